Background: an optimization exercise with open tools, aiming at a short achievable clock period and few clock cycles. Do not read the settings as production practice.
RTL that was checked went through simulation tests only; none was proved equivalent to the original.
Order is by start time. A run may have started before the one above it ended, and the first run may already hold edits.
The series may have gaps, and a smaller design here may also do less where the tests do not look.
No functional check of the RTL was part of runs 2 to 5.
No activity file was given, so power comes from the tool's default toggle rates.

### flow/config.mk
export PLATFORM = sky130hd
export DESIGN_NAME = cpu
export DESIGN_NICKNAME = cpu
export VERILOG_FILES = /design/flow/design.v
export SDC_FILE = /design/flow/constraint.sdc
export NUM_CORES = 4
export LEC_CHECK = 0
export CAP_MARGIN = 20
export CORE_MARGIN = 2
export CORE_UTILIZATION = 40
export PLACE_DENSITY = 0.6
export SLEW_MARGIN = 20
### flow/constraint.sdc
create_clock -name core_clock -period 10.0 [get_ports {clk}]
set_input_delay 2.0000 -clock core_clock [delete_from_list [all_inputs] [get_ports {clk}]]
set_output_delay 2.0000 -clock core_clock [all_outputs]
set_load 0.01 [all_outputs]
### flow/design.v
module decode(
	input wire [31:0] inst,
	output wire bout,lout, otout, sout, ldr, str, p, u, byt, w,
	output wire [23:0] offset,
	output wire [3:0] cond, op, rn, rd, rm,
	output wire [11:0] operand,
	output wire [31:0] branchimm
	);
	reg [3:0] r1_temp, r2_temp;
	reg [2:0] itype;
	reg optype;
	reg b, l;
	reg ldr_temp, str_temp;
	assign branchimm[31:26] = {6{inst[23]}};
   assign branchimm[25:2] = inst[23:0];
   assign branchimm[1:0] = 2'b00;
	assign cond = inst[31:28];
	assign op = inst[24:21];
	assign operand = inst[11:0];
	assign otout  = inst[25];
	assign sout = inst[20];
	assign offset = inst[23:0];
	assign p = inst[24];
	assign u = inst[23];
	assign byt = inst[22];
	assign w = inst[21];
	assign rn = inst[19:16];
	assign rd = inst[15:12];
	assign rm = inst[3:0];
	assign bout = b;
	assign lout = l;
	assign ldr = ldr_temp;
	assign str = str_temp;
	always @ ( * ) begin
		itype = inst[27:26];
		b = 1'b0; l = 1'b0; ldr_temp = 1'b0; str_temp = 1'b0;
		case (itype)
			2'b00: begin
					end	
			2'b01: begin
						ldr_temp = inst[20];
						str_temp = ~inst[20];
					end
			default: begin
							b = 1'b1;
							if (inst[24]) l = 1'b1;
							else l = 1'b0;
						end
		endcase
	end
endmodule
module ALU #(parameter width = 32)(
	input [3:0] ALUop,  
	input [width-1:0] oprd1,
	input [width-1:0] oprd2,
	output reg [width-1:0] result,
	output reg negative,
	output reg zero,
	output reg carry_bit,
	output reg overflow
	);
	reg [width:0] temp_result;  
	always @(*) begin
		carry_bit = 1'b0;
		overflow = 1'b0;
		negative = 1'b0;
		zero = 1'b0;
		temp_result = 33'b0;
		result = 32'b0;
		case(ALUop)
			4'b0100: begin  
							temp_result = oprd1 + oprd2;
							result = temp_result[width-1:0];
							carry_bit = temp_result[width];
							if((~oprd1[width-1] && ~oprd2[width-1] && temp_result[width-1]) || (oprd1[width-1] && oprd2[width-1] && ~temp_result[width-1]))
								overflow = 1'b1;
							if(temp_result[width-1]) negative = 1'b1;
						end
			4'b0010: begin   
							temp_result = oprd1 - oprd2;
							result = temp_result[width-1:0];
							carry_bit = temp_result[width];
							if((~oprd1[width-1] && oprd2[width-1] && temp_result[width-1]) || (oprd1[width-1] && ~oprd2[width-1] && temp_result[width-1]) 
							|| (~oprd1[width-1] && oprd2[width-1] && ~temp_result[width-1]) || (oprd1[width-1] && ~oprd2[width-1] && ~temp_result[width-1]))
								overflow = 1'b1;
							if(temp_result[width-1]) negative = 1'b1;
						end
			4'b1010: begin  
							result = oprd1 - oprd2;   
							if (result[width - 1]) negative = 1'b1;  
						end
			4'b1000: begin  
							result = oprd1 & oprd2;  
							if (result[width - 1]) negative = 1'b1;
						end
			4'b1001: begin  
							result = oprd1 ^ oprd2;   
							if (result[width - 1]) negative = 1'b1;
						end
			4'b1110: begin   
							result = oprd1 & ~oprd2;
							if (result[width - 1]) negative = 1'b1;
						end
			4'b1100: begin  
							result = oprd1 | oprd2;
							if (result[width - 1]) negative = 1'b1;
						end
			4'b0001: begin  
							result = oprd1 ^ oprd2;  
							if (result[width - 1]) negative = 1'b1;
						end
			4'b1101: begin  
							result = oprd2;
							if (result[width - 1]) negative = 1'b1;
						end
			4'b1111: begin  
							result = ~oprd2;
							if (result[width - 1]) negative = 1'b1;
						end
			default: begin end
		endcase
		if (result == 1'b0)
		zero = 1'b1;
	end
endmodule
module shifter(shift, data, out_shift, c_flag);  
	input wire [7:0] shift;
	input wire [31:0] data;
	output wire [31:0] out_shift;
	output wire c_flag;
	wire [4:0] shift_amount;
	wire [1:0] shift_type;
	wire do_shift_amount, do_shift_register;
	reg [31:0] out;
	reg t_c_flag;
	assign do_shift_amount = (!shift[0]) ? 1'b1 : 1'b0;
	assign shift_amount = shift[7:3];
	assign shift_type = shift[2:1];
	assign out_shift = out;
	assign c_flag = t_c_flag;
	always @(*) begin
			case(shift_type)
			2'b00: begin
						t_c_flag = data[31-shift_amount];
						out = data << shift_amount;
					 end
			2'b01: begin
						t_c_flag = data[shift_amount - 1];
						out = data >> shift_amount;
					end 	
			2'b10: begin
						t_c_flag = data[shift_amount - 1];
						out = data >>> shift_amount;
					 end
			2'b11: begin
						t_c_flag = 0;
						if (shift_amount == 0) begin
							out = data;
						end
						else out = (data << (32-shift_amount)) + (data >> shift_amount);
					 end
			endcase					 
	end			
endmodule
module rotate ( 
	input wire [3:0] rotate_amount, 
	input wire [7:0] value,
	output wire [31:0] out_rotate,
	output wire c_flag
	);
	reg [31:0] out;
	wire [31:0] temp_value;
	wire [4:0] true_rot;
	assign out_rotate = out;
	assign true_rot = {rotate_amount,1'b0};
	assign temp_value = {24'b0,value};
	assign c_flag = 0;
	always @(*) begin	
		if (true_rot == 0) out = temp_value;
		else out = ((temp_value >> true_rot) + (temp_value << (32 - true_rot)));
	end
endmodule
module cycles(
	input wire clk,
	input wire reset,
	input wire [31:0] pc,
	input wire [1:0] state,
	input wire [3:0] op,
	input wire b, l, t, s, ldr, str, p, u, byt, w,
	input wire [23:0] offset,
	input wire [3:0] cond, rn, rd, rm,
	input wire [11:0] operand,
	input wire [31:0] regdata1, regdata2, memdata,
	output wire [3:0] regaddrIn, 
	output wire [3:0] regaddrOut1, regaddrOut2, 
	output wire [31:0] regdataIn,
	output wire regwr, regrd1, regrd2,
	output wire [31:0] memaddrIn, memaddrOut, memdataIn,
	output wire memwr, memrd,
	output wire bf
	);
	reg [31:0]  alu1, alu2,cpsr;
	wire [31:0] ALUresult, out_shift, out_rotate;
	reg [3:0] opcode;
	wire [3:0] newcond;
	reg [3:0]temp;
	reg condition, tbf;
	wire c_flag, c_flag2;
	reg [3:0] tregaddrIn; 
	reg [3:0] tregaddrOut1, tregaddrOut2;
	reg [31:0] tregdataIn;
	reg tregwr, tregrd1, tregrd2;
	reg [31:0] tmemaddrIn, tmemaddrOut, tmemdataIn;
	reg tmemwr, tmemrd;
	assign regaddrIn 		= tregaddrIn;
	assign regaddrOut1 	= tregaddrOut1;
	assign regaddrOut2 	= tregaddrOut2;
	assign regdataIn 		= tregdataIn;
	assign regwr 			= tregwr;
	assign regrd1 			= tregrd1;
	assign regrd2 			= tregrd2;
	assign memaddrIn 		= tmemaddrIn;
	assign memaddrOut 	= tmemaddrOut;
	assign memdataIn 		= tmemdataIn;
	assign memwr 			= tmemwr;
	assign memrd 			= tmemrd;
	assign bf 				= tbf;
	localparam EQcc = 4'b0000;
	localparam NEcc = 4'b0001;
	localparam CScc = 4'b0010;
	localparam CCcc = 4'b0011;
	localparam MIcc = 4'b0100;
	localparam PLcc = 4'b0101;
	localparam VScc = 4'b0110;
	localparam VCcc = 4'b0111;
	localparam HIcc = 4'b1000;
	localparam LScc = 4'b1001;
	localparam GEcc = 4'b1010;
	localparam LTcc = 4'b1011;
	localparam GTcc = 4'b1100;
	localparam LEcc = 4'b1101;
	localparam ALcc = 4'b1110;
	always @(*) begin
		case (cond)
			EQcc: condition = cpsr[30];
			NEcc: condition = ~cpsr[30];
			CScc: condition = cpsr[29];
			CCcc: condition = ~cpsr[29];
			MIcc: condition = cpsr[31];
			PLcc: condition = ~cpsr[31];
			VScc: condition = cpsr[28];
			VCcc: condition = ~cpsr[28];
			HIcc: condition = cpsr[28] && ~cpsr[30];
			LScc: condition = ~cpsr[28] && cpsr[30];
			GEcc: condition = cpsr[31] == cpsr[28];
			LTcc: condition = cpsr[31] != cpsr[28];
			GTcc: condition = ~cpsr[30] && (cpsr[31] == cpsr[28]);
			LEcc: condition = cpsr[30] && (cpsr[31] != cpsr[28]);
			ALcc: condition = 1'b1;
			default: condition = 1'b1;
		endcase
	end
	shifter shifting (operand[11:4], regdata2, out_shift, c_flag);  
	rotate rotating(operand[11:8], operand[7:0], out_rotate, c_flag2);  
	ALU calculation(opcode, alu1, alu2, ALUresult, newcond[3], newcond[2], newcond[1], newcond[0]);
	always @(posedge clk) begin
		if (reset) cpsr <= 32'b0;
		else if (s && (state == 2'b10) && !b && !ldr && !str) cpsr <= {newcond, 28'b0};
	end
	always @(*) begin
		tregaddrIn = 0; tregaddrOut1 = 0; tregaddrOut2 = 0; tregdataIn = 0;
		tregwr = 0; tregrd1 = 0; tregrd2 = 0; 
		tmemaddrIn = 0; tmemaddrOut = 0; tmemdataIn = 0; 
		tmemwr = 0; tmemrd = 0; 
		opcode = 0; alu1 = 0; alu2 = 0;
		tbf = 0;
		if (ldr || str) begin
			if (condition) begin
				case (state)
				2'b00: begin
						end
				2'b01: begin
							if (ldr) begin
								tregaddrOut1 = rn;
								tregrd1 = 1'b1;
							end
							else begin
								tregaddrOut1 = rd;
								tregrd1 = 1'b1;
							end
						end
				2'b10: begin
							if (ldr) begin
								if (p) tmemaddrOut = regdata1 + operand;
								else tmemaddrOut = regdata1;
								tmemrd = 1'b1;
							end
							else begin
								tregaddrOut2 = rn;
								tregrd2 = 1'b1;
							end
						end
				2'b11: begin
							if (ldr) begin
								tregaddrIn = rd;
								tregwr = 1'b1;
								if (byt) tregdataIn = {24'b0, memdata[7:0]};
								else tregdataIn = memdata;
							end
							else begin
								if (p) tmemaddrIn = regdata2 + operand;
								else tmemaddrIn = regdata2;
								tmemwr = 1'b1;
								if (byt) tmemdataIn = {4{regdata1[7:0]}};
								else tmemdataIn = regdata1;
								if (w) begin
									tregaddrIn = rn;
									if (u)										
										tregdataIn = regdata2 + operand;
									else tregdataIn = regdata2 - operand;
								end
							end
						end
				endcase
			end
		end
		else begin
			if (b) begin
				if (condition) begin
					tbf = 1'b1;
					if (l) begin
						tregaddrIn = 4'b1110;  
						tregdataIn = pc;  
						tregwr = 1'b1;
					end
				end
			end
			else
				case (op)
				4'b0000: begin  
								case (state)
								2'b00: begin
										end
								2'b01: begin
										end
								2'b10: begin
										end
								2'b11: begin
										end
								endcase
							end
				4'b0001: begin  
								case (state)
								2'b00: begin
										end
								2'b01: begin
											tregaddrOut1 = rn; tregrd1 = 1;
											if (!t) begin
												tregaddrOut2 = rm; tregrd2 = 1;
											end
										end
								2'b10: begin
											opcode = 4'b0001;
											alu1 = regdata1;  
											if (t) alu2 = out_rotate;  
											else alu2 = out_shift;  
											tregaddrIn = rd; tregwr = 1;
											tregdataIn = ALUresult;
										end
								2'b11: begin
										end
								endcase
							end
				4'b0010: begin  
								case (state)
								2'b00: begin
										end
								2'b01: begin
											tregaddrOut1 = rn; tregrd1 = 1;
											if (!t) begin
												tregaddrOut2 = rm; tregrd2 = 1;
											end
										end
								2'b10: begin
											opcode = 4'b0010;
											alu1 = regdata1;  
											if (t) alu2 = out_rotate;  
											else alu2 = out_shift;  
											tregaddrIn = rd; tregwr = 1;
											tregdataIn = ALUresult;
										end
								2'b11: begin
										end
								endcase
							end
				4'b0011: begin  
								case (state)
								2'b00: begin
										end
								2'b01: begin
										end
								2'b10: begin
										end
								2'b11: begin
										end
								endcase
							end
				4'b0100: begin  
								case (state)
								2'b00: begin
										end
								2'b01: begin
											tregaddrOut1 = rn; tregrd1 = 1;
											if (!t) begin
												tregaddrOut2 = rm; tregrd2 = 1;
											end
										end
								2'b10: begin	
											opcode = 4'b0100;
											alu1 = regdata1;  
											if (t) alu2 = out_rotate;  
											else alu2 = out_shift;  
											tregaddrIn = rd; tregwr = 1;
											tregdataIn = ALUresult;
										end
								2'b11: begin
										end
								endcase
							end
				4'b0101: begin  
								case (state)
								2'b00: begin
										end
								2'b01: begin
										end
								2'b10: begin
										end
								2'b11: begin
										end
								endcase
							end
				4'b0110: begin  
								case (state)
								2'b00: begin
										end
								2'b01: begin
										end
								2'b10: begin
										end
								2'b11: begin
										end
								endcase
							end
				4'b0111: begin  
								case (state)
								2'b00: begin
										end
								2'b01: begin
										end
								2'b10: begin
										end
								2'b11: begin
										end
								endcase
							end
				4'b1000: begin  
								case (state)
								2'b00: begin
										end
								2'b01: begin
											tregaddrOut1 = rn; tregrd1 = 1;
											if (!t) begin
												tregaddrOut2 = rm; tregrd2 = 1;
											end
										end
								2'b10: begin
											opcode = 4'b1000;											
											alu1 = regdata1;  
											if (t) alu2 = out_rotate;  
											else alu2 = out_shift;  
											tregaddrIn = rd; tregwr = 1;
											tregdataIn = ALUresult;
										end
								2'b11: begin
										end
								endcase
							end
				4'b1001: begin 
								case (state)
								2'b00: begin
										end
								2'b01: begin
											tregaddrOut1 = rn; tregrd1 = 1;
											if (!t) begin
												tregaddrOut2 = rm; tregrd2 = 1;
											end
										end
								2'b10: begin
											opcode = 4'b1001;
											alu1 = regdata1;  
											if (t) alu2 = out_rotate;  
											else alu2 = out_shift;  
										end
								2'b11: begin
										end
								endcase
							end
				4'b1010: begin 
								case (state)
								2'b00: begin
										end
								2'b01: begin
											tregaddrOut1 = rn; tregrd1 = 1;
											if (!t) begin
												tregaddrOut2 = rm; tregrd2 = 1;
											end
										end
								2'b10: begin
											opcode = 4'b1010;
											alu1 = regdata1;  
											if (t) alu2 = out_rotate;
											else alu2 = out_shift;  
										end
								2'b11: begin
										end
								endcase
							end
				4'b1011: begin 
								case (state)
								2'b00: begin
										end
								2'b01: begin
										end
								2'b10: begin
										end
								2'b11: begin
										end
								endcase
							end
				4'b1100: begin  
								case (state)
								2'b00: begin
										end
								2'b01: begin
											tregaddrOut1 = rn; tregrd1 = 1;
											if (!t) begin
												tregaddrOut2 = rm; tregrd2 = 1;
											end
										end
								2'b10: begin
											opcode = 4'b1100;
											alu1 = regdata1;  
											if (t) alu2 = out_rotate;  
											else alu2 = out_shift;  
											tregaddrIn = rd; tregwr = 1;
											tregdataIn = ALUresult;
										end
								2'b11: begin
										end
								endcase
							end
				4'b1101: begin 
								case (state)
								2'b00: begin
										end
								2'b01: begin
											tregaddrOut1 = rm; tregrd1 = 1;	
										end
								2'b10: begin
											opcode = 4'b1101;
											alu1 = rd;  
											alu2 = regdata1;  
											tregaddrIn = rd; tregwr = 1;
											tregdataIn = ALUresult;
										end
								2'b11: begin 
										end
								endcase
							end
				4'b1110: begin  
								case (state)
								2'b00: begin
										end
								2'b01: begin
											tregaddrOut1 = rm; tregrd1 = 1;
											tregaddrOut2 = rn; tregrd2 = 1;
										end
								2'b10: begin
											opcode = 4'b1110;
											alu1 = regdata1;
											alu2 = regdata2;											
											tregaddrIn = rd; tregwr = 1;
											tregdataIn = ALUresult;
										end
								2'b11: begin
										end
								endcase
							end
				4'b1111: begin  
								case (state)
								2'b00: begin
										end
								2'b01: begin
											tregaddrOut1 = rm; tregrd1 = 1;				
										end
								2'b10: begin
											opcode = 4'b1111;
											alu1 = rd;  
											alu2 = regdata1;  
											tregaddrIn = rd; tregwr = 1;
											tregdataIn = ALUresult;
										end
								2'b11: begin
										end
								endcase
							end
				endcase
		end
	end
endmodule
module registers(
	input wire clk,
	input wire [3:0] addrIn,
	input wire [3:0] addrOut1, addrOut2,
	input wire [31:0] dataIn,
	input wire wr, rd1, rd2,
	output wire [31:0] dataOut1, dataOut2,
	input wire [3:0] dbgAddr,
	output wire [31:0] dbgData) ;
	reg [31:0] ram [0:15];
	reg [31:0] out1, out2;
	assign dataOut1 = out1;
	assign dataOut2 = out2;
	assign dbgData = ram[dbgAddr];
	always @(posedge clk) begin
		if (wr)
			ram[addrIn] <= dataIn;
		if (rd1)
			out1 <= ram[addrOut1];
		if (rd2)
			out2 <= ram[addrOut2];
	end
endmodule
module memory(
	input wire clk,
	input wire [31:0] addrIn,
	input wire [31:0] addrOut,
	input wire [31:0] dataIn,
	input wire wr, rd,
	output wire [31:0] dataOut,
	input wire [4:0] dbgAddr,
	output wire [7:0] dbgData) ;
	reg [7:0] mem [31:0];
	reg [7:0] a,b,c,d;
	wire [4:0] wa, ra;
	assign wa = addrIn[4:0];
	assign ra = addrOut[4:0];
	assign dataOut = {a,b,c,d};
	assign dbgData = mem[dbgAddr];
	always @(posedge clk) begin
		if (wr) begin
			mem[wa] <= dataIn[7:0];
			mem[wa + 5'd1] <= dataIn[15:8];
			mem[wa + 5'd2] <= dataIn[23:16];
			mem[wa + 5'd3] <= dataIn[31:24];
		end
		if (rd) begin
			d <= mem[ra];
			c <= mem[ra + 5'd1];
			b <= mem[ra + 5'd2];
			a <= mem[ra + 5'd3];
		end
	end
endmodule
module cpu(
	input wire clk,
	input wire nreset,
	output wire [31:0] imem_addr,
	input wire [31:0] imem_data,
	input wire [3:0] dbg_reg_addr,
	output wire [31:0] dbg_reg_data,
	input wire [4:0] dbg_mem_addr,
	output wire [7:0] dbg_mem_data,
	output wire halted
	);
	wire reset;
	wire [31:0] regdata1, regdata2, memdata;
	wire [31:0] inst;
	reg [31:0] pc;
	reg [1:0] state;
	wire [3:0] cond, op, rn, rd, rm; 
	wire [11:0] operand;
	wire b, l, t, s, ldr, str, p, u, byt, w;
	wire [23:0] offset;
	wire [3:0] regaddrIn, regaddrOut1, regaddrOut2;
	wire regwr, regrd1, regrd2, memwr, memrd;
	wire [31:0] regdataIn, memaddrIn, memaddrOut, memdataIn; 
	wire bf;
	wire [31:0] branchimm; 
	assign reset = ~nreset;
	assign imem_addr = pc;
	assign inst = imem_data;
	assign halted = (inst == 32'hEAFFFFFE);
	decode decoder(inst, b, l, t, s, ldr, str, p, u, byt, w, offset, cond, op, rn, rd, rm, operand, branchimm);
	cycles operation(clk, reset, pc, state, op, b, l, t, s, ldr, str, p, u, byt, w, offset, cond, rn, rd, rm, operand, regdata1, regdata2, memdata,
						 regaddrIn, regaddrOut1, regaddrOut2, regdataIn, regwr, regrd1, regrd2, 
						 memaddrIn, memaddrOut, memdataIn, memwr, memrd, bf); 
	registers RAM(clk, regaddrIn, regaddrOut1, regaddrOut2, regdataIn, regwr, regrd1, regrd2, regdata1, regdata2,
					  dbg_reg_addr, dbg_reg_data);
	memory MEM(clk, memaddrIn, memaddrOut, memdataIn, memwr, memrd, memdata, dbg_mem_addr, dbg_mem_data);
	always @(posedge clk) begin
		if (reset) begin
			state <= 2'b00;
			pc <= 32'b0;
		end
		else begin
			if (state == 2'b11) begin
				if (!bf) pc <= pc + 1;
				else pc <= pc + {{2{branchimm[31]}}, branchimm[31:2]} + 32'd2;
				state <= 2'b00;
			end
			else state <= state + 1'b1;
		end
	end
endmodule
### flow/run.sh
#!/bin/bash
# synth_recipe.tcl (not shown) runs the flow's synth.tcl, then flattens the netlist and writes it again
# the make line also repeats each setting of config.mk as NAME=value (left out here)
make -C /OpenROAD-flow-scripts/flow DESIGN_CONFIG=/design/flow/config.mk WORK_HOME=/design/flow/orfs CLKGATE_MAP_FILE= SYNTH_SCRIPT=/design/flow/synth_recipe.tcl finish
==> results of run 1 <==
power groups by stage:
stage                     clock (uW)  sequential [uW]  combinational [uW]
after CTS                       4130             4170                2020
final                           4120             4180                2100
after global placement             0             4250                2010
after global routing            4270             4170                2170
after detailed placement           0             4250                2010
after floorplan                    0             4220                1090
cells in the final DEF (no fill, tap or decap), types with 49 or more instances in the layout:
cell	instances
buf_4	939
a221oi_1	107
clkbuf_16	103
inv_1	215
nand3_1	379
mux4_2	434
and3_1	126
a22oi_1	69
clkdlybuf4s50_1	98
a31oi_1	151
xor2_1	49
o22ai_1	96
xnor2_1	79
o211ai_1	89
mux2i_1	237
mux2_2	81
nand2_1	1772
a211oi_1	307
o221ai_1	81
and2_1	186
ha_1	244
a311oi_1	208
o21ai_0	374
edfxtp_1	864
a21oi_1	614
nor2_1	698
a21o_1	68
nor3_1	94
timing repair:
action | 4_1_cts | 5_1_grt
endpoints found under the setup margin | 0 | 17
buffers inserted | 0 | 0
hold endpoints to repair | 0 | 0
resized for setup | 0 | 3
area by class of cell:
| class | count | area [sq um] | area share (%) |
|---|---|---|---|
| clock inverters | 66 | 930 | 0.974 |
| repair buffers | 1082 | 8800 | 9.21 |
| diodes | 18 | 45.0 | 0.0472 |
| flip-flops and latches | 902 | 26700 | 28.0 |
| well taps | 2688 | 3360 | 3.52 |
| multi-input cells | 7417 | 52100 | 54.6 |
| inverters | 227 | 862 | 0.903 |
| clock buffers | 122 | 2650 | 2.77 |
how the worst max path moves through the flow:
stage	startpoint	end	slack (ps)
after global placement	imem_data[8]	RAM.ram[12][31]	-260
after global routing	imem_data[8]	operation.cpsr[30]	30
final	imem_data[8]	RAM.ram[13][31]	320
after detailed placement	imem_data[8]	RAM.ram[13][31]	-240
after floorplan	imem_data[7]	operation.cpsr[30]	4
after CTS	imem_data[8]	RAM.ram[2][31]	540
routing by layer:
metal  part of all wire, %  routed length, um  global-route usage [%]  vias to the layer above
met4                   5.8              27700                    21.4                       42
met5                 0.089                425                   0.574                        -
li1                      -                  -                       -                    36400
met3                    17              79700                    20.6                     1358
met2                    39             183000                    58.0                     7408
met1                    39             184000                    58.7                    43700
registers in the layout, indices dropped and copies added (netlist names):
signal	count
MEM.a	8
RAM.ram	512
MEM.d	8
RAM.out2	32
RAM.out1	32
pc	32
state	2
MEM.b	8
MEM.mem	256
MEM.c	8
operation.cpsr	4
cell families after synthesis:
| logic type | count (synthesis) | synth area share [%] |
|---|---|---|
| flops | 902 | 32.4 |
| mux | 758 | 15.9 |
| xor+xnor | 132 | 1.40 |
| fa+ha+maj | 254 | 3.93 |
| buf+inv | 1074 | 5.01 |
| compound gates | 2652 | 21.9 |
| simple gates | 3621 | 19.4 |
stage by stage:
step           area [sq um]  utilization (%)  hold WS [ps]  instances  power, uW
2_1_floorplan         82500                -           433       9393       5310
3_3_place_gp          91700             44.8           449      12300       6260
3_5_place_dp          91800             44.8           456      12300       6260
4_1_cts               95400             46.6           472      12500      10300
5_1_grt               95400             46.6           515      12500      10600
6_report              95500             46.6           478      12500      10400
critical path, delay by kind of cell:
kind / cells / cell delay (ps)
buffers and inverters: 12 / 2100
AO/OA/AOI/OAI: 12 / 3500
AND/OR/NAND/NOR: 8 / 910
XOR/XNOR: 3 / 800
adder cells (fa/ha/maj): 3 / 900
==> impl_metrics.toml, run 1 <==
[synthesis]
avgSynthCellArea_sq_um = 8.77
ys_seq_area_share_pct = 32.4
synth_edf_count = 864
ys_ff_latch = 902
synth_top_cell_area_share_pct = 31.5
async_reset_ff_share_pct = 0
synth_nets = 9689
synth_area_sq_mm = 0.0824
synth_cells = 9393
synth_area_leaders = "edfxtp_1 31%, mux4_2 12%, nand2_1 8.1%, a21oi_1 3.8%, ha_1 3.7%"
yosys_warnings = 8
synth_commonest_cells = "1775 x nand2_1, 864 x edfxtp_1, 728 x nor2_1"
synth_area_leader_cell = "edfxtp_1"
ys_types = 105
synthFlopType = "edfxtp_1"
yosysMostFrequentCell = "nand2_1"

[sta]
period_needed_ps = 9680
fin_setup_tns_ps = 0
relSlewSlack_pct = 12.0
max_freq_mhz = 103
finalClockSkew_ps = 100
period_share_pct = 96.8
finalSetupViolCount = 0
rsz0062_at_grt = "false"
fin_ws_ps = 319
hold_viol = 0
worst_pin_slew_ps = 1300
drv_slew = 0

[worst_setup_path]
crit_fanout = 16
worstRegToRegCells = 33
slowest_stage = "a2111oi_0"
worstPathRequired_ps = 10540
critPathArrivalTime_ps = 10220
cp_slowest_stage_delay_ps = 640
r2r-end = "operation.cpsr[30]"
startpoint_type = "primary input"
rrSetupSlack_ps = 940
crit_type = "primary input to flip-flop"
r2r_start = "RAM.out2[11]"
cpMostUsedCell = "buf_4"
cp-end-kind = "flip-flop"

[floorplan]
ios = 116
fp.dieW_um = 458
die-area_sq_mm = 0.210
coreArea_sq_mm = 0.205
start_util_pct = 40.2
rows = 166
die_h_um = 458

[route]
drt-initial-drc-count = 16700
via_per_inst = 7.10
wl_per_cell_um = 38.0
ant_nets = 0
dr_total_vias = 88900
drc_errors = 0
drt_pass1_iterations = 9
wl_mm = 475

[worst_hold_path]
hp-class = "flip-flop to flip-flop"
hold_start = "state[0]"
hold_depth = 1
hold_path_end = "state[0]"

[global_routing]
grt_pass1_vias = 80700
grt_pass1_wl_mm = 648
grt.total_usage_pct = 43.7
overflow = 0
antenna_found_initial = 59
grt_max_degree = 192

[power]
combPwrFrac_pct = 20.2
switchingPower_uw = 3160
p_clk_share_pct = 39.6
vdd_ir_drop_max_uv = 151
cell_internal_pwr_uw = 7240
swShare_pct = 30.4
p_leak_uw = 0.0359
p_per_area_mw_per_mm2 = 109
seq_power_share_pct = 40.2

[finish]
drive_above_1_share_pct = 18.4
nNetsFinal = 10000
fillers = 19600
area_growth_syn_to_layout_pct = 15.9

[clock_tree]
cts_tree = "yes"
htree_num_levels = 3
clkSinkCount = 902
clock_path_buffers = 3
cts_buffers = 102
clk_pin_slew_ps = 70
cts-root-buf = "clkbuf_16"
cts_hold_buf = 0
clock_latency_ps = 840

[placed_design]
dp_hpwl_mm = 349
gp_congestion = 1.10
portBuffers = 115
pre_cts_ws_ps = -244

[status]
status = "timing/DRC/antenna clean"

[job]
cap_violations = 0
Testbench counts, summed over its fixed seeds: cycles 299,092.
==> run 2: changes to the inputs <==
==> flow/design.v (replaced) <==
module condition (
	input wire [3:0] cond,
	input wire [3:0] flags,
	output reg ok
	);
	wire n = flags[3], z = flags[2], c = flags[1], v = flags[0];
	always @(*) begin
		case (cond)
			4'd0:  ok = z;
			4'd1:  ok = ~z;
			4'd2:  ok = c;
			4'd3:  ok = ~c;
			4'd4:  ok = n;
			4'd5:  ok = ~n;
			4'd6:  ok = v;
			4'd7:  ok = ~v;
			4'd8:  ok = v & ~z;
			4'd9:  ok = ~v & z;
			4'd10: ok = (n == v);
			4'd11: ok = (n != v);
			4'd12: ok = ~z & (n == v);
			4'd13: ok = z & (n != v);
			default: ok = 1'b1;
		endcase
	end
endmodule
module ALU (
	input wire [3:0] op,
	input wire [31:0] a, b, op2,
	output reg [31:0] result,
	output wire [3:0] flags
	);
	wire [32:0] sum = {1'b0, a} + {1'b0, op2};
	wire [32:0] dif = {1'b0, a} - {1'b0, op2};
	wire [31:0] x = a ^ op2;
	wire add_zero = (x == {a[30:0] | op2[30:0], 1'b0});
	wire eq = (x == 32'b0);
	reg c, v, z;
	always @(*) begin
		c = 1'b0; v = 1'b0;
		case (op)
			4'b0001: begin result = x;                  z = eq; end                     
			4'b0010: begin result = dif[31:0];          z = eq;                         
			         c = dif[32]; v = a[31] ^ op2[31]; end
			4'b0100: begin result = sum[31:0];          z = add_zero;                   
			         c = sum[32]; v = (a[31] == op2[31]) & (sum[31] != a[31]); end
			4'b1000: begin result = a & op2;            z = ((a & op2) == 32'b0); end   
			4'b1001: begin result = x;                  z = eq; end                     
			4'b1010: begin result = dif[31:0];          z = eq; end                     
			4'b1100: begin result = a | op2;            z = ((a | op2) == 32'b0); end   
			4'b1101: begin result = b;                  z = (b == 32'b0); end           
			4'b1110: begin result = b & ~a;             z = ((b & ~a) == 32'b0); end    
			4'b1111: begin result = ~b;                 z = (b == 32'hFFFFFFFF); end    
			default: begin result = 32'b0;              z = 1'b1; end                   
		endcase
	end
	assign flags = {result[31], z, c, v};
endmodule
module shifter (
	input wire [4:0] amount,
	input wire [1:0] stype,
	input wire [31:0] data,
	output wire [31:0] out_shift
	);
	wire [63:0] ror_in = {data, data};
	wire [63:0] ror_out = ror_in >> amount;
	assign out_shift = (stype == 2'b00) ? (data << amount) :
	                   (stype == 2'b11) ? ror_out[31:0] :
	                                      (data >> amount);
endmodule
module rotate (
	input wire [3:0] rotate_amount,
	input wire [7:0] value,
	output wire [31:0] out_rotate
	);
	wire [63:0] twice = {24'b0, value, 24'b0, value};
	wire [63:0] shifted = twice >> {rotate_amount, 1'b0};
	assign out_rotate = shifted[31:0];
endmodule
module registers (
	input wire clk,
	input wire wr,
	input wire [3:0] waddr,
	input wire [31:0] wdata,
	input wire [3:0] ra1, ra2, ra3,
	output wire [31:0] rd1, rd2, rd3,
	input wire [3:0] dbgAddr,
	output wire [31:0] dbgData
	);
	reg [31:0] ram [0:15];
	always @(posedge clk)
		if (wr) ram[waddr] <= wdata;
	function [31:0] rsel(input [3:0] addr, input [511:0] flat);
		integer k;
		begin
			rsel = 32'b0;
			for (k = 0; k < 16; k = k + 1)
				rsel = rsel | ({32{addr == k}} & flat[32*k +: 32]);
		end
	endfunction
	wire [511:0] flat;
	genvar i;
	generate for (i = 0; i < 16; i = i + 1) begin : g
		assign flat[32*i +: 32] = ram[i];
	end endgenerate
	assign rd1 = (wr && waddr == ra1) ? wdata : rsel(ra1, flat);
	assign rd2 = (wr && waddr == ra2) ? wdata : rsel(ra2, flat);
	assign rd3 = (wr && waddr == ra3) ? wdata : rsel(ra3, flat);
	assign dbgData = rsel(dbgAddr, flat);
endmodule
module memory (
	input wire clk,
	input wire [4:0] addr,
	input wire [31:0] wdata,
	input wire wr,
	output wire [31:0] rdata,
	input wire [4:0] dbgAddr,
	output wire [7:0] dbgData
	);
	reg [7:0] mem [0:31];
	function [7:0] bsel(input [4:0] a, input [255:0] flat);
		integer k;
		begin
			bsel = 8'b0;
			for (k = 0; k < 32; k = k + 1)
				bsel = bsel | ({8{a == k}} & flat[8*k +: 8]);
		end
	endfunction
	wire [255:0] flat;
	genvar i;
	generate for (i = 0; i < 32; i = i + 1) begin : g
		assign flat[8*i +: 8] = mem[i];
	end endgenerate
	assign rdata = {bsel(addr + 5'd3, flat), bsel(addr + 5'd2, flat), bsel(addr + 5'd1, flat), bsel(addr, flat)};
	assign dbgData = bsel(dbgAddr, flat);
	always @(posedge clk)
		if (wr) begin
			mem[addr]        <= wdata[7:0];
			mem[addr + 5'd1] <= wdata[15:8];
			mem[addr + 5'd2] <= wdata[23:16];
			mem[addr + 5'd3] <= wdata[31:24];
		end
endmodule
module cpu(
	input wire clk,
	input wire nreset,
	output wire [31:0] imem_addr,
	input wire [31:0] imem_data,
	input wire [3:0] dbg_reg_addr,
	output wire [31:0] dbg_reg_data,
	input wire [4:0] dbg_mem_addr,
	output wire [7:0] dbg_mem_data,
	output wire halted
	);
	wire reset = ~nreset;
	wire [31:0] inst = imem_data;
	reg [31:0] pc;
	reg [3:0] flags;           
	assign imem_addr = pc;
	reg [31:0] a2, b2;         
	reg [31:0] op2r;           
	reg [3:0]  op2c;           
	reg        setf2;          
	reg        wdp2;           
	reg        ldr2, str2, byt2;
	reg [3:0]  cond2;
	reg [4:0]  off2;
	reg        link2;
	reg [31:0] lpc2;
	reg [3:0]  rd2;
	wire [31:0] alu_res;
	wire [3:0]  alu_flags;
	ALU calculation(op2c, a2, b2, op2r, alu_res, alu_flags);
	wire ls_ok;
	condition ls_cond(cond2, flags, ls_ok);
	wire [4:0]  maddr = a2[4:0] + off2;
	wire [31:0] mword;
	wire        mwr = str2 & ls_ok;
	memory MEM(clk, maddr, byt2 ? {4{b2[7:0]}} : b2, mwr, mword, dbg_mem_addr, dbg_mem_data);
	wire        rwr = wdp2 | (ldr2 & ls_ok) | link2;
	wire [3:0]  rwaddr = link2 ? 4'd14 : rd2;
	wire [31:0] rwdata = link2 ? lpc2 : ldr2 ? (byt2 ? {24'b0, mword[7:0]} : mword) : alu_res;
	wire [3:0] flags_next = setf2 ? alu_flags : flags;
	always @(posedge clk)
		if (reset) flags <= 4'b0;
		else flags <= flags_next;
	wire [1:0] cls = inst[27:26];
	wire dp  = (cls == 2'b00);
	wire ls  = (cls == 2'b01);
	wire br  = inst[27];
	wire [3:0] op = inst[24:21];
	wire [3:0] rn = inst[19:16], rd = inst[15:12], rm = inst[3:0];
	wire [31:0] vn, vm, vd;
	registers RAM(clk, rwr, rwaddr, rwdata, rn, rm, rd, vn, vm, vd, dbg_reg_addr, dbg_reg_data);
	wire [31:0] rot;
	rotate rotating(inst[11:8], inst[7:0], rot);
	wire [31:0] sh_out;
	shifter shifting(inst[11:7], inst[6:5], vm, sh_out);
	wire br_ok;
	condition br_cond(inst[31:28], flags_next, br_ok);
	wire taken = br & br_ok;
	wire writes_rd = (op == 4'b0001) | (op == 4'b0010) | (op == 4'b0100) | (op == 4'b1000) |
	                 (op == 4'b1100) | (op == 4'b1101) | (op == 4'b1110) | (op == 4'b1111);
	always @(posedge clk) begin
		a2    <= vn;
		b2    <= (ls & ~inst[20]) ? vd : vm;
		op2r  <= inst[25] ? rot : sh_out;
		op2c  <= op;
		byt2  <= inst[22];
		cond2 <= inst[31:28];
		off2  <= inst[24] ? inst[4:0] : 5'd0;
		lpc2  <= pc;
		rd2   <= rd;
		if (reset) begin
			setf2 <= 1'b0; wdp2 <= 1'b0; ldr2 <= 1'b0; str2 <= 1'b0; link2 <= 1'b0;
		end else begin
			setf2 <= dp & inst[20];
			wdp2  <= dp & writes_rd;
			ldr2  <= ls & inst[20];
			str2  <= ls & ~inst[20];
			link2 <= taken & inst[24];
		end
	end
	always @(posedge clk)
		if (reset) pc <= 32'b0;
		else if (taken) pc <= pc + {{8{inst[23]}}, inst[23:0]} + 32'd2;
		else pc <= pc + 32'd1;
	wire busy2 = rwr | mwr | setf2;
	assign halted = (inst == 32'hEAFFFFFE) & ~busy2;
endmodule
--- a/flow/config.mk
+++ b/flow/config.mk
@@ -5,8 +5,10 @@
 export SDC_FILE = /design/flow/constraint.sdc
 export NUM_CORES = 4
 export LEC_CHECK = 0
+export ABC_CLOCK_PERIOD_IN_PS = 4500
 export CAP_MARGIN = 20
 export CORE_MARGIN = 2
 export CORE_UTILIZATION = 40
 export PLACE_DENSITY = 0.6
+export SETUP_SLACK_MARGIN = 5
 export SLEW_MARGIN = 20
==> impl_metrics.toml, run 2 <==
[status]
status = "aborted with a tool error"
lastStage = "global routing"
firstError = "[ERROR GRT-0116] Global routing finished with congestion. Check the congestion regions in the DRC Viewer."

[clock_tree]
cts_buffers = 110
cts-root-buf = "clkbuf_16"
htree_num_levels = 3
clock_path_buffers = 3
clkSinkCount = 954

[placed_design]
dp_hpwl_mm = 457
placedCellCount = 11500
gp_congestion = 1.36
placed_cell_area_sq_mm = 0.0862
portBuffers = 115

[synthesis]
synth_edf_count = 768
synth_top_cell_area_share_pct = 29.0
synth_area_leader_cell = "edfxtp_1"
synth_area_sq_mm = 0.0794
synth_area_leaders = "edfxtp_1 29%, a22oi_1 4.8%, dfxtp_1 4.7%, a221oi_1 4.6%, a22o_1 4.5%"
yosysMostFrequentCell = "nor2_1"
synth_nets = 9354
ys_ff_latch = 954
avgSynthCellArea_sq_um = 8.69
ys_seq_area_share_pct = 33.7
synthFlopType = "edfxtp_1"
synth_commonest_cells = "774 x nor2_1, 768 x edfxtp_1, 634 x clkbuf_1"
async_reset_ff_share_pct = 0
synth_cells = 9141
yosys_warnings = 5
ys_types = 127

[floorplan]
fp.dieW_um = 450
rows = 163
start_util_pct = 40.2
die_h_um = 450
ios = 116

[global_routing]
grt_pass1_vias = 110000
overflow = 477
grt.total_usage_pct = 74.2
grt_max_degree = 74
grt_pass1_wl_mm = 1070
==> run 2: cells by family after synthesis <==
family	share of synthesized area, %
xor gates and xnor gates	1.25
DFF	33.7
AOI/OAI and AO/OA	36.2
buffers and inverters	5.39
adders and majority gates	2.72
muxes	4.43
and+or+nand+nor	16.3
==> run 2: worst max path at each step <==
| stage | from | endpoint | cells past startpoint |
|---|---|---|---|
| 4_1_cts | imem_data[19] | halted | 8 |
| 3_3_place_gp | a2[0] | RAM.ram[12][28] | 15 |
| 3_5_place_dp | a2[0] | RAM.ram[10][28] | 15 |
| 2_1_floorplan | a2[0] | op2r[29] | 27 |
==> run 2: what timing repair did <==
item	in CTS
pin swaps	240
hold buffers	0
setup endpoints to repair	1195
cloned	29
gates resized for setup	1247
setup buffers	359
==> run 2: routing by layer <==
layer  track usage (%)  overflow
met1              76.1        12
met2              87.9       246
met3              61.7        21
met4              69.3       196
met5              31.8         2
==> run 2: power by group through the flow <==
stage               Combinational (uW)  Sequential [uW]  Clock [uW]
global placement                  7260             4960           0
CTS                               8560             4880        4230
detailed placement                7260             4960           0
floorplan                         4050             4760           0
==> run 2: metrics by stage <==
step	hold slack (ps)	worst slack, ps
after detailed placement	377	1760
after CTS	388	3940
after global placement	378	1710
after floorplan	405	4320
==> run 3: changes to the inputs <==
--- a/flow/design.v
+++ b/flow/design.v
@@ -77,13 +77,39 @@
 	wire [63:0] shifted = twice >> {rotate_amount, 1'b0};
 	assign out_rotate = shifted[31:0];
 endmodule
+module ksadd (
+	input wire [31:0] a, b,
+	input wire cin,
+	output wire [31:0] s,
+	output wire cout
+	);
+	wire [31:0] p0 = a ^ b;
+	wire [31:0] g0 = a & b;
+	wire [31:0] g1, p1, g2, p2, g3, p3, g4, p4, g5, p5;
+	wire [31:0] gi = {g0[31:1], g0[0] | (p0[0] & cin)};
+	genvar i;
+	generate for (i = 0; i < 32; i = i + 1) begin : t
+		if (i >= 1)  begin assign g1[i] = gi[i] | (p0[i] & gi[i-1]);  assign p1[i] = p0[i] & p0[i-1]; end
+		else         begin assign g1[i] = gi[i];                      assign p1[i] = p0[i]; end
+		if (i >= 2)  begin assign g2[i] = g1[i] | (p1[i] & g1[i-2]);  assign p2[i] = p1[i] & p1[i-2]; end
+		else         begin assign g2[i] = g1[i];                      assign p2[i] = p1[i]; end
+		if (i >= 4)  begin assign g3[i] = g2[i] | (p2[i] & g2[i-4]);  assign p3[i] = p2[i] & p2[i-4]; end
+		else         begin assign g3[i] = g2[i];                      assign p3[i] = p2[i]; end
+		if (i >= 8)  begin assign g4[i] = g3[i] | (p3[i] & g3[i-8]);  assign p4[i] = p3[i] & p3[i-8]; end
+		else         begin assign g4[i] = g3[i];                      assign p4[i] = p3[i]; end
+		if (i >= 16) begin assign g5[i] = g4[i] | (p4[i] & g4[i-16]); assign p5[i] = p4[i] & p4[i-16]; end
+		else         begin assign g5[i] = g4[i];                      assign p5[i] = p4[i]; end
+	end endgenerate
+	assign s = p0 ^ {g5[30:0], cin};
+	assign cout = g5[31];
+endmodule
 module registers (
 	input wire clk,
 	input wire wr,
 	input wire [3:0] waddr,
 	input wire [31:0] wdata,
 	input wire [3:0] ra1, ra2, ra3,
-	output wire [31:0] rd1, rd2, rd3,
+	output wire [31:0] rd1, rd2, rd3, rd2_old,
 	input wire [3:0] dbgAddr,
 	output wire [31:0] dbgData
 	);
@@ -104,7 +130,8 @@
 		assign flat[32*i +: 32] = ram[i];
 	end endgenerate
 	assign rd1 = (wr && waddr == ra1) ? wdata : rsel(ra1, flat);
-	assign rd2 = (wr && waddr == ra2) ? wdata : rsel(ra2, flat);
+	assign rd2_old = rsel(ra2, flat);
+	assign rd2 = (wr && waddr == ra2) ? wdata : rd2_old;
 	assign rd3 = (wr && waddr == ra3) ? wdata : rsel(ra3, flat);
 	assign dbgData = rsel(dbgAddr, flat);
 endmodule
@@ -190,12 +217,14 @@
 	wire br  = inst[27];
 	wire [3:0] op = inst[24:21];
 	wire [3:0] rn = inst[19:16], rd = inst[15:12], rm = inst[3:0];
-	wire [31:0] vn, vm, vd;
-	registers RAM(clk, rwr, rwaddr, rwdata, rn, rm, rd, vn, vm, vd, dbg_reg_addr, dbg_reg_data);
+	wire [31:0] vn, vm, vd, vm_old;
+	registers RAM(clk, rwr, rwaddr, rwdata, rn, rm, rd, vn, vm, vd, vm_old, dbg_reg_addr, dbg_reg_data);
+	wire shop  = dp & ~inst[25] & ~(op == 4'b1101 | op == 4'b1110 | op == 4'b1111);
+	wire stall = shop & rwr & (rwaddr == rm);
 	wire [31:0] rot;
 	rotate rotating(inst[11:8], inst[7:0], rot);
 	wire [31:0] sh_out;
-	shifter shifting(inst[11:7], inst[6:5], vm, sh_out);
+	shifter shifting(inst[11:7], inst[6:5], vm_old, sh_out);
 	wire br_ok;
 	condition br_cond(inst[31:28], flags_next, br_ok);
 	wire taken = br & br_ok;
@@ -211,7 +240,7 @@
 		off2  <= inst[24] ? inst[4:0] : 5'd0;
 		lpc2  <= pc;
 		rd2   <= rd;
-		if (reset) begin
+		if (reset | stall) begin
 			setf2 <= 1'b0; wdp2 <= 1'b0; ldr2 <= 1'b0; str2 <= 1'b0; link2 <= 1'b0;
 		end else begin
 			setf2 <= dp & inst[20];
@@ -221,9 +250,13 @@
 			link2 <= taken & inst[24];
 		end
 	end
+	wire [31:0] target;
+	wire        target_c;
+	ksadd target_add(pc + 32'd2, {{8{inst[23]}}, inst[23:0]}, 1'b0, target, target_c);
 	always @(posedge clk)
 		if (reset) pc <= 32'b0;
-		else if (taken) pc <= pc + {{8{inst[23]}}, inst[23:0]} + 32'd2;
+		else if (stall) pc <= pc;
+		else if (taken) pc <= target;
 		else pc <= pc + 32'd1;
 	wire busy2 = rwr | mwr | setf2;
 	assign halted = (inst == 32'hEAFFFFFE) & ~busy2;
--- a/flow/config.mk
+++ b/flow/config.mk
@@ -8,7 +8,7 @@
 export ABC_CLOCK_PERIOD_IN_PS = 4500
 export CAP_MARGIN = 20
 export CORE_MARGIN = 2
-export CORE_UTILIZATION = 40
-export PLACE_DENSITY = 0.6
+export CORE_UTILIZATION = 60
+export PLACE_DENSITY = 0.72
 export SETUP_SLACK_MARGIN = 5
 export SLEW_MARGIN = 20
==> impl_metrics.toml, run 3 <==
[status]
status = "aborted with a tool error"
lastStage = "global routing"
firstError = "[ERROR GRT-0116] Global routing finished with congestion. Check the congestion regions in the DRC Viewer."

[synthesis]
synth_nets = 8522
synth_commonest_cells = "883 x nor2_1, 768 x edfxtp_1, 657 x a21oi_1"
ys_ff_latch = 954
async_reset_ff_share_pct = 0
synth_cells = 8338
ys_types = 96
synth_edf_count = 768
synthFlopType = "edfxtp_1"
ys_seq_area_share_pct = 36.6
yosys_warnings = 5
synth_area_leader_cell = "edfxtp_1"
synth_top_cell_area_share_pct = 31.5
synth_area_sq_mm = 0.0731
synth_area_leaders = "edfxtp_1 32%, a22oi_1 6.6%, a221oi_1 5.1%, dfxtp_1 5.1%, a22o_1 4.7%"
avgSynthCellArea_sq_um = 8.77
yosysMostFrequentCell = "nor2_1"

[floorplan]
die_h_um = 353
ios = 116
start_util_pct = 60.2
fp.dieW_um = 353
rows = 128

[placed_design]
pre_cts_ws_ps = 2530
placed_cell_area_sq_mm = 0.0782
dp_hpwl_mm = 319
placedCellCount = 9780
portBuffers = 115
gp_congestion = 1.59

[clock_tree]
clkSinkCount = 954
clock_path_buffers = 3
cts-root-buf = "clkbuf_16"
htree_num_levels = 3
cts_buffers = 100
cts_hold_buf = 0

[global_routing]
grt_pass1_vias = 100000
grt.total_usage_pct = 90.8
grt_pass1_wl_mm = 830
grt_max_degree = 60
overflow = 2490
run 3: logic make-up after synthesis:
| logic type | count (synthesis) | synth area share [%] |
|---|---|---|
| compound gates | 3472 | 34.2 |
| simple gates | 2475 | 16.0 |
| xor+xnor | 136 | 1.72 |
| buf+inv | 893 | 4.71 |
| mux | 267 | 4.25 |
| fa+ha+maj | 141 | 2.45 |
| flops | 954 | 36.6 |
run 3: per-layer routing:
| layer | GRT overflow | global-route usage, % |
|---|---|---|
| met4 | 772 | 89.4 |
| met1 | 216 | 90.5 |
| met5 | 53 | 64.3 |
| met3 | 295 | 82.7 |
| met2 | 1154 | 101 |
run 3: repair_timing:
item / CTS
gates cloned: 36
pin swaps: 139
setup buffers: 232
gates resized for setup: 927
endpoints found under the setup margin: 1093
run 3: how the worst max path moves through the flow:
stage	to	slack, ps	depth (start not counted)
floorplan	halted	4330	9
global placement	dbg_reg_data[7]	2630	8
CTS	dbg_mem_data[1]	4190	9
detailed placement	dbg_reg_data[7]	2530	8
run 3: power by group through the flow:
| stage | clock network [uW] | logic [uW] | registers (uW) |
|---|---|---|---|
| floorplan | 0 | 2940 | 4780 |
| global placement | 0 | 4950 | 4950 |
| detailed placement | 0 | 5020 | 4960 |
| CTS | 3990 | 5530 | 4870 |
run 3: metrics by stage:
stage / util (%) / power, uW / hold WS (ps)
global placement: 64.3 / 9900 / 413
CTS: 71.8 / 14400 / 428
floorplan: - / 7720 / 392
detailed placement: 64.4 / 9980 / 409
==> run 4: changes to the inputs <==
--- a/flow/design.v
+++ b/flow/design.v
@@ -108,65 +108,55 @@
 	input wire wr,
 	input wire [3:0] waddr,
 	input wire [31:0] wdata,
-	input wire [3:0] ra1, ra2, ra3,
-	output wire [31:0] rd1, rd2, rd3, rd2_old,
+	input wire [3:0] ra1, ra2,
+	output wire [31:0] rd1, rd2, rd2_old,
 	input wire [3:0] dbgAddr,
-	output wire [31:0] dbgData
-	);
-	reg [31:0] ram [0:15];
-	always @(posedge clk)
-		if (wr) ram[waddr] <= wdata;
-	function [31:0] rsel(input [3:0] addr, input [511:0] flat);
-		integer k;
-		begin
-			rsel = 32'b0;
-			for (k = 0; k < 16; k = k + 1)
-				rsel = rsel | ({32{addr == k}} & flat[32*k +: 32]);
-		end
-	endfunction
+	output reg [31:0] dbgData
+	);
 	wire [511:0] flat;
 	genvar i;
-	generate for (i = 0; i < 16; i = i + 1) begin : g
-		assign flat[32*i +: 32] = ram[i];
+	generate for (i = 0; i < 16; i = i + 1) begin : r
+		reg [31:0] q;
+		always @(posedge clk)
+			if (wr && waddr == i) q <= wdata;
+		assign flat[32*i +: 32] = q;
 	end endgenerate
-	assign rd1 = (wr && waddr == ra1) ? wdata : rsel(ra1, flat);
-	assign rd2_old = rsel(ra2, flat);
+	assign rd1 = (wr && waddr == ra1) ? wdata : flat[32*ra1 +: 32];
+	assign rd2_old = flat[32*ra2 +: 32];
 	assign rd2 = (wr && waddr == ra2) ? wdata : rd2_old;
-	assign rd3 = (wr && waddr == ra3) ? wdata : rsel(ra3, flat);
-	assign dbgData = rsel(dbgAddr, flat);
+	integer k;
+	always @(*) begin
+		dbgData = 32'b0;
+		for (k = 0; k < 16; k = k + 1)
+			dbgData = dbgData | ({32{dbgAddr == k}} & flat[32*k +: 32]);
+	end
 endmodule
 module memory (
 	input wire clk,
 	input wire [4:0] addr,
+	input wire [19:0] raddr,      
 	input wire [31:0] wdata,
 	input wire wr,
 	output wire [31:0] rdata,
 	input wire [4:0] dbgAddr,
-	output wire [7:0] dbgData
-	);
-	reg [7:0] mem [0:31];
-	function [7:0] bsel(input [4:0] a, input [255:0] flat);
-		integer k;
-		begin
-			bsel = 8'b0;
-			for (k = 0; k < 32; k = k + 1)
-				bsel = bsel | ({8{a == k}} & flat[8*k +: 8]);
-		end
-	endfunction
+	output reg [7:0] dbgData
+	);
 	wire [255:0] flat;
 	genvar i;
-	generate for (i = 0; i < 32; i = i + 1) begin : g
-		assign flat[8*i +: 8] = mem[i];
+	generate for (i = 0; i < 32; i = i + 1) begin : b
+		reg [7:0] q;
+		wire [4:0] d = i - addr;
+		always @(posedge clk)
+			if (wr && d[4:2] == 3'b0) q <= wdata[8*d[1:0] +: 8];
+		assign flat[8*i +: 8] = q;
 	end endgenerate
-	assign rdata = {bsel(addr + 5'd3, flat), bsel(addr + 5'd2, flat), bsel(addr + 5'd1, flat), bsel(addr, flat)};
-	assign dbgData = bsel(dbgAddr, flat);
-	always @(posedge clk)
-		if (wr) begin
-			mem[addr]        <= wdata[7:0];
-			mem[addr + 5'd1] <= wdata[15:8];
-			mem[addr + 5'd2] <= wdata[23:16];
-			mem[addr + 5'd3] <= wdata[31:24];
-		end
+	assign rdata = {flat[8*raddr[19:15] +: 8], flat[8*raddr[14:10] +: 8], flat[8*raddr[9:5] +: 8], flat[8*raddr[4:0] +: 8]};
+	integer k;
+	always @(*) begin
+		dbgData = 8'b0;
+		for (k = 0; k < 32; k = k + 1)
+			dbgData = dbgData | ({8{dbgAddr == k}} & flat[8*k +: 8]);
+	end
 endmodule
 module cpu(
 	input wire clk,
@@ -191,7 +181,7 @@
 	reg        wdp2;           
 	reg        ldr2, str2, byt2;
 	reg [3:0]  cond2;
-	reg [4:0]  off2;
+	reg [4:0]  off2, off2_1, off2_2, off2_3;    
 	reg        link2;
 	reg [31:0] lpc2;
 	reg [3:0]  rd2;
@@ -201,9 +191,10 @@
 	wire ls_ok;
 	condition ls_cond(cond2, flags, ls_ok);
 	wire [4:0]  maddr = a2[4:0] + off2;
+	wire [19:0] mraddr = {a2[4:0] + off2_3, a2[4:0] + off2_2, a2[4:0] + off2_1, maddr};
 	wire [31:0] mword;
 	wire        mwr = str2 & ls_ok;
-	memory MEM(clk, maddr, byt2 ? {4{b2[7:0]}} : b2, mwr, mword, dbg_mem_addr, dbg_mem_data);
+	memory MEM(clk, maddr, mraddr, byt2 ? {4{b2[7:0]}} : b2, mwr, mword, dbg_mem_addr, dbg_mem_data);
 	wire        rwr = wdp2 | (ldr2 & ls_ok) | link2;
 	wire [3:0]  rwaddr = link2 ? 4'd14 : rd2;
 	wire [31:0] rwdata = link2 ? lpc2 : ldr2 ? (byt2 ? {24'b0, mword[7:0]} : mword) : alu_res;
@@ -217,14 +208,16 @@
 	wire br  = inst[27];
 	wire [3:0] op = inst[24:21];
 	wire [3:0] rn = inst[19:16], rd = inst[15:12], rm = inst[3:0];
-	wire [31:0] vn, vm, vd, vm_old;
-	registers RAM(clk, rwr, rwaddr, rwdata, rn, rm, rd, vn, vm, vd, vm_old, dbg_reg_addr, dbg_reg_data);
+	wire        st1 = ls & ~inst[20];
+	wire [3:0]  r2 = st1 ? rd : rm;
+	wire [31:0] vn, v2, v2_old;
+	registers RAM(clk, rwr, rwaddr, rwdata, rn, r2, vn, v2, v2_old, dbg_reg_addr, dbg_reg_data);
 	wire shop  = dp & ~inst[25] & ~(op == 4'b1101 | op == 4'b1110 | op == 4'b1111);
 	wire stall = shop & rwr & (rwaddr == rm);
 	wire [31:0] rot;
 	rotate rotating(inst[11:8], inst[7:0], rot);
 	wire [31:0] sh_out;
-	shifter shifting(inst[11:7], inst[6:5], vm_old, sh_out);
+	shifter shifting(inst[11:7], inst[6:5], v2_old, sh_out);
 	wire br_ok;
 	condition br_cond(inst[31:28], flags_next, br_ok);
 	wire taken = br & br_ok;
@@ -232,12 +225,15 @@
 	                 (op == 4'b1100) | (op == 4'b1101) | (op == 4'b1110) | (op == 4'b1111);
 	always @(posedge clk) begin
 		a2    <= vn;
-		b2    <= (ls & ~inst[20]) ? vd : vm;
+		b2    <= v2;
 		op2r  <= inst[25] ? rot : sh_out;
 		op2c  <= op;
 		byt2  <= inst[22];
 		cond2 <= inst[31:28];
 		off2  <= inst[24] ? inst[4:0] : 5'd0;
+		off2_1 <= (inst[24] ? inst[4:0] : 5'd0) + 5'd1;
+		off2_2 <= (inst[24] ? inst[4:0] : 5'd0) + 5'd2;
+		off2_3 <= (inst[24] ? inst[4:0] : 5'd0) + 5'd3;
 		lpc2  <= pc;
 		rd2   <= rd;
 		if (reset | stall) begin
==> flow/config.mk (replaced) <==
export PLATFORM = sky130hd
export DESIGN_NAME = cpu
export DESIGN_NICKNAME = cpu
export VERILOG_FILES = /design/flow/design.v
export SDC_FILE = /design/flow/constraint.sdc
export NUM_CORES = 4
export LEC_CHECK = 0
export CAP_MARGIN = 20
export CORE_MARGIN = 2
export CORE_UTILIZATION = 50
export PLACE_DENSITY = 0.65
export SETUP_SLACK_MARGIN = 5
export SLEW_MARGIN = 20
==> impl_metrics.toml, run 4 <==
[synthesis]
synth_area_leader_cell = "edfxtp_1"
synth_cells = 6129
yosysMostFrequentCell = "edfxtp_1"
ys_types = 99
synth_top_cell_area_share_pct = 34.6
ys_seq_area_share_pct = 40.6
synthFlopType = "edfxtp_1"
ys_ff_latch = 967
yosys_warnings = 5
synth_area_leaders = "edfxtp_1 35%, mux4_2 15%, dfxtp_1 6.0%, nand2_1 4.3%, mux2i_1 3.4%"
synth_commonest_cells = "768 x edfxtp_1, 758 x nand2_1, 452 x mux4_2"
async_reset_ff_share_pct = 0
synth_nets = 6334
synth_edf_count = 768
synth_area_sq_mm = 0.0666
avgSynthCellArea_sq_um = 10.9

[power]
p_per_area_mw_per_mm2 = 180
vdd_ir_drop_max_uv = 173
p_leak_uw = 0.0298

[placed_design]
dp_hpwl_mm = 196
portBuffers = 115
placed_cell_area_sq_mm = 0.0704
pre_cts_ws_ps = 2320
gp_congestion = 1.04

[worst_setup_path]
crit_fanout = 7
crit_type = "primary input to primary output"
crit_chain = "buf_12 -> nand2b_4 -> buf_4 -> nor2_4 -> buf_6 -> buf_12 -> buf_6 -> a221oi_4 -> nand4_1 -> buf_2"
startpoint_type = "primary input"
cp-end-kind = "primary output"
slowest_stage = "a221oi_4"
critPathArrivalTime_ps = 3890
cp_slowest_stage_delay_ps = 560
crit_family = "buffers and inverters"
path_buf_inv = 6
worstPathRequired_ps = 8000

[finish]
finish.utilization_pct = 63.5
final_common_cell = "edfxtp_1"
reg.largest.list = "RAM.r.q x512, MEM.b.q x256"
drive_above_1_share_pct = 31.9
largest_reg_flops = 512
largest_register = "RAM.r.q"
stdcell_area_sq_mm = 0.0837
nNetsFinal = 6692
area_growth_syn_to_layout_pct = 25.8
final_cell_mix = "768 x edfxtp_1, 728 x nand2_1, 452 x mux4_2"

[floorplan]
die_h_um = 369
ios = 116
fp.dieW_um = 369
coreArea_sq_mm = 0.132
start_util_pct = 50.5
rows = 133
die-area_sq_mm = 0.136

[route]
wl_met3_mm = 59.3
drt_pass1_iterations = 11
dr_total_vias = 66100
via_per_inst = 7.91
wl_met1_mm = 108
drt-initial-drc-count = 12300
drc_errors = 0
wl_per_cell_um = 40.8
ant_nets = 0
top_layer_used = "met5"
routed-wl-met2_mm = 137
wl_mm = 341

[clock_tree]
cts_hold_buf = 0
clk_pin_slew_ps = 60
cts-root-buf = "clkbuf_16"
clock_path_buffers = 3
clock_latency_ps = 830
cts_buffers = 106
clkSinkCount = 967
htree_num_levels = 3
cts_tree = "yes"

[sta]
hold_viol = 0
drv_slew = 0
worst_pin_slew_ps = 1270
period_share_pct = 58.9
fin_setup_tns_ps = 0
max_freq_mhz = 170
hold_slack_ps = 460
relSlewSlack_pct = 15.2
rsz0062_at_grt = "true"
fin_ws_ps = 4110
period_needed_ps = 5890
finalSetupViolCount = 0
finalClockSkew_ps = 98.2

[job]
cap_violations = 0

[global_routing]
antenna_found_initial = 32
grt_pass1_vias = 60900
overflow = 0
grt.total_usage_pct = 47.6
grt_pass1_wl_mm = 462
grt_max_degree = 89

[worst_hold_path]
hp-class = "flip-flop to flip-flop"

[status]
status = "timing/DRC/antenna clean"
-- run 4: cell types whose count changed after synthesis, moves of 251 or more --
cell / before / now
clkbuf_1: 603 / 327
nor2_1: 883 / 331
a221oi_1: 429 / 178
a22oi_1: 640 / 96
mux4_2: 26 / 452
nand2_1: 484 / 758
a21oi_1: 657 / 210
-- run 4: layout make-up --
class | instances | area (sq um)
Fill cell | 9906 | 48100
Multi-Input combinational cell | 4518 | 41300
Sequential cell | 967 | 27100
Timing Repair Buffer | 727 | 8640
Clock buffer | 128 | 2780
Tap cell | 1755 | 2200
Clock inverter | 71 | 1000
Inverter | 167 | 627
Antenna cell | 20 | 50.0
-- run 4: final timing paths --
kind	from	to	slack (ps)	cells after the start
worst min-delay path	pc[31]	lpc2[31]	460	0
worst max register to register	a2[1]	a2[10]	4990	14
worst max-delay path	dbg_reg_addr[1]	dbg_reg_data[14]	4110	10
worst min register to register	pc[31]	lpc2[31]	460	0
-- run 4: what timing repair did --
| item | 4_1_cts | 5_1_grt |
|---|---|---|
| hold endpoints to repair | 0 | 0 |
| gates resized for setup | 947 | 340 |
| setup buffers | 258 | 118 |
| endpoints found under the setup margin | 408 | 374 |
| gates cloned | 53 | 13 |
| pin swaps | 194 | 172 |
-- run 4: metrics by stage --
| step | std cells | power (uW) |
|---|---|---|
| after floorplan | 6129 | 7860 |
| after global placement | 7690 | 9660 |
| after detailed placement | 7690 | 9690 |
| after CTS | 8200 | 14400 |
| after global routing | 8337 | 15300 |
| final | 8353 | 15100 |
-- run 4: routing by layer --
metal	track usage [%]	vias up
li1	-	25200
met5	0	-
met3	20.1	2294
met1	56.9	31500
met2	66.2	7062
met4	39.9	24
-- run 4: cell families (layout without fill, tap and decap cells) --
| family | count (synthesis) | in the layout | share of synthesized area (%) |
|---|---|---|---|
| xor gates and xnor gates | 144 | 144 | 1.89 |
| buffers and inverters | 663 | 1093 | 4.12 |
| other | 0 | 20 | 0 |
| adders and majority gates | 162 | 162 | 3.12 |
| muxes | 794 | 794 | 20.7 |
| DFF | 967 | 967 | 40.6 |
| and+or+nand+nor | 1957 | 1964 | 13.7 |
| AOI/OAI and AO/OA | 1442 | 1454 | 15.8 |
-- run 4: worst register-to-register path, cell delays in order, from the launching register on --
cell     delay (ps)
dfxtp_1         310
buf_4           270
ha_1            300
a21o_1          170
a21oi_1         220
xnor2_2         140
buf_4           420
mux4_2          420
mux4_2          490
mux2i_1         510
nor2_1          190
a21oi_2         320
nor2_1          130
a21oi_4         390
o21ai_0         400
-- run 4: where the power goes --
part	switching (uW)	leakage, uW	total (uW)	internal, uW
clock network	1900	0.00180	4380	2470
registers	262	0.00863	4970	4710
logic	3560	0.0194	5750	2190
total	5730	0.0298	15100	9370
==> run 5: changes to the inputs <==
--- a/flow/config.mk
+++ b/flow/config.mk
@@ -7,7 +7,7 @@
 export LEC_CHECK = 0
 export CAP_MARGIN = 20
 export CORE_MARGIN = 2
-export CORE_UTILIZATION = 50
-export PLACE_DENSITY = 0.65
+export CORE_UTILIZATION = 40
+export PLACE_DENSITY = 0.6
 export SETUP_SLACK_MARGIN = 5
 export SLEW_MARGIN = 20
==> impl_metrics.toml, run 5 <==
[sta]
period_share_pct = 58.7
drv_slew = 0
hold_viol = 0
finalClockSkew_ps = 46.7
period_needed_ps = 5870
max_freq_mhz = 170
hold_slack_ps = 444
fin_setup_tns_ps = 0
rsz0062_at_grt = "true"
relSlewSlack_pct = 17.4
worst_pin_slew_ps = 1230
finalSetupViolCount = 0

[worst_hold_path]
hp-class = "flip-flop to flip-flop"

[synthesis]
ys_types = 99
synth_nets = 6334
async_reset_ff_share_pct = 0
yosys_warnings = 5
avgSynthCellArea_sq_um = 10.9
synth_edf_count = 768
synth_area_sq_mm = 0.0666
synth_area_leaders = "edfxtp_1 35%, mux4_2 15%, dfxtp_1 6.0%, nand2_1 4.3%, mux2i_1 3.4%"
synth_top_cell_area_share_pct = 34.6
yosysMostFrequentCell = "edfxtp_1"
synth_cells = 6129
ys_ff_latch = 967
ys_seq_area_share_pct = 40.6
synthFlopType = "edfxtp_1"
synth_commonest_cells = "768 x edfxtp_1, 758 x nand2_1, 452 x mux4_2"
synth_area_leader_cell = "edfxtp_1"

[route]
drt_pass1_iterations = 10
ant_nets = 0
drt-initial-drc-count = 12000
wl_mm = 346
wl_per_cell_um = 39.3
via_per_inst = 7.40
dr_total_vias = 65300
drc_errors = 0

[floorplan]
start_util_pct = 40.3
die-area_sq_mm = 0.170
die_h_um = 412
fp.dieW_um = 412
ios = 116
rows = 149
coreArea_sq_mm = 0.165

[clock_tree]
htree_num_levels = 3
cts_buffers = 108
clkSinkCount = 967
clock_path_buffers = 3
clock_latency_ps = 810
cts-root-buf = "clkbuf_16"
cts_tree = "yes"
clk_pin_slew_ps = 60

[worst_setup_path]
r2r-end = "RAM.r[3].q[19]"
startpoint = "dbg_mem_addr[4]"
crit_path_end = "dbg_mem_data[0]"
r2r_start = "a2[1]"
rrSetupSlack_ps = 5000
crit_type = "primary input to primary output"
critPathArrivalTime_ps = 3870
crit_fanout = 8
worstPathRequired_ps = 8000
startpoint_type = "primary input"
worstRegToRegCells = 14
cp-end-kind = "primary output"

[placed_design]
portBuffers = 115
dp_hpwl_mm = 201
gp_congestion = 1.04

[power]
p_leak_uw = 0.0302
p_per_area_mw_per_mm2 = 177
vdd_ir_drop_max_uv = 155

[finish]
final_common_cell = "edfxtp_1"
reg.largest.list = "RAM.r.q x512, MEM.b.q x256"
drive_above_1_share_pct = 32.3
area_growth_syn_to_layout_pct = 27.5
largest_register = "RAM.r.q"
nNetsFinal = 6736
fillers = 14000
final_cell_mix = "768 x edfxtp_1, 742 x nand2_1, 452 x mux4_2"
largest_reg_flops = 512

[global_routing]
grt_pass1_wl_mm = 469
antenna_found_initial = 26
grt_max_degree = 113
grt_pass1_vias = 60600
grt.total_usage_pct = 38.8
overflow = 0

[job]
cap_violations = 0

[status]
status = "timing/DRC/antenna clean"
run 5: cell counts after synthesis:
No cell type changed its count.
run 5: what timing repair did:
item	4_1_cts	5_1_grt
pin swaps	165	182
hold buffers	0	0
resized for setup	984	345
cloned	49	19
buffers inserted	287	132
endpoints found under the setup margin	462	394
run 5: how the worst min path moves through the flow:
stage	endpoint	cells after the start	from	slack [ps]
2_1_floorplan	lpc2[11]	0	pc[11]	390
3_3_place_gp	lpc2[31]	0	pc[31]	420
3_5_place_dp	lpc2[31]	0	pc[31]	430
4_1_cts	lpc2[31]	0	pc[31]	440
5_1_grt	lpc2[31]	0	pc[31]	450
6_report	lpc2[31]	0	pc[31]	440
run 5: logic make-up after synthesis:
kind of cell / synth area share [%]
simple gates: 13.7
flops: 40.6
fa+ha+maj: 3.12
buf+inv: 4.12
mux: 20.7
compound gates: 15.8
xor+xnor: 1.89
run 5: metrics by stage:
step	util [%]	setup WS (ps)	power, uW	area [sq um]	std cells
floorplan	-	4720	7860	67300	6129
global placement	42.9	2480	9690	70800	8120
detailed placement	42.9	2450	9730	70900	8123
CTS	49.4	4150	14400	81500	8664
global route	51.4	4120	15300	84800	8816
finish	51.4	4130	15000	84900	8826
run 5: critical path: stages:
cell and delay, ps:
buf_8 110, nand3b_1 270, buf_6 170, nor2_4 30, buf_8 150, buf_6 130
a22oi_2 160, nand4_1 120, or4_4 560, buf_6 150
run 5: cell type report:
type | count | area, sq um | area share [%]
diodes | 11 | 27.5 | 0.0324
clock buffers | 140 | 2940 | 3.47
clock inverters | 65 | 790 | 0.930
inverters | 167 | 631 | 0.743
multi-input cells | 4508 | 41300 | 48.6
flip-flops and latches | 967 | 27100 | 31.9
well taps | 2189 | 2740 | 3.23
repair buffers | 779 | 9370 | 11.0
run 5: power breakdown:
part | total (uW) | leakage, uW | switching [uW] | internal, uW
clock | 4290 | 0.00181 | 1900 | 2390
combinational | 5770 | 0.0198 | 3550 | 2220
sequential | 4990 | 0.00863 | 275 | 4710
total | 15000 | 0.0302 | 5720 | 9320
run 5: routing by layer:
| layer | track usage (%) | share of wire, % |
|---|---|---|
| met1 | 47.9 | 34 |
| met2 | 54.1 | 40 |
| met3 | 15.2 | 16 |
| met4 | 29.9 | 9.7 |
| met5 | 0.311 | 0.18 |
==> run 6: changes to the inputs <==
--- a/flow/design.v
+++ b/flow/design.v
@@ -173,7 +173,8 @@
 	wire [31:0] inst = imem_data;
 	reg [31:0] pc;
 	reg [3:0] flags;           
-	assign imem_addr = pc;
+	wire [31:0] pc_f = reset ? 32'b0 : pc;
+	assign imem_addr = pc_f;
 	reg [31:0] a2, b2;         
 	reg [31:0] op2r;           
 	reg [3:0]  op2c;           
@@ -193,9 +194,9 @@
 	wire [4:0]  maddr = a2[4:0] + off2;
 	wire [19:0] mraddr = {a2[4:0] + off2_3, a2[4:0] + off2_2, a2[4:0] + off2_1, maddr};
 	wire [31:0] mword;
-	wire        mwr = str2 & ls_ok;
+	wire        mwr = str2 & ls_ok & nreset;
 	memory MEM(clk, maddr, mraddr, byt2 ? {4{b2[7:0]}} : b2, mwr, mword, dbg_mem_addr, dbg_mem_data);
-	wire        rwr = wdp2 | (ldr2 & ls_ok) | link2;
+	wire        rwr = (wdp2 | (ldr2 & ls_ok) | link2) & nreset;
 	wire [3:0]  rwaddr = link2 ? 4'd14 : rd2;
 	wire [31:0] rwdata = link2 ? lpc2 : ldr2 ? (byt2 ? {24'b0, mword[7:0]} : mword) : alu_res;
 	wire [3:0] flags_next = setf2 ? alu_flags : flags;
@@ -219,7 +220,7 @@
 	wire [31:0] sh_out;
 	shifter shifting(inst[11:7], inst[6:5], v2_old, sh_out);
 	wire br_ok;
-	condition br_cond(inst[31:28], flags_next, br_ok);
+	condition br_cond(inst[31:28], reset ? 4'b0 : flags_next, br_ok);
 	wire taken = br & br_ok;
 	wire writes_rd = (op == 4'b0001) | (op == 4'b0010) | (op == 4'b0100) | (op == 4'b1000) |
 	                 (op == 4'b1100) | (op == 4'b1101) | (op == 4'b1110) | (op == 4'b1111);
@@ -234,9 +235,9 @@
 		off2_1 <= (inst[24] ? inst[4:0] : 5'd0) + 5'd1;
 		off2_2 <= (inst[24] ? inst[4:0] : 5'd0) + 5'd2;
 		off2_3 <= (inst[24] ? inst[4:0] : 5'd0) + 5'd3;
-		lpc2  <= pc;
+		lpc2  <= pc_f;
 		rd2   <= rd;
-		if (reset | stall) begin
+		if (stall) begin
 			setf2 <= 1'b0; wdp2 <= 1'b0; ldr2 <= 1'b0; str2 <= 1'b0; link2 <= 1'b0;
 		end else begin
 			setf2 <= dp & inst[20];
@@ -249,8 +250,9 @@
 	wire [31:0] target;
 	wire        target_c;
 	ksadd target_add(pc + 32'd2, {{8{inst[23]}}, inst[23:0]}, 1'b0, target, target_c);
+	wire [31:0] target0 = {{8{inst[23]}}, inst[23:0]} + 32'd2;    
 	always @(posedge clk)
-		if (reset) pc <= 32'b0;
+		if (reset) pc <= taken ? target0 : 32'd1;
 		else if (stall) pc <= pc;
 		else if (taken) pc <= target;
 		else pc <= pc + 32'd1;
==> impl_metrics.toml, run 6 <==
[clock_tree]
cts_hold_buf = 0
clock_path_buffers = 3
clock_latency_ps = 830
cts_tree = "yes"
clk_pin_slew_ps = 60
htree_num_levels = 3
clkSinkCount = 967
cts-root-buf = "clkbuf_16"
cts_buffers = 108

[floorplan]
coreArea_sq_mm = 0.169
ios = 116
die_h_um = 417
die-area_sq_mm = 0.174
start_util_pct = 40.3
rows = 151
fp.dieW_um = 417

[sta]
worst_pin_slew_ps = 1210
fin_setup_tns_ps = 0
max_freq_mhz = 171
finalSetupViolCount = 0
rsz0062_at_grt = "true"
relSlewSlack_pct = 19.0
period_share_pct = 58.6
finalClockSkew_ps = 67.2
fin_ws_ps = 4140
drv_slew = 0
hold_viol = 0
period_needed_ps = 5860

[finish]
area_growth_syn_to_layout_pct = 26.8
regArea_sq_mm = 0.0274
largest_reg_flops = 512
largest_register = "RAM.r.q"
drive_above_1_share_pct = 34.3
multiInputGateArea_sq_mm = 0.0429
final_cell_mix = "800 x edfxtp_1, 497 x mux4_2, 476 x nand2_1"
reg.largest.list = "RAM.r.q x512, MEM.b.q x256"
final_common_cell = "edfxtp_1"
fillers = 14300
final_cells = 8776
nNetsFinal = 6662

[synthesis]
async_reset_ff_share_pct = 0
synthXorXnorAreaFrac_pct = 2.33
yosys_warnings = 5
ys_ff_latch = 967
synth_area_leaders = "edfxtp_1 35%, mux4_2 16%, mux2i_1 6.4%, dfxtp_1 4.9%, ha_1 2.9%"
synth-adder-area-share_pct = 3.06
synth_area_sq_mm = 0.0683
synth_nets = 6221
ys_seq_area_share_pct = 40.0
synth_commonest_cells = "800 x edfxtp_1, 498 x nand2_1, 497 x mux4_2"
synth_top_cell_area_share_pct = 35.2
avgSynthCellArea_sq_um = 11.4
yosysMostFrequentCell = "edfxtp_1"
synth_edf_count = 800
yosys.area_share.simple_pct = 10.5
synth_area_leader_cell = "edfxtp_1"
synth_cells = 6015
synth-compound-area-share_pct = 16.2
synth_top_family_by_area = "multiplexers"
synthMuxAreaShare_pct = 23.9
synthFlopType = "edfxtp_1"
ys_types = 108

[route]
drt-initial-drc-count = 11100
wl_per_cell_um = 40.1
drc_errors = 0
ant_nets = 0
via_per_inst = 7.39
dr_total_vias = 64900
wl_mm = 352
drt_pass1_iterations = 10

[status]
status = "timing/DRC/antenna clean"

[power]
p_leak_uw = 0.0314
vdd_ir_drop_max_uv = 164
p_per_area_mw_per_mm2 = 176

[global_routing]
grt_pass1_wl_mm = 477
antenna_found_initial = 23
overflow = 0
grt.total_usage_pct = 38.7
grt_pass1_vias = 60300
grt_max_degree = 80

[worst_hold_path]
hp-class = "flip-flop to flip-flop"
hold_depth = 2

[worst_setup_path]
critPathArrivalTime_ps = 3860
cp-end-kind = "primary output"
worstRegToRegCells = 14
startpoint_type = "primary input"
worstPathRequired_ps = 8000
crit_type = "primary input to primary output"
crit_fanout = 8

[job]
cap_violations = 0

[placed_design]
pre_cts_ws_ps = 2410
dp_hpwl_mm = 216
placedCellCount = 8049
gp_congestion = 1.07
portBuffers = 115
[run 6: path summary, 6_finish.rpt]
path / startpoint / end / slack (ps)
worst max-delay path: dbg_mem_addr[1] / dbg_mem_data[4] / 4140
worst min-delay path: flags[1] / flags[1] / 570
worst max register to register: a2[1] / b2[6] / 4940
worst min register to register: flags[1] / flags[1] / 570
[run 6: cell families after synthesis]
logic type / after synthesis
buffers and inverters: 654
DFF: 967
xor gates and xnor gates: 182
muxes: 1000
and+or+nand+nor: 1519
AOI/OAI and AO/OA: 1530
adders and majority gates: 163
[run 6: cell type report]
cell class	count	share of cell area, %
Antenna cell	8	0.0231
Clock buffer	131	3.36
Clock inverter	73	0.873
Inverter	183	0.832
Multi-Input combinational cell	4401	49.4
Sequential cell	967	31.6
Tap cell	2218	3.20
Timing Repair Buffer	793	10.6
Timing Repair inverter	2	0.0202
[run 6: worst max-delay path, stage by stage]
cell     delay [ps]
buf_8           110
or3b_4          300
nor2_4           70
buf_6           130
buf_4           140
a22oi_2         180
nand3_1         100
or4_4           640
buf_6           160
[run 6: per-stage QoR]
step | hold slack [ps] | util [%] | area, sq um | power [uW]
finish | 569 | 51.1 | 86700 | 15200
global route | 692 | 51.1 | 86700 | 15500
CTS | 596 | 49.1 | 83200 | 14600
detailed placement | 582 | 42.9 | 72700 | 10000
global placement | 532 | 42.9 | 72700 | 9970
floorplan | 487 | - | 69000 | 8090
[run 6: per-layer routing]
metal,track usage (%),vias up,part of all wire (%)
met1,44.4,31300,32
met5,0.0834,-,0.070
li1,-,25100,-
met4,35.7,26,13
met2,56.3,6277,41
met3,14.0,2165,15
[run 6: repair_timing]
item                                    in CTS  in global routing
endpoints found under the hold margin        0                  0
cloned                                      50                  8
gates resized for setup                    983                433
pin swaps                                  178                166
endpoints found under the setup margin     638                375
setup buffers                              310                146
[run 6: report_power, final]
group	leakage (uW)	switching [uW]	internal, uW
Clock	0.00179	1880	2310
Combinational	0.0209	3670	2330
Sequential	0.00872	276	4750
Testbench counts for the RTL of run 6, summed over its fixed seeds: cycles 74,777.
==> run 7: changes to the inputs <==
--- a/flow/design.v
+++ b/flow/design.v
@@ -113,13 +113,17 @@
 	input wire [3:0] dbgAddr,
 	output reg [31:0] dbgData
 	);
-	wire [511:0] flat;
+	wire [511:0] flat, flatn;
 	genvar i;
 	generate for (i = 0; i < 16; i = i + 1) begin : r
-		reg [31:0] q;
+		reg [31:0] q, qn;
 		always @(posedge clk)
-			if (wr && waddr == i) q <= wdata;
+			if (wr && waddr == i) begin
+				q <= wdata;
+				qn <= ~wdata;
+			end
 		assign flat[32*i +: 32] = q;
+		assign flatn[32*i +: 32] = qn;
 	end endgenerate
 	assign rd1 = (wr && waddr == ra1) ? wdata : flat[32*ra1 +: 32];
 	assign rd2_old = flat[32*ra2 +: 32];
@@ -128,7 +132,7 @@
 	always @(*) begin
 		dbgData = 32'b0;
 		for (k = 0; k < 16; k = k + 1)
-			dbgData = dbgData | ({32{dbgAddr == k}} & flat[32*k +: 32]);
+			dbgData = dbgData | ({32{dbgAddr == k}} & ~flatn[32*k +: 32]);
 	end
 endmodule
 module memory (
@@ -141,21 +145,25 @@
 	input wire [4:0] dbgAddr,
 	output reg [7:0] dbgData
 	);
-	wire [255:0] flat;
+	wire [255:0] flat, flatn;
 	genvar i;
 	generate for (i = 0; i < 32; i = i + 1) begin : b
-		reg [7:0] q;
+		reg [7:0] q, qn;
 		wire [4:0] d = i - addr;
 		always @(posedge clk)
-			if (wr && d[4:2] == 3'b0) q <= wdata[8*d[1:0] +: 8];
+			if (wr && d[4:2] == 3'b0) begin
+				q <= wdata[8*d[1:0] +: 8];
+				qn <= ~wdata[8*d[1:0] +: 8];
+			end
 		assign flat[8*i +: 8] = q;
+		assign flatn[8*i +: 8] = qn;
 	end endgenerate
 	assign rdata = {flat[8*raddr[19:15] +: 8], flat[8*raddr[14:10] +: 8], flat[8*raddr[9:5] +: 8], flat[8*raddr[4:0] +: 8]};
 	integer k;
 	always @(*) begin
 		dbgData = 8'b0;
 		for (k = 0; k < 32; k = k + 1)
-			dbgData = dbgData | ({8{dbgAddr == k}} & flat[8*k +: 8]);
+			dbgData = dbgData | ({8{dbgAddr == k}} & ~flatn[8*k +: 8]);
 	end
 endmodule
 module cpu(
==> impl_metrics.toml, run 7 <==
[status]
status = "timing/DRC/antenna clean"

[synthesis]
yosys_warnings = 5
ys_seq_area_share_pct = 56.2
synth_cells = 7069
synth-compound-area-share_pct = 11.6
synthFlopType = "edfxtp_1"
synth_nets = 7275
synth-adder-area-share_pct = 2.33
synth_top_cell_area_share_pct = 52.5
synthXorXnorAreaFrac_pct = 1.87
synthMuxAreaShare_pct = 15.2
synth_area_sq_mm = 0.0897
ys_types = 88
avgSynthCellArea_sq_um = 12.7
ys_ff_latch = 1735
yosys.area_share.simple_pct = 9.52
synth_top_family_by_area = "multiplexers"
yosysMostFrequentCell = "edfxtp_1"
synth_commonest_cells = "1568 x edfxtp_1, 765 x nand2_1, 442 x mux4_2"
synth_edf_count = 1568
synth_area_leader_cell = "edfxtp_1"
synth_area_leaders = "edfxtp_1 52%, mux4_2 11%, dfxtp_1 3.7%, nand2_1 3.2%, mux2i_1 3.0%"
async_reset_ff_share_pct = 0

[worst_setup_path]
crit_fanout = 8
crit_chain = "buf_12 -> buf_6 -> nor3b_4 -> buf_4 -> nand2_8 -> o22ai_1 -> nor4_4 -> nand3_2 -> buf_6"
worstRegToRegCells = 14
startpoint_type = "primary input"
cp-end-kind = "primary output"
cpMostUsedCell = "buf_6"
crit_type = "primary input to primary output"
slowest_stage = "nor3b_4"
cp_slowest_stage_delay_ps = 490
critPathArrivalTime_ps = 3870
worstPathRequired_ps = 8000

[route]
ant_nets = 0
via_per_inst = 6.69
drt-initial-drc-count = 10800
drt_pass1_iterations = 9
wl_mm = 382
wl_per_cell_um = 35.4
drc_errors = 0
dr_total_vias = 72100

[sta]
period_share_pct = 58.7
finalSetupViolCount = 0
rsz0062_at_grt = "true"
relSlewSlack_pct = 19.2
drv_slew = 0
fin_ws_ps = 4130
fin_setup_tns_ps = 0
finalClockSkew_ps = 81.5
worst_pin_slew_ps = 1200
period_needed_ps = 5870
max_freq_mhz = 170
hold_viol = 0

[floorplan]
ios = 116
start_util_pct = 40.3
rows = 173
coreArea_sq_mm = 0.223
die_h_um = 478
die-area_sq_mm = 0.228
fp.dieW_um = 478

[global_routing]
antenna_found_initial = 14
grt_max_degree = 121
grt_pass1_wl_mm = 519
grt.total_usage_pct = 31.7
grt_pass1_vias = 67900
overflow = 0

[finish]
reg.largest.list = "RAM.r.q x512, RAM.r.qn x512"
area_growth_syn_to_layout_pct = 26.3
drive_above_1_share_pct = 30.7
final_common_cell = "edfxtp_1"
fillers = 18500
nNetsFinal = 7853
final_cell_mix = "1568 x edfxtp_1, 711 x nand2_1, 442 x mux4_2"
stdcell_area_sq_mm = 0.113

[clock_tree]
cts_hold_buf = 0
clkSinkCount = 1735
clock_latency_ps = 900
cts_buffers = 180
clk_pin_slew_ps = 70
cts_tree = "yes"
htree_num_levels = 4
clock_path_buffers = 3
cts-root-buf = "clkbuf_16"

[power]
p_leak_uw = 0.0394
vdd_ir_drop_max_uv = 190
p_per_area_mw_per_mm2 = 195

[worst_hold_path]
hp-class = "flip-flop to flip-flop"
hold_depth = 1

[placed_design]
portBuffers = 115
pre_cts_ws_ps = 2130
dp_hpwl_mm = 221
placed_cell_area_sq_mm = 0.0955
gp_congestion = 1.03

[job]
cap_violations = 0
==> run 7: cell types whose count changed after synthesis, sizes merged, moves of 63 or more <==
cell,delta
edfxtp,+768
o22ai,+357
nand2,+267
mux2i,-166
a221oi,-162
a22o,-156
nand3,+87
a22oi,-83
a311oi,+65
nor2,+63
==> run 7: area by class of cell <==
type	instances	area [sq um]	area share, %
well taps	2975	3720	3.28
repair inverters	1	7.51	0.00662
diodes	8	20.0	0.0177
inverters	228	917	0.809
flip-flops and latches	1735	50500	44.5
clock buffers	222	4830	4.26
multi-input cells	4636	41800	36.9
repair buffers	865	10300	9.08
clock inverters	105	1250	1.10
==> run 7: worst max-delay path, delay by kind of cell <==
kind / cells / cell delay [ps]
AND/OR/NAND/NOR: 4 / 870
buffers and inverters: 4 / 610
AO/OA/AOI/OAI: 1 / 380
==> run 7: cells by family (layout without fill, tap and decap cells) <==
group | Yosys count | after routing
AND/OR/NAND/NOR | 1885 | 1892
XOR/XNOR | 192 | 192
adder cells (fa/ha/maj) | 163 | 163
flip-flops | 1735 | 1735
AO/OA/AOI/OAI | 1584 | 1591
multiplexers | 795 | 798
buffers and inverters | 715 | 1421
other | 0 | 8
==> run 7: report_power, final <==
group	leakage (uW)	internal, uW	switching, uW
Clock	0.00295	3930	3050
Sequential	0.0155	8590	301
Combinational	0.0209	2320	3950
==> run 7: through the flow <==
stage               power, uW  hold slack, ps  utilization [%]  std cells
global route            22600             672             50.9      10800
global placement        14300             684             42.9       9894
finish                  22100             670             50.9      10800
detailed placement      14300             698             42.9       9894
CTS                     21600             667             48.8      10600
floorplan               12100             544                -       7069
==> run 7: final timing paths <==
check                     to  slack (ps)       startpoint
max reg2reg   RAM.r[0].q[18]        4980            a2[1]
min                 lpc2[30]         670           pc[30]
min reg2reg         lpc2[30]         670           pc[30]
max          dbg_mem_data[1]        4130  dbg_mem_addr[2]
==> run 7: repair_timing <==
item,in CTS,in global routing
setup endpoints to repair,1356,740
resized for setup,941,535
pin swaps,170,217
buffers inserted,277,187
cloned,61,19
==> run 7: routing by layer <==
layer  wire (um)  share of wire [%]  up-vias  global-route usage (%)
li1            -                  -    29000                       -
met1      140000                 37    36400                    42.0
met2      170000                 45     5522                    48.5
met3       47100                 12     1219                    7.65
met4       24500                6.4        6                    16.4
met5          43              0.011        -                       0
Testbench counts for the RTL of run 7, summed over its fixed seeds: cycles 74,777.
==> run 8: changes to the inputs <==
--- a/flow/design.v
+++ b/flow/design.v
@@ -108,8 +108,8 @@
 	input wire wr,
 	input wire [3:0] waddr,
 	input wire [31:0] wdata,
-	input wire [3:0] ra1, ra2,
-	output wire [31:0] rd1, rd2, rd2_old,
+	input wire [3:0] ra1, ra2, ra3,
+	output wire [31:0] rd1, rd2, rd3_old,
 	input wire [3:0] dbgAddr,
 	output reg [31:0] dbgData
 	);
@@ -126,8 +126,8 @@
 		assign flatn[32*i +: 32] = qn;
 	end endgenerate
 	assign rd1 = (wr && waddr == ra1) ? wdata : flat[32*ra1 +: 32];
-	assign rd2_old = flat[32*ra2 +: 32];
-	assign rd2 = (wr && waddr == ra2) ? wdata : rd2_old;
+	assign rd2 = (wr && waddr == ra2) ? wdata : flat[32*ra2 +: 32];
+	assign rd3_old = flat[32*ra3 +: 32];
 	integer k;
 	always @(*) begin
 		dbgData = 32'b0;
@@ -219,14 +219,14 @@
 	wire [3:0] rn = inst[19:16], rd = inst[15:12], rm = inst[3:0];
 	wire        st1 = ls & ~inst[20];
 	wire [3:0]  r2 = st1 ? rd : rm;
-	wire [31:0] vn, v2, v2_old;
-	registers RAM(clk, rwr, rwaddr, rwdata, rn, r2, vn, v2, v2_old, dbg_reg_addr, dbg_reg_data);
+	wire [31:0] vn, v2, vm_old;
+	registers RAM(clk, rwr, rwaddr, rwdata, rn, r2, rm, vn, v2, vm_old, dbg_reg_addr, dbg_reg_data);
 	wire shop  = dp & ~inst[25] & ~(op == 4'b1101 | op == 4'b1110 | op == 4'b1111);
 	wire stall = shop & rwr & (rwaddr == rm);
 	wire [31:0] rot;
 	rotate rotating(inst[11:8], inst[7:0], rot);
 	wire [31:0] sh_out;
-	shifter shifting(inst[11:7], inst[6:5], v2_old, sh_out);
+	shifter shifting(inst[11:7], inst[6:5], vm_old, sh_out);
 	wire br_ok;
 	condition br_cond(inst[31:28], reset ? 4'b0 : flags_next, br_ok);
 	wire taken = br & br_ok;
==> flow/flow/run.sh (new file) <==
#!/bin/bash
# Layout flow: the standard layout (standard.sh, all steps unchanged), with
# the slow 3- and 4-input OR/NOR cells added to the platform's don't-use list,
# so that synthesis maps the wide ORs of the debug read ports and the rest of
# the logic into faster NAND/NOR/AOI trees. Runs in the work folder; the full
# output of the make run (synthesis and every layout step) goes to
# flow_make.log there, and ORFS's own per-step logs to orfs/logs.
set -euo pipefail
cd "$(dirname "$0")/.."
PLATFORM_DONT_USE="sky130_fd_sc_hd__probe_p_8 sky130_fd_sc_hd__probec_p_8 sky130_fd_sc_hd__lpflow_bleeder_1 sky130_fd_sc_hd__lpflow_clkbufkapwr_1 sky130_fd_sc_hd__lpflow_clkbufkapwr_16 sky130_fd_sc_hd__lpflow_clkbufkapwr_2 sky130_fd_sc_hd__lpflow_clkbufkapwr_4 sky130_fd_sc_hd__lpflow_clkbufkapwr_8 sky130_fd_sc_hd__lpflow_clkinvkapwr_1 sky130_fd_sc_hd__lpflow_clkinvkapwr_16 sky130_fd_sc_hd__lpflow_clkinvkapwr_2 sky130_fd_sc_hd__lpflow_clkinvkapwr_4 sky130_fd_sc_hd__lpflow_clkinvkapwr_8 sky130_fd_sc_hd__lpflow_decapkapwr_12 sky130_fd_sc_hd__lpflow_decapkapwr_3 sky130_fd_sc_hd__lpflow_decapkapwr_4 sky130_fd_sc_hd__lpflow_decapkapwr_6 sky130_fd_sc_hd__lpflow_decapkapwr_8 sky130_fd_sc_hd__lpflow_inputiso0n_1 sky130_fd_sc_hd__lpflow_inputiso0p_1 sky130_fd_sc_hd__lpflow_inputiso1n_1 sky130_fd_sc_hd__lpflow_inputiso1p_1 sky130_fd_sc_hd__lpflow_inputisolatch_1 sky130_fd_sc_hd__lpflow_isobufsrc_1 sky130_fd_sc_hd__lpflow_isobufsrc_16 sky130_fd_sc_hd__lpflow_isobufsrc_2 sky130_fd_sc_hd__lpflow_isobufsrc_4 sky130_fd_sc_hd__lpflow_isobufsrc_8 sky130_fd_sc_hd__lpflow_isobufsrckapwr_16 sky130_fd_sc_hd__lpflow_lsbuf_lh_hl_isowell_tap_1 sky130_fd_sc_hd__lpflow_lsbuf_lh_hl_isowell_tap_2 sky130_fd_sc_hd__lpflow_lsbuf_lh_hl_isowell_tap_4 sky130_fd_sc_hd__lpflow_lsbuf_lh_isowell_4 sky130_fd_sc_hd__lpflow_lsbuf_lh_isowell_tap_1 sky130_fd_sc_hd__lpflow_lsbuf_lh_isowell_tap_2 sky130_fd_sc_hd__lpflow_lsbuf_lh_isowell_tap_4 "
SLOW=""
for c in or4 or4b or4bb nor4 nor4b nor4bb or3 or3b; do
  for s in 1 2 4; do SLOW="$SLOW sky130_fd_sc_hd__${c}_$s"; done
done
{ echo "== config.mk"; cat config.mk; echo "== standard.sh"; cat standard.sh; } > flow_setup.log 2>&1
bash standard.sh "DONT_USE_CELLS=$PLATFORM_DONT_USE $SLOW" finish > flow_make.log 2>&1
test -s out/final.def
==> flow/standard.sh (new file) <==
#!/bin/bash
# synth_recipe.tcl (not shown) runs the flow's synth.tcl, then flattens the netlist and writes it again
# the make line also repeats each setting of config.mk as NAME=value (left out here)
make -C /OpenROAD-flow-scripts/flow DESIGN_CONFIG=/design/flow/config.mk WORK_HOME=/design/flow/orfs CLKGATE_MAP_FILE= SYNTH_SCRIPT=/design/flow/synth_recipe.tcl "${@:-finish}"
removed: flow/run.sh
==> impl_metrics.toml, run 8 <==
[status]
status = "timing/DRC/antenna clean"

[floorplan]
rows = 177
ios = 116
fp.dieW_um = 487
coreArea_sq_mm = 0.233
die-area_sq_mm = 0.238
die_h_um = 487
start_util_pct = 40.2

[synthesis]
async_reset_ff_share_pct = 0
ys_types = 97
synth_area_sq_mm = 0.0935
yosysMostFrequentCell = "edfxtp_1"
synth_top_cell_area_share_pct = 50.4
ys_ff_latch = 1735
synth_cells = 7510
ys_seq_area_share_pct = 53.9
synth_area_leader_cell = "edfxtp_1"
synth_edf_count = 1568
avgSynthCellArea_sq_um = 12.4
synth_nets = 7716
synth_area_leaders = "edfxtp_1 50%, mux4_2 14%, nand2_1 3.9%, dfxtp_1 3.6%, o22ai_1 2.4%"
synth_commonest_cells = "1568 x edfxtp_1, 970 x nand2_1, 588 x mux4_2"
yosys_warnings = 5
synthFlopType = "edfxtp_1"

[worst_hold_path]
hp-class = "flip-flop to flip-flop"
hold_start = "pc[31]"
hold_depth = 1
hold_path_end = "lpc2[31]"

[global_routing]
grt_pass1_wl_mm = 541
overflow = 0
grt_pass1_vias = 70200
grt_max_degree = 186
grt.total_usage_pct = 31.9
antenna_found_initial = 19

[sta]
worst_pin_slew_ps = 1250
period_needed_ps = 5650
period_share_pct = 56.5
finalSetupViolCount = 0
max_freq_mhz = 177
fin_setup_tns_ps = 0
finalClockSkew_ps = 56.2
hold_viol = 0
rsz0062_at_grt = "true"
relSlewSlack_pct = 16.0
drv_slew = 0

[finish]
stdcell_area_sq_mm = 0.112
final_cell_mix = "1568 x edfxtp_1, 926 x nand2_1, 588 x mux4_2"
fillers = 19900
regArea_sq_mm = 0.0504
final_common_cell = "edfxtp_1"
area_growth_syn_to_layout_pct = 19.4
drive_above_1_share_pct = 25.3
multiInputGateArea_sq_mm = 0.0433
reg.largest.list = "RAM.r.q x512, RAM.r.qn x512"
nNetsFinal = 7980

[worst_setup_path]
cp_slowest_stage_delay_ps = 310
worstPathRequired_ps = 8000
path_buf_inv = 4
slowest_stage = "o22ai_1"
r2r-end = "RAM.r[13].q[8]"
r2r_start = "a2[0]"
rrSetupSlack_ps = 5020
startpoint = "dbg_reg_addr[0]"
crit_type = "primary input to primary output"
cp-end-kind = "primary output"
cpMostUsedCell = "buf_12"
startpoint_type = "primary input"
crit_fanout = 16
crit_chain = "buf_12 -> nor2_4 -> buf_12 -> buf_4 -> nand2_8 -> o22ai_1 -> nor2_1 -> nand4_1 -> buf_2"
worstRegToRegCells = 9
crit_family = "simple AND/OR/NAND/NOR gates"
critPathArrivalTime_ps = 3650

[power]
p_per_area_mw_per_mm2 = 198
seq_power_share_pct = 40.1
p_leak_uw = 0.0384
vdd_ir_drop_max_uv = 182
p_clk_share_pct = 32.9
cell_internal_pwr_uw = 14800
swShare_pct = 32.9
switchingPower_uw = 7270
combPwrFrac_pct = 27.0

[placed_design]
placed_cell_area_sq_mm = 0.0988
portBuffers = 115
dp_hpwl_mm = 236
gp_congestion = 0.982

[clock_tree]
clock_latency_ps = 890
cts-root-buf = "clkbuf_16"
cts_hold_buf = 0
htree_num_levels = 4
clk_pin_slew_ps = 70
cts_tree = "yes"
clkSinkCount = 1735
cts_buffers = 186
clock_path_buffers = 3

[job]
cap_violations = 0

[route]
drc_errors = 0
drt_pass1_iterations = 6
wl_mm = 390
dr_total_vias = 74000
wl_per_cell_um = 35.5
drt-initial-drc-count = 11400
ant_nets = 0
via_per_inst = 6.74
[run 8: logic make-up (layout without fill, tap and decap cells)]
| logic type | count (synthesis) | count (layout) | synth area share (%) |
|---|---|---|---|
| other | 0 | 9 | 0 |
| xor gates and xnor gates | 189 | 189 | 1.77 |
| muxes | 834 | 834 | 16.9 |
| adders and majority gates | 163 | 163 | 2.24 |
| buffers and inverters | 750 | 1155 | 3.14 |
| AOI/OAI and AO/OA | 1534 | 1535 | 11.1 |
| DFF | 1735 | 1735 | 53.9 |
| and+or+nand+nor | 2305 | 2322 | 10.9 |
[run 8: routing by layer]
layer	global-route usage (%)	wire length [um]
met1	43.1	146000
met3	6.98	47200
met4	16.4	24900
met5	0	61
met2	48.4	172000
[run 8: layout make-up]
| cell class | instances | share of cell area, % |
|---|---|---|
| antenna | 9 | 0.0202 |
| clock buffer | 216 | 4.38 |
| clock inverter | 131 | 1.32 |
| inverter | 205 | 0.730 |
| multi-input combinational | 5043 | 38.8 |
| sequential | 1735 | 45.2 |
| tap | 3043 | 3.41 |
| timing repair buffer | 602 | 6.19 |
| timing repair inverter | 1 | 0.00672 |
[run 8: repair_timing]
action | CTS | global route
gates resized for setup | 814 | 188
buffers inserted | 179 | 67
pin swaps | 158 | 101
hold endpoints to repair | 0 | 0
gates cloned | 50 | 3
setup endpoints to repair | 1173 | 629
[run 8: power by group through the flow]
| stage | Sequential [uW] | Combinational, uW | Clock (uW) |
|---|---|---|---|
| after floorplan | 8830 | 3270 | 0 |
| after global placement | 8980 | 5360 | 0 |
| after detailed placement | 8980 | 5400 | 0 |
| after CTS | 8830 | 5700 | 7270 |
| after global routing | 8840 | 6180 | 7550 |
| final | 8850 | 5960 | 7250 |
[run 8: worst max-delay path by stage]
stage / slack, ps / end / cells after the start
finish: 4350 / dbg_reg_data[6] / 9
global route: 4390 / dbg_reg_data[6] / 7
CTS: 4450 / dbg_reg_data[17] / 11
detailed placement: 2690 / dbg_mem_data[5] / 7
global placement: 2790 / dbg_mem_data[5] / 7
floorplan: 4010 / RAM.r[7].q[0] / 5
[run 8: through the flow]
step / total power (uW) / worst slack (ps) / std cells / hold slack [ps] / util (%)
floorplan: 12100 / 4010 / 7510 / 589 / -
global placement: 14300 / 2790 / 10300 / 691 / 42.5
detailed placement: 14400 / 2690 / 10300 / 700 / 42.5
CTS: 21800 / 4450 / 10900 / 669 / 47.3
global route: 22600 / 4390 / 11000 / 702 / 48.0
finish: 22100 / 4350 / 11000 / 673 / 48.0
Testbench counts for the RTL of run 8, summed over its fixed seeds: cycles 74,777.
==> run 9: changes to the inputs <==
--- a/flow/design.v
+++ b/flow/design.v
@@ -113,17 +113,13 @@
 	input wire [3:0] dbgAddr,
 	output reg [31:0] dbgData
 	);
-	wire [511:0] flat, flatn;
+	wire [511:0] flat;
 	genvar i;
 	generate for (i = 0; i < 16; i = i + 1) begin : r
-		reg [31:0] q, qn;
+		reg [31:0] q;
 		always @(posedge clk)
-			if (wr && waddr == i) begin
-				q <= wdata;
-				qn <= ~wdata;
-			end
+			if (wr && waddr == i) q <= wdata;
 		assign flat[32*i +: 32] = q;
-		assign flatn[32*i +: 32] = qn;
 	end endgenerate
 	assign rd1 = (wr && waddr == ra1) ? wdata : flat[32*ra1 +: 32];
 	assign rd2 = (wr && waddr == ra2) ? wdata : flat[32*ra2 +: 32];
@@ -132,7 +128,7 @@
 	always @(*) begin
 		dbgData = 32'b0;
 		for (k = 0; k < 16; k = k + 1)
-			dbgData = dbgData | ({32{dbgAddr == k}} & ~flatn[32*k +: 32]);
+			dbgData = dbgData | ({32{dbgAddr == k}} & flat[32*k +: 32]);
 	end
 endmodule
 module memory (
@@ -145,25 +141,21 @@
 	input wire [4:0] dbgAddr,
 	output reg [7:0] dbgData
 	);
-	wire [255:0] flat, flatn;
+	wire [255:0] flat;
 	genvar i;
 	generate for (i = 0; i < 32; i = i + 1) begin : b
-		reg [7:0] q, qn;
+		reg [7:0] q;
 		wire [4:0] d = i - addr;
 		always @(posedge clk)
-			if (wr && d[4:2] == 3'b0) begin
-				q <= wdata[8*d[1:0] +: 8];
-				qn <= ~wdata[8*d[1:0] +: 8];
-			end
+			if (wr && d[4:2] == 3'b0) q <= wdata[8*d[1:0] +: 8];
 		assign flat[8*i +: 8] = q;
-		assign flatn[8*i +: 8] = qn;
 	end endgenerate
 	assign rdata = {flat[8*raddr[19:15] +: 8], flat[8*raddr[14:10] +: 8], flat[8*raddr[9:5] +: 8], flat[8*raddr[4:0] +: 8]};
 	integer k;
 	always @(*) begin
 		dbgData = 8'b0;
 		for (k = 0; k < 32; k = k + 1)
-			dbgData = dbgData | ({8{dbgAddr == k}} & ~flatn[8*k +: 8]);
+			dbgData = dbgData | ({8{dbgAddr == k}} & flat[8*k +: 8]);
 	end
 endmodule
 module cpu(
==> impl_metrics.toml, run 9 <==
[sta]
period_share_pct = 58.9
worst_pin_slew_ps = 1290
hold_viol = 0
period_needed_ps = 5890
drv_slew = 0
relSlewSlack_pct = 14.1
max_freq_mhz = 170
fin_setup_tns_ps = 0
rsz0062_at_grt = "true"
finalClockSkew_ps = 76.0
finalSetupViolCount = 0
fin_ws_ps = 4110

[synthesis]
ys_seq_area_share_pct = 39.4
synth_area_leaders = "edfxtp_1 35%, mux4_2 24%, dfxtp_1 4.8%, nand2_1 2.8%, ha_1 2.8%"
avgSynthCellArea_sq_um = 11.9
ys_types = 88
yosysMostFrequentCell = "edfxtp_1"
synthFlopType = "edfxtp_1"
yosys_warnings = 5
synth_top_cell_area_share_pct = 34.6
synth_area_sq_mm = 0.0694
synth_edf_count = 800
synth_commonest_cells = "800 x edfxtp_1, 732 x mux4_2, 524 x nand2_1"
ys_ff_latch = 967
async_reset_ff_share_pct = 0
synth_cells = 5850
synth_area_leader_cell = "edfxtp_1"
synth_nets = 6055

[power]
vdd_ir_drop_max_uv = 156
p_leak_uw = 0.0291
p_per_area_mw_per_mm2 = 176
power_uw = 14600

[clock_tree]
clk_pin_slew_ps = 60
cts_buffers = 110
cts_tree = "yes"
htree_num_levels = 3
clock_latency_ps = 820
clkSinkCount = 967
cts-root-buf = "clkbuf_16"
clock_path_buffers = 3

[global_routing]
antenna_found_initial = 21
grt_pass1_wl_mm = 446
grt_pass1_vias = 58100
grt_max_degree = 131
grt.total_usage_pct = 35.4
overflow = 0

[finish]
drive_above_1_share_pct = 31.4
finish.utilization_pct = 48.3
final_cell_mix = "800 x edfxtp_1, 732 x mux4_2, 514 x nand2_1"
final_common_cell = "edfxtp_1"
fillers = 15000
largest_reg_flops = 512
reg.largest.list = "RAM.r.q x512, MEM.b.q x256"
final_cells = 8467
largest_register = "RAM.r.q"
nNetsFinal = 6264
area_growth_syn_to_layout_pct = 19.7

[floorplan]
die-area_sq_mm = 0.177
coreArea_sq_mm = 0.172
fp.dieW_um = 421
start_util_pct = 40.3
ios = 116
rows = 152
die_h_um = 421

[worst_setup_path]
critPathArrivalTime_ps = 3890
worstPathRequired_ps = 8000
crit_fanout = 11
crit_type = "primary input to primary output"
cp-end-kind = "primary output"
startpoint_type = "primary input"

[placed_design]
gp_congestion = 1.06
pre_cts_ws_ps = 2390
portBuffers = 115
placedCellCount = 7957
dp_hpwl_mm = 201

[worst_hold_path]
hp-class = "flip-flop to flip-flop"

[route]
drt-initial-drc-count = 10900
drc_errors = 0
drt_pass1_iterations = 6
via_per_inst = 7.29
dr_total_vias = 61700
wl_per_cell_um = 38.0
wl_mm = 322
ant_nets = 0

[job]
cap_violations = 0

[status]
status = "timing/DRC/antenna clean"
## run 9: cell families after synthesis
kind of cell | synth area share, %
AND/OR/NAND/NOR | 10.0
buffers and inverters | 3.60
adder cells (fa/ha/maj) | 2.99
flip-flops | 39.4
AO/OA/AOI/OAI | 14.1
multiplexers | 27.5
XOR/XNOR | 2.42
## run 9: final cells by class
class,instances,area [sq um],share of cell area (%)
multi-input combinational,4249,41900,50.4
sequential,967,27400,32.9
timing repair buffer,569,6280,7.56
clock buffer,133,3050,3.67
tap,2310,2890,3.48
clock inverter,73,911,1.10
inverter,158,654,0.787
timing repair inverter,4,33.8,0.0406
antenna,4,10.0,0.0120
## run 9: power by group
group | total, uW | switching, uW | leakage (uW) | internal, uW
combinational | 5200 | 3230 | 0.0184 | 1970
sequential | 4990 | 258 | 0.00874 | 4740
clock | 4430 | 1870 | 0.00194 | 2560
total | 14600 | 5360 | 0.0291 | 9260
## run 9: per-stage QoR
step / instance area [sq um] / hold WS [ps]
CTS: 81600 / 638
global route: 83100 / 670
global placement: 73700 / 614
floorplan: 70100 / 503
detailed placement: 73700 / 623
finish: 83100 / 653
## run 9: repair_timing
item / in CTS / in global routing
buffers inserted: 202 / 71
cloned: 22 / 5
endpoints found under the setup margin: 511 / 415
hold buffers: 0 / 0
resized for setup: 707 / 188
pin swaps: 146 / 87
## run 9: final timing paths
path | startpoint | to | slack [ps] | cells past startpoint
hold reg to reg | pc[30] | lpc2[30] | 650 | 1
setup / recovery | dbg_reg_addr[0] | dbg_reg_data[5] | 4110 | 8
setup reg to reg | a2[1] | b2[25] | 5060 | 14
hold / removal | pc[30] | lpc2[30] | 650 | 1
## run 9: worst max-delay path, cell delays in order
cell      delay [ps]
buf_8            100
nand2b_4         190
nor2_4           100
buf_6            190
a22o_1           240
a221oi_1         200
nand4_1          520
buf_2            340
## run 9: per-layer routing
layer / GRT usage (%) / routed length, um
met1: 45.2 / 112000
met2: 49.4 / 131000
met4: 23.8 / 28800
met5: 0 / 164
met3: 13.8 / 50600
Testbench counts for the RTL of run 9, summed over its fixed seeds: cycles 74,777.
==> run 10: changes to the inputs <==
--- a/flow/design.v
+++ b/flow/design.v
@@ -113,13 +113,17 @@
 	input wire [3:0] dbgAddr,
 	output reg [31:0] dbgData
 	);
-	wire [511:0] flat;
+	wire [511:0] flat, flatn;
 	genvar i;
 	generate for (i = 0; i < 16; i = i + 1) begin : r
-		reg [31:0] q;
+		reg [31:0] q, qn;
 		always @(posedge clk)
-			if (wr && waddr == i) q <= wdata;
+			if (wr && waddr == i) begin
+				q <= wdata;
+				qn <= ~wdata;
+			end
 		assign flat[32*i +: 32] = q;
+		assign flatn[32*i +: 32] = qn;
 	end endgenerate
 	assign rd1 = (wr && waddr == ra1) ? wdata : flat[32*ra1 +: 32];
 	assign rd2 = (wr && waddr == ra2) ? wdata : flat[32*ra2 +: 32];
@@ -128,7 +132,7 @@
 	always @(*) begin
 		dbgData = 32'b0;
 		for (k = 0; k < 16; k = k + 1)
-			dbgData = dbgData | ({32{dbgAddr == k}} & flat[32*k +: 32]);
+			dbgData = dbgData | ({32{dbgAddr == k}} & ~flatn[32*k +: 32]);
 	end
 endmodule
 module memory (
@@ -141,21 +145,25 @@
 	input wire [4:0] dbgAddr,
 	output reg [7:0] dbgData
 	);
-	wire [255:0] flat;
+	wire [255:0] flat, flatn;
 	genvar i;
 	generate for (i = 0; i < 32; i = i + 1) begin : b
-		reg [7:0] q;
+		reg [7:0] q, qn;
 		wire [4:0] d = i - addr;
 		always @(posedge clk)
-			if (wr && d[4:2] == 3'b0) q <= wdata[8*d[1:0] +: 8];
+			if (wr && d[4:2] == 3'b0) begin
+				q <= wdata[8*d[1:0] +: 8];
+				qn <= ~wdata[8*d[1:0] +: 8];
+			end
 		assign flat[8*i +: 8] = q;
+		assign flatn[8*i +: 8] = qn;
 	end endgenerate
 	assign rdata = {flat[8*raddr[19:15] +: 8], flat[8*raddr[14:10] +: 8], flat[8*raddr[9:5] +: 8], flat[8*raddr[4:0] +: 8]};
 	integer k;
 	always @(*) begin
 		dbgData = 8'b0;
 		for (k = 0; k < 32; k = k + 1)
-			dbgData = dbgData | ({8{dbgAddr == k}} & flat[8*k +: 8]);
+			dbgData = dbgData | ({8{dbgAddr == k}} & ~flatn[8*k +: 8]);
 	end
 endmodule
 module cpu(
--- a/flow/config.mk
+++ b/flow/config.mk
@@ -8,6 +8,6 @@
 export CAP_MARGIN = 20
 export CORE_MARGIN = 2
 export CORE_UTILIZATION = 40
-export PLACE_DENSITY = 0.6
+export PLACE_DENSITY = 0.75
 export SETUP_SLACK_MARGIN = 5
 export SLEW_MARGIN = 20
==> impl_metrics.toml, run 10 <==
[job]
cap_violations = 0

[finish]
area_growth_syn_to_layout_pct = 17.7
final_cells = 10900
drive_above_1_share_pct = 23.9
fillers = 19500
multiInputGateArea_sq_mm = 0.0431
regArea_sq_mm = 0.0504
nNetsFinal = 7863
final_cell_mix = "1568 x edfxtp_1, 925 x nand2_1, 588 x mux4_2"
final_common_cell = "edfxtp_1"
reg.largest.list = "RAM.r.q x512, RAM.r.qn x512"

[synthesis]
yosysMostFrequentCell = "edfxtp_1"
synth_edf_count = 1568
synth_commonest_cells = "1568 x edfxtp_1, 970 x nand2_1, 588 x mux4_2"
synthFlopType = "edfxtp_1"
ys_ff_latch = 1735
ys_types = 97
synth_area_sq_mm = 0.0935
avgSynthCellArea_sq_um = 12.4
synth_top_cell_area_share_pct = 50.4
synth_area_leader_cell = "edfxtp_1"
yosys_warnings = 5
synth_area_leaders = "edfxtp_1 50%, mux4_2 14%, nand2_1 3.9%, dfxtp_1 3.6%, o22ai_1 2.4%"
synth_cells = 7510
async_reset_ff_share_pct = 0
synth_nets = 7716
ys_seq_area_share_pct = 53.9

[power]
seq_power_share_pct = 41.4
cell_internal_pwr_uw = 14300
power_uw = 21400
switchingPower_uw = 7130
p_clk_share_pct = 31.5
combPwrFrac_pct = 27.1
p_per_area_mw_per_mm2 = 194
p_leak_uw = 0.0376
swShare_pct = 33.4
vdd_ir_drop_max_uv = 181

[route]
wl_mm = 377
drt_pass1_iterations = 10
via_per_inst = 6.96
drc_errors = 0
dr_total_vias = 75500
drt-initial-drc-count = 14500
wl_per_cell_um = 34.8
ant_nets = 0

[clock_tree]
cts_tree = "yes"
cts_hold_buf = 0
cts-root-buf = "clkbuf_16"
clock_path_buffers = 3
clk_pin_slew_ps = 60
htree_num_levels = 4
clkSinkCount = 1735
clock_latency_ps = 920
cts_buffers = 179

[worst_setup_path]
cp_slowest_stage_delay_ps = 320
crit_chain = "buf_8 -> and2_4 -> nand2_8 -> o22a_1 -> o221ai_2 -> nor3_1 -> nand4_1 -> buf_2"
crit_fanout = 8
critPathArrivalTime_ps = 3730
slowest_stage = "o22a_1"
worstPathRequired_ps = 8000
rrSetupSlack_ps = 4940
crit_family = "simple AND/OR/NAND/NOR gates"
r2r-end = "MEM.b[26].q[2]"
cp-end-kind = "primary output"
path_buf_inv = 2
startpoint_type = "primary input"
crit_type = "primary input to primary output"
r2r_start = "a2[0]"
worstRegToRegCells = 11

[worst_hold_path]
hold_path_end = "lpc2[29]"
hold_start = "pc[29]"
hold_depth = 1
hp-class = "flip-flop to flip-flop"

[placed_design]
gp_congestion = 1.04
portBuffers = 115
placedCellCount = 10300
dp_hpwl_mm = 221

[sta]
period_share_pct = 57.3
rsz0062_at_grt = "true"
worst_pin_slew_ps = 1290
drv_slew = 0
finalSetupViolCount = 0
hold_viol = 0
relSlewSlack_pct = 13.8
period_needed_ps = 5730
max_freq_mhz = 174
finalClockSkew_ps = 110
fin_setup_tns_ps = 0

[global_routing]
overflow = 0
grt_pass1_vias = 72300
grt_max_degree = 143
antenna_found_initial = 19
grt.total_usage_pct = 30.2
grt_pass1_wl_mm = 521

[floorplan]
fp.dieW_um = 487
die_h_um = 487
die-area_sq_mm = 0.238
ios = 116
rows = 177
start_util_pct = 40.2
coreArea_sq_mm = 0.233

[status]
status = "timing/DRC/antenna clean"
==> run 10: cell types whose count changed after synthesis, sizes merged, moves of 73 or more <==
| cell | before | now |
|---|---|---|
| nand3 | 179 | 383 |
| nor2 | 362 | 487 |
| edfxtp | 800 | 1568 |
| a221oi | 190 | 30 |
| nand2 | 524 | 972 |
| mux4 | 732 | 588 |
| a311oi | 11 | 84 |
| o22ai | 47 | 362 |
| a22oi | 95 | 15 |
| a22o | 168 | 8 |
==> run 10: layout make-up <==
| type | instances | share of cell area, % |
|---|---|---|
| repair buffers | 505 | 5.50 |
| clock buffers | 227 | 4.36 |
| inverters | 205 | 0.728 |
| clock inverters | 98 | 0.950 |
| diodes | 9 | 0.0205 |
| multi-input cells | 5031 | 39.1 |
| well taps | 3043 | 3.46 |
| flip-flops and latches | 1735 | 45.8 |
==> run 10: layer usage <==
layer  wire (um)  part of all wire, %  track usage, %
met1      123000                   33            37.5
met2      164000                   43            45.6
met3       57800                   15            9.39
met4       32800                  8.7            19.7
met5         125                0.033               0
==> run 10: cells by family after synthesis <==
group | after synthesis | synth area share (%)
and+or+nand+nor | 2305 | 10.9
xor gates and xnor gates | 189 | 1.77
DFF | 1735 | 53.9
adders and majority gates | 163 | 2.24
AOI/OAI and AO/OA | 1534 | 11.1
buffers and inverters | 750 | 3.14
muxes | 834 | 16.9
==> run 10: timing repair <==
item	in CTS	in global routing
pin swaps	111	109
cloned	37	11
gates resized for setup	743	232
buffers inserted	111	59
setup endpoints to repair	1134	494
==> run 10: power by group through the flow <==
stage / Sequential, uW / Combinational [uW] / Clock (uW)
6_report: 8860 / 5800 / 6730
5_1_grt: 8850 / 5950 / 6980
4_1_cts: 8830 / 5440 / 6690
3_5_place_dp: 8980 / 5220 / 0
3_3_place_gp: 8980 / 5120 / 0
2_1_floorplan: 8830 / 3270 / 0
==> run 10: worst max-delay path by stage <==
stage,end,cells after the start,startpoint
after global placement,dbg_mem_data[6],7,dbg_mem_addr[0]
after floorplan,RAM.r[7].q[0],5,nreset
after global routing,dbg_mem_data[3],8,dbg_mem_addr[0]
after detailed placement,dbg_mem_data[6],7,dbg_mem_addr[0]
final,dbg_mem_data[3],8,dbg_mem_addr[0]
after CTS,dbg_reg_data[20],9,dbg_reg_addr[1]
==> run 10: worst register-to-register path: stages (launching register included) <==
cell and delay (ps):
dfxtp_2 430, ha_4 240, fa_4 520, xor2_4 190
buf_4 330, inv_1 190, buf_4 510, ha_1 530
a21oi_1 100, xnor2_1 450, nand2_1 230, nor2_4 890
==> run 10: stage by stage <==
step	utilization [%]	hold slack, ps	instance area, sq um	worst slack (ps)
3_5_place_dp	42.4	657	98600	2780
2_1_floorplan	-	589	93900	4010
4_1_cts	46.5	670	108000	4500
6_report	47.3	669	110000	4270
3_3_place_gp	42.4	643	98600	2840
5_1_grt	47.3	676	110000	4110
Testbench counts for the RTL of run 10, summed over its fixed seeds: cycles 74,777.
==> run 11: changes to the inputs <==
--- a/flow/config.mk
+++ b/flow/config.mk
@@ -7,7 +7,7 @@
 export LEC_CHECK = 0
 export CAP_MARGIN = 20
 export CORE_MARGIN = 2
-export CORE_UTILIZATION = 40
-export PLACE_DENSITY = 0.75
+export CORE_UTILIZATION = 55
+export PLACE_DENSITY = 0.72
 export SETUP_SLACK_MARGIN = 5
 export SLEW_MARGIN = 20
==> impl_metrics.toml, run 11 <==
[worst_setup_path]
r2r-end = "RAM.r[2].q[18]"
rrSetupSlack_ps = 4900
startpoint = "dbg_reg_addr[0]"
startpoint_type = "primary input"
cp-end-kind = "primary output"
worstRegToRegCells = 16
crit_fanout = 6
crit_type = "primary input to primary output"
crit_path_end = "dbg_reg_data[8]"
critPathArrivalTime_ps = 3800
worstPathRequired_ps = 8000
r2r_start = "a2[0]"

[synthesis]
synth_area_leaders = "edfxtp_1 50%, mux4_2 14%, nand2_1 3.9%, dfxtp_1 3.6%, o22ai_1 2.4%"
synthMuxAreaShare_pct = 16.9
ys_seq_area_share_pct = 53.9
yosys.area_share.simple_pct = 10.9
synth_edf_count = 1568
ys_ff_latch = 1735
synth_commonest_cells = "1568 x edfxtp_1, 970 x nand2_1, 588 x mux4_2"
synthFlopType = "edfxtp_1"
synthXorXnorAreaFrac_pct = 1.77
synth-adder-area-share_pct = 2.24
synth_cells = 7510
synth_nets = 7716
yosysMostFrequentCell = "edfxtp_1"
async_reset_ff_share_pct = 0
ys_types = 97
avgSynthCellArea_sq_um = 12.4
synth_area_leader_cell = "edfxtp_1"
synth-compound-area-share_pct = 11.1
synth_top_cell_area_share_pct = 50.4
synth_area_sq_mm = 0.0935
yosys_warnings = 5
synth_top_family_by_area = "multiplexers"

[sta]
max_freq_mhz = 172
hold_slack_ps = 636
fin_setup_tns_ps = 0
finalClockSkew_ps = 93.8
rsz0062_at_grt = "true"
period_share_pct = 58.0
hold_viol = 0
period_needed_ps = 5800
drv_slew = 0
worst_pin_slew_ps = 1200
finalSetupViolCount = 0
relSlewSlack_pct = 20.2

[job]
cap_violations = 0

[finish]
final_common_cell = "edfxtp_1"
reg.largest.list = "RAM.r.q x512, RAM.r.qn x512"
final_cell_mix = "1568 x edfxtp_1, 926 x nand2_1, 588 x mux4_2"
drive_above_1_share_pct = 25.0
nNetsFinal = 7958
area_growth_syn_to_layout_pct = 18.2

[clock_tree]
htree_num_levels = 4
cts_hold_buf = 0
clock_latency_ps = 880
cts-root-buf = "clkbuf_16"
clk_pin_slew_ps = 60
clock_path_buffers = 3
cts_tree = "yes"
clkSinkCount = 1735
cts_buffers = 176

[global_routing]
grt_pass1_vias = 72000
antenna_found_initial = 17
grt_pass1_wl_mm = 524
overflow = 0
grt.total_usage_pct = 42.2
grt_max_degree = 196

[floorplan]
coreArea_sq_mm = 0.169
die-area_sq_mm = 0.173
start_util_pct = 55.3
ios = 116
fp.dieW_um = 416
die_h_um = 416
rows = 151

[power]
vdd_ir_drop_max_uv = 164
p_per_area_mw_per_mm2 = 198
p_leak_uw = 0.0382

[route]
drt-initial-drc-count = 15200
drc_errors = 0
wl_per_cell_um = 37.9
via_per_inst = 7.58
drt_pass1_iterations = 15
ant_nets = 0
wl_mm = 384
dr_total_vias = 76800

[placed_design]
gp_congestion = 1.02
dp_hpwl_mm = 217
portBuffers = 115

[status]
status = "timing/DRC/antenna clean"

[worst_hold_path]
hp-class = "flip-flop to flip-flop"
-- run 11: cell counts after synthesis --
Identical to the previous run, type by type.
-- run 11: cell families (layout without fill, tap and decap cells) --
family / Yosys count / after routing
compound gates: 1534 / 1535
buf+inv: 750 / 1125
other cells: 0 / 9
mux: 834 / 834
simple gates: 2305 / 2323
fa+ha+maj: 163 / 163
xor+xnor: 189 / 189
flops: 1735 / 1735
-- run 11: cell type report --
cell class	instances	area, sq um
antenna	9	22.5
clock buffer	211	4630
clock inverter	119	1510
fill	11600	58600
inverter	205	821
multi-input combinational	5044	43500
sequential	1735	50400
tap	2218	2780
timing repair buffer	588	6850
timing repair inverter	2	15.0
-- run 11: per-stage QoR --
stage	utilization [%]	setup slack [ps]	cell area, sq um	instances	total power [uW]
detailed placement	57.8	2580	97800	9486	14200
global route	65.4	4190	111000	10100	22200
finish	65.4	4200	111000	10100	21900
CTS	64.0	4510	108000	10000	21300
global placement	57.7	2730	97600	9481	14200
floorplan	-	4010	93900	7510	12100
-- run 11: layer usage --
layer	vias up	share of wire, %	GRT usage (%)
met3	1918	16	13.9
met2	7882	42	61.1
met4	14	8.2	26.8
met5	-	0.023	0
li1	29900	-	-
met1	37000	33	54.9
-- run 11: how the worst min path moves through the flow --
stage	start	endpoint	slack, ps	cells after the start
2_1_floorplan	flags[1]	flags[1]	590	3
3_3_place_gp	pc[30]	lpc2[30]	620	1
3_5_place_dp	pc[31]	lpc2[31]	620	1
4_1_cts	pc[30]	lpc2[30]	640	1
5_1_grt	pc[29]	lpc2[29]	650	1
6_report	pc[30]	lpc2[30]	640	1
-- run 11: power by group --
part           internal (uW)  switching [uW]  total, uW  leakage (uW)
combinational           2050            3880       5930        0.0197
clock                   4000            3130       7130       0.00297
sequential              8590             255       8840        0.0155
total                  14600            7270      21900        0.0382
-- run 11: what timing repair did --
item	in CTS	in global routing
setup endpoints to repair	1271	559
pin swaps	120	139
gates resized for setup	743	271
buffers inserted	141	104
endpoints found under the hold margin	0	0
cloned	50	10
-- run 11: worst max-delay path, cell delays in order --
cell     delay [ps]
buf_12          120
nor2b_4         150
buf_6           120
nand3_4         160
buf_12          160
o22ai_1         100
nor2_1          170
nand4_1         470
buf_2           330
==> run 12: changes to the inputs <==
--- a/flow/config.mk
+++ b/flow/config.mk
@@ -7,7 +7,7 @@
 export LEC_CHECK = 0
 export CAP_MARGIN = 20
 export CORE_MARGIN = 2
-export CORE_UTILIZATION = 55
-export PLACE_DENSITY = 0.72
+export CORE_UTILIZATION = 40
+export PLACE_DENSITY = 0.68
 export SETUP_SLACK_MARGIN = 5
 export SLEW_MARGIN = 20
==> impl_metrics.toml, run 12 <==
[global_routing]
grt_pass1_vias = 70900
grt_max_degree = 173
overflow = 0
antenna_found_initial = 16
grt.total_usage_pct = 30.2
grt_pass1_wl_mm = 520

[power]
vdd_ir_drop_max_uv = 166
p_leak_uw = 0.0377
power_uw = 21500
p_per_area_mw_per_mm2 = 195

[floorplan]
fp.dieW_um = 487
die_h_um = 487
start_util_pct = 40.2
rows = 177
ios = 116
die-area_sq_mm = 0.238
coreArea_sq_mm = 0.233

[worst_setup_path]
worstPathRequired_ps = 8000
path_buf_inv = 5
crit_type = "primary input to primary output"
crit_fanout = 6
startpoint_type = "primary input"
cp_slowest_stage_delay_ps = 420
slowest_stage = "nand4_1"
cpMostUsedCell = "buf_12"
crit_chain = "buf_12 -> nor2b_4 -> buf_12 -> buf_12 -> nand2_8 -> buf_16 -> o22ai_1 -> nor2_1 -> nand4_1 -> buf_2"
crit_family = "simple AND/OR/NAND/NOR gates"
cp-end-kind = "primary output"
critPathArrivalTime_ps = 3850

[route]
wl_per_cell_um = 34.5
via_per_inst = 6.84
drt-initial-drc-count = 13800
drc_errors = 0
dr_total_vias = 74500
drt_pass1_iterations = 10
ant_nets = 0
wl_mm = 376

[finish]
reg.largest.list = "RAM.r.q x512, RAM.r.qn x512"
regArea_sq_mm = 0.0504
nNetsFinal = 7898
multiInputGateArea_sq_mm = 0.0432
drive_above_1_share_pct = 24.1
area_growth_syn_to_layout_pct = 18.1
fillers = 19700
final_common_cell = "edfxtp_1"
final_cell_mix = "1568 x edfxtp_1, 925 x nand2_1, 588 x mux4_2"

[clock_tree]
cts_hold_buf = 0
clock_path_buffers = 3
clkSinkCount = 1735
clock_latency_ps = 900
clk_pin_slew_ps = 80
cts_tree = "yes"
cts_buffers = 173
htree_num_levels = 4
cts-root-buf = "clkbuf_16"

[sta]
relSlewSlack_pct = 18.7
max_freq_mhz = 171
finalSetupViolCount = 0
hold_viol = 0
rsz0062_at_grt = "true"
period_needed_ps = 5850
finalClockSkew_ps = 130
fin_setup_tns_ps = 0
fin_ws_ps = 4150
period_share_pct = 58.5
worst_pin_slew_ps = 1220
drv_slew = 0

[synthesis]
ys_seq_area_share_pct = 53.9
synthFlopType = "edfxtp_1"
synth_nets = 7716
synth_commonest_cells = "1568 x edfxtp_1, 970 x nand2_1, 588 x mux4_2"
synth_area_leader_cell = "edfxtp_1"
yosysMostFrequentCell = "edfxtp_1"
synth_cells = 7510
yosys_warnings = 5
synth_top_cell_area_share_pct = 50.4
synth_area_leaders = "edfxtp_1 50%, mux4_2 14%, nand2_1 3.9%, dfxtp_1 3.6%, o22ai_1 2.4%"
synth_edf_count = 1568
avgSynthCellArea_sq_um = 12.4
ys_types = 97
ys_ff_latch = 1735
async_reset_ff_share_pct = 0
synth_area_sq_mm = 0.0935

[worst_hold_path]
hp-class = "flip-flop to flip-flop"

[placed_design]
dp_hpwl_mm = 223
portBuffers = 115
gp_congestion = 1.04
pre_cts_ws_ps = 2700

[job]
cap_violations = 0

[status]
status = "timing/DRC/antenna clean"
run 12: cell counts after synthesis:
Identical to the previous run, type by type.
run 12: final timing paths:
path / from / end / slack (ps) / depth (start not counted)
worst max-delay path: dbg_reg_addr[3] / dbg_reg_data[30] / 4150 / 10
worst min-delay path: pc[30] / lpc2[30] / 690 / 1
worst max register to register: op2r[8] / pc[21] / 4980 / 16
worst min register to register: pc[30] / lpc2[30] / 690 / 1
run 12: metrics by stage:
step                area, sq um  hold slack (ps)  utilization (%)  cells
floorplan                 93900              589                -   7510
global placement          98700              676             42.4  10300
detailed placement        98700              687             42.4  10300
CTS                      109000              683             46.7  10800
global route             110000              711             47.5  10900
finish                   110000              690             47.5  10900
run 12: kinds of logic (layout without fill, tap and decap cells):
kind of cell / after synthesis / count (layout) / synth area share, %
buf+inv: 750 / 1063 / 3.14
other cells: 0 / 7 / 0
mux: 834 / 834 / 16.9
xor+xnor: 189 / 189 / 1.77
simple gates: 2305 / 2321 / 10.9
flops: 1735 / 1735 / 53.9
fa+ha+maj: 163 / 163 / 2.24
compound gates: 1534 / 1535 / 11.1
run 12: repair_timing:
action                     in CTS  in global routing
cloned                         43                 10
pin swaps                     138                116
setup endpoints to repair    1251                405
setup buffers                 132                 65
gates resized for setup       747                214
run 12: cell type report:
| type | instances | share of cell area (%) |
|---|---|---|
| sequential | 1735 | 45.7 |
| multi-input combinational | 5042 | 39.1 |
| timing repair buffer | 535 | 5.62 |
| clock buffer | 218 | 4.14 |
| tap | 3043 | 3.45 |
| clock inverter | 105 | 1.27 |
| inverter | 205 | 0.730 |
| antenna | 7 | 0.0159 |
run 12: per-layer routing:
layer	track usage, %	part of all wire [%]	vias up
li1	-	-	29800
met1	38.2	34	36600
met2	46.5	44	6495
met3	8.05	14	1519
met4	18.4	7.6	14
met5	0	0.080	-
run 12: power breakdown:
part | leakage (uW) | internal (uW) | switching [uW] | total (uW)
combinational | 0.0193 | 2010 | 3780 | 5790
sequential | 0.0155 | 8590 | 269 | 8860
clock | 0.00287 | 3820 | 3030 | 6850
total | 0.0377 | 14400 | 7080 | 21500
==> run 13: changes to the inputs <==
--- a/flow/config.mk
+++ b/flow/config.mk
@@ -7,7 +7,7 @@
 export LEC_CHECK = 0
 export CAP_MARGIN = 20
 export CORE_MARGIN = 2
-export CORE_UTILIZATION = 40
-export PLACE_DENSITY = 0.68
+export CORE_UTILIZATION = 33
+export PLACE_DENSITY = 0.66
 export SETUP_SLACK_MARGIN = 5
 export SLEW_MARGIN = 20
==> impl_metrics.toml, run 13 <==
[power]
p_clk_share_pct = 32.8
switchingPower_uw = 7050
p_per_area_mw_per_mm2 = 195
swShare_pct = 32.3
cell_internal_pwr_uw = 14800
vdd_ir_drop_max_uv = 146
p_leak_uw = 0.0382
seq_power_share_pct = 40.4
combPwrFrac_pct = 26.8

[synthesis]
synth_cells = 7510
async_reset_ff_share_pct = 0
avgSynthCellArea_sq_um = 12.4
yosysMostFrequentCell = "edfxtp_1"
synth_edf_count = 1568
synth_area_sq_mm = 0.0935
synthFlopType = "edfxtp_1"
yosys_warnings = 5
ys_seq_area_share_pct = 53.9
ys_types = 97
ys_ff_latch = 1735
synth_area_leaders = "edfxtp_1 50%, mux4_2 14%, nand2_1 3.9%, dfxtp_1 3.6%, o22ai_1 2.4%"
synth_area_leader_cell = "edfxtp_1"
synth_nets = 7716
synth_top_cell_area_share_pct = 50.4
synth_commonest_cells = "1568 x edfxtp_1, 970 x nand2_1, 588 x mux4_2"

[clock_tree]
cts_buffers = 182
clkSinkCount = 1735
cts_tree = "yes"
cts_hold_buf = 0
cts-root-buf = "clkbuf_16"
clk_pin_slew_ps = 70
clock_latency_ps = 940
clock_path_buffers = 4
htree_num_levels = 4

[status]
status = "timing/DRC/antenna clean"

[route]
drt-initial-drc-count = 11400
drc_errors = 0
via_per_inst = 6.34
drt_pass1_iterations = 8
wl_per_cell_um = 32.3
wl_mm = 377
ant_nets = 0
dr_total_vias = 74100

[worst_setup_path]
critPathArrivalTime_ps = 3630
worstRegToRegCells = 15
r2r_start = "a2[1]"
crit_type = "primary input to primary output"
r2r-end = "a2[22]"
startpoint_type = "primary input"
rrSetupSlack_ps = 5000
crit_fanout = 8
worstPathRequired_ps = 8000
cp-end-kind = "primary output"

[finish]
area_growth_syn_to_layout_pct = 19.9
drive_above_1_share_pct = 25.0
fillers = 25700
nNetsFinal = 7984
final_cells = 11700
final_cell_mix = "1568 x edfxtp_1, 923 x nand2_1, 588 x mux4_2"
reg.largest.list = "RAM.r.q x512, RAM.r.qn x512"
final_common_cell = "edfxtp_1"

[worst_hold_path]
hold_path_end = "lpc2[13]"
hp-class = "flip-flop to flip-flop"
hold_start = "pc[13]"
hold_depth = 1

[floorplan]
rows = 195
coreArea_sq_mm = 0.282
ios = 116
start_util_pct = 33.1
die-area_sq_mm = 0.288
die_h_um = 536
fp.dieW_um = 536

[placed_design]
portBuffers = 115
dp_hpwl_mm = 230
gp_congestion = 1.02
pre_cts_ws_ps = 2690
placedCellCount = 11000

[sta]
period_share_pct = 56.3
relSlewSlack_pct = 18.5
fin_ws_ps = 4370
rsz0062_at_grt = "true"
finalClockSkew_ps = 158
drv_slew = 0
period_needed_ps = 5630
finalSetupViolCount = 0
fin_setup_tns_ps = 0
worst_pin_slew_ps = 1220
hold_viol = 0
max_freq_mhz = 178

[global_routing]
grt_max_degree = 154
overflow = 0
grt_pass1_wl_mm = 523
grt.total_usage_pct = 24.9
antenna_found_initial = 17
grt_pass1_vias = 71000

[job]
cap_violations = 0
run 13: worst max path at each step:
stage / slack (ps) / endpoint / start / cells past startpoint
finish: 4370 / dbg_mem_data[5] / dbg_mem_addr[3] / 9
global route: 4390 / dbg_reg_data[26] / dbg_reg_addr[3] / 8
CTS: 4430 / dbg_reg_data[17] / dbg_reg_addr[0] / 10
detailed placement: 2690 / dbg_reg_data[27] / dbg_reg_addr[3] / 7
global placement: 2740 / dbg_reg_data[21] / dbg_reg_addr[2] / 8
floorplan: 4010 / RAM.r[7].q[0] / nreset / 5
run 13: repair_timing:
action | in CTS | in global routing
resized for setup | 743 | 226
setup endpoints to repair | 967 | 484
buffers inserted | 176 | 99
pin swaps | 121 | 111
gates cloned | 34 | 11
run 13: logic make-up (layout without fill, tap and decap cells):
group | count (synthesis) | after routing | share of synthesized area [%]
flops | 1735 | 1735 | 53.9
simple gates | 2305 | 2313 | 10.9
other cells | 0 | 13 | 0
xor+xnor | 189 | 189 | 1.77
mux | 834 | 835 | 16.9
buf+inv | 750 | 1147 | 3.14
fa+ha+maj | 163 | 163 | 2.24
compound gates | 1534 | 1535 | 11.1
run 13: area by class of cell:
class / count / area [sq um] / share of cell area [%]
timing repair buffer: 619 / 6940 / 6.19
multi-input combinational: 5035 / 43000 / 38.4
antenna: 13 / 32.5 / 0.0290
clock inverter: 99 / 1260 / 1.13
clock buffer: 224 / 4870 / 4.35
sequential: 1735 / 50400 / 45.0
tap: 3743 / 4680 / 4.18
inverter: 205 / 816 / 0.728
run 13: through the flow:
step	utilization [%]	instance area (sq um)	total power, uW	hold WS, ps
6_report	39.7	112000	21900	726
5_1_grt	39.7	112000	22400	722
4_1_cts	39.0	110000	21500	708
3_5_place_dp	35.3	99600	14300	696
3_3_place_gp	35.3	99600	14200	680
2_1_floorplan	-	93900	12100	589
run 13: critical path: stages:
cell and delay [ps]:
buf_12 120, and3b_4 220, buf_12 140, nand2_8 100, o22a_1 140, o221ai_1 100
nor3_1 280, nand4_1 290, buf_2 240
run 13: routing by layer:
| layer | track usage, % | vias to the layer above | part of all wire (%) |
|---|---|---|---|
| li1 | - | 30000 | - |
| met2 | 39.4 | 5900 | 45 |
| met3 | 6.28 | 1438 | 12 |
| met4 | 15.9 | 16 | 7.8 |
| met1 | 30.4 | 36700 | 35 |
| met5 | 0 | - | 0.025 |
run 13: power by group through the flow:
stage | Combinational, uW | Sequential (uW) | Clock, uW
finish | 5860 | 8840 | 7170
global route | 6070 | 8840 | 7460
CTS | 5510 | 8820 | 7180
detailed placement | 5280 | 8980 | 0
global placement | 5200 | 8970 | 0
floorplan | 3270 | 8830 | 0
==> run 14: changes to the inputs <==
--- a/flow/config.mk
+++ b/flow/config.mk
@@ -7,7 +7,8 @@
 export LEC_CHECK = 0
 export CAP_MARGIN = 20
 export CORE_MARGIN = 2
-export CORE_UTILIZATION = 33
-export PLACE_DENSITY = 0.66
+export CORE_UTILIZATION = 40
+export GPL_ROUTABILITY_DRIVEN = 0
+export PLACE_DENSITY = 0.6
 export SETUP_SLACK_MARGIN = 5
 export SLEW_MARGIN = 20
==> impl_metrics.toml, run 14 <==
[worst_setup_path]
critPathArrivalTime_ps = 3630
path_buf_inv = 5
crit_chain = "buf_8 -> and2_4 -> buf_12 -> nand2_8 -> buf_4 -> buf_4 -> o221ai_1 -> nor3_1 -> nand4_1 -> buf_2"
worstPathRequired_ps = 8000
crit_type = "primary input to primary output"
crit_family = "simple AND/OR/NAND/NOR gates"
startpoint_type = "primary input"
slowest_stage = "nand4_1"
cp_slowest_stage_delay_ps = 250
crit_fanout = 8
cp-end-kind = "primary output"
cpMostUsedCell = "buf_4"

[route]
drt_pass1_iterations = 9
via_per_inst = 6.79
wl_mm = 378
drt-initial-drc-count = 12200
ant_nets = 0
dr_total_vias = 74500
drc_errors = 0
wl_per_cell_um = 34.5

[finish]
fillers = 19900
reg.largest.list = "RAM.r.q x512, RAM.r.qn x512"
final_cell_mix = "1568 x edfxtp_1, 925 x nand2_1, 588 x mux4_2"
final_common_cell = "edfxtp_1"
final_cells = 11000
nNetsFinal = 7960
area_growth_syn_to_layout_pct = 19.5
drive_above_1_share_pct = 25.4

[synthesis]
synth_cells = 7510
yosys_warnings = 5
async_reset_ff_share_pct = 0
synth_edf_count = 1568
yosysMostFrequentCell = "edfxtp_1"
synth_area_sq_mm = 0.0935
synth_top_cell_area_share_pct = 50.4
synth_area_leader_cell = "edfxtp_1"
synth_commonest_cells = "1568 x edfxtp_1, 970 x nand2_1, 588 x mux4_2"
synth_area_leaders = "edfxtp_1 50%, mux4_2 14%, nand2_1 3.9%, dfxtp_1 3.6%, o22ai_1 2.4%"
ys_seq_area_share_pct = 53.9
synthFlopType = "edfxtp_1"
ys_types = 97
synth_nets = 7716
ys_ff_latch = 1735
avgSynthCellArea_sq_um = 12.4

[global_routing]
grt_max_degree = 169
grt_pass1_vias = 70900
grt.total_usage_pct = 30.7
overflow = 0
grt_pass1_wl_mm = 526
antenna_found_initial = 25

[sta]
period_share_pct = 56.3
period_needed_ps = 5630
max_freq_mhz = 178
fin_setup_tns_ps = 0
finalClockSkew_ps = 75.8
rsz0062_at_grt = "true"
relSlewSlack_pct = 15.5
finalSetupViolCount = 0
drv_slew = 0
hold_viol = 0
worst_pin_slew_ps = 1260

[clock_tree]
clkSinkCount = 1735
cts_buffers = 189
clk_pin_slew_ps = 60
htree_num_levels = 4
cts_tree = "yes"
clock_path_buffers = 3
cts_hold_buf = 0
clock_latency_ps = 890
cts-root-buf = "clkbuf_16"

[floorplan]
coreArea_sq_mm = 0.233
ios = 116
start_util_pct = 40.2
die-area_sq_mm = 0.238
die_h_um = 487
fp.dieW_um = 487
rows = 177

[power]
p_per_area_mw_per_mm2 = 198
vdd_ir_drop_max_uv = 164
p_leak_uw = 0.0384

[worst_hold_path]
hp-class = "flip-flop to flip-flop"

[placed_design]
portBuffers = 115
dp_hpwl_mm = 222
placedCellCount = 10300

[job]
cap_violations = 0

[status]
status = "timing/DRC/antenna clean"
## run 14: cell counts after synthesis
No cell type changed its count.
## run 14: logic make-up after synthesis
| logic type | count (synthesis) | synth area share, % |
|---|---|---|
| muxes | 834 | 16.9 |
| AOI/OAI and AO/OA | 1534 | 11.1 |
| DFF | 1735 | 53.9 |
| buffers and inverters | 750 | 3.14 |
| adders and majority gates | 163 | 2.24 |
| xor gates and xnor gates | 189 | 1.77 |
| and+or+nand+nor | 2305 | 10.9 |
## run 14: final timing paths
path / startpoint / end / slack [ps] / cells past startpoint
setup / recovery: dbg_mem_addr[1] / dbg_mem_data[4] / 4370 / 10
hold / removal: pc[13] / lpc2[13] / 660 / 1
setup reg to reg: a2[2] / RAM.r[14].q[20] / 5020 / 14
hold reg to reg: pc[13] / lpc2[13] / 660 / 1
## run 14: per-layer routing
metal | track usage (%) | up-vias | routed length, um
met5 | 0 | - | 68
met3 | 7.59 | 1393 | 48200
met1 | 39.5 | 37000 | 135000
li1 | - | 29900 | -
met2 | 46.5 | 6096 | 166000
met4 | 19.3 | 10 | 28600
## run 14: layout make-up
cell class                      count  area, sq um  share of cell area [%]
Timing Repair inverter              1         7.51                 0.00672
Multi-Input combinational cell   5047        43500                    38.9
Sequential cell                  1735        50400                    45.1
Antenna cell                        5         12.5                  0.0112
Clock buffer                      226         4960                    4.44
Timing Repair Buffer              575         6660                    5.96
Tap cell                         3043         3810                    3.41
Inverter                          205          825                   0.738
Clock inverter                    128         1550                    1.38
## run 14: where the power goes
group	switching (uW)	total, uW	internal (uW)
sequential	259	8850	8590
clock	3090	7340	4250
combinational	3870	5960	2090
## run 14: stage by stage
step / hold slack [ps] / cell area (sq um) / power [uW] / utilization (%) / worst slack, ps
6_report: 663 / 112000 / 22100 / 48.1 / 4370
2_1_floorplan: 589 / 93900 / 12100 / - / 4010
4_1_cts: 658 / 110000 / 21800 / 47.3 / 4450
3_3_place_gp: 687 / 98700 / 14200 / 42.5 / 2770
5_1_grt: 675 / 112000 / 22700 / 48.1 / 4340
3_5_place_dp: 695 / 98700 / 14300 / 42.5 / 2670
## run 14: worst reg2reg max path: stages (launching register included)
cell	delay, ps
dfxtp_2	520
inv_1	230
ha_4	400
o21bai_1	130
a2111oi_1	560
nor2_1	160
nor2_2	340
o21bai_1	280
a311oi_1	410
o221ai_1	180
a21oi_1	350
o221ai_1	220
o21ai_2	130
buf_4	360
inv_1	340
## run 14: timing repair
| action | 4_1_cts | 5_1_grt |
|---|---|---|
| setup endpoints to repair | 1139 | 506 |
| gates resized for setup | 790 | 201 |
| buffers inserted | 158 | 64 |
| pin swaps | 153 | 100 |
| gates cloned | 51 | 9 |
| endpoints found under the hold margin | 0 | 0 |

## separate check: timing with driven ports
No port has a modelled driver above. Below, the same layouts with a new extraction and two added sets of constraints. Step 1, drivers: a clkbuf_16 drives clk and a buf_2 each remaining input, both assumed. Step 2, shift: input delay + t, output delay - t, t = (earliest + latest rising clock arrival at the registers) / 2. This alone moves slack from input paths to output paths. Three values: no drivers, after step 1, after step 2; two values: the first two.
run | t (ns) | setup WS [ns] | worst hold slack (ns) | worst data-port slew with drivers (ns) | cell pins on the clock port's net
run 1 | 0.870 | 0.319 / 0.383 / -0.487 | 0.478 / 0.478 / 0.478 | 0.19 | 1
run 4 | 0.866 | 4.112 / 4.034 / 3.748 | 0.460 / 0.460 / 0.460 | 0.41 | 1
run 5 | 0.879 | 4.133 / 4.074 / 3.746 | 0.444 / 0.444 / 0.444 | 0.45 | 1
run 6 | 0.885 | 4.142 / 4.088 / 3.935 | 0.569 / 0.569 / 0.569 | 0.11 | 1
run 7 | 0.950 | 4.134 / 4.058 / 3.726 | 0.670 / 0.670 / 0.670 | 0.16 | 1
run 8 | 0.943 | 4.351 / 4.285 / 3.801 | 0.673 / 0.673 / 0.673 | 0.33 | 1
run 9 | 0.871 | 4.115 / 4.057 / 3.971 | 0.653 / 0.653 / 0.653 | 0.35 | 1
run 10 | 0.948 | 4.268 / 4.223 / 3.782 | 0.669 / 0.669 / 0.669 | 0.45 | 1
run 11 | 0.923 | 4.195 / 4.132 / 3.911 | 0.636 / 0.636 / 0.636 | 0.46 | 1
run 12 | 0.926 | 4.153 / 4.102 / 3.920 | 0.690 / 0.690 / 0.690 | 0.41 | 1
run 13 | 0.955 | 4.367 / 4.280 / 3.896 | 0.726 / 0.726 / 0.726 | 0.37 | 1
run 14 | 0.950 | 4.370 / 4.332 / 4.028 | 0.663 / 0.663 / 0.663 | 0.28 | 1
With both steps, setup timing fails in run 1, where it was met with ideal ports. The setup slack of run 1, which loses most, moves by +0.064 ns with the drivers and by -0.806 ns with both steps.
